Context: an optimization exercise on an open-source flow, tuned for small area. The choices shown serve that exercise and are no tape-out recipe. At most, simulation tests tie the RTL to the original design; equivalence was not proved. Runs are listed by start time; runs that overlapped did not see each other's results, and the first one shown may already differ from the original design. Not every run is shown, and edits may drop behaviour that the tests do not exercise. Function not checked in run 2: the RTL went through the layout flow alone. Power figures rest on the tool's default switching activity, not on a simulated workload.

==> flow/design.v <==
`timescale 1ns / 1ps
module alu_decoder (
    input            opb5,
    input [2:0]      funct3,
    input            funct7b5,
    input [1:0]      ALUOp,
    output reg [3:0] ALUControl
);
always @(*) begin
    case (ALUOp)
        2'b00: ALUControl = 4'b0000;              
        2'b01: ALUControl = 4'b0001;              
        default:
            case (funct3)  
                3'b000: begin
                    if   (funct7b5 & opb5) ALUControl = 4'b0001;  
                    else ALUControl = 4'b0000;  
                end
                3'b001:  ALUControl = 4'b0100;  
                3'b010:  ALUControl = 4'b0101;  
                3'b011:  ALUControl = 4'b0101;  
                3'b100:  ALUControl = 4'b0110;  
                3'b101: begin
                    if (funct7b5) ALUControl = 4'b0111;  
                    else ALUControl = 4'b1000;           
                end
                3'b110:  ALUControl = 4'b0011;  
                3'b111:  ALUControl = 4'b0010;  
                default: ALUControl = 4'b0000;  
            endcase
    endcase
end
endmodule
module main_decoder (
    input  [6:0] op,
    input  [2:0] funct3,
    output [1:0] ResultSrc,
    output       MemWrite, Branch,
    input        ALUR31,
    output       ALUSrc,
    output       RegWrite,
    input        Zero,
    output       Jump, Jalr,
    output reg   Take_Branch,
    output [1:0] ImmSrc,
    output [1:0] ALUOp, Store,
    output [2:0] Load
);
reg [16:0] controls;
always @(*) begin
    case (op)
        7'b0000011: begin
                        case (funct3)
                        3'b000: controls = 17'b1_00_1_0_01_0_00_0_00_000_0;  
                        3'b001: controls = 17'b1_00_1_0_01_0_00_0_00_001_0;  
                        3'b010: controls = 17'b1_00_1_0_01_0_00_0_00_010_0;  
                        3'b100: controls = 17'b1_00_1_0_01_0_00_0_00_011_0;  
                        3'b101: controls = 17'b1_00_1_0_01_0_00_0_00_100_0;  
                        default: controls = 17'b0;
                        endcase
                    end
        7'b0100011: begin
                        case (funct3)
                        3'b000: controls = 17'b0_01_1_1_00_0_00_0_00_000_0;  
                        3'b001: controls = 17'b0_01_1_1_00_0_00_0_01_000_0;  
                        3'b010: controls = 17'b0_01_1_1_00_0_00_0_10_000_0;  
                        default: controls = 17'b0;
                        endcase
                    end
        7'b0110011: controls = 17'b1_00_0_0_00_0_10_0_00_010_0;  
        7'b1100011: controls = 17'b0_10_0_0_00_1_01_0_00_010_0;  
        7'b0010011: controls = 17'b1_00_1_0_00_0_10_0_00_010_0;  
        7'b1100111: controls = 17'b1_00_1_0_10_0_00_0_00_010_1;  
        7'b1101111: controls = 17'b1_11_0_0_10_0_00_1_00_010_0;  
        7'b0010111: controls = 17'b1_00_0_0_11_0_00_0_00_010_0;  
        7'b0110111: controls = 17'b1_00_0_0_11_0_00_0_00_010_0;  
        default:    controls = 17'b0;  
    endcase
    Take_Branch = 0;
    if (Branch) begin
        case (funct3)
            3'b000:  Take_Branch = Zero;
            3'b001:  Take_Branch = ~Zero;
            3'b100:  Take_Branch = ALUR31;
            3'b101:  Take_Branch = !ALUR31;
            default: Take_Branch = 0;
        endcase
    end
end
assign {RegWrite, ImmSrc, ALUSrc, MemWrite, ResultSrc, Branch, ALUOp, Jump, Store, Load, Jalr} = controls;
endmodule
module controller (
    input [6:0]  op,
    input [2:0]  funct3,
    input        funct7b5,
    input        Zero, ALUR31,
    output [1:0] ResultSrc,
    output       MemWrite,
    output       PCSrc, Jalr, ALUSrc,
    output       RegWrite, Op5,
    output [1:0] ImmSrc, Store,
    output [2:0] Load,
    output [3:0] ALUControl
);
wire [1:0] ALUOp;
wire       Branch, Jump, Take_Branch;
main_decoder    md (op, funct3, ResultSrc, MemWrite, Branch, ALUR31,
                    ALUSrc, RegWrite, Zero, Jump, Jalr, Take_Branch,
                    ImmSrc, ALUOp, Store, Load);
alu_decoder     ad (op[5], funct3, funct7b5, ALUOp, ALUControl);
assign PCSrc = (Branch & Take_Branch) | Jump;
assign Op5 = op[5];
endmodule
`timescale 1ns / 1ps
module store_extend (
    input   [31:0] y,
    input   [1:0] sel,
    output reg [31:0] data
);
always @(*) begin
    case(sel)
        2'b00: data = y;
        2'b01: data = {24'b0, y[7:0]};
        2'b10: data = {16'b0, y[15:0]};
        default: data = y;
    endcase
end
endmodule
module reg_file #(parameter DATA_WIDTH = 32) (
    input       clk,
    input       wr_en,
    input       [4:0] rd_addr1, rd_addr2, wr_addr,
    input       [DATA_WIDTH-1:0] wr_data,
    output      [DATA_WIDTH-1:0] rd_data1, rd_data2
);
reg [DATA_WIDTH-1:0] reg_file_arr [0:31];
always @(posedge clk) begin
    if (wr_en) reg_file_arr[wr_addr] <= wr_data;
end
assign rd_data1 = ( rd_addr1 != 0 ) ? reg_file_arr[rd_addr1] : 0;
assign rd_data2 = ( rd_addr2 != 0 ) ? reg_file_arr[rd_addr2] : 0;
endmodule
module mux4 #(parameter WIDTH = 8) (
    input       [WIDTH-1:0] d0, d1, d2, d3,
    input       [1:0] sel,
    output      [WIDTH-1:0] y
);
assign y = sel[1] ? (sel[0] ? d3 : d2) : (sel[0] ? d1 : d0);
endmodule
module reset_ff #(parameter WIDTH = 8) (
    input       clk, rst,
    input       [WIDTH-1:0] d,
    output reg  [WIDTH-1:0] q
);
always @(posedge clk or posedge rst) begin
    if (rst) q <= 0;
    else     q <= d;
end
endmodule
module mux2 #(parameter WIDTH = 8) (
    input       [WIDTH-1:0] d0, d1,
    input       sel,
    output      [WIDTH-1:0] y
);
assign y = sel ? d1 : d0;
endmodule
module load_extend (
    input [31:0] y,
    input [ 2:0] sel,
    output reg [31:0] data
);
always @(*) begin
    case (sel)
    3'b000: data = {{24{y[7]}}, y[7:0]};
    3'b001: data = {{16{y[15]}}, y[15:0]};
    3'b010: data = y;
    3'b011: data = {24'b0, y[7:0]};
    3'b100: data = {16'b0, y[15:0]};
    default: data = y;
    endcase
end
endmodule
module imm_extend (
    input  [31:7]     instr,
    input  [ 1:0]     immsrc,
    output reg [31:0] immext
);
always @(*) begin
    case(immsrc)
        2'b00:   immext = {{20{instr[31]}}, instr[31:20]};
        2'b01:   immext = {{20{instr[31]}}, instr[31:25], instr[11:7]};
        2'b10:   immext = {{20{instr[31]}}, instr[7], instr[30:25], instr[11:8], 1'b0};
        2'b11:   immext = {{12{instr[31]}}, instr[19:12], instr[20], instr[30:21], 1'b0};
        default: immext = 32'bx;  
    endcase
end
endmodule
module adder #(parameter WIDTH = 32) (
    input       [WIDTH-1:0] a, b,
    output      [WIDTH-1:0] sum
);
assign sum = a + b;
endmodule
module alu #(parameter WIDTH = 32) (
    input       [WIDTH-1:0] a, b,        
    input       [3:0] alu_ctrl,          
    output reg  [WIDTH-1:0] alu_out,     
    output      zero                     
);
always @(a, b, alu_ctrl) begin
    case (alu_ctrl)
        4'b0000: alu_out <= a + b;        
        4'b0001: alu_out <= a + ~b + 1;   
        4'b0010: alu_out <= a & b;        
        4'b0011: alu_out <= a | b;        
        4'b0100: alu_out <= a << b[4:0];  
        4'b0101: begin                    
                    if (a[31] != b[31]) alu_out <= a[31] ? 0 : 1;
                    else alu_out <= a < b ? 1 : 0;
                end
        4'b0110: alu_out <= a ^ b;          
        4'b0111: alu_out <= a >> b[4:0];    
        4'b1000: alu_out <= a >>> b[4:0];   
        default: alu_out = 0;
    endcase
end
assign zero = (alu_out == 0) ? 1'b1 : 1'b0;
endmodule
module datapath (
    input         clk, reset,
    input   [1:0] ResultSrc,
    input         PCSrc, Jalr, ALUSrc,
    input         RegWrite, Op5,
    input   [1:0] ImmSrc, Store,
    input   [2:0] Load,
    input   [3:0] ALUControl,
    output        Zero, ALUR31,
    output [31:0] PC,
    input  [31:0] Instr,
    output [31:0] Mem_WrAddr, Mem_WrData,
    input  [31:0] ReadData
);
wire [31:0] PCNext, PCNextJalr, PCPlus4, PCTarget;
wire [31:0] ImmExt, SrcA, SrcB, Result, WriteData, ALUResult;
wire [31:0] ReadDataMem, AUIPc, URd;
reset_ff #(32)  pcreg (clk, reset, PCNextJalr, PC);
adder           pcadd4 (PC, 32'd4, PCPlus4);
adder           pcaddbranch (PC, ImmExt, PCTarget);
mux2 #(32)      pcjalrmux(PCNext, ALUResult, Jalr, PCNextJalr);
mux2 #(32)      pcmux (PCPlus4, PCTarget, PCSrc, PCNext);
reg_file       rf (clk, RegWrite, Instr[19:15], Instr[24:20], Instr[11:7], Result, SrcA, WriteData);
imm_extend    ext (Instr[31:7], ImmSrc, ImmExt);
mux2 #(32)     srcbmux (WriteData, ImmExt, ALUSrc, SrcB);
alu            alu (SrcA, SrcB, ALUControl, ALUResult, Zero);
load_extend     ldextd (ReadData, Load, ReadDataMem);
adder       auipcadd  (PC, {Instr[31:12], 12'b0}, AUIPc);
mux2 #(32)  luipcmux  (AUIPc, {Instr[31:12], 12'b0}, Op5, URd);
mux4 #(32)  resultmux (ALUResult, ReadDataMem, PCPlus4, URd, ResultSrc, Result);
store_extend strextd (WriteData, Store, Mem_WrData);
assign Mem_WrAddr = ALUResult;
assign ALUR31 = ALUResult[31];
endmodule
`timescale 1ns / 1ps
module risc_cpu (
    input         clk, reset,
    output [31:0] PC,
    input  [31:0] Instr,
    output        MemWrite,
    output [31:0] Mem_WrAddr, Mem_WrData,
    input  [31:0] ReadData
);
wire       ALUSrc, RegWrite, Zero, ALUR31;
wire       PCSrc, Jalr, Jump, Op5;
wire [1:0] ResultSrc, ImmSrc, Store;
wire [3:0] ALUControl;
wire [2:0] Load;
controller  c  (Instr[6:0], Instr[14:12], Instr[30], Zero, ALUR31,
                ResultSrc, MemWrite, PCSrc, Jalr, ALUSrc, RegWrite,
                Op5, ImmSrc, Store, Load, ALUControl);
datapath    dp (clk, reset, ResultSrc, PCSrc, Jalr, ALUSrc, RegWrite,
                Op5, ImmSrc, Store, Load, ALUControl, Zero, ALUR31, PC,
                Instr, Mem_WrAddr, Mem_WrData, ReadData);
endmodule
==> flow/run.sh <==
#!/bin/bash
# synth_recipe.tcl (not shown) runs the flow's synth.tcl, then flattens the netlist and writes it again
# the make line also repeats each setting of config.mk as NAME=value (left out here)
make -C /OpenROAD-flow-scripts/flow DESIGN_CONFIG=/design/flow/config.mk WORK_HOME=/design/flow/orfs CLKGATE_MAP_FILE= SYNTH_SCRIPT=/design/flow/synth_recipe.tcl finish
==> flow/config.mk <==
export PLATFORM = sky130hd
export DESIGN_NAME = risc_cpu
export DESIGN_NICKNAME = risc_cpu
export VERILOG_FILES = /design/flow/design.v
export SDC_FILE = /design/flow/constraint.sdc
export NUM_CORES = 4
export LEC_CHECK = 0
export CAP_MARGIN = 20
export CORE_MARGIN = 2
export CORE_UTILIZATION = 40
export SLEW_MARGIN = 20
==> flow/constraint.sdc <==
create_clock -name core_clock -period 20.0 [get_ports {clk}]
set_input_delay 4.0000 -clock core_clock [delete_from_list [all_inputs] [get_ports {clk}]]
set_output_delay 4.0000 -clock core_clock [all_outputs]
set_load 0.01 [all_outputs]
==> results.txt, run 1 <==
Once placement completed, the tool counted placed cells totaling 6721. The most common library cell in the layout ignoring fill and taps is sky130_fd_sc_hd__edfxtp_1. The worst slew margin relative to its limit is 22.6%.

The count of buffers inserted at the top-level ports came out at 162. At the end of the flow the core is filled with cells to 45.5%. The number of cell instances on the worst register-to-register path is 25. The sort of element at the end of the critical path is a primary output. Among all flip-flop cells after synthesis, the most frequent one is sky130_fd_sc_hd__edfxtp_1. The final antenna-violating net count is 0. The worst setup path is of the primary input to primary output kind. The die outline width came out at 401 µm. The number of antenna violations at the first check in global routing came out at 9.

The total standard cell area after synthesis is 63200 µm². The detailed-route via count came out at 46800. In the routed layout, each cell is associated on average with a via count of 6.77. The iteration-0 DRC count of the detailed router came out at 6575.

The standard cell core area came out at 157000 µm². The instance count of the mapped netlist came out at 4653. The boundary pin count is 163. The element type at the critical path start is a primary input. The highest clock rate came out at 59.2 MHz.

The initial core utilization came out at 40.3%. The clock edge transition at the registers on the reported setup and hold paths came out at 0.07 ns. The total track usage is 30.9%. After the flow finishes, the layout carries non-filler instances totaling 6918. The worst-skew pair later-pin latency came out at 0.75 ns. The total of max-cap violations came out at 0. Power spread over the standard cell area amounts to 102 nW/µm². The portion of the post-synthesis area used by sequential elements came out at 50.0%. The count of unresolved DRC violations after routing is 0.

The number of nets in the layout is 4995. The flip-flop and latch count after synthesis came out at 1056. The max-slew violation count is 0. The weighted congestion at the end of routability-driven global placement is 1.00. In this run, synthesis inferred 1024 flip-flops with an integrated enable.

The setup clock skew after layout came out at 0.0511 ns. Leaving out fill and tap cells, the most frequent cells in the layout are sky130_fd_sc_hd__edfxtp_1 (1024), sky130_fd_sc_hd__mux4_2 (510), sky130_fd_sc_hd__nand2_1 (292). The number of cells upsized or downsized after cts is 0.

The die height is 401 µm. The clock root buffer master is sky130_fd_sc_hd__clkbuf_16. The layout has 13800 filler cells.

The final-layout setup total negative slack is 0 ns. Yosys printed 8 warnings. The share of async-settable or async-resettable flops after synthesis is 3.03%. From synthesis to final layout, the design area changed by 12.7%. The leakage dissipation came out at 23.9 nW. The sink count of the clock tree is 1056. The mean routed wirelength per cell is 36.7 µm. The setup fix buffers added after clock tree synthesis is 0. The cts-stage hold buffer count came out at 0. The largest net degree at the start of global routing came out at 85. The number of optimization iterations in the first detailed-route pass came out at 8. The share of the clock period used by the worst path after layout is 84.5%. VDD sags by at most 0.0820 mV. The number of buffers created by CTS came out at 107. The number of distinct standard cells referenced by the synthesized netlist came out at 102. Setup repair after global routing left no endpoint under its margin.

The first-pass GRT wire length came out at 354000 µm. The data arrival time of the critical path came out at 12.89 ns. The pin slew with the least headroom to its limit is 1.15 ns. The total power came out at 7.27 mW. The global-route congestion overflow total came out at 0. After detailed routing, the total wire length is 254000 µm. After synthesis, the largest area contributor takes up 48.7% of total cell area.

The flow ran to the end and the layout has no timing, DRC or antenna violations. The dominant cell type by area after synthesis is sky130_fd_sc_hd__edfxtp_1. The total die area is 161000 µm².

The post-detailed-placement half-perimeter wirelength came out at 167000 µm. Of the cells placed in the final design, the portion with a size suffix greater than 1 is 22.9%. The path category of the worst min-delay check is register to register. The standard-cell row count is 145. The maximum clock insertion buffer count is 3. The worst hold path was traced through 2 stages.

For the worst setup path, the data required time is 16.00 ns. The H-tree level count came out at 3. The maximum fanout along the worst path came out at 39. The final-report setup violation count is 0. The number of failing hold endpoints at the final stage is 0. A synthesized cell averages 13.6 µm². After layout, the minimum clock period comes to 16.89 ns. Ranked by total cell area, the synthesized netlist is headed by sky130_fd_sc_hd__edfxtp_1 (49%), sky130_fd_sc_hd__mux4_2 (18%), sky130_fd_sc_hd__mux2i_1 (3.1%). TritonCTS built the clock tree.

The number of global-route vias before repair came to 45700.
## final timing paths
kind / from / endpoint / slack, ns
worst max-delay path: Instr[3] / Mem_WrAddr[31] / 3.11
worst min-delay path: dp.pcreg.q[0]$_DFFE_PP0P_ / dp.pcreg.q[0]$_DFFE_PP0P_ / 0.64
worst max register to register: dp.rf.reg_file_arr[20][0]$_DFFE_PP_ / dp.pcreg.q[19]$_DFF_PP0_ / 10.65
worst min register to register: dp.pcreg.q[0]$_DFFE_PP0P_ / dp.pcreg.q[0]$_DFFE_PP0P_ / 0.64
max in group asynchronous: reset / dp.pcreg.q[16]$_DFF_PP0_ / 15.98
min in group asynchronous: reset / dp.pcreg.q[10]$_DFF_PP0_ / 3.68
## kinds of logic after synthesis
| logic type | count (synthesis) | share of synthesized area, % |
|---|---|---|
| flops | 1056 | 50.0 |
| buf+inv | 484 | 3.50 |
| mux | 804 | 23.1 |
| fa+ha+maj | 157 | 3.16 |
| xor+xnor | 81 | 1.12 |
| compound gates | 1017 | 11.2 |
| simple gates | 1054 | 7.96 |
## registers in the layout, summed over array words and instances, names as in the netlist
signal              flops
dp.pcreg.q             32
dp.rf.reg_file_arr   1024
## metal layers
metal | global-route usage [%] | up-vias | wire [µm]
met2 | 49.6 | 2968 | 118000
li1 | - | 19100 | -
met1 | 40.8 | 24200 | 96500
met5 | 0 | - | 71
met3 | 5.82 | 637 | 25200
met4 | 14.4 | 10 | 14100
## per-stage QoR
step | setup WS, ns | instance area (µm²) | hold WS (ns)
3_3_place_gp | 3.50 | 67700 | 0.594
4_1_cts | 3.33 | 71200 | 0.631
3_5_place_dp | 3.42 | 67700 | 0.616
5_1_grt | 2.88 | 71200 | 0.674
2_1_floorplan | 5.67 | 63200 | 0.606
6_report | 3.11 | 71200 | 0.637
## layout make-up
cell class	count	area, µm²	area share, %
Antenna cell	4	10.0	0.0141
Timing Repair Buffer	336	2950	4.14
Sequential cell	1056	31600	44.3
Clock inverter	71	682	0.958
Clock buffer	122	2780	3.90
Tap cell	2058	2570	3.62
Multi-Input combinational cell	3113	30000	42.2
Inverter	158	596	0.837
## worst max-delay path: stages
cell	delay (ns)
sky130_fd_sc_hd__clkdlybuf4s50_1	0.40
sky130_fd_sc_hd__buf_4	0.28
sky130_fd_sc_hd__inv_1	0.47
sky130_fd_sc_hd__nand4_1	0.79
sky130_fd_sc_hd__o211a_1	0.61
sky130_fd_sc_hd__o31a_1	0.21
sky130_fd_sc_hd__buf_4	0.22
sky130_fd_sc_hd__nor2_8	0.45
sky130_fd_sc_hd__inv_4	0.30
sky130_fd_sc_hd__ha_1	0.31
sky130_fd_sc_hd__nand2b_1	0.18
sky130_fd_sc_hd__a2111oi_0	0.79
sky130_fd_sc_hd__or3_1	0.27
sky130_fd_sc_hd__a211oi_1	0.14
sky130_fd_sc_hd__o41ai_1	0.74
sky130_fd_sc_hd__a221oi_1	0.29
sky130_fd_sc_hd__a211o_1	0.37
sky130_fd_sc_hd__a211oi_1	0.27
sky130_fd_sc_hd__or3_1	0.16
sky130_fd_sc_hd__a21oi_1	0.07
sky130_fd_sc_hd__or4_1	0.85
sky130_fd_sc_hd__clkdlybuf4s50_1	0.64
## power breakdown
group          switching [mW]  internal, mW
sequential             0.0890          2.77
combinational            1.60         0.804
clock                   0.893          1.11
total                    2.58          4.68
## cells in the mapped netlist (17+ instances only)
cell type,n
sky130_fd_sc_hd__xor2_1,35
sky130_fd_sc_hd__inv_1,151
sky130_fd_sc_hd__and2_1,27
sky130_fd_sc_hd__a21oi_1,260
sky130_fd_sc_hd__edfxtp_1,1024
sky130_fd_sc_hd__mux2i_1,198
sky130_fd_sc_hd__a31oi_1,24
sky130_fd_sc_hd__buf_6,22
sky130_fd_sc_hd__a211oi_1,95
sky130_fd_sc_hd__nor3_1,121
sky130_fd_sc_hd__or3_1,35
sky130_fd_sc_hd__nand3_1,96
sky130_fd_sc_hd__and3_1,24
sky130_fd_sc_hd__dfrtp_1,32
sky130_fd_sc_hd__a211o_1,17
sky130_fd_sc_hd__mux2_2,91
sky130_fd_sc_hd__o2111ai_1,21
sky130_fd_sc_hd__buf_2,71
sky130_fd_sc_hd__o21ai_0,146
sky130_fd_sc_hd__xnor2_1,46
sky130_fd_sc_hd__nor2b_1,30
sky130_fd_sc_hd__nand2_1,293
sky130_fd_sc_hd__a21o_1,29
sky130_fd_sc_hd__o211ai_1,40
sky130_fd_sc_hd__mux4_2,510
sky130_fd_sc_hd__clkbuf_1,164
sky130_fd_sc_hd__nor2_1,297
sky130_fd_sc_hd__o221ai_1,27
sky130_fd_sc_hd__buf_4,21
sky130_fd_sc_hd__o22ai_1,39
sky130_fd_sc_hd__nand2b_1,20
sky130_fd_sc_hd__ha_1,153
sky130_fd_sc_hd__nor4_1,21
sky130_fd_sc_hd__a22oi_1,48
sky130_fd_sc_hd__a221oi_1,59
sky130_fd_sc_hd__buf_1,43
==> run 2, diff against run 1 <==
==> flow/design.v (replaced) <==
module controller (
    input  [31:0] instr,
    output        is_load, is_store, is_branch, is_jump,
    output        reg_write,
    output        a_pc, a_rs1,          
    output        b_rs2,                
    output        alu_class,            
    output        sub,                  
    output [31:0] imm
);
wire [2:0] f3 = instr[14:12];
assign is_load   = ~instr[6] & ~instr[5] & ~instr[4];
assign is_store  = ~instr[6] &  instr[5] & ~instr[4];
assign is_branch =  instr[6] & ~instr[2];
wire   is_jal    =  instr[6] &  instr[3];
assign is_jump   =  instr[6] &  instr[2];
wire   is_u      = ~instr[6] &  instr[4] & instr[2];
assign alu_class = ~instr[6] &  instr[4] & ~instr[2];
assign reg_write = ~is_store & ~is_branch;
assign a_pc  = instr[2] & (instr[3] | ~instr[5]);    
assign a_rs1 = ~instr[2] | (instr[6] & ~instr[3]);   
assign b_rs2 = instr[5] & ~instr[2] & (instr[4] | instr[6]);
assign sub = is_branch | (alu_class & ((f3 == 3'b000 & instr[30] & instr[5]) |
                                       (f3[2:1] == 2'b01)));
wire t_s = is_store;
wire t_b = is_branch;
wire t_u = is_u;
wire t_j = is_jal;
wire t_i = ~(t_s | t_b | t_u | t_j);
wire s   = instr[31];
assign imm[0]     = t_i ? instr[20] : t_s ? instr[7] : 1'b0;
assign imm[4:1]   = t_u ? 4'b0 : (t_s | t_b) ? instr[11:8] : instr[24:21];
assign imm[10:5]  = t_u ? 6'b0 : instr[30:25];
assign imm[11]    = t_u ? 1'b0 : t_b ? instr[7] : t_j ? instr[20] : s;
assign imm[19:12] = (t_u | t_j) ? instr[19:12] : {8{s}};
assign imm[30:20] = t_u ? instr[30:20] : {11{s}};
assign imm[31]    = s;
endmodule
module rf_row (
    input             clk,
    input             s, ns,
    input      [31:0] wdx,
    output reg [31:0] q
);
always @(posedge clk) q <= ~((q & {32{ns}}) | (wdx & {32{s}}));
endmodule
module rf_aoi3 (
    input  [2:0] a, b,
    output       y
);
assign y = ~|(a & b);
endmodule
module rf_rdbit (
    input  [30:0] q,
    input  [30:0] sel,
    input         t,
    output        y
);
wire [10:0] n;
genvar g;
generate
    for (g = 0; g < 10; g = g + 1) begin : g3
        rf_aoi3 a (q[3*g+2:3*g], sel[3*g+2:3*g], n[g]);
    end
endgenerate
assign n[10] = ~(q[30] & sel[30]);
rf_rdcomb c (n, t, y);
endmodule
module rf_rdcomb (
    input  [10:0] n,
    input         t,
    output        y
);
assign y = ~&n ^ t;
endmodule
module rf_dec (
    input  [4:0]  a,
    input         en,
    output [30:0] sel
);
genvar g;
generate
    for (g = 1; g < 32; g = g + 1) begin : d
        assign sel[g-1] = en & (a == g);
    end
endgenerate
endmodule
module reg_file (
    input         clk,
    input         we,
    input  [4:0]  ra1, ra2, wa,
    input  [31:0] wd,
    output [31:0] rd1, rd2
);
reg t;
always @(posedge clk) t <= ~t;
wire [30:0] ws, s1, s2;
rf_dec dw (wa, we, ws);
rf_dec d1 (ra1, 1'b1, s1);
rf_dec d2 (ra2, 1'b1, s2);
wire [31:0] wdx = wd ^ {32{t}};
wire [31:0] q [0:30];
genvar g, b;
generate
    for (g = 0; g < 31; g = g + 1) begin : row
        rf_row r (clk, ws[g], ~ws[g], wdx, q[g]);
    end
    for (b = 0; b < 32; b = b + 1) begin : col_b
        wire [30:0] col;
        for (g = 0; g < 31; g = g + 1) begin : c
            assign col[g] = q[g][b];
        end
        rf_rdbit p1 (col, s1, t & (ra1 != 0), rd1[b]);
        rf_rdbit p2 (col, s2, t & (ra2 != 0), rd2[b]);
    end
endgenerate
endmodule
module alu (
    input  [31:0] a, b,
    input         sub,
    input         alu_class,
    input  [2:0]  f3,
    output [31:0] sum,
    output [31:0] y
);
assign sum = a + (b ^ {32{sub}}) + {31'b0, sub};
wire slt = (a[31] ^ b[31]) ? ~a[31] : sum[31];
wire        right = f3[2];
reg  [31:0] a_rev;
integer i;
always @(*) for (i = 0; i < 32; i = i + 1) a_rev[i] = a[31-i];
wire [31:0] sh_in = right ? a_rev : a;
wire [31:0] sh    = sh_in << b[4:0];
reg  [31:0] sh_rev;
always @(*) for (i = 0; i < 32; i = i + 1) sh_rev[i] = sh[31-i];
reg [31:0] res;
always @(*) begin
    case (f3)
        3'b000:  res = sum;
        3'b001:  res = sh;
        3'b010,
        3'b011:  res = {31'b0, slt};
        3'b100:  res = a ^ b;
        3'b101:  res = sh_rev;
        3'b110:  res = a | b;
        default: res = a & b;
    endcase
end
assign y = alu_class ? res : sum;
endmodule
module risc_cpu (
    input         clk, reset,
    output [31:0] PC,
    input  [31:0] Instr,
    output        MemWrite,
    output [31:0] Mem_WrAddr, Mem_WrData,
    input  [31:0] ReadData
);
wire        is_load, is_store, is_branch, is_jump, reg_write;
wire        a_pc, a_rs1, b_rs2, alu_class, sub;
wire [31:0] imm;
wire [2:0]  f3 = Instr[14:12];
controller c (Instr, is_load, is_store, is_branch, is_jump, reg_write,
              a_pc, a_rs1, b_rs2, alu_class, sub, imm);
wire [31:0] rs1, rs2, result;
reg_file rf (clk, reg_write, Instr[19:15], Instr[24:20], Instr[11:7],
             result, rs1, rs2);
wire [31:0] a = ({32{a_rs1}} & rs1) | ({32{a_pc}} & PC);
wire [31:0] b = b_rs2 ? rs2 : imm;
wire [31:0] sum, alu_y;
alu alu (a, b, sub, alu_class, f3, sum, alu_y);
wire zero  = (sum == 32'b0);
wire taken = is_branch & ~f3[1] & (f3[2] ? (sum[31] ^ f3[0]) : (zero ^ f3[0]));
wire [31:0] pc_add = PC + (taken ? imm : 32'd4);
reg [31:0] pc_q;
always @(posedge clk or posedge reset)
    if (reset) pc_q <= 32'b0;
    else       pc_q <= is_jump ? sum : pc_add;
assign PC = pc_q;
wire        ld_word = f3[1];
wire        ld_half = f3[0];
wire        ld_sign = ~f3[2] & (ld_half ? ReadData[15] : ReadData[7]);
wire [31:0] ld_data = {ld_word ? ReadData[31:16] : {16{ld_sign}},
                       (ld_word | ld_half) ? ReadData[15:8] : {8{ld_sign}},
                       ReadData[7:0]};
assign result = is_load ? ld_data : is_jump ? pc_add : alu_y;
assign MemWrite   = is_store;
assign Mem_WrAddr = sum;
assign Mem_WrData = {(f3[1:0] == 2'b00) ? rs2[31:16] : 16'b0,
                     f3[0] ? 8'b0 : rs2[15:8],
                     rs2[7:0]};
endmodule
--- a/flow/config.mk
+++ b/flow/config.mk
@@ -11 +11,2 @@
 export SLEW_MARGIN = 20
+export SYNTH_HIERARCHICAL = 1
==> results.txt, run 2 <==
The die outline width came out at 361 µm. STA classifies the critical path startpoint as a primary input. TritonCTS built the clock tree. In this design, the critical path's most frequently occurring cell is sky130_fd_sc_hd__nand4_1. The cts-stage hold buffer count is 0. The area of the multi-input gates is 28900 µm².

The mean instance size in the synthesized netlist came out at 10.1 µm². The met1 routing resource usage after global routing is 46.2%. The data arrival time of the critical path came out at 17.74 ns. The flip-flop and latch area came out at 20700 µm². The multiplexer area fraction after synthesis came out at 3.73%. The largest net degree at the start of global routing came out at 55. The share of the clock period used by the worst path after layout came out at 86.1%. The first detailed-routing pass took 17 iterations. The standard-cell row count is 130. The die covers 130000 µm².

The number of antenna diodes in the final layout is 0. At the end of routability-driven placement, the weighted congestion stood at 1.03. The number of antenna violations at the first check in global routing came to 6.

The maximum fanout along the worst path came out at 31. The post-route netlist has 13.1% of its cells at a drive strength greater than 1. The register with the most flip-flops in the final layout is rf.row.r.q. The library cell used most frequently in the layout, excluding fill and tap cells, is sky130_fd_sc_hd__a22oi_1.

Among all stages on the critical path, the largest delay is contributed by sky130_fd_sc_hd__a222oi_1. The number of buffers created by CTS is 106. The analysis attributes to cell leakage a power of 22.2 nW. The most used routing layer in global routing is met2. The final worst-path setup slack came out at 2.77 ns. The peak supply drop is 0.0988 mV. The synthesized design contains 0 enable-type register cells. Excluding fillers, the count of instances in the completed layout stands at 6931. The worst path required time came out at 20.51 ns. After clock tree synthesis, the clock-pin slew on the worst setup and hold paths is 0.06 ns. Global routing consumed, on the met3 layer, 10.9% of the routing resources. The sink count of the clock tree came out at 1025.

The area added between synthesis and finish is 15.6%. The share of synthesized cell area in and, or, nand and nor gates is 10.3%. The dominant cell type by area after synthesis is sky130_fd_sc_hd__dfxtp_1. Sequential elements use 40.6% of the synthesized area. The highest clock rate is 58.0 MHz. The worst-skew pair later-pin latency is 0.74 ns. After synthesis, the cell types taking the most area are sky130_fd_sc_hd__dfxtp_1 (39%), sky130_fd_sc_hd__a22oi_1 (15%), sky130_fd_sc_hd__a222oi_1 (13%).

Once detail routing completed, the nets flagged for antenna violations numbered 0. Once the clock tree was built, the setup fixing pass inserted 0 buffers. The total length of routed wires is 248000 µm. The smallest clock period supported by the final layout is computed as 17.23 ns. For the pin with the worst max-slew slack, the measured transition is 1.26 ns. The final-layout fill cell count is 12000. The iteration-0 DRC count of the detailed router is 12100. The total power is 9.38 mW. In the synthesized netlist, the cells that appear most often are sky130_fd_sc_hd__a22oi_1 (1008), sky130_fd_sc_hd__dfxtp_1 (993), sky130_fd_sc_hd__a222oi_1 (644), sky130_fd_sc_hd__nand2_1 (296), sky130_fd_sc_hd__nor2_1 (187). The sort of element at the end of the critical path is a register.

Including well taps, the total number of placed cells is 6727. The worst pin sits at a relative slew slack of 15.6%. The mean routed wirelength per cell is 35.7 µm. The maximum clock insertion buffer count is 3.

The flow ran to the end and the layout has no timing, DRC or antenna violations. The final hold slack came out at 0.484 ns. The top cell type by area accounts for 39.0% of the synthesized area. The number of failing hold endpoints at the final stage is 0. The routed via count divided by cell count is 7.52. The fraction of synthesized cell area in xor and xnor cells came out at 3.23%. The fraction of the mapped netlist area in compound gates came out at 33.9%.

The instance count of the mapped netlist is 5047. The register with the most flip-flops in the layout has 992 of them. The number of warnings reported in the yosys synthesis log came out at 10. The number of distinct standard cells referenced by the synthesized netlist came out at 84. The detailed-route via count is 52100. The total of max-cap violations came out at 0.

The setup clock skew after layout is 0.0522 ns. Leaving out fill and tap cells, the most frequent cells in the layout are sky130_fd_sc_hd__a22oi_1 (1008), sky130_fd_sc_hd__dfxtp_1 (992), sky130_fd_sc_hd__a222oi_1 (644). By startpoint and endpoint, the worst setup path is classified as primary input to register. Setup repair after global routing left no endpoint under its margin. After Yosys synthesis, full adders, half adders and majority gates account for 3.15% of the synthesized area.

The total track usage is 36.0%. After legalization and detailed placement, the total HPWL measured 161000 µm. The final-report setup violation count came out at 0.

The path class of the tightest hold or removal check is register to register. The standard cell core area came out at 126000 µm². The number of global-route vias before repair is 48100.

The fraction of met2 tracks used by global routing came out at 52.8%. The first-pass GRT wire length is 348000 µm. In the final timing run, aggregate negative setup slack is 0 ns. The cell type group with the largest total delay on the critical path is compound AO/OA/AOI/OAI gates. The share of async-settable or async-resettable flops after synthesis came out at 3.12%. The count of buffers added on input and output ports is 160.

The boundary pin count came out at 163. The max-slew violation count is 0. The global-route congestion overflow total is 0. The total standard cell area after synthesis is 51000 µm². The flip-flop and latch count after synthesis is 1025.

The number of cells upsized or downsized after cts is 0. By area, the combinational part of the netlist is dominated by compound AO/OA/AOI/OAI gates. sky130_fd_sc_hd__a22oi_1 is the most common cell in the netlist. In the synthesized netlist the dominant register cell turns out to be sky130_fd_sc_hd__dfxtp_1.

In this run the vertical extent of the chip is 361 µm. Timing analysis after detailed placement gives a worst setup slack of 2.84 ns. After detailed routing, the number of remaining DRC violations is 0. The clock tree synthesis step divided the H-tree into 3 levels. The largest registers in the layout are rf.row.r.q: 992 flops, pc_q: 32 flops, rf.t: 1 flops.

For this run, the slowest stage of the critical path takes 0.93 ns. The power density over cell area is 159 nW/µm². The critical path contains buffers and inverters numbering 3 combined. The tree is rooted in a sky130_fd_sc_hd__clkbuf_16.

The number of nets in the layout is 5387. The initial core utilization is 40.4%.
## run 2: changes by cell type after synthesis, moves of 69 or more
cell	delta
sky130_fd_sc_hd__a211oi_1	-75
sky130_fd_sc_hd__a21oi_1	-163
sky130_fd_sc_hd__a222oi_1	+638
sky130_fd_sc_hd__a22oi_1	+960
sky130_fd_sc_hd__buf_6	+76
sky130_fd_sc_hd__clkbuf_1	-69
sky130_fd_sc_hd__dfxtp_1	+993
sky130_fd_sc_hd__edfxtp_1	-1024
sky130_fd_sc_hd__mux2i_1	-154
sky130_fd_sc_hd__mux4_2	-477
sky130_fd_sc_hd__nand4_1	+134
sky130_fd_sc_hd__nor2_1	-110
sky130_fd_sc_hd__nor3_1	-102
## run 2: kinds of logic after synthesis
kind of cell / after synthesis
AO/OA/AOI/OAI: 2137
flip-flops: 1025
AND/OR/NAND/NOR: 993
buffers and inverters: 440
XOR/XNOR: 188
multiplexers: 136
adder cells (fa/ha/maj): 127
other: 1
## run 2: cell type report
class	instances	share of cell area, %
multi-input combinational	3597	49.1
sequential	1025	35.1
timing repair buffer	344	5.43
clock buffer	154	5.39
tap	1650	3.50
inverter	120	0.764
clock inverter	41	0.760
## run 2: final timing paths
check | from | to | slack [ns] | cells past startpoint
min in group asynchronous | reset | pc_q[23]$_DFF_PP0_ | 3.73 | 3
hold reg to reg | rf.row[4].r.q[4]$_DFF_P_ | rf.row[4].r.q[4]$_DFF_P_ | 0.48 | 1
setup reg to reg | rf.t$_DFF_P_ | rf.row[28].r.q[15]$_DFF_P_ | 7.47 | 35
hold / removal | rf.row[4].r.q[4]$_DFF_P_ | rf.row[4].r.q[4]$_DFF_P_ | 0.48 | 1
setup / recovery | Instr[21] | rf.row[28].r.q[15]$_DFF_P_ | 2.77 | 36
max in group asynchronous | reset | pc_q[30]$_DFF_PP0_ | 15.87 | 3
## run 2: routing by layer
layer / wire length [µm] / up-vias
met5: 54 / -
met1: 91700 / 25800
met4: 18200 / 8
li1: - / 21500
met3: 34500 / 812
met2: 103000 / 4057
## run 2: per-module statistics from Yosys, one instance, submodules excluded, a selection
module      flip-flops and latches  copies in the design
rf_row                          32                    31
rf_aoi3                          0                   640
controller                       0                     1
rf_dec                           0                     3
reg_file                         1                     1
risc_cpu                        32                     1
alu                              0                     1
rf_rdbit                         0                    64
## run 2: stage by stage
stage | area, µm² | util [%]
floorplan | 51000 | -
global placement | 55000 | 43.6
detailed placement | 55100 | 43.7
CTS | 58700 | 46.6
global route | 58900 | 46.7
finish | 58900 | 46.7
## run 2: report_power, final
group	internal, mW	total [mW]	switching (mW)	leakage [nW]
combinational	1.41	3.58	2.17	11.5
sequential	2.98	3.73	0.749	8.87
clock	1.17	2.07	0.895	1.79
==> run 3, diff against run 2 <==
==> flow/design.v (replaced) <==
module controller (
    input  [31:0] instr,
    output        is_load, is_store, is_branch, is_jump,
    output        reg_write,
    output        a_pc, a_rs1,          
    output        b_rs2,                
    output        sub,                  
    output [31:0] imm,                  
    output [31:0] immm,                 
    output        s_sum, s_xor, s_and, ns_sh, s_slt, s_j,
    output        st_mid, st_hi
);
wire [2:0] f3 = instr[14:12];
assign is_load   = ~instr[6] & ~instr[5] & ~instr[4];
assign is_store  = ~instr[6] &  instr[5] & ~instr[4];
assign is_branch =  instr[6] & ~instr[2];
wire   is_jal    =  instr[6] &  instr[3];
assign is_jump   =  instr[6] &  instr[2];
wire   is_u      = ~instr[6] &  instr[4] & instr[2];
wire   alu_class = ~instr[6] &  instr[4] & ~instr[2];
assign reg_write = ~is_store & ~is_branch;
assign a_pc  = instr[2] & (instr[3] | ~instr[5]);    
assign a_rs1 = ~instr[2] | (instr[6] & ~instr[3]);   
assign b_rs2 = instr[5] & ~instr[2] & (instr[4] | instr[6]);
assign sub = is_branch | (alu_class & ((f3 == 3'b000 & instr[30] & instr[5]) |
                                       (f3[2:1] == 2'b01)));
wire t_s = is_store;
wire t_b = is_branch;
wire t_u = is_u;
wire t_j = is_jal;
wire t_i = ~(t_s | t_b | t_u | t_j);
wire s   = instr[31];
assign imm[0]     = t_i ? instr[20] : t_s ? instr[7] : 1'b0;
assign imm[4:1]   = t_u ? 4'b0 : (t_s | t_b) ? instr[11:8] : instr[24:21];
assign imm[10:5]  = t_u ? 6'b0 : instr[30:25];
assign imm[11]    = t_u ? 1'b0 : t_b ? instr[7] : t_j ? instr[20] : s;
assign imm[19:12] = (t_u | t_j) ? instr[19:12] : {8{s}};
assign imm[30:20] = t_u ? instr[30:20] : {11{s}};
assign imm[31]    = s;
assign immm = b_rs2 ? 32'b0 : imm ^ {32{sub}};
assign s_sum = ~is_load & ~is_jump & (~alu_class | f3 == 3'b000);
assign s_xor = alu_class & f3[2] & ~f3[0];           
assign s_and = alu_class & f3[2] & f3[1];            
assign ns_sh = ~(alu_class & ~f3[1] & f3[0]);        
assign s_slt = alu_class & ~f3[2] & f3[1];           
assign s_j   = is_jump;
assign st_mid = ~f3[0];
assign st_hi  = ~f3[1] & ~f3[0];
endmodule
module rf_row (
    input             clk,
    input             s, ns,
    input      [31:0] wdx,
    output reg [31:0] q
);
always @(posedge clk) q <= ~((q | {32{s}}) & (wdx | {32{ns}}));
endmodule
module rf_dec (
    input  [4:0]  a,
    input         en,
    output [30:0] sel
);
genvar g;
generate
    for (g = 1; g < 32; g = g + 1) begin : d
        assign sel[g-1] = en & (a == g);
    end
endgenerate
endmodule
module rf_wdec (
    input  [4:0]  a,
    input         en,
    output [30:0] s, ns
);
genvar g;
generate
    for (g = 1; g < 32; g = g + 1) begin : d
        assign s[g-1]  = en & (a == g);
        assign ns[g-1] = ~(en & (a == g));
    end
endgenerate
endmodule
module rf_toggle (
    input      clk,
    output reg t
);
always @(posedge clk) t <= ~t;
endmodule
module rf_pol (
    input        t,
    input  [4:0] ra1, ra2,
    input        en1, inv2,
    output       pol1, pol2
);
assign pol1 = t & en1 & (ra1 != 5'd0);
assign pol2 = (t & (ra2 != 5'd0)) ^ inv2;
endmodule
module reg_file (
    input         clk,
    input         we,
    input  [4:0]  wa,
    input  [31:0] wdx,
    input  [4:0]  ra1,
    input         en1,
    input  [31:0] x1,
    input         x1sel,
    input  [4:0]  ra2,
    input         inv2,
    output [31:0] rd1, rd2,
    output        t
);
wire [30:0] ws, wns, s1, s2;
wire        pol1, pol2;
rf_toggle tg (clk, t);
rf_wdec   dw (wa, we, ws, wns);
rf_dec    d1 (ra1, en1, s1);
rf_dec    d2 (ra2, 1'b1, s2);
rf_pol    pl (t, ra1, ra2, en1, inv2, pol1, pol2);
wire [31:0] q [0:30];
genvar g, b;
generate
    for (g = 0; g < 31; g = g + 1) begin : row
        rf_row r (clk, ws[g], wns[g], wdx, q[g]);
    end
    for (b = 0; b < 32; b = b + 1) begin : col_b
        wire [30:0] col;
        for (g = 0; g < 31; g = g + 1) begin : c
            assign col[g] = q[g][b];
        end
        rf_rdbit  p1 (col, s1, x1[b], x1sel, pol1, rd1[b]);
        rf_rdbit2 p2 (col, s2, pol2, rd2[b]);
    end
endgenerate
endmodule
module alu_flags (
    input  [31:0] sum,
    input         a31, bx31,
    input         is_branch, is_jump,
    input  [2:0]  f3,
    output        slt, p_j, p_t, p_n
);
wire zero = (sum == 32'b0);
assign slt = (a31 == bx31) ? ~a31 : sum[31];
wire taken = is_branch & ~f3[1] & (f3[2] ? (sum[31] ^ f3[0]) : (zero ^ f3[0]));
assign p_j = is_jump;
assign p_t = taken;
assign p_n = ~is_jump & ~taken;
endmodule
module sh_sel (
    input  [4:0] n,
    input        right,
    output [4:0] k0, kl, kr
);
assign k0 = ~n;
assign kl = n & {5{~right}};
assign kr = n & {5{right}};
endmodule
module ld_sel (
    input  [2:0] f3,
    input        is_load,
    input        r7, r15,
    output       s_ld0, s_ld1, s_ld2, sx1, sx2
);
wire sign = ~f3[2] & (f3[0] ? r15 : r7);
assign s_ld0 = is_load;
assign s_ld1 = is_load & (f3[0] | f3[1]);
assign s_ld2 = is_load & f3[1];
assign sx1   = is_load & ~f3[0] & ~f3[1] & sign;
assign sx2   = is_load & ~f3[1] & sign;
endmodule
module pc_reg (
    input             clk, reset,
    input      [31:0] d,
    output reg [31:0] q
);
always @(posedge clk or posedge reset)
    if (reset) q <= 32'b0;
    else       q <= d;
endmodule
module g_inv (input a, output y);
assign y = ~a;
endmodule
module g_nand2 (input a, b, output y);
assign y = ~(a & b);
endmodule
module g_nor2 (input a, b, output y);
assign y = ~(a | b);
endmodule
module g_and2 (input a, b, output y);
assign y = a & b;
endmodule
module g_nand3 (input a, b, c, output y);
assign y = ~(a & b & c);
endmodule
module g_nor3 (input a, b, c, output y);
assign y = ~(a | b | c);
endmodule
module g_nand4 (input a, b, c, d, output y);
assign y = ~(a & b & c & d);
endmodule
module g_xor2 (input a, b, output y);
assign y = a ^ b;
endmodule
module g_xnor2 (input a, b, output y);
assign y = ~(a ^ b);
endmodule
module g_a21oi (input a1, a2, b1, output y);
assign y = ~((a1 & a2) | b1);
endmodule
module g_a21o (input a1, a2, b1, output y);
assign y = (a1 & a2) | b1;
endmodule
module g_a22oi (input a1, a2, b1, b2, output y);
assign y = ~((a1 & a2) | (b1 & b2));
endmodule
module g_a221oi (input a1, a2, b1, b2, c1, output y);
assign y = ~((a1 & a2) | (b1 & b2) | c1);
endmodule
module g_a222oi (input a1, a2, b1, b2, c1, c2, output y);
assign y = ~((a1 & a2) | (b1 & b2) | (c1 & c2));
endmodule
module g_o211ai (input a1, a2, b1, c1, output y);
assign y = ~((a1 | a2) & b1 & c1);
endmodule
module g_ha (input a, b, output s, co);
assign {co, s} = a + b;
endmodule
module g_fa (input a, b, ci, output s, co);
assign {co, s} = a + b + ci;
endmodule
module alu_shift (
    input  [31:0] a,
    input  [4:0]  k0, kl, kr,
    output [31:0] yn
);
    wire [31:0] d0;
    wire [31:0] d1;
    wire [31:0] d2;
    wire [31:0] d3;
    wire [31:0] d4;
    wire [31:0] d5;
    assign d0 = a;
    g_a22oi u1 (d0[0], k0[0], d0[1], kr[0], d1[0]);
    g_a222oi u2 (d0[1], k0[0], d0[0], kl[0], d0[2], kr[0], d1[1]);
    g_a222oi u3 (d0[2], k0[0], d0[1], kl[0], d0[3], kr[0], d1[2]);
    g_a222oi u4 (d0[3], k0[0], d0[2], kl[0], d0[4], kr[0], d1[3]);
    g_a222oi u5 (d0[4], k0[0], d0[3], kl[0], d0[5], kr[0], d1[4]);
    g_a222oi u6 (d0[5], k0[0], d0[4], kl[0], d0[6], kr[0], d1[5]);
    g_a222oi u7 (d0[6], k0[0], d0[5], kl[0], d0[7], kr[0], d1[6]);
    g_a222oi u8 (d0[7], k0[0], d0[6], kl[0], d0[8], kr[0], d1[7]);
    g_a222oi u9 (d0[8], k0[0], d0[7], kl[0], d0[9], kr[0], d1[8]);
    g_a222oi u10 (d0[9], k0[0], d0[8], kl[0], d0[10], kr[0], d1[9]);
    g_a222oi u11 (d0[10], k0[0], d0[9], kl[0], d0[11], kr[0], d1[10]);
    g_a222oi u12 (d0[11], k0[0], d0[10], kl[0], d0[12], kr[0], d1[11]);
    g_a222oi u13 (d0[12], k0[0], d0[11], kl[0], d0[13], kr[0], d1[12]);
    g_a222oi u14 (d0[13], k0[0], d0[12], kl[0], d0[14], kr[0], d1[13]);
    g_a222oi u15 (d0[14], k0[0], d0[13], kl[0], d0[15], kr[0], d1[14]);
    g_a222oi u16 (d0[15], k0[0], d0[14], kl[0], d0[16], kr[0], d1[15]);
    g_a222oi u17 (d0[16], k0[0], d0[15], kl[0], d0[17], kr[0], d1[16]);
    g_a222oi u18 (d0[17], k0[0], d0[16], kl[0], d0[18], kr[0], d1[17]);
    g_a222oi u19 (d0[18], k0[0], d0[17], kl[0], d0[19], kr[0], d1[18]);
    g_a222oi u20 (d0[19], k0[0], d0[18], kl[0], d0[20], kr[0], d1[19]);
    g_a222oi u21 (d0[20], k0[0], d0[19], kl[0], d0[21], kr[0], d1[20]);
    g_a222oi u22 (d0[21], k0[0], d0[20], kl[0], d0[22], kr[0], d1[21]);
    g_a222oi u23 (d0[22], k0[0], d0[21], kl[0], d0[23], kr[0], d1[22]);
    g_a222oi u24 (d0[23], k0[0], d0[22], kl[0], d0[24], kr[0], d1[23]);
    g_a222oi u25 (d0[24], k0[0], d0[23], kl[0], d0[25], kr[0], d1[24]);
    g_a222oi u26 (d0[25], k0[0], d0[24], kl[0], d0[26], kr[0], d1[25]);
    g_a222oi u27 (d0[26], k0[0], d0[25], kl[0], d0[27], kr[0], d1[26]);
    g_a222oi u28 (d0[27], k0[0], d0[26], kl[0], d0[28], kr[0], d1[27]);
    g_a222oi u29 (d0[28], k0[0], d0[27], kl[0], d0[29], kr[0], d1[28]);
    g_a222oi u30 (d0[29], k0[0], d0[28], kl[0], d0[30], kr[0], d1[29]);
    g_a222oi u31 (d0[30], k0[0], d0[29], kl[0], d0[31], kr[0], d1[30]);
    g_a22oi u32 (d0[31], k0[0], d0[30], kl[0], d1[31]);
    g_a221oi u33 (d1[0], k0[1], d1[2], kr[1], kl[1], d2[0]);
    g_a221oi u34 (d1[1], k0[1], d1[3], kr[1], kl[1], d2[1]);
    g_a222oi u35 (d1[2], k0[1], d1[0], kl[1], d1[4], kr[1], d2[2]);
    g_a222oi u36 (d1[3], k0[1], d1[1], kl[1], d1[5], kr[1], d2[3]);
    g_a222oi u37 (d1[4], k0[1], d1[2], kl[1], d1[6], kr[1], d2[4]);
    g_a222oi u38 (d1[5], k0[1], d1[3], kl[1], d1[7], kr[1], d2[5]);
    g_a222oi u39 (d1[6], k0[1], d1[4], kl[1], d1[8], kr[1], d2[6]);
    g_a222oi u40 (d1[7], k0[1], d1[5], kl[1], d1[9], kr[1], d2[7]);
    g_a222oi u41 (d1[8], k0[1], d1[6], kl[1], d1[10], kr[1], d2[8]);
    g_a222oi u42 (d1[9], k0[1], d1[7], kl[1], d1[11], kr[1], d2[9]);
    g_a222oi u43 (d1[10], k0[1], d1[8], kl[1], d1[12], kr[1], d2[10]);
    g_a222oi u44 (d1[11], k0[1], d1[9], kl[1], d1[13], kr[1], d2[11]);
    g_a222oi u45 (d1[12], k0[1], d1[10], kl[1], d1[14], kr[1], d2[12]);
    g_a222oi u46 (d1[13], k0[1], d1[11], kl[1], d1[15], kr[1], d2[13]);
    g_a222oi u47 (d1[14], k0[1], d1[12], kl[1], d1[16], kr[1], d2[14]);
    g_a222oi u48 (d1[15], k0[1], d1[13], kl[1], d1[17], kr[1], d2[15]);
    g_a222oi u49 (d1[16], k0[1], d1[14], kl[1], d1[18], kr[1], d2[16]);
    g_a222oi u50 (d1[17], k0[1], d1[15], kl[1], d1[19], kr[1], d2[17]);
    g_a222oi u51 (d1[18], k0[1], d1[16], kl[1], d1[20], kr[1], d2[18]);
    g_a222oi u52 (d1[19], k0[1], d1[17], kl[1], d1[21], kr[1], d2[19]);
    g_a222oi u53 (d1[20], k0[1], d1[18], kl[1], d1[22], kr[1], d2[20]);
    g_a222oi u54 (d1[21], k0[1], d1[19], kl[1], d1[23], kr[1], d2[21]);
    g_a222oi u55 (d1[22], k0[1], d1[20], kl[1], d1[24], kr[1], d2[22]);
    g_a222oi u56 (d1[23], k0[1], d1[21], kl[1], d1[25], kr[1], d2[23]);
    g_a222oi u57 (d1[24], k0[1], d1[22], kl[1], d1[26], kr[1], d2[24]);
    g_a222oi u58 (d1[25], k0[1], d1[23], kl[1], d1[27], kr[1], d2[25]);
    g_a222oi u59 (d1[26], k0[1], d1[24], kl[1], d1[28], kr[1], d2[26]);
    g_a222oi u60 (d1[27], k0[1], d1[25], kl[1], d1[29], kr[1], d2[27]);
    g_a222oi u61 (d1[28], k0[1], d1[26], kl[1], d1[30], kr[1], d2[28]);
    g_a222oi u62 (d1[29], k0[1], d1[27], kl[1], d1[31], kr[1], d2[29]);
    g_a221oi u63 (d1[30], k0[1], d1[28], kl[1], kr[1], d2[30]);
    g_a221oi u64 (d1[31], k0[1], d1[29], kl[1], kr[1], d2[31]);
    g_a22oi u65 (d2[0], k0[2], d2[4], kr[2], d3[0]);
    g_a22oi u66 (d2[1], k0[2], d2[5], kr[2], d3[1]);
    g_a22oi u67 (d2[2], k0[2], d2[6], kr[2], d3[2]);
    g_a22oi u68 (d2[3], k0[2], d2[7], kr[2], d3[3]);
    g_a222oi u69 (d2[4], k0[2], d2[0], kl[2], d2[8], kr[2], d3[4]);
    g_a222oi u70 (d2[5], k0[2], d2[1], kl[2], d2[9], kr[2], d3[5]);
    g_a222oi u71 (d2[6], k0[2], d2[2], kl[2], d2[10], kr[2], d3[6]);
    g_a222oi u72 (d2[7], k0[2], d2[3], kl[2], d2[11], kr[2], d3[7]);
    g_a222oi u73 (d2[8], k0[2], d2[4], kl[2], d2[12], kr[2], d3[8]);
    g_a222oi u74 (d2[9], k0[2], d2[5], kl[2], d2[13], kr[2], d3[9]);
    g_a222oi u75 (d2[10], k0[2], d2[6], kl[2], d2[14], kr[2], d3[10]);
    g_a222oi u76 (d2[11], k0[2], d2[7], kl[2], d2[15], kr[2], d3[11]);
    g_a222oi u77 (d2[12], k0[2], d2[8], kl[2], d2[16], kr[2], d3[12]);
    g_a222oi u78 (d2[13], k0[2], d2[9], kl[2], d2[17], kr[2], d3[13]);
    g_a222oi u79 (d2[14], k0[2], d2[10], kl[2], d2[18], kr[2], d3[14]);
    g_a222oi u80 (d2[15], k0[2], d2[11], kl[2], d2[19], kr[2], d3[15]);
    g_a222oi u81 (d2[16], k0[2], d2[12], kl[2], d2[20], kr[2], d3[16]);
    g_a222oi u82 (d2[17], k0[2], d2[13], kl[2], d2[21], kr[2], d3[17]);
    g_a222oi u83 (d2[18], k0[2], d2[14], kl[2], d2[22], kr[2], d3[18]);
    g_a222oi u84 (d2[19], k0[2], d2[15], kl[2], d2[23], kr[2], d3[19]);
    g_a222oi u85 (d2[20], k0[2], d2[16], kl[2], d2[24], kr[2], d3[20]);
    g_a222oi u86 (d2[21], k0[2], d2[17], kl[2], d2[25], kr[2], d3[21]);
    g_a222oi u87 (d2[22], k0[2], d2[18], kl[2], d2[26], kr[2], d3[22]);
    g_a222oi u88 (d2[23], k0[2], d2[19], kl[2], d2[27], kr[2], d3[23]);
    g_a222oi u89 (d2[24], k0[2], d2[20], kl[2], d2[28], kr[2], d3[24]);
    g_a222oi u90 (d2[25], k0[2], d2[21], kl[2], d2[29], kr[2], d3[25]);
    g_a222oi u91 (d2[26], k0[2], d2[22], kl[2], d2[30], kr[2], d3[26]);
    g_a222oi u92 (d2[27], k0[2], d2[23], kl[2], d2[31], kr[2], d3[27]);
    g_a22oi u93 (d2[28], k0[2], d2[24], kl[2], d3[28]);
    g_a22oi u94 (d2[29], k0[2], d2[25], kl[2], d3[29]);
    g_a22oi u95 (d2[30], k0[2], d2[26], kl[2], d3[30]);
    g_a22oi u96 (d2[31], k0[2], d2[27], kl[2], d3[31]);
    g_a221oi u97 (d3[0], k0[3], d3[8], kr[3], kl[3], d4[0]);
    g_a221oi u98 (d3[1], k0[3], d3[9], kr[3], kl[3], d4[1]);
    g_a221oi u99 (d3[2], k0[3], d3[10], kr[3], kl[3], d4[2]);
    g_a221oi u100 (d3[3], k0[3], d3[11], kr[3], kl[3], d4[3]);
    g_a221oi u101 (d3[4], k0[3], d3[12], kr[3], kl[3], d4[4]);
    g_a221oi u102 (d3[5], k0[3], d3[13], kr[3], kl[3], d4[5]);
    g_a221oi u103 (d3[6], k0[3], d3[14], kr[3], kl[3], d4[6]);
    g_a221oi u104 (d3[7], k0[3], d3[15], kr[3], kl[3], d4[7]);
    g_a222oi u105 (d3[8], k0[3], d3[0], kl[3], d3[16], kr[3], d4[8]);
    g_a222oi u106 (d3[9], k0[3], d3[1], kl[3], d3[17], kr[3], d4[9]);
    g_a222oi u107 (d3[10], k0[3], d3[2], kl[3], d3[18], kr[3], d4[10]);
    g_a222oi u108 (d3[11], k0[3], d3[3], kl[3], d3[19], kr[3], d4[11]);
    g_a222oi u109 (d3[12], k0[3], d3[4], kl[3], d3[20], kr[3], d4[12]);
    g_a222oi u110 (d3[13], k0[3], d3[5], kl[3], d3[21], kr[3], d4[13]);
    g_a222oi u111 (d3[14], k0[3], d3[6], kl[3], d3[22], kr[3], d4[14]);
    g_a222oi u112 (d3[15], k0[3], d3[7], kl[3], d3[23], kr[3], d4[15]);
    g_a222oi u113 (d3[16], k0[3], d3[8], kl[3], d3[24], kr[3], d4[16]);
    g_a222oi u114 (d3[17], k0[3], d3[9], kl[3], d3[25], kr[3], d4[17]);
    g_a222oi u115 (d3[18], k0[3], d3[10], kl[3], d3[26], kr[3], d4[18]);
    g_a222oi u116 (d3[19], k0[3], d3[11], kl[3], d3[27], kr[3], d4[19]);
    g_a222oi u117 (d3[20], k0[3], d3[12], kl[3], d3[28], kr[3], d4[20]);
    g_a222oi u118 (d3[21], k0[3], d3[13], kl[3], d3[29], kr[3], d4[21]);
    g_a222oi u119 (d3[22], k0[3], d3[14], kl[3], d3[30], kr[3], d4[22]);
    g_a222oi u120 (d3[23], k0[3], d3[15], kl[3], d3[31], kr[3], d4[23]);
    g_a221oi u121 (d3[24], k0[3], d3[16], kl[3], kr[3], d4[24]);
    g_a221oi u122 (d3[25], k0[3], d3[17], kl[3], kr[3], d4[25]);
    g_a221oi u123 (d3[26], k0[3], d3[18], kl[3], kr[3], d4[26]);
    g_a221oi u124 (d3[27], k0[3], d3[19], kl[3], kr[3], d4[27]);
    g_a221oi u125 (d3[28], k0[3], d3[20], kl[3], kr[3], d4[28]);
    g_a221oi u126 (d3[29], k0[3], d3[21], kl[3], kr[3], d4[29]);
    g_a221oi u127 (d3[30], k0[3], d3[22], kl[3], kr[3], d4[30]);
    g_a221oi u128 (d3[31], k0[3], d3[23], kl[3], kr[3], d4[31]);
    g_a22oi u129 (d4[0], k0[4], d4[16], kr[4], d5[0]);
    g_a22oi u130 (d4[1], k0[4], d4[17], kr[4], d5[1]);
    g_a22oi u131 (d4[2], k0[4], d4[18], kr[4], d5[2]);
    g_a22oi u132 (d4[3], k0[4], d4[19], kr[4], d5[3]);
    g_a22oi u133 (d4[4], k0[4], d4[20], kr[4], d5[4]);
    g_a22oi u134 (d4[5], k0[4], d4[21], kr[4], d5[5]);
    g_a22oi u135 (d4[6], k0[4], d4[22], kr[4], d5[6]);
    g_a22oi u136 (d4[7], k0[4], d4[23], kr[4], d5[7]);
    g_a22oi u137 (d4[8], k0[4], d4[24], kr[4], d5[8]);
    g_a22oi u138 (d4[9], k0[4], d4[25], kr[4], d5[9]);
    g_a22oi u139 (d4[10], k0[4], d4[26], kr[4], d5[10]);
    g_a22oi u140 (d4[11], k0[4], d4[27], kr[4], d5[11]);
    g_a22oi u141 (d4[12], k0[4], d4[28], kr[4], d5[12]);
    g_a22oi u142 (d4[13], k0[4], d4[29], kr[4], d5[13]);
    g_a22oi u143 (d4[14], k0[4], d4[30], kr[4], d5[14]);
    g_a22oi u144 (d4[15], k0[4], d4[31], kr[4], d5[15]);
    g_a22oi u145 (d4[16], k0[4], d4[0], kl[4], d5[16]);
    g_a22oi u146 (d4[17], k0[4], d4[1], kl[4], d5[17]);
    g_a22oi u147 (d4[18], k0[4], d4[2], kl[4], d5[18]);
    g_a22oi u148 (d4[19], k0[4], d4[3], kl[4], d5[19]);
    g_a22oi u149 (d4[20], k0[4], d4[4], kl[4], d5[20]);
    g_a22oi u150 (d4[21], k0[4], d4[5], kl[4], d5[21]);
    g_a22oi u151 (d4[22], k0[4], d4[6], kl[4], d5[22]);
    g_a22oi u152 (d4[23], k0[4], d4[7], kl[4], d5[23]);
    g_a22oi u153 (d4[24], k0[4], d4[8], kl[4], d5[24]);
    g_a22oi u154 (d4[25], k0[4], d4[9], kl[4], d5[25]);
    g_a22oi u155 (d4[26], k0[4], d4[10], kl[4], d5[26]);
    g_a22oi u156 (d4[27], k0[4], d4[11], kl[4], d5[27]);
    g_a22oi u157 (d4[28], k0[4], d4[12], kl[4], d5[28]);
    g_a22oi u158 (d4[29], k0[4], d4[13], kl[4], d5[29]);
    g_a22oi u159 (d4[30], k0[4], d4[14], kl[4], d5[30]);
    g_a22oi u160 (d4[31], k0[4], d4[15], kl[4], d5[31]);
    assign yn = d5;
endmodule
module alu_add (
    input  [31:0] a, b,
    input         ci,
    output [31:0] s
);
    wire [16:0] c;
    wire [31:16] h, hc, pr, nx;
    assign c[0] = ci;
    g_fa u161 (a[0], b[0], c[0], s[0], c[1]);
    g_fa u162 (a[1], b[1], c[1], s[1], c[2]);
    g_fa u163 (a[2], b[2], c[2], s[2], c[3]);
    g_fa u164 (a[3], b[3], c[3], s[3], c[4]);
    g_fa u165 (a[4], b[4], c[4], s[4], c[5]);
    g_fa u166 (a[5], b[5], c[5], s[5], c[6]);
    g_fa u167 (a[6], b[6], c[6], s[6], c[7]);
    g_fa u168 (a[7], b[7], c[7], s[7], c[8]);
    g_fa u169 (a[8], b[8], c[8], s[8], c[9]);
    g_fa u170 (a[9], b[9], c[9], s[9], c[10]);
    g_fa u171 (a[10], b[10], c[10], s[10], c[11]);
    g_fa u172 (a[11], b[11], c[11], s[11], c[12]);
    g_fa u173 (a[12], b[12], c[12], s[12], c[13]);
    g_fa u174 (a[13], b[13], c[13], s[13], c[14]);
    g_fa u175 (a[14], b[14], c[14], s[14], c[15]);
    g_fa u176 (a[15], b[15], c[15], s[15], c[16]);
    g_ha u177 (a[16], b[16], h[16], hc[16]);
    g_fa u178 (a[17], b[17], hc[16], h[17], hc[17]);
    g_fa u179 (a[18], b[18], hc[17], h[18], hc[18]);
    g_fa u180 (a[19], b[19], hc[18], h[19], hc[19]);
    g_fa u181 (a[20], b[20], hc[19], h[20], hc[20]);
    g_fa u182 (a[21], b[21], hc[20], h[21], hc[21]);
    g_fa u183 (a[22], b[22], hc[21], h[22], hc[22]);
    g_fa u184 (a[23], b[23], hc[22], h[23], hc[23]);
    g_fa u185 (a[24], b[24], hc[23], h[24], hc[24]);
    g_fa u186 (a[25], b[25], hc[24], h[25], hc[25]);
    g_fa u187 (a[26], b[26], hc[25], h[26], hc[26]);
    g_fa u188 (a[27], b[27], hc[26], h[27], hc[27]);
    g_fa u189 (a[28], b[28], hc[27], h[28], hc[28]);
    g_fa u190 (a[29], b[29], hc[28], h[29], hc[29]);
    g_fa u191 (a[30], b[30], hc[29], h[30], hc[30]);
    g_fa u192 (a[31], b[31], hc[30], h[31], hc[31]);
    g_xor2 u193 (h[16], c[16], s[16]);
    assign pr[17] = h[16];
    g_and2 u194 (pr[17], h[17], pr[18]);
    g_and2 u195 (pr[18], h[18], pr[19]);
    g_and2 u196 (pr[19], h[19], pr[20]);
    g_and2 u197 (pr[20], h[20], pr[21]);
    g_and2 u198 (pr[21], h[21], pr[22]);
    g_and2 u199 (pr[22], h[22], pr[23]);
    g_and2 u200 (pr[23], h[23], pr[24]);
    g_and2 u201 (pr[24], h[24], pr[25]);
    g_and2 u202 (pr[25], h[25], pr[26]);
    g_and2 u203 (pr[26], h[26], pr[27]);
    g_and2 u204 (pr[27], h[27], pr[28]);
    g_and2 u205 (pr[28], h[28], pr[29]);
    g_and2 u206 (pr[29], h[29], pr[30]);
    g_and2 u207 (pr[30], h[30], pr[31]);
    g_nand2 u208 (c[16], pr[17], nx[17]);
    g_xnor2 u209 (h[17], nx[17], s[17]);
    g_nand2 u210 (c[16], pr[18], nx[18]);
    g_xnor2 u211 (h[18], nx[18], s[18]);
    g_nand2 u212 (c[16], pr[19], nx[19]);
    g_xnor2 u213 (h[19], nx[19], s[19]);
    g_nand2 u214 (c[16], pr[20], nx[20]);
    g_xnor2 u215 (h[20], nx[20], s[20]);
    g_nand2 u216 (c[16], pr[21], nx[21]);
    g_xnor2 u217 (h[21], nx[21], s[21]);
    g_nand2 u218 (c[16], pr[22], nx[22]);
    g_xnor2 u219 (h[22], nx[22], s[22]);
    g_nand2 u220 (c[16], pr[23], nx[23]);
    g_xnor2 u221 (h[23], nx[23], s[23]);
    g_nand2 u222 (c[16], pr[24], nx[24]);
    g_xnor2 u223 (h[24], nx[24], s[24]);
    g_nand2 u224 (c[16], pr[25], nx[25]);
    g_xnor2 u225 (h[25], nx[25], s[25]);
    g_nand2 u226 (c[16], pr[26], nx[26]);
    g_xnor2 u227 (h[26], nx[26], s[26]);
    g_nand2 u228 (c[16], pr[27], nx[27]);
    g_xnor2 u229 (h[27], nx[27], s[27]);
    g_nand2 u230 (c[16], pr[28], nx[28]);
    g_xnor2 u231 (h[28], nx[28], s[28]);
    g_nand2 u232 (c[16], pr[29], nx[29]);
    g_xnor2 u233 (h[29], nx[29], s[29]);
    g_nand2 u234 (c[16], pr[30], nx[30]);
    g_xnor2 u235 (h[30], nx[30], s[30]);
    g_nand2 u236 (c[16], pr[31], nx[31]);
    g_xnor2 u237 (h[31], nx[31], s[31]);
endmodule
module pc_add (
    input  [31:0] pc, imm,
    output [31:0] y
);
    wire [31:0] c;
    assign y[0] = pc[0];
    g_ha u238 (pc[1], imm[1], y[1], c[1]);
    g_fa u239 (pc[2], imm[2], c[1], y[2], c[2]);
    g_fa u240 (pc[3], imm[3], c[2], y[3], c[3]);
    g_fa u241 (pc[4], imm[4], c[3], y[4], c[4]);
    g_fa u242 (pc[5], imm[5], c[4], y[5], c[5]);
    g_fa u243 (pc[6], imm[6], c[5], y[6], c[6]);
    g_fa u244 (pc[7], imm[7], c[6], y[7], c[7]);
    g_fa u245 (pc[8], imm[8], c[7], y[8], c[8]);
    g_fa u246 (pc[9], imm[9], c[8], y[9], c[9]);
    g_fa u247 (pc[10], imm[10], c[9], y[10], c[10]);
    g_fa u248 (pc[11], imm[11], c[10], y[11], c[11]);
    g_fa u249 (pc[12], imm[12], c[11], y[12], c[12]);
    g_fa u250 (pc[13], imm[13], c[12], y[13], c[13]);
    g_fa u251 (pc[14], imm[14], c[13], y[14], c[14]);
    g_fa u252 (pc[15], imm[15], c[14], y[15], c[15]);
    g_fa u253 (pc[16], imm[16], c[15], y[16], c[16]);
    g_fa u254 (pc[17], imm[17], c[16], y[17], c[17]);
    g_fa u255 (pc[18], imm[18], c[17], y[18], c[18]);
    g_fa u256 (pc[19], imm[19], c[18], y[19], c[19]);
    g_fa u257 (pc[20], imm[20], c[19], y[20], c[20]);
    g_fa u258 (pc[21], imm[21], c[20], y[21], c[21]);
    g_fa u259 (pc[22], imm[22], c[21], y[22], c[22]);
    g_fa u260 (pc[23], imm[23], c[22], y[23], c[23]);
    g_fa u261 (pc[24], imm[24], c[23], y[24], c[24]);
    g_fa u262 (pc[25], imm[25], c[24], y[25], c[25]);
    g_fa u263 (pc[26], imm[26], c[25], y[26], c[26]);
    g_fa u264 (pc[27], imm[27], c[26], y[27], c[27]);
    g_fa u265 (pc[28], imm[28], c[27], y[28], c[28]);
    g_fa u266 (pc[29], imm[29], c[28], y[29], c[29]);
    g_fa u267 (pc[30], imm[30], c[29], y[30], c[30]);
    g_fa u268 (pc[31], imm[31], c[30], y[31], c[31]);
endmodule
module pc_inc (
    input  [31:0] pc,
    output [31:0] y
);
    wire [31:0] c;
    assign y[1:0] = pc[1:0];
    assign c[1] = 1'b1;
    g_inv u269 (pc[2], y[2]);
    assign c[2] = pc[2];
    g_ha u270 (pc[3], c[2], y[3], c[3]);
    g_ha u271 (pc[4], c[3], y[4], c[4]);
    g_ha u272 (pc[5], c[4], y[5], c[5]);
    g_ha u273 (pc[6], c[5], y[6], c[6]);
    g_ha u274 (pc[7], c[6], y[7], c[7]);
    g_ha u275 (pc[8], c[7], y[8], c[8]);
    g_ha u276 (pc[9], c[8], y[9], c[9]);
    g_ha u277 (pc[10], c[9], y[10], c[10]);
    g_ha u278 (pc[11], c[10], y[11], c[11]);
    g_ha u279 (pc[12], c[11], y[12], c[12]);
    g_ha u280 (pc[13], c[12], y[13], c[13]);
    g_ha u281 (pc[14], c[13], y[14], c[14]);
    g_ha u282 (pc[15], c[14], y[15], c[15]);
    g_ha u283 (pc[16], c[15], y[16], c[16]);
    g_ha u284 (pc[17], c[16], y[17], c[17]);
    g_ha u285 (pc[18], c[17], y[18], c[18]);
    g_ha u286 (pc[19], c[18], y[19], c[19]);
    g_ha u287 (pc[20], c[19], y[20], c[20]);
    g_ha u288 (pc[21], c[20], y[21], c[21]);
    g_ha u289 (pc[22], c[21], y[22], c[22]);
    g_ha u290 (pc[23], c[22], y[23], c[23]);
    g_ha u291 (pc[24], c[23], y[24], c[24]);
    g_ha u292 (pc[25], c[24], y[25], c[25]);
    g_ha u293 (pc[26], c[25], y[26], c[26]);
    g_ha u294 (pc[27], c[26], y[27], c[27]);
    g_ha u295 (pc[28], c[27], y[28], c[28]);
    g_ha u296 (pc[29], c[28], y[29], c[29]);
    g_ha u297 (pc[30], c[29], y[30], c[30]);
    g_xor2 u298 (pc[31], c[30], y[31]);
endmodule
module dp_slices (
    input  [31:0] a, rs2x, immm, sum, shn, pc4, pcimm, rdata,
    input         b_rs2,
    input         s_sum, s_xor, s_and, ns_sh, s_slt, slt,
    input         s_ld0, s_ld1, s_ld2, sx1, sx2, s_j,
    input         p_j, p_t, p_n,
    input         t,
    input         st_mid, st_hi,
    output [31:0] bx, wdx, pcn, wdata
);
    wire [31:0] p, g, x1, x2, res, pcnn;
    g_a21o u299 (rs2x[0], b_rs2, immm[0], bx[0]);
    g_a21o u300 (rs2x[1], b_rs2, immm[1], bx[1]);
    g_a21o u301 (rs2x[2], b_rs2, immm[2], bx[2]);
    g_a21o u302 (rs2x[3], b_rs2, immm[3], bx[3]);
    g_a21o u303 (rs2x[4], b_rs2, immm[4], bx[4]);
    g_a21o u304 (rs2x[5], b_rs2, immm[5], bx[5]);
    g_a21o u305 (rs2x[6], b_rs2, immm[6], bx[6]);
    g_a21o u306 (rs2x[7], b_rs2, immm[7], bx[7]);
    g_a21o u307 (rs2x[8], b_rs2, immm[8], bx[8]);
    g_a21o u308 (rs2x[9], b_rs2, immm[9], bx[9]);
    g_a21o u309 (rs2x[10], b_rs2, immm[10], bx[10]);
    g_a21o u310 (rs2x[11], b_rs2, immm[11], bx[11]);
    g_a21o u311 (rs2x[12], b_rs2, immm[12], bx[12]);
    g_a21o u312 (rs2x[13], b_rs2, immm[13], bx[13]);
    g_a21o u313 (rs2x[14], b_rs2, immm[14], bx[14]);
    g_a21o u314 (rs2x[15], b_rs2, immm[15], bx[15]);
    g_a21o u315 (rs2x[16], b_rs2, immm[16], bx[16]);
    g_a21o u316 (rs2x[17], b_rs2, immm[17], bx[17]);
    g_a21o u317 (rs2x[18], b_rs2, immm[18], bx[18]);
    g_a21o u318 (rs2x[19], b_rs2, immm[19], bx[19]);
    g_a21o u319 (rs2x[20], b_rs2, immm[20], bx[20]);
    g_a21o u320 (rs2x[21], b_rs2, immm[21], bx[21]);
    g_a21o u321 (rs2x[22], b_rs2, immm[22], bx[22]);
    g_a21o u322 (rs2x[23], b_rs2, immm[23], bx[23]);
    g_a21o u323 (rs2x[24], b_rs2, immm[24], bx[24]);
    g_a21o u324 (rs2x[25], b_rs2, immm[25], bx[25]);
    g_a21o u325 (rs2x[26], b_rs2, immm[26], bx[26]);
    g_a21o u326 (rs2x[27], b_rs2, immm[27], bx[27]);
    g_a21o u327 (rs2x[28], b_rs2, immm[28], bx[28]);
    g_a21o u328 (rs2x[29], b_rs2, immm[29], bx[29]);
    g_a21o u329 (rs2x[30], b_rs2, immm[30], bx[30]);
    g_a21o u330 (rs2x[31], b_rs2, immm[31], bx[31]);
    g_ha u331 (a[0], bx[0], p[0], g[0]);
    g_a222oi u332 (sum[0], s_sum, p[0], s_xor, g[0], s_and, x1[0]);
    g_a222oi u333 (rdata[0], s_ld0, pc4[0], s_j, slt, s_slt, x2[0]);
    g_o211ai u334 (shn[0], ns_sh, x1[0], x2[0], res[0]);
    g_xor2 u335 (res[0], t, wdx[0]);
    g_ha u336 (a[1], bx[1], p[1], g[1]);
    g_a222oi u337 (sum[1], s_sum, p[1], s_xor, g[1], s_and, x1[1]);
    g_a22oi u338 (rdata[1], s_ld0, pc4[1], s_j, x2[1]);
    g_o211ai u339 (shn[1], ns_sh, x1[1], x2[1], res[1]);
    g_xor2 u340 (res[1], t, wdx[1]);
    g_ha u341 (a[2], bx[2], p[2], g[2]);
    g_a222oi u342 (sum[2], s_sum, p[2], s_xor, g[2], s_and, x1[2]);
    g_a22oi u343 (rdata[2], s_ld0, pc4[2], s_j, x2[2]);
    g_o211ai u344 (shn[2], ns_sh, x1[2], x2[2], res[2]);
    g_xor2 u345 (res[2], t, wdx[2]);
    g_ha u346 (a[3], bx[3], p[3], g[3]);
    g_a222oi u347 (sum[3], s_sum, p[3], s_xor, g[3], s_and, x1[3]);
    g_a22oi u348 (rdata[3], s_ld0, pc4[3], s_j, x2[3]);
    g_o211ai u349 (shn[3], ns_sh, x1[3], x2[3], res[3]);
    g_xor2 u350 (res[3], t, wdx[3]);
    g_ha u351 (a[4], bx[4], p[4], g[4]);
    g_a222oi u352 (sum[4], s_sum, p[4], s_xor, g[4], s_and, x1[4]);
    g_a22oi u353 (rdata[4], s_ld0, pc4[4], s_j, x2[4]);
    g_o211ai u354 (shn[4], ns_sh, x1[4], x2[4], res[4]);
    g_xor2 u355 (res[4], t, wdx[4]);
    g_ha u356 (a[5], bx[5], p[5], g[5]);
    g_a222oi u357 (sum[5], s_sum, p[5], s_xor, g[5], s_and, x1[5]);
    g_a22oi u358 (rdata[5], s_ld0, pc4[5], s_j, x2[5]);
    g_o211ai u359 (shn[5], ns_sh, x1[5], x2[5], res[5]);
    g_xor2 u360 (res[5], t, wdx[5]);
    g_ha u361 (a[6], bx[6], p[6], g[6]);
    g_a222oi u362 (sum[6], s_sum, p[6], s_xor, g[6], s_and, x1[6]);
    g_a22oi u363 (rdata[6], s_ld0, pc4[6], s_j, x2[6]);
    g_o211ai u364 (shn[6], ns_sh, x1[6], x2[6], res[6]);
    g_xor2 u365 (res[6], t, wdx[6]);
    g_ha u366 (a[7], bx[7], p[7], g[7]);
    g_a222oi u367 (sum[7], s_sum, p[7], s_xor, g[7], s_and, x1[7]);
    g_a22oi u368 (rdata[7], s_ld0, pc4[7], s_j, x2[7]);
    g_o211ai u369 (shn[7], ns_sh, x1[7], x2[7], res[7]);
    g_xor2 u370 (res[7], t, wdx[7]);
    g_ha u371 (a[8], bx[8], p[8], g[8]);
    g_a222oi u372 (sum[8], s_sum, p[8], s_xor, g[8], s_and, x1[8]);
    g_a221oi u373 (rdata[8], s_ld1, pc4[8], s_j, sx1, x2[8]);
    g_o211ai u374 (shn[8], ns_sh, x1[8], x2[8], res[8]);
    g_xor2 u375 (res[8], t, wdx[8]);
    g_ha u376 (a[9], bx[9], p[9], g[9]);
    g_a222oi u377 (sum[9], s_sum, p[9], s_xor, g[9], s_and, x1[9]);
    g_a221oi u378 (rdata[9], s_ld1, pc4[9], s_j, sx1, x2[9]);
    g_o211ai u379 (shn[9], ns_sh, x1[9], x2[9], res[9]);
    g_xor2 u380 (res[9], t, wdx[9]);
    g_ha u381 (a[10], bx[10], p[10], g[10]);
    g_a222oi u382 (sum[10], s_sum, p[10], s_xor, g[10], s_and, x1[10]);
    g_a221oi u383 (rdata[10], s_ld1, pc4[10], s_j, sx1, x2[10]);
    g_o211ai u384 (shn[10], ns_sh, x1[10], x2[10], res[10]);
    g_xor2 u385 (res[10], t, wdx[10]);
    g_ha u386 (a[11], bx[11], p[11], g[11]);
    g_a222oi u387 (sum[11], s_sum, p[11], s_xor, g[11], s_and, x1[11]);
    g_a221oi u388 (rdata[11], s_ld1, pc4[11], s_j, sx1, x2[11]);
    g_o211ai u389 (shn[11], ns_sh, x1[11], x2[11], res[11]);
    g_xor2 u390 (res[11], t, wdx[11]);
    g_ha u391 (a[12], bx[12], p[12], g[12]);
    g_a222oi u392 (sum[12], s_sum, p[12], s_xor, g[12], s_and, x1[12]);
    g_a221oi u393 (rdata[12], s_ld1, pc4[12], s_j, sx1, x2[12]);
    g_o211ai u394 (shn[12], ns_sh, x1[12], x2[12], res[12]);
    g_xor2 u395 (res[12], t, wdx[12]);
    g_ha u396 (a[13], bx[13], p[13], g[13]);
    g_a222oi u397 (sum[13], s_sum, p[13], s_xor, g[13], s_and, x1[13]);
    g_a221oi u398 (rdata[13], s_ld1, pc4[13], s_j, sx1, x2[13]);
    g_o211ai u399 (shn[13], ns_sh, x1[13], x2[13], res[13]);
    g_xor2 u400 (res[13], t, wdx[13]);
    g_ha u401 (a[14], bx[14], p[14], g[14]);
    g_a222oi u402 (sum[14], s_sum, p[14], s_xor, g[14], s_and, x1[14]);
    g_a221oi u403 (rdata[14], s_ld1, pc4[14], s_j, sx1, x2[14]);
    g_o211ai u404 (shn[14], ns_sh, x1[14], x2[14], res[14]);
    g_xor2 u405 (res[14], t, wdx[14]);
    g_ha u406 (a[15], bx[15], p[15], g[15]);
    g_a222oi u407 (sum[15], s_sum, p[15], s_xor, g[15], s_and, x1[15]);
    g_a221oi u408 (rdata[15], s_ld1, pc4[15], s_j, sx1, x2[15]);
    g_o211ai u409 (shn[15], ns_sh, x1[15], x2[15], res[15]);
    g_xor2 u410 (res[15], t, wdx[15]);
    g_ha u411 (a[16], bx[16], p[16], g[16]);
    g_a222oi u412 (sum[16], s_sum, p[16], s_xor, g[16], s_and, x1[16]);
    g_a221oi u413 (rdata[16], s_ld2, pc4[16], s_j, sx2, x2[16]);
    g_o211ai u414 (shn[16], ns_sh, x1[16], x2[16], res[16]);
    g_xor2 u415 (res[16], t, wdx[16]);
    g_ha u416 (a[17], bx[17], p[17], g[17]);
    g_a222oi u417 (sum[17], s_sum, p[17], s_xor, g[17], s_and, x1[17]);
    g_a221oi u418 (rdata[17], s_ld2, pc4[17], s_j, sx2, x2[17]);
    g_o211ai u419 (shn[17], ns_sh, x1[17], x2[17], res[17]);
    g_xor2 u420 (res[17], t, wdx[17]);
    g_ha u421 (a[18], bx[18], p[18], g[18]);
    g_a222oi u422 (sum[18], s_sum, p[18], s_xor, g[18], s_and, x1[18]);
    g_a221oi u423 (rdata[18], s_ld2, pc4[18], s_j, sx2, x2[18]);
    g_o211ai u424 (shn[18], ns_sh, x1[18], x2[18], res[18]);
    g_xor2 u425 (res[18], t, wdx[18]);
    g_ha u426 (a[19], bx[19], p[19], g[19]);
    g_a222oi u427 (sum[19], s_sum, p[19], s_xor, g[19], s_and, x1[19]);
    g_a221oi u428 (rdata[19], s_ld2, pc4[19], s_j, sx2, x2[19]);
    g_o211ai u429 (shn[19], ns_sh, x1[19], x2[19], res[19]);
    g_xor2 u430 (res[19], t, wdx[19]);
    g_ha u431 (a[20], bx[20], p[20], g[20]);
    g_a222oi u432 (sum[20], s_sum, p[20], s_xor, g[20], s_and, x1[20]);
    g_a221oi u433 (rdata[20], s_ld2, pc4[20], s_j, sx2, x2[20]);
    g_o211ai u434 (shn[20], ns_sh, x1[20], x2[20], res[20]);
    g_xor2 u435 (res[20], t, wdx[20]);
    g_ha u436 (a[21], bx[21], p[21], g[21]);
    g_a222oi u437 (sum[21], s_sum, p[21], s_xor, g[21], s_and, x1[21]);
    g_a221oi u438 (rdata[21], s_ld2, pc4[21], s_j, sx2, x2[21]);
    g_o211ai u439 (shn[21], ns_sh, x1[21], x2[21], res[21]);
    g_xor2 u440 (res[21], t, wdx[21]);
    g_ha u441 (a[22], bx[22], p[22], g[22]);
    g_a222oi u442 (sum[22], s_sum, p[22], s_xor, g[22], s_and, x1[22]);
    g_a221oi u443 (rdata[22], s_ld2, pc4[22], s_j, sx2, x2[22]);
    g_o211ai u444 (shn[22], ns_sh, x1[22], x2[22], res[22]);
    g_xor2 u445 (res[22], t, wdx[22]);
    g_ha u446 (a[23], bx[23], p[23], g[23]);
    g_a222oi u447 (sum[23], s_sum, p[23], s_xor, g[23], s_and, x1[23]);
    g_a221oi u448 (rdata[23], s_ld2, pc4[23], s_j, sx2, x2[23]);
    g_o211ai u449 (shn[23], ns_sh, x1[23], x2[23], res[23]);
    g_xor2 u450 (res[23], t, wdx[23]);
    g_ha u451 (a[24], bx[24], p[24], g[24]);
    g_a222oi u452 (sum[24], s_sum, p[24], s_xor, g[24], s_and, x1[24]);
    g_a221oi u453 (rdata[24], s_ld2, pc4[24], s_j, sx2, x2[24]);
    g_o211ai u454 (shn[24], ns_sh, x1[24], x2[24], res[24]);
    g_xor2 u455 (res[24], t, wdx[24]);
    g_ha u456 (a[25], bx[25], p[25], g[25]);
    g_a222oi u457 (sum[25], s_sum, p[25], s_xor, g[25], s_and, x1[25]);
    g_a221oi u458 (rdata[25], s_ld2, pc4[25], s_j, sx2, x2[25]);
    g_o211ai u459 (shn[25], ns_sh, x1[25], x2[25], res[25]);
    g_xor2 u460 (res[25], t, wdx[25]);
    g_ha u461 (a[26], bx[26], p[26], g[26]);
    g_a222oi u462 (sum[26], s_sum, p[26], s_xor, g[26], s_and, x1[26]);
    g_a221oi u463 (rdata[26], s_ld2, pc4[26], s_j, sx2, x2[26]);
    g_o211ai u464 (shn[26], ns_sh, x1[26], x2[26], res[26]);
    g_xor2 u465 (res[26], t, wdx[26]);
    g_ha u466 (a[27], bx[27], p[27], g[27]);
    g_a222oi u467 (sum[27], s_sum, p[27], s_xor, g[27], s_and, x1[27]);
    g_a221oi u468 (rdata[27], s_ld2, pc4[27], s_j, sx2, x2[27]);
    g_o211ai u469 (shn[27], ns_sh, x1[27], x2[27], res[27]);
    g_xor2 u470 (res[27], t, wdx[27]);
    g_ha u471 (a[28], bx[28], p[28], g[28]);
    g_a222oi u472 (sum[28], s_sum, p[28], s_xor, g[28], s_and, x1[28]);
    g_a221oi u473 (rdata[28], s_ld2, pc4[28], s_j, sx2, x2[28]);
    g_o211ai u474 (shn[28], ns_sh, x1[28], x2[28], res[28]);
    g_xor2 u475 (res[28], t, wdx[28]);
    g_ha u476 (a[29], bx[29], p[29], g[29]);
    g_a222oi u477 (sum[29], s_sum, p[29], s_xor, g[29], s_and, x1[29]);
    g_a221oi u478 (rdata[29], s_ld2, pc4[29], s_j, sx2, x2[29]);
    g_o211ai u479 (shn[29], ns_sh, x1[29], x2[29], res[29]);
    g_xor2 u480 (res[29], t, wdx[29]);
    g_ha u481 (a[30], bx[30], p[30], g[30]);
    g_a222oi u482 (sum[30], s_sum, p[30], s_xor, g[30], s_and, x1[30]);
    g_a221oi u483 (rdata[30], s_ld2, pc4[30], s_j, sx2, x2[30]);
    g_o211ai u484 (shn[30], ns_sh, x1[30], x2[30], res[30]);
    g_xor2 u485 (res[30], t, wdx[30]);
    g_ha u486 (a[31], bx[31], p[31], g[31]);
    g_a222oi u487 (sum[31], s_sum, p[31], s_xor, g[31], s_and, x1[31]);
    g_a221oi u488 (rdata[31], s_ld2, pc4[31], s_j, sx2, x2[31]);
    g_o211ai u489 (shn[31], ns_sh, x1[31], x2[31], res[31]);
    g_xor2 u490 (res[31], t, wdx[31]);
    g_a222oi u491 (sum[0], p_j, pcimm[0], p_t, pc4[0], p_n, pcnn[0]);
    g_inv u492 (pcnn[0], pcn[0]);
    g_a222oi u493 (sum[1], p_j, pcimm[1], p_t, pc4[1], p_n, pcnn[1]);
    g_inv u494 (pcnn[1], pcn[1]);
    g_a222oi u495 (sum[2], p_j, pcimm[2], p_t, pc4[2], p_n, pcnn[2]);
    g_inv u496 (pcnn[2], pcn[2]);
    g_a222oi u497 (sum[3], p_j, pcimm[3], p_t, pc4[3], p_n, pcnn[3]);
    g_inv u498 (pcnn[3], pcn[3]);
    g_a222oi u499 (sum[4], p_j, pcimm[4], p_t, pc4[4], p_n, pcnn[4]);
    g_inv u500 (pcnn[4], pcn[4]);
    g_a222oi u501 (sum[5], p_j, pcimm[5], p_t, pc4[5], p_n, pcnn[5]);
    g_inv u502 (pcnn[5], pcn[5]);
    g_a222oi u503 (sum[6], p_j, pcimm[6], p_t, pc4[6], p_n, pcnn[6]);
    g_inv u504 (pcnn[6], pcn[6]);
    g_a222oi u505 (sum[7], p_j, pcimm[7], p_t, pc4[7], p_n, pcnn[7]);
    g_inv u506 (pcnn[7], pcn[7]);
    g_a222oi u507 (sum[8], p_j, pcimm[8], p_t, pc4[8], p_n, pcnn[8]);
    g_inv u508 (pcnn[8], pcn[8]);
    g_a222oi u509 (sum[9], p_j, pcimm[9], p_t, pc4[9], p_n, pcnn[9]);
    g_inv u510 (pcnn[9], pcn[9]);
    g_a222oi u511 (sum[10], p_j, pcimm[10], p_t, pc4[10], p_n, pcnn[10]);
    g_inv u512 (pcnn[10], pcn[10]);
    g_a222oi u513 (sum[11], p_j, pcimm[11], p_t, pc4[11], p_n, pcnn[11]);
    g_inv u514 (pcnn[11], pcn[11]);
    g_a222oi u515 (sum[12], p_j, pcimm[12], p_t, pc4[12], p_n, pcnn[12]);
    g_inv u516 (pcnn[12], pcn[12]);
    g_a222oi u517 (sum[13], p_j, pcimm[13], p_t, pc4[13], p_n, pcnn[13]);
    g_inv u518 (pcnn[13], pcn[13]);
    g_a222oi u519 (sum[14], p_j, pcimm[14], p_t, pc4[14], p_n, pcnn[14]);
    g_inv u520 (pcnn[14], pcn[14]);
    g_a222oi u521 (sum[15], p_j, pcimm[15], p_t, pc4[15], p_n, pcnn[15]);
    g_inv u522 (pcnn[15], pcn[15]);
    g_a222oi u523 (sum[16], p_j, pcimm[16], p_t, pc4[16], p_n, pcnn[16]);
    g_inv u524 (pcnn[16], pcn[16]);
    g_a222oi u525 (sum[17], p_j, pcimm[17], p_t, pc4[17], p_n, pcnn[17]);
    g_inv u526 (pcnn[17], pcn[17]);
    g_a222oi u527 (sum[18], p_j, pcimm[18], p_t, pc4[18], p_n, pcnn[18]);
    g_inv u528 (pcnn[18], pcn[18]);
    g_a222oi u529 (sum[19], p_j, pcimm[19], p_t, pc4[19], p_n, pcnn[19]);
    g_inv u530 (pcnn[19], pcn[19]);
    g_a222oi u531 (sum[20], p_j, pcimm[20], p_t, pc4[20], p_n, pcnn[20]);
    g_inv u532 (pcnn[20], pcn[20]);
    g_a222oi u533 (sum[21], p_j, pcimm[21], p_t, pc4[21], p_n, pcnn[21]);
    g_inv u534 (pcnn[21], pcn[21]);
    g_a222oi u535 (sum[22], p_j, pcimm[22], p_t, pc4[22], p_n, pcnn[22]);
    g_inv u536 (pcnn[22], pcn[22]);
    g_a222oi u537 (sum[23], p_j, pcimm[23], p_t, pc4[23], p_n, pcnn[23]);
    g_inv u538 (pcnn[23], pcn[23]);
    g_a222oi u539 (sum[24], p_j, pcimm[24], p_t, pc4[24], p_n, pcnn[24]);
    g_inv u540 (pcnn[24], pcn[24]);
    g_a222oi u541 (sum[25], p_j, pcimm[25], p_t, pc4[25], p_n, pcnn[25]);
    g_inv u542 (pcnn[25], pcn[25]);
    g_a222oi u543 (sum[26], p_j, pcimm[26], p_t, pc4[26], p_n, pcnn[26]);
    g_inv u544 (pcnn[26], pcn[26]);
    g_a222oi u545 (sum[27], p_j, pcimm[27], p_t, pc4[27], p_n, pcnn[27]);
    g_inv u546 (pcnn[27], pcn[27]);
    g_a222oi u547 (sum[28], p_j, pcimm[28], p_t, pc4[28], p_n, pcnn[28]);
    g_inv u548 (pcnn[28], pcn[28]);
    g_a222oi u549 (sum[29], p_j, pcimm[29], p_t, pc4[29], p_n, pcnn[29]);
    g_inv u550 (pcnn[29], pcn[29]);
    g_a222oi u551 (sum[30], p_j, pcimm[30], p_t, pc4[30], p_n, pcnn[30]);
    g_inv u552 (pcnn[30], pcn[30]);
    g_a222oi u553 (sum[31], p_j, pcimm[31], p_t, pc4[31], p_n, pcnn[31]);
    g_inv u554 (pcnn[31], pcn[31]);
    assign wdata[0] = rs2x[0];
    assign wdata[1] = rs2x[1];
    assign wdata[2] = rs2x[2];
    assign wdata[3] = rs2x[3];
    assign wdata[4] = rs2x[4];
    assign wdata[5] = rs2x[5];
    assign wdata[6] = rs2x[6];
    assign wdata[7] = rs2x[7];
    g_and2 u555 (rs2x[8], st_mid, wdata[8]);
    g_and2 u556 (rs2x[9], st_mid, wdata[9]);
    g_and2 u557 (rs2x[10], st_mid, wdata[10]);
    g_and2 u558 (rs2x[11], st_mid, wdata[11]);
    g_and2 u559 (rs2x[12], st_mid, wdata[12]);
    g_and2 u560 (rs2x[13], st_mid, wdata[13]);
    g_and2 u561 (rs2x[14], st_mid, wdata[14]);
    g_and2 u562 (rs2x[15], st_mid, wdata[15]);
    g_and2 u563 (rs2x[16], st_hi, wdata[16]);
    g_and2 u564 (rs2x[17], st_hi, wdata[17]);
    g_and2 u565 (rs2x[18], st_hi, wdata[18]);
    g_and2 u566 (rs2x[19], st_hi, wdata[19]);
    g_and2 u567 (rs2x[20], st_hi, wdata[20]);
    g_and2 u568 (rs2x[21], st_hi, wdata[21]);
    g_and2 u569 (rs2x[22], st_hi, wdata[22]);
    g_and2 u570 (rs2x[23], st_hi, wdata[23]);
    g_and2 u571 (rs2x[24], st_hi, wdata[24]);
    g_and2 u572 (rs2x[25], st_hi, wdata[25]);
    g_and2 u573 (rs2x[26], st_hi, wdata[26]);
    g_and2 u574 (rs2x[27], st_hi, wdata[27]);
    g_and2 u575 (rs2x[28], st_hi, wdata[28]);
    g_and2 u576 (rs2x[29], st_hi, wdata[29]);
    g_and2 u577 (rs2x[30], st_hi, wdata[30]);
    g_and2 u578 (rs2x[31], st_hi, wdata[31]);
endmodule
module rf_rdbit (
    input  [30:0] q,
    input  [30:0] sel,
    input         x, xsel,
    input         pol,
    output        y
);
    wire [10:0] n;
    wire [2:0]  o;
    wire        on;
    g_a222oi u579 (q[0], sel[0], q[1], sel[1], q[2], sel[2], n[0]);
    g_a222oi u580 (q[3], sel[3], q[4], sel[4], q[5], sel[5], n[1]);
    g_a222oi u581 (q[6], sel[6], q[7], sel[7], q[8], sel[8], n[2]);
    g_a222oi u582 (q[9], sel[9], q[10], sel[10], q[11], sel[11], n[3]);
    g_a222oi u583 (q[12], sel[12], q[13], sel[13], q[14], sel[14], n[4]);
    g_a222oi u584 (q[15], sel[15], q[16], sel[16], q[17], sel[17], n[5]);
    g_a222oi u585 (q[18], sel[18], q[19], sel[19], q[20], sel[20], n[6]);
    g_a222oi u586 (q[21], sel[21], q[22], sel[22], q[23], sel[23], n[7]);
    g_a222oi u587 (q[24], sel[24], q[25], sel[25], q[26], sel[26], n[8]);
    g_a222oi u588 (q[27], sel[27], q[28], sel[28], q[29], sel[29], n[9]);
    g_a22oi u589 (q[30], sel[30], x, xsel, n[10]);
    g_nand4 u590 (n[0], n[1], n[2], n[3], o[0]);
    g_nand4 u591 (n[4], n[5], n[6], n[7], o[1]);
    g_nand3 u592 (n[8], n[9], n[10], o[2]);
    g_nor3 u593 (o[0], o[1], o[2], on);
    g_xnor2 u594 (on, pol, y);
endmodule
module rf_rdbit2 (
    input  [30:0] q,
    input  [30:0] sel,
    input         pol,
    output        y
);
    wire [10:0] n;
    wire [2:0]  o;
    wire        on;
    g_a222oi u595 (q[0], sel[0], q[1], sel[1], q[2], sel[2], n[0]);
    g_a222oi u596 (q[3], sel[3], q[4], sel[4], q[5], sel[5], n[1]);
    g_a222oi u597 (q[6], sel[6], q[7], sel[7], q[8], sel[8], n[2]);
    g_a222oi u598 (q[9], sel[9], q[10], sel[10], q[11], sel[11], n[3]);
    g_a222oi u599 (q[12], sel[12], q[13], sel[13], q[14], sel[14], n[4]);
    g_a222oi u600 (q[15], sel[15], q[16], sel[16], q[17], sel[17], n[5]);
    g_a222oi u601 (q[18], sel[18], q[19], sel[19], q[20], sel[20], n[6]);
    g_a222oi u602 (q[21], sel[21], q[22], sel[22], q[23], sel[23], n[7]);
    g_a222oi u603 (q[24], sel[24], q[25], sel[25], q[26], sel[26], n[8]);
    g_a222oi u604 (q[27], sel[27], q[28], sel[28], q[29], sel[29], n[9]);
    g_nand2 u605 (q[30], sel[30], n[10]);
    g_nand4 u606 (n[0], n[1], n[2], n[3], o[0]);
    g_nand4 u607 (n[4], n[5], n[6], n[7], o[1]);
    g_nand3 u608 (n[8], n[9], n[10], o[2]);
    g_nor3 u609 (o[0], o[1], o[2], on);
    g_xnor2 u610 (on, pol, y);
endmodule
module risc_cpu (
    input         clk, reset,
    output [31:0] PC,
    input  [31:0] Instr,
    output        MemWrite,
    output [31:0] Mem_WrAddr, Mem_WrData,
    input  [31:0] ReadData
);
wire        is_load, is_store, is_branch, is_jump, reg_write;
wire        a_pc, a_rs1, b_rs2, sub;
wire        s_sum, s_xor, s_and, ns_sh, s_slt, s_j, st_mid, st_hi;
wire [31:0] imm, immm;
wire [2:0]  f3 = Instr[14:12];
controller c (Instr, is_load, is_store, is_branch, is_jump, reg_write,
              a_pc, a_rs1, b_rs2, sub, imm, immm,
              s_sum, s_xor, s_and, ns_sh, s_slt, s_j, st_mid, st_hi);
wire [31:0] a, rs2x, wdx;
wire        t;
reg_file rf (clk, reg_write, Instr[11:7], wdx,
             Instr[19:15], a_rs1, PC, a_pc,
             Instr[24:20], sub, a, rs2x, t);
wire [31:0] bx, sum, shn, pc4, pcimm, pcn;
wire [4:0]  k0, kl, kr;
wire        slt, p_j, p_t, p_n;
wire        s_ld0, s_ld1, s_ld2, sx1, sx2;
alu_add   add (a, bx, sub, sum);
sh_sel    ss  (bx[4:0], f3[2], k0, kl, kr);
alu_shift shf (a, k0, kl, kr, shn);
alu_flags flg (sum, a[31], bx[31], is_branch, is_jump, f3, slt, p_j, p_t, p_n);
ld_sel    ls  (f3, is_load, ReadData[7], ReadData[15], s_ld0, s_ld1, s_ld2, sx1, sx2);
pc_inc    inc (PC, pc4);
pc_add    pad (PC, imm, pcimm);
dp_slices sl (a, rs2x, immm, sum, shn, pc4, pcimm, ReadData,
              b_rs2,
              s_sum, s_xor, s_and, ns_sh, s_slt, slt,
              s_ld0, s_ld1, s_ld2, sx1, sx2, s_j,
              p_j, p_t, p_n,
              t,
              st_mid, st_hi,
              bx, wdx, pcn, Mem_WrData);
pc_reg pcr (clk, reset, pcn, PC);
assign MemWrite   = is_store;
assign Mem_WrAddr = sum;
endmodule
==> results.txt, run 3 <==
The run finished with no timing, DRC or antenna violations. The worst setup path is launched from a primary input. The startpoint identified for the worst register-to-register timing path is pcr.q[1]$_DFF_PP0_.

Leaving out fill and tap cells, the most frequent cell in the layout is sky130_fd_sc_hd__o22ai_1. The power density over cell area is 167 nW/µm². Global routing finished with a remaining overflow of 0.

The count of unresolved DRC violations after routing came out at 0. The H-tree level count is 3. The post-route netlist has 17.1% of its cells at a drive strength greater than 1. The detailed-route via count is 48300. The flip-flop count of the largest register, all copies and words added is 992.

The area added between synthesis and finish came out at 17.5%. The highest clock rate came out at 51.4 MHz. Leaving out fill and tap cells, the most frequent cells in the layout are sky130_fd_sc_hd__o22ai_1 (994), sky130_fd_sc_hd__dfxtp_1 (992), sky130_fd_sc_hd__a222oi_1 (803). After clock tree synthesis, the clock-pin slew on the worst setup and hold paths is 0.06 ns. The path category of the worst min-delay check is register to register. The worst-skew pair later-pin latency is 0.72 ns. The weighted congestion at the end of routability-driven global placement is 1.01. Following the worst setup path forward leads to its endpoint at Mem_WrAddr[27]. The share of the clock period used by the worst path after layout is 97.2%. The total die area is 119000 µm².

The die outline width is 345 µm. At the worst endpoint, the required time is 16.00 ns. The library cell contributing the largest single delay on the critical path is sky130_fd_sc_hd__clkdlybuf4s50_1. The time the worst path needs with I/O delays and setup came out at 19.44 ns.

The number of buffers and inverters on the critical path is 2. The routed via count divided by cell count is 7.92. Final hold analysis gives a worst-case slack of 0.471 ns. The average instance in the mapped netlist occupies 11.0 µm². The post-placement worst setup slack came out at 0.870 ns.

The final-layout setup total negative slack is 0 ns. The number of nets in the layout is 4697. The initialized floorplan defines 124 standard-cell rows. The peak supply drop is 0.110 mV.

STA classifies the critical path endpoint as a primary output. The largest registers in the layout are rf.row.r.q: 992 flops, pcr.q: 32 flops, rf.tg.t: 1 flops. Entering global routing, the biggest net connects 66 pins.

The cts-stage hold buffer count came out at 0. Counting stages on the worst path, the most repeated cell is sky130_fd_sc_hd__fa_1. The reg-to-reg critical path endpoint is pcr.q[31]$_DFF_PP0_. The number of standard cells in the layout, taps in and fillers out came out at 6101. The die height came out at 345 µm. The final antenna-violating net count is 0.

The number of optimization iterations in the first detailed-route pass came out at 14. The number of global-route vias before repair came out at 44700. TritonCTS created 104 clock buffers. The total of max-cap violations is 0. The leakage dissipation is 19.3 nW. The instance count of the mapped netlist came out at 4232. The tree is rooted in a sky130_fd_sc_hd__clkbuf_16. The number of failing hold endpoints at the final stage came out at 0.

The final worst-path setup slack came out at 0.560 ns. Input and output buffers added on the ports amount to 160. TritonCTS built the clock tree.

The max-slew violation count was 0. The setup clock skew after layout came out at 0.0343 ns. The number of warnings reported in the yosys synthesis log came out at 10. In this run the tightest slew margin relative to its limit is 16.7%.

The number of cells upsized or downsized after cts is 0. Setup repair after global routing left no endpoint under its margin. At the worst endpoint, the arrival time is 15.44 ns. The number of logic stages on the critical path including buffering is 27. The worst register-to-register path has a depth of 33. The total length of routed wires is 221000 µm. The standard cell core area is 115000 µm². The setup fix buffers added after clock tree synthesis is 0. Detailed placement ended at an HPWL of 138000 µm. The sink count of the clock tree came out at 1025. After synthesis the cells add up to 46400 µm².

The longest clock path from root to sink contains 3 buffers. The initial core utilization came out at 40.5%. The setup slack on the worst flop-to-flop path is 6.53 ns. The final-report setup violation count is 0. The kind of cell with the highest combined delay along the critical path is adder cells. The setup path with the least slack is of type primary input to primary output. The number of antenna violations at the first check in global routing is 4. Once placement completed, the tool counted placed cells totaling 5907. The boundary pin count came out at 163. The first-pass GRT wire length is 313000 µm.

At the pin with the least slew margin, the transition time is 1.25 ns. The iteration-0 DRC count of the detailed router is 13000. The total track usage came out at 35.3%. rf.row.r.q holds more flip-flops than any other register. In the final routed layout, each cell accounts on average for 36.3 µm. Tracing the worst setup path back leads to its startpoint at Instr[20]. In this design, the stage delay of the slowest critical-path cell is 0.85 ns. The maximum fanout along the worst path came out at 16.
-- run 3: worst min-delay path by stage --
stage | start | to | cells after the start
2_1_floorplan | rf.row[0].r.q[0]$_DFF_P_ | rf.row[0].r.q[0]$_DFF_P_ | 1
3_3_place_gp | rf.row[18].r.q[21]$_DFF_P_ | rf.row[18].r.q[21]$_DFF_P_ | 1
3_5_place_dp | rf.row[15].r.q[27]$_DFF_P_ | rf.row[15].r.q[27]$_DFF_P_ | 1
4_1_cts | rf.row[18].r.q[2]$_DFF_P_ | rf.row[18].r.q[2]$_DFF_P_ | 1
5_1_grt | rf.row[4].r.q[1]$_DFF_P_ | rf.row[4].r.q[1]$_DFF_P_ | 1
6_report | rf.row[18].r.q[28]$_DFF_P_ | rf.row[18].r.q[28]$_DFF_P_ | 1
-- run 3: per-layer routing --
metal / GRT usage, % / up-vias / share of wire [%]
li1: - / 19500 / -
met1: 44.7 / 23500 / 36
met2: 51.8 / 4423 / 42
met3: 13.3 / 967 / 16
met4: 19.5 / 6 / 6.6
met5: 0 / - / 0.018
-- run 3: area by class of cell --
cell class | count | area, µm²
fillers | 10600 | 60100
multi-input cells | 2923 | 24600
flip-flops and latches | 1025 | 20700
repair buffers | 395 | 3560
clock buffers | 143 | 2990
well taps | 1512 | 1890
clock inverters | 43 | 558
inverters | 59 | 221
diodes | 1 | 2.50
-- run 3: power by group --
group          leakage (nW)  internal (mW)  switching (mW)  total [mW]
clock network          1.74           1.17           0.877        2.04
registers              8.86           3.01           0.827        3.84
logic                  8.74           1.31            1.88        3.20
-- run 3: worst reg2reg max path: cells and delay by family, from the launching register on --
family                     cells  cell delay, ns
AOI/OAI and AO/OA              1            0.28
adders and majority gates     31           12.53
DFF                            1            0.52
buffers and inverters          1            0.07
-- run 3: per-stage QoR --
stage                     area [µm²]  util (%)  total power [mW]
after CTS                      54300      47.4              8.93
after detailed placement       50800      44.3              6.91
after global routing           54500      47.6              9.44
after floorplan                46400         -              5.58
after global placement         50700      44.2              6.81
final                          54500      47.6              9.08
==> run 4, diff against run 3 <==
--- a/flow/design.v
+++ b/flow/design.v
@@ -7,3 +7,3 @@
     output        sub,                  
-    output [31:0] imm,                  
+    output        inv_a,                
     output [31:0] immm,                 
@@ -24,18 +24,16 @@
 assign b_rs2 = instr[5] & ~instr[2] & (instr[4] | instr[6]);
-assign sub = is_branch | (alu_class & ((f3 == 3'b000 & instr[30] & instr[5]) |
-                                       (f3[2:1] == 2'b01)));
+assign sub   = is_branch | (alu_class & f3 == 3'b000 & instr[30] & instr[5]);
+assign inv_a = alu_class & f3[2:1] == 2'b01;
 wire t_s = is_store;
-wire t_b = is_branch;
 wire t_u = is_u;
 wire t_j = is_jal;
-wire t_i = ~(t_s | t_b | t_u | t_j);
+wire t_i = ~b_rs2 & ~(t_s | t_u | t_j);
 wire s   = instr[31];
-assign imm[0]     = t_i ? instr[20] : t_s ? instr[7] : 1'b0;
-assign imm[4:1]   = t_u ? 4'b0 : (t_s | t_b) ? instr[11:8] : instr[24:21];
-assign imm[10:5]  = t_u ? 6'b0 : instr[30:25];
-assign imm[11]    = t_u ? 1'b0 : t_b ? instr[7] : t_j ? instr[20] : s;
-assign imm[19:12] = (t_u | t_j) ? instr[19:12] : {8{s}};
-assign imm[30:20] = t_u ? instr[30:20] : {11{s}};
-assign imm[31]    = s;
-assign immm = b_rs2 ? 32'b0 : imm ^ {32{sub}};
+assign immm[0]     = (t_i & instr[20]) | (t_s & instr[7]);
+assign immm[4:1]   = t_s ? instr[11:8] : (t_i | t_j) ? instr[24:21] : 4'b0;
+assign immm[10:5]  = (t_i | t_s | t_j) ? instr[30:25] : 6'b0;
+assign immm[11]    = t_j ? instr[20] : (t_i | t_s) & s;
+assign immm[19:12] = (t_u | t_j) ? instr[19:12] : {8{(t_i | t_s) & s}};
+assign immm[30:20] = t_u ? instr[30:20] : {11{(t_i | t_s | t_j) & s}};
+assign immm[31]    = ~b_rs2 & s;
 assign s_sum = ~is_load & ~is_jump & (~alu_class | f3 == 3'b000);
@@ -91,6 +89,6 @@
     input  [4:0] ra1, ra2,
-    input        en1, inv2,
+    input        en1, inv1, inv2,
     output       pol1, pol2
 );
-assign pol1 = t & en1 & (ra1 != 5'd0);
+assign pol1 = (t & en1 & (ra1 != 5'd0)) ^ inv1;
 assign pol2 = (t & (ra2 != 5'd0)) ^ inv2;
@@ -101,5 +99,5 @@
     input  [4:0]  wa,
-    input  [31:0] wdx,
+    input  [31:0] wdx_lo, wdx_hi,    
     input  [4:0]  ra1,
-    input         en1,
+    input         en1, inv1,
     input  [31:0] x1,
@@ -111,9 +109,11 @@
 );
-wire [30:0] ws, wns, s1, s2;
+wire [30:0] ws, wns, s1a, s1b, s2a, s2b;
 wire        pol1, pol2;
-rf_toggle tg (clk, t);
-rf_wdec   dw (wa, we, ws, wns);
-rf_dec    d1 (ra1, en1, s1);
-rf_dec    d2 (ra2, 1'b1, s2);
-rf_pol    pl (t, ra1, ra2, en1, inv2, pol1, pol2);
+rf_toggle tg  (clk, t);
+rf_wdec   dw  (wa, we, ws, wns);
+rf_dec    d1a (ra1, en1, s1a);
+rf_dec    d1b (ra1, en1, s1b);
+rf_dec    d2a (ra2, 1'b1, s2a);
+rf_dec    d2b (ra2, 1'b1, s2b);
+rf_pol    pl (t, ra1, ra2, en1, inv1, inv2, pol1, pol2);
 wire [31:0] q [0:30];
@@ -122,3 +122,3 @@
     for (g = 0; g < 31; g = g + 1) begin : row
-        rf_row r (clk, ws[g], wns[g], wdx, q[g]);
+        rf_row r (clk, ws[g], wns[g], (g < 16) ? wdx_lo : wdx_hi, q[g]);
     end
@@ -129,4 +129,4 @@
         end
-        rf_rdbit  p1 (col, s1, x1[b], x1sel, pol1, rd1[b]);
-        rf_rdbit2 p2 (col, s2, pol2, rd2[b]);
+        rf_rdbit  p1 (col, (b < 16) ? s1a : s1b, x1[b], x1sel, pol1, rd1[b]);
+        rf_rdbit2 p2 (col, (b < 16) ? s2a : s2b, pol2, rd2[b]);
     end
@@ -136,3 +136,3 @@
     input  [31:0] sum,
-    input         a31, bx31,
+    input         ax31, bx31,
     input         is_branch, is_jump,
@@ -142,3 +142,3 @@
 wire zero = (sum == 32'b0);
-assign slt = (a31 == bx31) ? ~a31 : sum[31];
+assign slt = (ax31 == bx31) ? ax31 : ~sum[31];
 wire taken = is_branch & ~f3[1] & (f3[2] ? (sum[31] ^ f3[0]) : (zero ^ f3[0]));
@@ -576,3 +576,3 @@
     input         st_mid, st_hi,
-    output [31:0] bx, wdx, pcn, wdata
+    output [31:0] bx, wdx_lo, wdx_hi, pcn, wdata
 );
@@ -615,222 +615,254 @@
     g_o211ai u334 (shn[0], ns_sh, x1[0], x2[0], res[0]);
-    g_xor2 u335 (res[0], t, wdx[0]);
-    g_ha u336 (a[1], bx[1], p[1], g[1]);
-    g_a222oi u337 (sum[1], s_sum, p[1], s_xor, g[1], s_and, x1[1]);
-    g_a22oi u338 (rdata[1], s_ld0, pc4[1], s_j, x2[1]);
-    g_o211ai u339 (shn[1], ns_sh, x1[1], x2[1], res[1]);
-    g_xor2 u340 (res[1], t, wdx[1]);
-    g_ha u341 (a[2], bx[2], p[2], g[2]);
-    g_a222oi u342 (sum[2], s_sum, p[2], s_xor, g[2], s_and, x1[2]);
-    g_a22oi u343 (rdata[2], s_ld0, pc4[2], s_j, x2[2]);
-    g_o211ai u344 (shn[2], ns_sh, x1[2], x2[2], res[2]);
-    g_xor2 u345 (res[2], t, wdx[2]);
-    g_ha u346 (a[3], bx[3], p[3], g[3]);
-    g_a222oi u347 (sum[3], s_sum, p[3], s_xor, g[3], s_and, x1[3]);
-    g_a22oi u348 (rdata[3], s_ld0, pc4[3], s_j, x2[3]);
-    g_o211ai u349 (shn[3], ns_sh, x1[3], x2[3], res[3]);
-    g_xor2 u350 (res[3], t, wdx[3]);
-    g_ha u351 (a[4], bx[4], p[4], g[4]);
-    g_a222oi u352 (sum[4], s_sum, p[4], s_xor, g[4], s_and, x1[4]);
-    g_a22oi u353 (rdata[4], s_ld0, pc4[4], s_j, x2[4]);
-    g_o211ai u354 (shn[4], ns_sh, x1[4], x2[4], res[4]);
-    g_xor2 u355 (res[4], t, wdx[4]);
-    g_ha u356 (a[5], bx[5], p[5], g[5]);
-    g_a222oi u357 (sum[5], s_sum, p[5], s_xor, g[5], s_and, x1[5]);
-    g_a22oi u358 (rdata[5], s_ld0, pc4[5], s_j, x2[5]);
-    g_o211ai u359 (shn[5], ns_sh, x1[5], x2[5], res[5]);
-    g_xor2 u360 (res[5], t, wdx[5]);
-    g_ha u361 (a[6], bx[6], p[6], g[6]);
-    g_a222oi u362 (sum[6], s_sum, p[6], s_xor, g[6], s_and, x1[6]);
-    g_a22oi u363 (rdata[6], s_ld0, pc4[6], s_j, x2[6]);
-    g_o211ai u364 (shn[6], ns_sh, x1[6], x2[6], res[6]);
-    g_xor2 u365 (res[6], t, wdx[6]);
-    g_ha u366 (a[7], bx[7], p[7], g[7]);
-    g_a222oi u367 (sum[7], s_sum, p[7], s_xor, g[7], s_and, x1[7]);
-    g_a22oi u368 (rdata[7], s_ld0, pc4[7], s_j, x2[7]);
-    g_o211ai u369 (shn[7], ns_sh, x1[7], x2[7], res[7]);
-    g_xor2 u370 (res[7], t, wdx[7]);
-    g_ha u371 (a[8], bx[8], p[8], g[8]);
-    g_a222oi u372 (sum[8], s_sum, p[8], s_xor, g[8], s_and, x1[8]);
-    g_a221oi u373 (rdata[8], s_ld1, pc4[8], s_j, sx1, x2[8]);
-    g_o211ai u374 (shn[8], ns_sh, x1[8], x2[8], res[8]);
-    g_xor2 u375 (res[8], t, wdx[8]);
-    g_ha u376 (a[9], bx[9], p[9], g[9]);
-    g_a222oi u377 (sum[9], s_sum, p[9], s_xor, g[9], s_and, x1[9]);
-    g_a221oi u378 (rdata[9], s_ld1, pc4[9], s_j, sx1, x2[9]);
-    g_o211ai u379 (shn[9], ns_sh, x1[9], x2[9], res[9]);
-    g_xor2 u380 (res[9], t, wdx[9]);
-    g_ha u381 (a[10], bx[10], p[10], g[10]);
-    g_a222oi u382 (sum[10], s_sum, p[10], s_xor, g[10], s_and, x1[10]);
-    g_a221oi u383 (rdata[10], s_ld1, pc4[10], s_j, sx1, x2[10]);
-    g_o211ai u384 (shn[10], ns_sh, x1[10], x2[10], res[10]);
-    g_xor2 u385 (res[10], t, wdx[10]);
-    g_ha u386 (a[11], bx[11], p[11], g[11]);
-    g_a222oi u387 (sum[11], s_sum, p[11], s_xor, g[11], s_and, x1[11]);
-    g_a221oi u388 (rdata[11], s_ld1, pc4[11], s_j, sx1, x2[11]);
-    g_o211ai u389 (shn[11], ns_sh, x1[11], x2[11], res[11]);
-    g_xor2 u390 (res[11], t, wdx[11]);
-    g_ha u391 (a[12], bx[12], p[12], g[12]);
-    g_a222oi u392 (sum[12], s_sum, p[12], s_xor, g[12], s_and, x1[12]);
-    g_a221oi u393 (rdata[12], s_ld1, pc4[12], s_j, sx1, x2[12]);
-    g_o211ai u394 (shn[12], ns_sh, x1[12], x2[12], res[12]);
-    g_xor2 u395 (res[12], t, wdx[12]);
-    g_ha u396 (a[13], bx[13], p[13], g[13]);
-    g_a222oi u397 (sum[13], s_sum, p[13], s_xor, g[13], s_and, x1[13]);
-    g_a221oi u398 (rdata[13], s_ld1, pc4[13], s_j, sx1, x2[13]);
-    g_o211ai u399 (shn[13], ns_sh, x1[13], x2[13], res[13]);
-    g_xor2 u400 (res[13], t, wdx[13]);
-    g_ha u401 (a[14], bx[14], p[14], g[14]);
-    g_a222oi u402 (sum[14], s_sum, p[14], s_xor, g[14], s_and, x1[14]);
-    g_a221oi u403 (rdata[14], s_ld1, pc4[14], s_j, sx1, x2[14]);
-    g_o211ai u404 (shn[14], ns_sh, x1[14], x2[14], res[14]);
-    g_xor2 u405 (res[14], t, wdx[14]);
-    g_ha u406 (a[15], bx[15], p[15], g[15]);
-    g_a222oi u407 (sum[15], s_sum, p[15], s_xor, g[15], s_and, x1[15]);
-    g_a221oi u408 (rdata[15], s_ld1, pc4[15], s_j, sx1, x2[15]);
-    g_o211ai u409 (shn[15], ns_sh, x1[15], x2[15], res[15]);
-    g_xor2 u410 (res[15], t, wdx[15]);
-    g_ha u411 (a[16], bx[16], p[16], g[16]);
-    g_a222oi u412 (sum[16], s_sum, p[16], s_xor, g[16], s_and, x1[16]);
-    g_a221oi u413 (rdata[16], s_ld2, pc4[16], s_j, sx2, x2[16]);
-    g_o211ai u414 (shn[16], ns_sh, x1[16], x2[16], res[16]);
-    g_xor2 u415 (res[16], t, wdx[16]);
-    g_ha u416 (a[17], bx[17], p[17], g[17]);
-    g_a222oi u417 (sum[17], s_sum, p[17], s_xor, g[17], s_and, x1[17]);
-    g_a221oi u418 (rdata[17], s_ld2, pc4[17], s_j, sx2, x2[17]);
-    g_o211ai u419 (shn[17], ns_sh, x1[17], x2[17], res[17]);
-    g_xor2 u420 (res[17], t, wdx[17]);
-    g_ha u421 (a[18], bx[18], p[18], g[18]);
-    g_a222oi u422 (sum[18], s_sum, p[18], s_xor, g[18], s_and, x1[18]);
-    g_a221oi u423 (rdata[18], s_ld2, pc4[18], s_j, sx2, x2[18]);
-    g_o211ai u424 (shn[18], ns_sh, x1[18], x2[18], res[18]);
-    g_xor2 u425 (res[18], t, wdx[18]);
-    g_ha u426 (a[19], bx[19], p[19], g[19]);
-    g_a222oi u427 (sum[19], s_sum, p[19], s_xor, g[19], s_and, x1[19]);
-    g_a221oi u428 (rdata[19], s_ld2, pc4[19], s_j, sx2, x2[19]);
-    g_o211ai u429 (shn[19], ns_sh, x1[19], x2[19], res[19]);
-    g_xor2 u430 (res[19], t, wdx[19]);
-    g_ha u431 (a[20], bx[20], p[20], g[20]);
-    g_a222oi u432 (sum[20], s_sum, p[20], s_xor, g[20], s_and, x1[20]);
-    g_a221oi u433 (rdata[20], s_ld2, pc4[20], s_j, sx2, x2[20]);
-    g_o211ai u434 (shn[20], ns_sh, x1[20], x2[20], res[20]);
-    g_xor2 u435 (res[20], t, wdx[20]);
-    g_ha u436 (a[21], bx[21], p[21], g[21]);
-    g_a222oi u437 (sum[21], s_sum, p[21], s_xor, g[21], s_and, x1[21]);
-    g_a221oi u438 (rdata[21], s_ld2, pc4[21], s_j, sx2, x2[21]);
-    g_o211ai u439 (shn[21], ns_sh, x1[21], x2[21], res[21]);
-    g_xor2 u440 (res[21], t, wdx[21]);
-    g_ha u441 (a[22], bx[22], p[22], g[22]);
-    g_a222oi u442 (sum[22], s_sum, p[22], s_xor, g[22], s_and, x1[22]);
-    g_a221oi u443 (rdata[22], s_ld2, pc4[22], s_j, sx2, x2[22]);
-    g_o211ai u444 (shn[22], ns_sh, x1[22], x2[22], res[22]);
-    g_xor2 u445 (res[22], t, wdx[22]);
-    g_ha u446 (a[23], bx[23], p[23], g[23]);
-    g_a222oi u447 (sum[23], s_sum, p[23], s_xor, g[23], s_and, x1[23]);
-    g_a221oi u448 (rdata[23], s_ld2, pc4[23], s_j, sx2, x2[23]);
-    g_o211ai u449 (shn[23], ns_sh, x1[23], x2[23], res[23]);
-    g_xor2 u450 (res[23], t, wdx[23]);
-    g_ha u451 (a[24], bx[24], p[24], g[24]);
-    g_a222oi u452 (sum[24], s_sum, p[24], s_xor, g[24], s_and, x1[24]);
-    g_a221oi u453 (rdata[24], s_ld2, pc4[24], s_j, sx2, x2[24]);
-    g_o211ai u454 (shn[24], ns_sh, x1[24], x2[24], res[24]);
-    g_xor2 u455 (res[24], t, wdx[24]);
-    g_ha u456 (a[25], bx[25], p[25], g[25]);
-    g_a222oi u457 (sum[25], s_sum, p[25], s_xor, g[25], s_and, x1[25]);
-    g_a221oi u458 (rdata[25], s_ld2, pc4[25], s_j, sx2, x2[25]);
-    g_o211ai u459 (shn[25], ns_sh, x1[25], x2[25], res[25]);
-    g_xor2 u460 (res[25], t, wdx[25]);
-    g_ha u461 (a[26], bx[26], p[26], g[26]);
-    g_a222oi u462 (sum[26], s_sum, p[26], s_xor, g[26], s_and, x1[26]);
-    g_a221oi u463 (rdata[26], s_ld2, pc4[26], s_j, sx2, x2[26]);
-    g_o211ai u464 (shn[26], ns_sh, x1[26], x2[26], res[26]);
-    g_xor2 u465 (res[26], t, wdx[26]);
-    g_ha u466 (a[27], bx[27], p[27], g[27]);
-    g_a222oi u467 (sum[27], s_sum, p[27], s_xor, g[27], s_and, x1[27]);
-    g_a221oi u468 (rdata[27], s_ld2, pc4[27], s_j, sx2, x2[27]);
-    g_o211ai u469 (shn[27], ns_sh, x1[27], x2[27], res[27]);
-    g_xor2 u470 (res[27], t, wdx[27]);
-    g_ha u471 (a[28], bx[28], p[28], g[28]);
-    g_a222oi u472 (sum[28], s_sum, p[28], s_xor, g[28], s_and, x1[28]);
-    g_a221oi u473 (rdata[28], s_ld2, pc4[28], s_j, sx2, x2[28]);
-    g_o211ai u474 (shn[28], ns_sh, x1[28], x2[28], res[28]);
-    g_xor2 u475 (res[28], t, wdx[28]);
-    g_ha u476 (a[29], bx[29], p[29], g[29]);
-    g_a222oi u477 (sum[29], s_sum, p[29], s_xor, g[29], s_and, x1[29]);
-    g_a221oi u478 (rdata[29], s_ld2, pc4[29], s_j, sx2, x2[29]);
-    g_o211ai u479 (shn[29], ns_sh, x1[29], x2[29], res[29]);
-    g_xor2 u480 (res[29], t, wdx[29]);
-    g_ha u481 (a[30], bx[30], p[30], g[30]);
-    g_a222oi u482 (sum[30], s_sum, p[30], s_xor, g[30], s_and, x1[30]);
-    g_a221oi u483 (rdata[30], s_ld2, pc4[30], s_j, sx2, x2[30]);
-    g_o211ai u484 (shn[30], ns_sh, x1[30], x2[30], res[30]);
-    g_xor2 u485 (res[30], t, wdx[30]);
-    g_ha u486 (a[31], bx[31], p[31], g[31]);
-    g_a222oi u487 (sum[31], s_sum, p[31], s_xor, g[31], s_and, x1[31]);
-    g_a221oi u488 (rdata[31], s_ld2, pc4[31], s_j, sx2, x2[31]);
-    g_o211ai u489 (shn[31], ns_sh, x1[31], x2[31], res[31]);
-    g_xor2 u490 (res[31], t, wdx[31]);
-    g_a222oi u491 (sum[0], p_j, pcimm[0], p_t, pc4[0], p_n, pcnn[0]);
-    g_inv u492 (pcnn[0], pcn[0]);
-    g_a222oi u493 (sum[1], p_j, pcimm[1], p_t, pc4[1], p_n, pcnn[1]);
-    g_inv u494 (pcnn[1], pcn[1]);
-    g_a222oi u495 (sum[2], p_j, pcimm[2], p_t, pc4[2], p_n, pcnn[2]);
-    g_inv u496 (pcnn[2], pcn[2]);
-    g_a222oi u497 (sum[3], p_j, pcimm[3], p_t, pc4[3], p_n, pcnn[3]);
-    g_inv u498 (pcnn[3], pcn[3]);
-    g_a222oi u499 (sum[4], p_j, pcimm[4], p_t, pc4[4], p_n, pcnn[4]);
-    g_inv u500 (pcnn[4], pcn[4]);
-    g_a222oi u501 (sum[5], p_j, pcimm[5], p_t, pc4[5], p_n, pcnn[5]);
-    g_inv u502 (pcnn[5], pcn[5]);
-    g_a222oi u503 (sum[6], p_j, pcimm[6], p_t, pc4[6], p_n, pcnn[6]);
-    g_inv u504 (pcnn[6], pcn[6]);
-    g_a222oi u505 (sum[7], p_j, pcimm[7], p_t, pc4[7], p_n, pcnn[7]);
-    g_inv u506 (pcnn[7], pcn[7]);
-    g_a222oi u507 (sum[8], p_j, pcimm[8], p_t, pc4[8], p_n, pcnn[8]);
-    g_inv u508 (pcnn[8], pcn[8]);
-    g_a222oi u509 (sum[9], p_j, pcimm[9], p_t, pc4[9], p_n, pcnn[9]);
-    g_inv u510 (pcnn[9], pcn[9]);
-    g_a222oi u511 (sum[10], p_j, pcimm[10], p_t, pc4[10], p_n, pcnn[10]);
-    g_inv u512 (pcnn[10], pcn[10]);
-    g_a222oi u513 (sum[11], p_j, pcimm[11], p_t, pc4[11], p_n, pcnn[11]);
-    g_inv u514 (pcnn[11], pcn[11]);
-    g_a222oi u515 (sum[12], p_j, pcimm[12], p_t, pc4[12], p_n, pcnn[12]);
-    g_inv u516 (pcnn[12], pcn[12]);
-    g_a222oi u517 (sum[13], p_j, pcimm[13], p_t, pc4[13], p_n, pcnn[13]);
-    g_inv u518 (pcnn[13], pcn[13]);
-    g_a222oi u519 (sum[14], p_j, pcimm[14], p_t, pc4[14], p_n, pcnn[14]);
-    g_inv u520 (pcnn[14], pcn[14]);
-    g_a222oi u521 (sum[15], p_j, pcimm[15], p_t, pc4[15], p_n, pcnn[15]);
-    g_inv u522 (pcnn[15], pcn[15]);
-    g_a222oi u523 (sum[16], p_j, pcimm[16], p_t, pc4[16], p_n, pcnn[16]);
-    g_inv u524 (pcnn[16], pcn[16]);
-    g_a222oi u525 (sum[17], p_j, pcimm[17], p_t, pc4[17], p_n, pcnn[17]);
-    g_inv u526 (pcnn[17], pcn[17]);
-    g_a222oi u527 (sum[18], p_j, pcimm[18], p_t, pc4[18], p_n, pcnn[18]);
-    g_inv u528 (pcnn[18], pcn[18]);
-    g_a222oi u529 (sum[19], p_j, pcimm[19], p_t, pc4[19], p_n, pcnn[19]);
-    g_inv u530 (pcnn[19], pcn[19]);
-    g_a222oi u531 (sum[20], p_j, pcimm[20], p_t, pc4[20], p_n, pcnn[20]);
-    g_inv u532 (pcnn[20], pcn[20]);
-    g_a222oi u533 (sum[21], p_j, pcimm[21], p_t, pc4[21], p_n, pcnn[21]);
-    g_inv u534 (pcnn[21], pcn[21]);
-    g_a222oi u535 (sum[22], p_j, pcimm[22], p_t, pc4[22], p_n, pcnn[22]);
-    g_inv u536 (pcnn[22], pcn[22]);
-    g_a222oi u537 (sum[23], p_j, pcimm[23], p_t, pc4[23], p_n, pcnn[23]);
-    g_inv u538 (pcnn[23], pcn[23]);
-    g_a222oi u539 (sum[24], p_j, pcimm[24], p_t, pc4[24], p_n, pcnn[24]);
-    g_inv u540 (pcnn[24], pcn[24]);
-    g_a222oi u541 (sum[25], p_j, pcimm[25], p_t, pc4[25], p_n, pcnn[25]);
-    g_inv u542 (pcnn[25], pcn[25]);
-    g_a222oi u543 (sum[26], p_j, pcimm[26], p_t, pc4[26], p_n, pcnn[26]);
-    g_inv u544 (pcnn[26], pcn[26]);
-    g_a222oi u545 (sum[27], p_j, pcimm[27], p_t, pc4[27], p_n, pcnn[27]);
-    g_inv u546 (pcnn[27], pcn[27]);
-    g_a222oi u547 (sum[28], p_j, pcimm[28], p_t, pc4[28], p_n, pcnn[28]);
-    g_inv u548 (pcnn[28], pcn[28]);
-    g_a222oi u549 (sum[29], p_j, pcimm[29], p_t, pc4[29], p_n, pcnn[29]);
-    g_inv u550 (pcnn[29], pcn[29]);
-    g_a222oi u551 (sum[30], p_j, pcimm[30], p_t, pc4[30], p_n, pcnn[30]);
-    g_inv u552 (pcnn[30], pcn[30]);
-    g_a222oi u553 (sum[31], p_j, pcimm[31], p_t, pc4[31], p_n, pcnn[31]);
-    g_inv u554 (pcnn[31], pcn[31]);
+    g_xor2 u335 (res[0], t, wdx_lo[0]);
+    g_xor2 u336 (res[0], t, wdx_hi[0]);
+    g_ha u337 (a[1], bx[1], p[1], g[1]);
+    g_a222oi u338 (sum[1], s_sum, p[1], s_xor, g[1], s_and, x1[1]);
+    g_a22oi u339 (rdata[1], s_ld0, pc4[1], s_j, x2[1]);
+    g_o211ai u340 (shn[1], ns_sh, x1[1], x2[1], res[1]);
+    g_xor2 u341 (res[1], t, wdx_lo[1]);
+    g_xor2 u342 (res[1], t, wdx_hi[1]);
+    g_ha u343 (a[2], bx[2], p[2], g[2]);
+    g_a222oi u344 (sum[2], s_sum, p[2], s_xor, g[2], s_and, x1[2]);
+    g_a22oi u345 (rdata[2], s_ld0, pc4[2], s_j, x2[2]);
+    g_o211ai u346 (shn[2], ns_sh, x1[2], x2[2], res[2]);
+    g_xor2 u347 (res[2], t, wdx_lo[2]);
+    g_xor2 u348 (res[2], t, wdx_hi[2]);
+    g_ha u349 (a[3], bx[3], p[3], g[3]);
+    g_a222oi u350 (sum[3], s_sum, p[3], s_xor, g[3], s_and, x1[3]);
+    g_a22oi u351 (rdata[3], s_ld0, pc4[3], s_j, x2[3]);
+    g_o211ai u352 (shn[3], ns_sh, x1[3], x2[3], res[3]);
+    g_xor2 u353 (res[3], t, wdx_lo[3]);
+    g_xor2 u354 (res[3], t, wdx_hi[3]);
+    g_ha u355 (a[4], bx[4], p[4], g[4]);
+    g_a222oi u356 (sum[4], s_sum, p[4], s_xor, g[4], s_and, x1[4]);
+    g_a22oi u357 (rdata[4], s_ld0, pc4[4], s_j, x2[4]);
+    g_o211ai u358 (shn[4], ns_sh, x1[4], x2[4], res[4]);
+    g_xor2 u359 (res[4], t, wdx_lo[4]);
+    g_xor2 u360 (res[4], t, wdx_hi[4]);
+    g_ha u361 (a[5], bx[5], p[5], g[5]);
+    g_a222oi u362 (sum[5], s_sum, p[5], s_xor, g[5], s_and, x1[5]);
+    g_a22oi u363 (rdata[5], s_ld0, pc4[5], s_j, x2[5]);
+    g_o211ai u364 (shn[5], ns_sh, x1[5], x2[5], res[5]);
+    g_xor2 u365 (res[5], t, wdx_lo[5]);
+    g_xor2 u366 (res[5], t, wdx_hi[5]);
+    g_ha u367 (a[6], bx[6], p[6], g[6]);
+    g_a222oi u368 (sum[6], s_sum, p[6], s_xor, g[6], s_and, x1[6]);
+    g_a22oi u369 (rdata[6], s_ld0, pc4[6], s_j, x2[6]);
+    g_o211ai u370 (shn[6], ns_sh, x1[6], x2[6], res[6]);
+    g_xor2 u371 (res[6], t, wdx_lo[6]);
+    g_xor2 u372 (res[6], t, wdx_hi[6]);
+    g_ha u373 (a[7], bx[7], p[7], g[7]);
+    g_a222oi u374 (sum[7], s_sum, p[7], s_xor, g[7], s_and, x1[7]);
+    g_a22oi u375 (rdata[7], s_ld0, pc4[7], s_j, x2[7]);
+    g_o211ai u376 (shn[7], ns_sh, x1[7], x2[7], res[7]);
+    g_xor2 u377 (res[7], t, wdx_lo[7]);
+    g_xor2 u378 (res[7], t, wdx_hi[7]);
+    g_ha u379 (a[8], bx[8], p[8], g[8]);
+    g_a222oi u380 (sum[8], s_sum, p[8], s_xor, g[8], s_and, x1[8]);
+    g_a221oi u381 (rdata[8], s_ld1, pc4[8], s_j, sx1, x2[8]);
+    g_o211ai u382 (shn[8], ns_sh, x1[8], x2[8], res[8]);
+    g_xor2 u383 (res[8], t, wdx_lo[8]);
+    g_xor2 u384 (res[8], t, wdx_hi[8]);
+    g_ha u385 (a[9], bx[9], p[9], g[9]);
+    g_a222oi u386 (sum[9], s_sum, p[9], s_xor, g[9], s_and, x1[9]);
+    g_a221oi u387 (rdata[9], s_ld1, pc4[9], s_j, sx1, x2[9]);
+    g_o211ai u388 (shn[9], ns_sh, x1[9], x2[9], res[9]);
+    g_xor2 u389 (res[9], t, wdx_lo[9]);
+    g_xor2 u390 (res[9], t, wdx_hi[9]);
+    g_ha u391 (a[10], bx[10], p[10], g[10]);
+    g_a222oi u392 (sum[10], s_sum, p[10], s_xor, g[10], s_and, x1[10]);
+    g_a221oi u393 (rdata[10], s_ld1, pc4[10], s_j, sx1, x2[10]);
+    g_o211ai u394 (shn[10], ns_sh, x1[10], x2[10], res[10]);
+    g_xor2 u395 (res[10], t, wdx_lo[10]);
+    g_xor2 u396 (res[10], t, wdx_hi[10]);
+    g_ha u397 (a[11], bx[11], p[11], g[11]);
+    g_a222oi u398 (sum[11], s_sum, p[11], s_xor, g[11], s_and, x1[11]);
+    g_a221oi u399 (rdata[11], s_ld1, pc4[11], s_j, sx1, x2[11]);
+    g_o211ai u400 (shn[11], ns_sh, x1[11], x2[11], res[11]);
+    g_xor2 u401 (res[11], t, wdx_lo[11]);
+    g_xor2 u402 (res[11], t, wdx_hi[11]);
+    g_ha u403 (a[12], bx[12], p[12], g[12]);
+    g_a222oi u404 (sum[12], s_sum, p[12], s_xor, g[12], s_and, x1[12]);
+    g_a221oi u405 (rdata[12], s_ld1, pc4[12], s_j, sx1, x2[12]);
+    g_o211ai u406 (shn[12], ns_sh, x1[12], x2[12], res[12]);
+    g_xor2 u407 (res[12], t, wdx_lo[12]);
+    g_xor2 u408 (res[12], t, wdx_hi[12]);
+    g_ha u409 (a[13], bx[13], p[13], g[13]);
+    g_a222oi u410 (sum[13], s_sum, p[13], s_xor, g[13], s_and, x1[13]);
+    g_a221oi u411 (rdata[13], s_ld1, pc4[13], s_j, sx1, x2[13]);
+    g_o211ai u412 (shn[13], ns_sh, x1[13], x2[13], res[13]);
+    g_xor2 u413 (res[13], t, wdx_lo[13]);
+    g_xor2 u414 (res[13], t, wdx_hi[13]);
+    g_ha u415 (a[14], bx[14], p[14], g[14]);
+    g_a222oi u416 (sum[14], s_sum, p[14], s_xor, g[14], s_and, x1[14]);
+    g_a221oi u417 (rdata[14], s_ld1, pc4[14], s_j, sx1, x2[14]);
+    g_o211ai u418 (shn[14], ns_sh, x1[14], x2[14], res[14]);
+    g_xor2 u419 (res[14], t, wdx_lo[14]);
+    g_xor2 u420 (res[14], t, wdx_hi[14]);
+    g_ha u421 (a[15], bx[15], p[15], g[15]);
+    g_a222oi u422 (sum[15], s_sum, p[15], s_xor, g[15], s_and, x1[15]);
+    g_a221oi u423 (rdata[15], s_ld1, pc4[15], s_j, sx1, x2[15]);
+    g_o211ai u424 (shn[15], ns_sh, x1[15], x2[15], res[15]);
+    g_xor2 u425 (res[15], t, wdx_lo[15]);
+    g_xor2 u426 (res[15], t, wdx_hi[15]);
+    g_ha u427 (a[16], bx[16], p[16], g[16]);
+    g_a222oi u428 (sum[16], s_sum, p[16], s_xor, g[16], s_and, x1[16]);
+    g_a221oi u429 (rdata[16], s_ld2, pc4[16], s_j, sx2, x2[16]);
+    g_o211ai u430 (shn[16], ns_sh, x1[16], x2[16], res[16]);
+    g_xor2 u431 (res[16], t, wdx_lo[16]);
+    g_xor2 u432 (res[16], t, wdx_hi[16]);
+    g_ha u433 (a[17], bx[17], p[17], g[17]);
+    g_a222oi u434 (sum[17], s_sum, p[17], s_xor, g[17], s_and, x1[17]);
+    g_a221oi u435 (rdata[17], s_ld2, pc4[17], s_j, sx2, x2[17]);
+    g_o211ai u436 (shn[17], ns_sh, x1[17], x2[17], res[17]);
+    g_xor2 u437 (res[17], t, wdx_lo[17]);
+    g_xor2 u438 (res[17], t, wdx_hi[17]);
+    g_ha u439 (a[18], bx[18], p[18], g[18]);
+    g_a222oi u440 (sum[18], s_sum, p[18], s_xor, g[18], s_and, x1[18]);
+    g_a221oi u441 (rdata[18], s_ld2, pc4[18], s_j, sx2, x2[18]);
+    g_o211ai u442 (shn[18], ns_sh, x1[18], x2[18], res[18]);
+    g_xor2 u443 (res[18], t, wdx_lo[18]);
+    g_xor2 u444 (res[18], t, wdx_hi[18]);
+    g_ha u445 (a[19], bx[19], p[19], g[19]);
+    g_a222oi u446 (sum[19], s_sum, p[19], s_xor, g[19], s_and, x1[19]);
+    g_a221oi u447 (rdata[19], s_ld2, pc4[19], s_j, sx2, x2[19]);
+    g_o211ai u448 (shn[19], ns_sh, x1[19], x2[19], res[19]);
+    g_xor2 u449 (res[19], t, wdx_lo[19]);
+    g_xor2 u450 (res[19], t, wdx_hi[19]);
+    g_ha u451 (a[20], bx[20], p[20], g[20]);
+    g_a222oi u452 (sum[20], s_sum, p[20], s_xor, g[20], s_and, x1[20]);
+    g_a221oi u453 (rdata[20], s_ld2, pc4[20], s_j, sx2, x2[20]);
+    g_o211ai u454 (shn[20], ns_sh, x1[20], x2[20], res[20]);
+    g_xor2 u455 (res[20], t, wdx_lo[20]);
+    g_xor2 u456 (res[20], t, wdx_hi[20]);
+    g_ha u457 (a[21], bx[21], p[21], g[21]);
+    g_a222oi u458 (sum[21], s_sum, p[21], s_xor, g[21], s_and, x1[21]);
+    g_a221oi u459 (rdata[21], s_ld2, pc4[21], s_j, sx2, x2[21]);
+    g_o211ai u460 (shn[21], ns_sh, x1[21], x2[21], res[21]);
+    g_xor2 u461 (res[21], t, wdx_lo[21]);
+    g_xor2 u462 (res[21], t, wdx_hi[21]);
+    g_ha u463 (a[22], bx[22], p[22], g[22]);
+    g_a222oi u464 (sum[22], s_sum, p[22], s_xor, g[22], s_and, x1[22]);
+    g_a221oi u465 (rdata[22], s_ld2, pc4[22], s_j, sx2, x2[22]);
+    g_o211ai u466 (shn[22], ns_sh, x1[22], x2[22], res[22]);
+    g_xor2 u467 (res[22], t, wdx_lo[22]);
+    g_xor2 u468 (res[22], t, wdx_hi[22]);
+    g_ha u469 (a[23], bx[23], p[23], g[23]);
+    g_a222oi u470 (sum[23], s_sum, p[23], s_xor, g[23], s_and, x1[23]);
+    g_a221oi u471 (rdata[23], s_ld2, pc4[23], s_j, sx2, x2[23]);
+    g_o211ai u472 (shn[23], ns_sh, x1[23], x2[23], res[23]);
+    g_xor2 u473 (res[23], t, wdx_lo[23]);
+    g_xor2 u474 (res[23], t, wdx_hi[23]);
+    g_ha u475 (a[24], bx[24], p[24], g[24]);
+    g_a222oi u476 (sum[24], s_sum, p[24], s_xor, g[24], s_and, x1[24]);
+    g_a221oi u477 (rdata[24], s_ld2, pc4[24], s_j, sx2, x2[24]);
+    g_o211ai u478 (shn[24], ns_sh, x1[24], x2[24], res[24]);
+    g_xor2 u479 (res[24], t, wdx_lo[24]);
+    g_xor2 u480 (res[24], t, wdx_hi[24]);
+    g_ha u481 (a[25], bx[25], p[25], g[25]);
+    g_a222oi u482 (sum[25], s_sum, p[25], s_xor, g[25], s_and, x1[25]);
+    g_a221oi u483 (rdata[25], s_ld2, pc4[25], s_j, sx2, x2[25]);
+    g_o211ai u484 (shn[25], ns_sh, x1[25], x2[25], res[25]);
+    g_xor2 u485 (res[25], t, wdx_lo[25]);
+    g_xor2 u486 (res[25], t, wdx_hi[25]);
+    g_ha u487 (a[26], bx[26], p[26], g[26]);
+    g_a222oi u488 (sum[26], s_sum, p[26], s_xor, g[26], s_and, x1[26]);
+    g_a221oi u489 (rdata[26], s_ld2, pc4[26], s_j, sx2, x2[26]);
+    g_o211ai u490 (shn[26], ns_sh, x1[26], x2[26], res[26]);
+    g_xor2 u491 (res[26], t, wdx_lo[26]);
+    g_xor2 u492 (res[26], t, wdx_hi[26]);
+    g_ha u493 (a[27], bx[27], p[27], g[27]);
+    g_a222oi u494 (sum[27], s_sum, p[27], s_xor, g[27], s_and, x1[27]);
+    g_a221oi u495 (rdata[27], s_ld2, pc4[27], s_j, sx2, x2[27]);
+    g_o211ai u496 (shn[27], ns_sh, x1[27], x2[27], res[27]);
+    g_xor2 u497 (res[27], t, wdx_lo[27]);
+    g_xor2 u498 (res[27], t, wdx_hi[27]);
+    g_ha u499 (a[28], bx[28], p[28], g[28]);
+    g_a222oi u500 (sum[28], s_sum, p[28], s_xor, g[28], s_and, x1[28]);
+    g_a221oi u501 (rdata[28], s_ld2, pc4[28], s_j, sx2, x2[28]);
+    g_o211ai u502 (shn[28], ns_sh, x1[28], x2[28], res[28]);
+    g_xor2 u503 (res[28], t, wdx_lo[28]);
+    g_xor2 u504 (res[28], t, wdx_hi[28]);
+    g_ha u505 (a[29], bx[29], p[29], g[29]);
+    g_a222oi u506 (sum[29], s_sum, p[29], s_xor, g[29], s_and, x1[29]);
+    g_a221oi u507 (rdata[29], s_ld2, pc4[29], s_j, sx2, x2[29]);
+    g_o211ai u508 (shn[29], ns_sh, x1[29], x2[29], res[29]);
+    g_xor2 u509 (res[29], t, wdx_lo[29]);
+    g_xor2 u510 (res[29], t, wdx_hi[29]);
+    g_ha u511 (a[30], bx[30], p[30], g[30]);
+    g_a222oi u512 (sum[30], s_sum, p[30], s_xor, g[30], s_and, x1[30]);
+    g_a221oi u513 (rdata[30], s_ld2, pc4[30], s_j, sx2, x2[30]);
+    g_o211ai u514 (shn[30], ns_sh, x1[30], x2[30], res[30]);
+    g_xor2 u515 (res[30], t, wdx_lo[30]);
+    g_xor2 u516 (res[30], t, wdx_hi[30]);
+    g_ha u517 (a[31], bx[31], p[31], g[31]);
+    g_a222oi u518 (sum[31], s_sum, p[31], s_xor, g[31], s_and, x1[31]);
+    g_a221oi u519 (rdata[31], s_ld2, pc4[31], s_j, sx2, x2[31]);
+    g_o211ai u520 (shn[31], ns_sh, x1[31], x2[31], res[31]);
+    g_xor2 u521 (res[31], t, wdx_lo[31]);
+    g_xor2 u522 (res[31], t, wdx_hi[31]);
+    g_a222oi u523 (sum[0], p_j, pcimm[0], p_t, pc4[0], p_n, pcnn[0]);
+    g_inv u524 (pcnn[0], pcn[0]);
+    g_a222oi u525 (sum[1], p_j, pcimm[1], p_t, pc4[1], p_n, pcnn[1]);
+    g_inv u526 (pcnn[1], pcn[1]);
+    g_a222oi u527 (sum[2], p_j, pcimm[2], p_t, pc4[2], p_n, pcnn[2]);
+    g_inv u528 (pcnn[2], pcn[2]);
+    g_a222oi u529 (sum[3], p_j, pcimm[3], p_t, pc4[3], p_n, pcnn[3]);
+    g_inv u530 (pcnn[3], pcn[3]);
+    g_a222oi u531 (sum[4], p_j, pcimm[4], p_t, pc4[4], p_n, pcnn[4]);
+    g_inv u532 (pcnn[4], pcn[4]);
+    g_a222oi u533 (sum[5], p_j, pcimm[5], p_t, pc4[5], p_n, pcnn[5]);
+    g_inv u534 (pcnn[5], pcn[5]);
+    g_a222oi u535 (sum[6], p_j, pcimm[6], p_t, pc4[6], p_n, pcnn[6]);
+    g_inv u536 (pcnn[6], pcn[6]);
+    g_a222oi u537 (sum[7], p_j, pcimm[7], p_t, pc4[7], p_n, pcnn[7]);
+    g_inv u538 (pcnn[7], pcn[7]);
+    g_a222oi u539 (sum[8], p_j, pcimm[8], p_t, pc4[8], p_n, pcnn[8]);
+    g_inv u540 (pcnn[8], pcn[8]);
+    g_a222oi u541 (sum[9], p_j, pcimm[9], p_t, pc4[9], p_n, pcnn[9]);
+    g_inv u542 (pcnn[9], pcn[9]);
+    g_a222oi u543 (sum[10], p_j, pcimm[10], p_t, pc4[10], p_n, pcnn[10]);
+    g_inv u544 (pcnn[10], pcn[10]);
+    g_a222oi u545 (sum[11], p_j, pcimm[11], p_t, pc4[11], p_n, pcnn[11]);
+    g_inv u546 (pcnn[11], pcn[11]);
+    g_a222oi u547 (sum[12], p_j, pcimm[12], p_t, pc4[12], p_n, pcnn[12]);
+    g_inv u548 (pcnn[12], pcn[12]);
+    g_a222oi u549 (sum[13], p_j, pcimm[13], p_t, pc4[13], p_n, pcnn[13]);
+    g_inv u550 (pcnn[13], pcn[13]);
+    g_a222oi u551 (sum[14], p_j, pcimm[14], p_t, pc4[14], p_n, pcnn[14]);
+    g_inv u552 (pcnn[14], pcn[14]);
+    g_a222oi u553 (sum[15], p_j, pcimm[15], p_t, pc4[15], p_n, pcnn[15]);
+    g_inv u554 (pcnn[15], pcn[15]);
+    g_a222oi u555 (sum[16], p_j, pcimm[16], p_t, pc4[16], p_n, pcnn[16]);
+    g_inv u556 (pcnn[16], pcn[16]);
+    g_a222oi u557 (sum[17], p_j, pcimm[17], p_t, pc4[17], p_n, pcnn[17]);
+    g_inv u558 (pcnn[17], pcn[17]);
+    g_a222oi u559 (sum[18], p_j, pcimm[18], p_t, pc4[18], p_n, pcnn[18]);
+    g_inv u560 (pcnn[18], pcn[18]);
+    g_a222oi u561 (sum[19], p_j, pcimm[19], p_t, pc4[19], p_n, pcnn[19]);
+    g_inv u562 (pcnn[19], pcn[19]);
+    g_a222oi u563 (sum[20], p_j, pcimm[20], p_t, pc4[20], p_n, pcnn[20]);
+    g_inv u564 (pcnn[20], pcn[20]);
+    g_a222oi u565 (sum[21], p_j, pcimm[21], p_t, pc4[21], p_n, pcnn[21]);
+    g_inv u566 (pcnn[21], pcn[21]);
+    g_a222oi u567 (sum[22], p_j, pcimm[22], p_t, pc4[22], p_n, pcnn[22]);
+    g_inv u568 (pcnn[22], pcn[22]);
+    g_a222oi u569 (sum[23], p_j, pcimm[23], p_t, pc4[23], p_n, pcnn[23]);
+    g_inv u570 (pcnn[23], pcn[23]);
+    g_a222oi u571 (sum[24], p_j, pcimm[24], p_t, pc4[24], p_n, pcnn[24]);
+    g_inv u572 (pcnn[24], pcn[24]);
+    g_a222oi u573 (sum[25], p_j, pcimm[25], p_t, pc4[25], p_n, pcnn[25]);
+    g_inv u574 (pcnn[25], pcn[25]);
+    g_a222oi u575 (sum[26], p_j, pcimm[26], p_t, pc4[26], p_n, pcnn[26]);
+    g_inv u576 (pcnn[26], pcn[26]);
+    g_a222oi u577 (sum[27], p_j, pcimm[27], p_t, pc4[27], p_n, pcnn[27]);
+    g_inv u578 (pcnn[27], pcn[27]);
+    g_a222oi u579 (sum[28], p_j, pcimm[28], p_t, pc4[28], p_n, pcnn[28]);
+    g_inv u580 (pcnn[28], pcn[28]);
+    g_a222oi u581 (sum[29], p_j, pcimm[29], p_t, pc4[29], p_n, pcnn[29]);
+    g_inv u582 (pcnn[29], pcn[29]);
+    g_a222oi u583 (sum[30], p_j, pcimm[30], p_t, pc4[30], p_n, pcnn[30]);
+    g_inv u584 (pcnn[30], pcn[30]);
+    g_a222oi u585 (sum[31], p_j, pcimm[31], p_t, pc4[31], p_n, pcnn[31]);
+    g_inv u586 (pcnn[31], pcn[31]);
     assign wdata[0] = rs2x[0];
@@ -843,26 +875,26 @@
     assign wdata[7] = rs2x[7];
-    g_and2 u555 (rs2x[8], st_mid, wdata[8]);
-    g_and2 u556 (rs2x[9], st_mid, wdata[9]);
-    g_and2 u557 (rs2x[10], st_mid, wdata[10]);
-    g_and2 u558 (rs2x[11], st_mid, wdata[11]);
-    g_and2 u559 (rs2x[12], st_mid, wdata[12]);
-    g_and2 u560 (rs2x[13], st_mid, wdata[13]);
-    g_and2 u561 (rs2x[14], st_mid, wdata[14]);
-    g_and2 u562 (rs2x[15], st_mid, wdata[15]);
-    g_and2 u563 (rs2x[16], st_hi, wdata[16]);
-    g_and2 u564 (rs2x[17], st_hi, wdata[17]);
-    g_and2 u565 (rs2x[18], st_hi, wdata[18]);
-    g_and2 u566 (rs2x[19], st_hi, wdata[19]);
-    g_and2 u567 (rs2x[20], st_hi, wdata[20]);
-    g_and2 u568 (rs2x[21], st_hi, wdata[21]);
-    g_and2 u569 (rs2x[22], st_hi, wdata[22]);
-    g_and2 u570 (rs2x[23], st_hi, wdata[23]);
-    g_and2 u571 (rs2x[24], st_hi, wdata[24]);
-    g_and2 u572 (rs2x[25], st_hi, wdata[25]);
-    g_and2 u573 (rs2x[26], st_hi, wdata[26]);
-    g_and2 u574 (rs2x[27], st_hi, wdata[27]);
-    g_and2 u575 (rs2x[28], st_hi, wdata[28]);
-    g_and2 u576 (rs2x[29], st_hi, wdata[29]);
-    g_and2 u577 (rs2x[30], st_hi, wdata[30]);
-    g_and2 u578 (rs2x[31], st_hi, wdata[31]);
+    g_and2 u587 (rs2x[8], st_mid, wdata[8]);
+    g_and2 u588 (rs2x[9], st_mid, wdata[9]);
+    g_and2 u589 (rs2x[10], st_mid, wdata[10]);
+    g_and2 u590 (rs2x[11], st_mid, wdata[11]);
+    g_and2 u591 (rs2x[12], st_mid, wdata[12]);
+    g_and2 u592 (rs2x[13], st_mid, wdata[13]);
+    g_and2 u593 (rs2x[14], st_mid, wdata[14]);
+    g_and2 u594 (rs2x[15], st_mid, wdata[15]);
+    g_and2 u595 (rs2x[16], st_hi, wdata[16]);
+    g_and2 u596 (rs2x[17], st_hi, wdata[17]);
+    g_and2 u597 (rs2x[18], st_hi, wdata[18]);
+    g_and2 u598 (rs2x[19], st_hi, wdata[19]);
+    g_and2 u599 (rs2x[20], st_hi, wdata[20]);
+    g_and2 u600 (rs2x[21], st_hi, wdata[21]);
+    g_and2 u601 (rs2x[22], st_hi, wdata[22]);
+    g_and2 u602 (rs2x[23], st_hi, wdata[23]);
+    g_and2 u603 (rs2x[24], st_hi, wdata[24]);
+    g_and2 u604 (rs2x[25], st_hi, wdata[25]);
+    g_and2 u605 (rs2x[26], st_hi, wdata[26]);
+    g_and2 u606 (rs2x[27], st_hi, wdata[27]);
+    g_and2 u607 (rs2x[28], st_hi, wdata[28]);
+    g_and2 u608 (rs2x[29], st_hi, wdata[29]);
+    g_and2 u609 (rs2x[30], st_hi, wdata[30]);
+    g_and2 u610 (rs2x[31], st_hi, wdata[31]);
 endmodule
@@ -878,18 +910,18 @@
     wire        on;
-    g_a222oi u579 (q[0], sel[0], q[1], sel[1], q[2], sel[2], n[0]);
-    g_a222oi u580 (q[3], sel[3], q[4], sel[4], q[5], sel[5], n[1]);
-    g_a222oi u581 (q[6], sel[6], q[7], sel[7], q[8], sel[8], n[2]);
-    g_a222oi u582 (q[9], sel[9], q[10], sel[10], q[11], sel[11], n[3]);
-    g_a222oi u583 (q[12], sel[12], q[13], sel[13], q[14], sel[14], n[4]);
-    g_a222oi u584 (q[15], sel[15], q[16], sel[16], q[17], sel[17], n[5]);
-    g_a222oi u585 (q[18], sel[18], q[19], sel[19], q[20], sel[20], n[6]);
-    g_a222oi u586 (q[21], sel[21], q[22], sel[22], q[23], sel[23], n[7]);
-    g_a222oi u587 (q[24], sel[24], q[25], sel[25], q[26], sel[26], n[8]);
-    g_a222oi u588 (q[27], sel[27], q[28], sel[28], q[29], sel[29], n[9]);
-    g_a22oi u589 (q[30], sel[30], x, xsel, n[10]);
-    g_nand4 u590 (n[0], n[1], n[2], n[3], o[0]);
-    g_nand4 u591 (n[4], n[5], n[6], n[7], o[1]);
-    g_nand3 u592 (n[8], n[9], n[10], o[2]);
-    g_nor3 u593 (o[0], o[1], o[2], on);
-    g_xnor2 u594 (on, pol, y);
+    g_a222oi u611 (q[0], sel[0], q[1], sel[1], q[2], sel[2], n[0]);
+    g_a222oi u612 (q[3], sel[3], q[4], sel[4], q[5], sel[5], n[1]);
+    g_a222oi u613 (q[6], sel[6], q[7], sel[7], q[8], sel[8], n[2]);
+    g_a222oi u614 (q[9], sel[9], q[10], sel[10], q[11], sel[11], n[3]);
+    g_a222oi u615 (q[12], sel[12], q[13], sel[13], q[14], sel[14], n[4]);
+    g_a222oi u616 (q[15], sel[15], q[16], sel[16], q[17], sel[17], n[5]);
+    g_a222oi u617 (q[18], sel[18], q[19], sel[19], q[20], sel[20], n[6]);
+    g_a222oi u618 (q[21], sel[21], q[22], sel[22], q[23], sel[23], n[7]);
+    g_a222oi u619 (q[24], sel[24], q[25], sel[25], q[26], sel[26], n[8]);
+    g_a222oi u620 (q[27], sel[27], q[28], sel[28], q[29], sel[29], n[9]);
+    g_a22oi u621 (q[30], sel[30], x, xsel, n[10]);
+    g_nand4 u622 (n[0], n[1], n[2], n[3], o[0]);
+    g_nand4 u623 (n[4], n[5], n[6], n[7], o[1]);
+    g_nand3 u624 (n[8], n[9], n[10], o[2]);
+    g_nor3 u625 (o[0], o[1], o[2], on);
+    g_xnor2 u626 (on, pol, y);
 endmodule
@@ -904,18 +936,18 @@
     wire        on;
-    g_a222oi u595 (q[0], sel[0], q[1], sel[1], q[2], sel[2], n[0]);
-    g_a222oi u596 (q[3], sel[3], q[4], sel[4], q[5], sel[5], n[1]);
-    g_a222oi u597 (q[6], sel[6], q[7], sel[7], q[8], sel[8], n[2]);
-    g_a222oi u598 (q[9], sel[9], q[10], sel[10], q[11], sel[11], n[3]);
-    g_a222oi u599 (q[12], sel[12], q[13], sel[13], q[14], sel[14], n[4]);
-    g_a222oi u600 (q[15], sel[15], q[16], sel[16], q[17], sel[17], n[5]);
-    g_a222oi u601 (q[18], sel[18], q[19], sel[19], q[20], sel[20], n[6]);
-    g_a222oi u602 (q[21], sel[21], q[22], sel[22], q[23], sel[23], n[7]);
-    g_a222oi u603 (q[24], sel[24], q[25], sel[25], q[26], sel[26], n[8]);
-    g_a222oi u604 (q[27], sel[27], q[28], sel[28], q[29], sel[29], n[9]);
-    g_nand2 u605 (q[30], sel[30], n[10]);
-    g_nand4 u606 (n[0], n[1], n[2], n[3], o[0]);
-    g_nand4 u607 (n[4], n[5], n[6], n[7], o[1]);
-    g_nand3 u608 (n[8], n[9], n[10], o[2]);
-    g_nor3 u609 (o[0], o[1], o[2], on);
-    g_xnor2 u610 (on, pol, y);
+    g_a222oi u627 (q[0], sel[0], q[1], sel[1], q[2], sel[2], n[0]);
+    g_a222oi u628 (q[3], sel[3], q[4], sel[4], q[5], sel[5], n[1]);
+    g_a222oi u629 (q[6], sel[6], q[7], sel[7], q[8], sel[8], n[2]);
+    g_a222oi u630 (q[9], sel[9], q[10], sel[10], q[11], sel[11], n[3]);
+    g_a222oi u631 (q[12], sel[12], q[13], sel[13], q[14], sel[14], n[4]);
+    g_a222oi u632 (q[15], sel[15], q[16], sel[16], q[17], sel[17], n[5]);
+    g_a222oi u633 (q[18], sel[18], q[19], sel[19], q[20], sel[20], n[6]);
+    g_a222oi u634 (q[21], sel[21], q[22], sel[22], q[23], sel[23], n[7]);
+    g_a222oi u635 (q[24], sel[24], q[25], sel[25], q[26], sel[26], n[8]);
+    g_a222oi u636 (q[27], sel[27], q[28], sel[28], q[29], sel[29], n[9]);
+    g_nand2 u637 (q[30], sel[30], n[10]);
+    g_nand4 u638 (n[0], n[1], n[2], n[3], o[0]);
+    g_nand4 u639 (n[4], n[5], n[6], n[7], o[1]);
+    g_nand3 u640 (n[8], n[9], n[10], o[2]);
+    g_nor3 u641 (o[0], o[1], o[2], on);
+    g_xnor2 u642 (on, pol, y);
 endmodule
@@ -930,13 +962,13 @@
 wire        is_load, is_store, is_branch, is_jump, reg_write;
-wire        a_pc, a_rs1, b_rs2, sub;
+wire        a_pc, a_rs1, b_rs2, sub, inv_a;
 wire        s_sum, s_xor, s_and, ns_sh, s_slt, s_j, st_mid, st_hi;
-wire [31:0] imm, immm;
+wire [31:0] immm;
 wire [2:0]  f3 = Instr[14:12];
 controller c (Instr, is_load, is_store, is_branch, is_jump, reg_write,
-              a_pc, a_rs1, b_rs2, sub, imm, immm,
+              a_pc, a_rs1, b_rs2, sub, inv_a, immm,
               s_sum, s_xor, s_and, ns_sh, s_slt, s_j, st_mid, st_hi);
-wire [31:0] a, rs2x, wdx;
+wire [31:0] a, rs2x, wdx_lo, wdx_hi;
 wire        t;
-reg_file rf (clk, reg_write, Instr[11:7], wdx,
-             Instr[19:15], a_rs1, PC, a_pc,
+reg_file rf (clk, reg_write, Instr[11:7], wdx_lo, wdx_hi,
+             Instr[19:15], a_rs1, inv_a, PC, a_pc,
              Instr[24:20], sub, a, rs2x, t);
@@ -952,3 +984,4 @@
 pc_inc    inc (PC, pc4);
-pc_add    pad (PC, imm, pcimm);
+wire [31:0] boff = {{20{Instr[31]}}, Instr[7], Instr[30:25], Instr[11:8], 1'b0};
+pc_add    pad (PC, boff, pcimm);
 dp_slices sl (a, rs2x, immm, sum, shn, pc4, pcimm, ReadData,
@@ -960,3 +993,3 @@
               st_mid, st_hi,
-              bx, wdx, pcn, Mem_WrData);
+              bx, wdx_lo, wdx_hi, pcn, Mem_WrData);
 pc_reg pcr (clk, reset, pcn, PC);
==> flow/flow/run.sh (new file) <==
#!/bin/bash
# Own flow: the standard layout (standard.sh) with
#  - the synthesised cells taken down to drive strength 1 after the
#    floorplan (the later repair steps size up what timing, slew and
#    capacitance need),
#  - drive-strength-1 port buffers,
#  - a clock tree of clkbuf_8 with larger sink clusters and no dummy loads,
#  - power recovery (downsizing of non-critical cells) after global routing.
# Each step's full output goes to a log file of its own here.
set -euo pipefail
HERE=$(pwd)
KNOBS=(
  "POST_FLOORPLAN_TCL=$HERE/flow/downsize_hook.tcl"
  "BUFFER_PORTS_ARGS=-buffer_cell sky130_fd_sc_hd__buf_1"
  "CTS_ARGS=-sink_clustering_enable -repair_clock_nets -dont_use_dummy_load -buf_list sky130_fd_sc_hd__clkbuf_8 -sink_clustering_size 12 -sink_clustering_max_diameter 80"
  "RECOVER_POWER=100"
)
bash standard.sh synth > synth.log 2>&1
bash standard.sh "${KNOBS[@]}" floorplan > floorplan.log 2>&1
bash standard.sh "${KNOBS[@]}" place > place.log 2>&1
bash standard.sh "${KNOBS[@]}" cts > cts.log 2>&1
bash standard.sh "${KNOBS[@]}" finish > finish.log 2>&1
==> flow/flow/downsize_hook.tcl (new file) <==
# POST_FLOORPLAN hook: swap every cell for the drive-strength-1 cell of its
# kind; the later repair steps size up what timing, slew and capacitance need.
set db [ord::get_db]
set n 0
foreach inst [[ord::get_db_block] getInsts] {
  set name [[$inst getMaster] getName]
  if {[regexp {^(sky130_fd_sc_hd__[a-z0-9]+)_([0-9]+)$} $name -> base drv] && $drv > 1} {
    set m [$db findMaster ${base}_1]
    if {$m != "NULL"} {
      $inst swapMaster $m
      incr n
    }
  }
}
puts "downsized $n cells"
==> flow/standard.sh (new file) <==
#!/bin/bash
# synth_recipe.tcl (not shown) runs the flow's synth.tcl, then flattens the netlist and writes it again
# the make line also repeats each setting of config.mk as NAME=value (left out here)
make -C /OpenROAD-flow-scripts/flow DESIGN_CONFIG=/design/flow/config.mk WORK_HOME=/design/flow/orfs CLKGATE_MAP_FILE= SYNTH_SCRIPT=/design/flow/synth_recipe.tcl "${@:-finish}"
--- a/flow/config.mk
+++ b/flow/config.mk
@@ -8,4 +8,7 @@
 export CAP_MARGIN = 20
+export CELL_PAD_IN_SITES_DETAIL_PLACEMENT = 1
+export CELL_PAD_IN_SITES_GLOBAL_PLACEMENT = 1
 export CORE_MARGIN = 2
-export CORE_UTILIZATION = 40
+export CORE_UTILIZATION = 35
+export GPL_TIMING_DRIVEN = 0
 export SLEW_MARGIN = 20
removed: flow/run.sh
==> results.txt, run 4 <==
The flow ran to the end, but the layout failed its checks. The layout checks failed on capacitance limit, slew limit. The slowest stage of the critical path belongs to the cell sky130_fd_sc_hd__xnor2_1. The maximum fanout along the worst path came out at 16. STA classifies the critical path endpoint as a primary output. For this run, the post-layout net count is 4808. Detailed placement finished with a half-perimeter wire length of 168000 µm. The final-layout setup total negative slack came out at 0 ns.

The mean routed wirelength per cell is 34.5 µm. The peak supply drop is 0.0925 mV. The max-slew violation count is 243. Each instance of the synthesized netlist takes up on average 10.9 µm². The maximum clock insertion buffer count came out at 3. The standard cell core area came out at 133000 µm². Across the run, the number of max-cap violations was 16.

The delay of the slowest cell on the worst path is 0.84 ns. The worst path required time is 16.00 ns. The total length of routed wires came out at 220000 µm. The total die area is 136000 µm². Input and output buffers added on the ports amount to 159.

Grouping stages by cell kind, the critical path spends the most delay in adder cells. The pin slew with the least headroom to its limit is 2.18 ns. The number of antenna violations at the first check in global routing was 8. The clock share of power came out at 14.8%. Timing analysis after detailed placement gives a worst setup slack of 0.386 ns.

Compared with the post-synthesis result, the final layout area differs by 7.15%. After detailed placement, the total cell area comes to 49300 µm². Ranked by flip-flop count, first place goes to rf.row.r.q. The highest clock rate is 50.6 MHz. The instance count of the mapped netlist came out at 4268. The sequential share of power is 48.6%.

The standard-cell row count came out at 134. The power density over cell area is 158 nW/µm². Net switching is 43.5% of the power.

The time the worst path needs with I/O delays and setup came out at 19.75 ns. The finished layout cell area came out at 50100 µm². Setup repair after global routing left no endpoint under its margin. The first-pass GRT wire length came out at 316000 µm.

The cts-stage hold buffer count is 0. The worst-skew pair later-pin latency is 0.83 ns. Fill cells in the final layout number 14900. Once the floorplan was initialized, standard cells occupied 35.1% of the core. In this run the power spent charging and discharging nets is 3.43 mW. In this run the tightest slew margin relative to its limit is -45.7%. The largest net degree at the start of global routing came out at 33.

The count of unresolved DRC violations after routing is 0. The number of global-route vias before repair is 44700. The internal power consumption came out at 4.46 mW. Among the stages of the critical path, the cell type that occurs most often is sky130_fd_sc_hd__fa_1. The total standard cell area after synthesis came out at 46700 µm². The total track usage came out at 30.9%. The final-report setup violation count came out at 0.

The number of optimization iterations in the first detailed-route pass is 14. Together, buffers and inverters on the worst path number 3. The iteration-0 DRC count of the detailed router is 7749. The detailed-route via count came out at 46300. The sink count of the clock tree came out at 1025.

By startpoint and endpoint, the worst setup path is classified as primary input to primary output. The design draws 7.89 mW. The data arrival time of the critical path came out at 15.75 ns. STA classifies the critical path startpoint as a primary input. The path category of the worst min-delay check is register to register. The die height came out at 369 µm.

For this run, the number of Yosys warnings is 10. The die outline width came out at 369 µm. The weighted congestion at the end of routability-driven global placement is 0.920.

The clock root buffer master is sky130_fd_sc_hd__clkbuf_8. The largest registers in the layout are rf.row.r.q: 992 flops, pcr.q: 32 flops, rf.tg.t: 1 flops. Using the TritonRoute via totals, the vias-per-cell ratio works out to 7.24.

The analysis attributes to cell leakage a power of 17.1 nW. The flip-flop count of the largest register, all copies and words added is 992. Once the clock tree was built, the setup fixing pass inserted 0 buffers.

Cells fill 37.7% of the core in the end. In the layout the commonest cells are sky130_fd_sc_hd__o22ai_1 (993), sky130_fd_sc_hd__dfxtp_1 (993), sky130_fd_sc_hd__a222oi_1 (803). The fraction of final layout cells sized beyond drive strength 1 is 6.39%. The clock edge transition at the registers on the reported setup and hold paths came out at 0.08 ns. The H-tree level count is 3. The total overflow left after global routing is 0.

Across all setup checks in the final design, the least slack found is 0.251 ns. The final hold slack is 0.477 ns. In this run, post-CTS repair resized a total of 0 instances.

The boundary pin count came out at 163. Once layout is complete, the cells apart from fillers number 6388. The share of the clock period used by the worst path after layout came out at 98.7%. The final antenna-violating net count came out at 0. The number of buffers created by CTS is 97.

The count of placed standard cells including taps came out at 6287. Between clock sinks in the finished design, the worst skew comes to 0.0942 ns. TritonCTS built the clock tree. The combinational power share came out at 36.6%. The number of failing hold endpoints at the final stage came out at 0.
==> run 4: cell types whose count changed in the layout (fill, tap and decap cells not counted), sizes merged, moves of 8 or more <==
cell and delta:
o21ai -8, nor2 +66, o2bb2ai +8, buf +187
nand3 -8, clkinv -25, a21oi -30, nand2 -9
conb +8, inv -18, bufinv -9, xor2 +32
clkdlybuf4s50 -160
==> run 4: power groups by stage <==
stage | Clock, mW | Sequential, mW | Combinational [mW]
6_report | 1.17 | 3.84 | 2.89
2_1_floorplan | 0 | 3.60 | 1.90
4_1_cts | 1.19 | 3.80 | 2.91
3_5_place_dp | 0 | 3.83 | 2.91
3_3_place_gp | 0 | 3.79 | 2.69
5_1_grt | 1.26 | 3.94 | 3.06
==> run 4: area by class of cell <==
type / count / area [µm²] / area share, %
multi-input cells: 2985 / 23300 / 46.6
flip-flops and latches: 1025 / 20700 / 41.3
well taps: 1768 / 2210 / 4.42
repair buffers: 237 / 1460 / 2.91
clock buffers: 97 / 1340 / 2.67
plain buffers: 229 / 862 / 1.72
inverters: 44 / 165 / 0.330
diodes: 3 / 7.51 / 0.0150
==> run 4: final timing paths <==
| check | startpoint | endpoint | slack, ns | cells past startpoint |
|---|---|---|---|---|
| setup / recovery | Instr[21] | Mem_WrAddr[31] | 0.25 | 27 |
| hold / removal | rf.row[4].r.q[28]$_DFF_P_ | rf.row[4].r.q[28]$_DFF_P_ | 0.48 | 1 |
| setup reg to reg | pcr.q[1]$_DFF_PP0_ | pcr.q[31]$_DFF_PP0_ | 6.49 | 33 |
| hold reg to reg | rf.row[4].r.q[28]$_DFF_P_ | rf.row[4].r.q[28]$_DFF_P_ | 0.48 | 1 |
| max in group asynchronous | reset | pcr.q[15]$_DFF_PP0_ | 14.98 | 3 |
| min in group asynchronous | reset | pcr.q[7]$_DFF_PP0_ | 3.14 | 2 |
==> run 4: worst reg2reg max path, delay by kind of cell, from the launching register on <==
kind | cells | cell delay, ns
buffers and inverters | 1 | 0.08
adders and majority gates | 31 | 12.52
AOI/OAI and AO/OA | 1 | 0.27
DFF | 1 | 0.48
==> run 4: layer usage <==
layer / global-route usage, % / up-vias / part of all wire, %
met5: 0 / - / 0.017
met4: 14.1 / 6 / 4.8
met3: 6.91 / 391 / 9.7
met2: 48.7 / 2454 / 45
met1: 40.1 / 23700 / 41
li1: - / 19700 / -
==> run 5, diff against run 4 <==
==> flow/design.v (replaced) <==
module controller (
    input  [31:0] instr,
    output        is_load, is_store, is_branch, is_jump,
    output        reg_write,
    output        a_pc, a_rs1,          
    output        b_rs2,                
    output        sub,                  
    output        inv_a,                
    output [31:0] immm,                 
    output        s_slt,                
    output        st_mid, st_hi
);
wire [2:0] f3 = instr[14:12];
assign is_load   = ~instr[6] & ~instr[5] & ~instr[4];
assign is_store  = ~instr[6] &  instr[5] & ~instr[4];
assign is_branch =  instr[6] & ~instr[2];
wire   is_jal    =  instr[6] &  instr[3];
assign is_jump   =  instr[6] &  instr[2];
wire   is_u      = ~instr[6] &  instr[4] & instr[2];
wire   alu_class = ~instr[6] &  instr[4] & ~instr[2];
assign reg_write = ~is_store & ~is_branch;
assign a_pc  = instr[2] & (instr[3] | ~instr[5]);    
assign a_rs1 = ~instr[2] | (instr[6] & ~instr[3]);   
assign b_rs2 = instr[5] & ~instr[2] & (instr[4] | instr[6]);
assign sub   = is_branch | (alu_class & f3 == 3'b000 & instr[30] & instr[5]);
assign inv_a = alu_class & f3[2:1] == 2'b01;
wire t_s = is_store;
wire t_u = is_u;
wire t_j = is_jal;
wire t_i = ~b_rs2 & ~(t_s | t_u | t_j);
wire s   = instr[31];
assign immm[0]     = (t_i & instr[20]) | (t_s & instr[7]);
assign immm[4:1]   = t_s ? instr[11:8] : (t_i | t_j) ? instr[24:21] : 4'b0;
assign immm[10:5]  = (t_i | t_s | t_j) ? instr[30:25] : 6'b0;
assign immm[11]    = t_j ? instr[20] : (t_i | t_s) & s;
assign immm[19:12] = (t_u | t_j) ? instr[19:12] : {8{(t_i | t_s) & s}};
assign immm[30:20] = t_u ? instr[30:20] : {11{(t_i | t_s | t_j) & s}};
assign immm[31]    = ~b_rs2 & s;
assign s_slt = alu_class & ~f3[2] & f3[1];           
assign st_mid = ~f3[0];
assign st_hi  = ~f3[1] & ~f3[0];
endmodule
module rf_row (
    input             clk,
    input             s_lo, ns_lo, s_hi, ns_hi,
    input      [31:0] wdx,
    output reg [31:0] q
);
wire [31:0] s  = {{16{s_hi}},  {16{s_lo}}};
wire [31:0] ns = {{16{ns_hi}}, {16{ns_lo}}};
always @(posedge clk) q <= ~((q | s) & (wdx | ns));
endmodule
module rf_dec (
    input  [4:0]  a,
    input         en,
    output [30:0] sel
);
genvar g;
generate
    for (g = 1; g < 32; g = g + 1) begin : d
        assign sel[g-1] = en & (a == g);
    end
endgenerate
endmodule
module rf_wdec (
    input  [4:0]  a,
    input         en,
    output [30:0] s, ns
);
genvar g;
generate
    for (g = 1; g < 32; g = g + 1) begin : d
        assign s[g-1]  = en & (a == g);
        assign ns[g-1] = ~(en & (a == g));
    end
endgenerate
endmodule
module rf_toggle (
    input      clk,
    output reg t
);
always @(posedge clk) t <= ~t;
endmodule
module rf_pol (
    input        t,
    input  [4:0] ra1, ra2,
    input        en1, inv1, inv2,
    output       pol1, pol2
);
assign pol1 = (t & en1 & (ra1 != 5'd0)) ^ inv1;
assign pol2 = (t & (ra2 != 5'd0)) ^ inv2;
endmodule
module reg_file (
    input         clk,
    input         we,
    input  [4:0]  wa,
    input  [31:0] wdx_lo, wdx_hi,    
    input  [4:0]  ra1,
    input         en1, inv1,
    input  [31:0] x1,
    input         x1sel,
    input  [4:0]  ra2,
    input         inv2,
    output [31:0] rd1, rd2,
    output        t
);
wire [30:0] wsa, wnsa, wsb, wnsb, s1a, s1b, s2a, s2b;
wire        pol1, pol2;
rf_toggle tg  (clk, t);
rf_wdec   dwa (wa, we, wsa, wnsa);
rf_wdec   dwb (wa, we, wsb, wnsb);
rf_dec    d1a (ra1, en1, s1a);
rf_dec    d1b (ra1, en1, s1b);
rf_dec    d2a (ra2, 1'b1, s2a);
rf_dec    d2b (ra2, 1'b1, s2b);
rf_pol    pl (t, ra1, ra2, en1, inv1, inv2, pol1, pol2);
wire [31:0] q [0:30];
genvar g, b;
generate
    for (g = 0; g < 31; g = g + 1) begin : row
        rf_row r (clk, wsa[g], wnsa[g], wsb[g], wnsb[g], (g < 16) ? wdx_lo : wdx_hi, q[g]);
    end
    for (b = 0; b < 32; b = b + 1) begin : col_b
        wire [30:0] col;
        for (g = 0; g < 31; g = g + 1) begin : c
            assign col[g] = q[g][b];
        end
        rf_rdbit  p1 (col, (b < 16) ? s1a : s1b, x1[b], x1sel, pol1, rd1[b]);
        rf_rdbit2 p2 (col, (b < 16) ? s2a : s2b, pol2, rd2[b]);
    end
endgenerate
endmodule
module alu_flags (
    input  [31:0] sum,
    input         ax31, bx31,
    input         is_branch,
    input  [2:0]  f3,
    output        slt, taken
);
wire zero = (sum == 32'b0);
assign slt = (ax31 == bx31) ? ax31 : ~sum[31];
assign taken = is_branch & ~f3[1] & (f3[2] ? (sum[31] ^ f3[0]) : (zero ^ f3[0]));
endmodule
module pc_sel (
    input  is_jump, taken,
    output p_j, p_t, p_n
);
assign p_j = is_jump;
assign p_t = taken;
assign p_n = ~is_jump & ~taken;
endmodule
module wb_sel (
    input  [6:2] op,
    input  [2:0] f3,
    output       b_rs2, s_sum, s_xor, s_and, ns_sh, s_j
);
wire is_load   = ~op[6] & ~op[5] & ~op[4];
wire is_jump   =  op[6] &  op[2];
wire alu_class = ~op[6] &  op[4] & ~op[2];
assign b_rs2 = op[5] & ~op[2] & (op[4] | op[6]);
assign s_sum = ~is_load & ~is_jump & (~alu_class | f3 == 3'b000);
assign s_xor = alu_class & f3[2] & ~f3[0];           
assign s_and = alu_class & f3[2] & f3[1];            
assign ns_sh = ~(alu_class & ~f3[1] & f3[0]);        
assign s_j   = is_jump;
endmodule
module sh_sel (
    input  [4:0] n,
    input        right,
    output [4:0] k0, kl, kr
);
assign k0 = ~n;
assign kl = n & {5{~right}};
assign kr = n & {5{right}};
endmodule
module ld_sel (
    input  [2:0] f3,
    input        is_load,
    input        r7, r15,
    output       s_ld0, s_ld1, s_ld2, sx1, sx2
);
wire sign = ~f3[2] & (f3[0] ? r15 : r7);
assign s_ld0 = is_load;
assign s_ld1 = is_load & (f3[0] | f3[1]);
assign s_ld2 = is_load & f3[1];
assign sx1   = is_load & ~f3[0] & ~f3[1] & sign;
assign sx2   = is_load & ~f3[1] & sign;
endmodule
module pc_reg (
    input             clk, reset,
    input      [31:0] d,
    output reg [31:0] q
);
always @(posedge clk or posedge reset)
    if (reset) q <= 32'b0;
    else       q <= d;
endmodule
module g_inv (input a, output y);
assign y = ~a;
endmodule
module g_nand2 (input a, b, output y);
assign y = ~(a & b);
endmodule
module g_nor2 (input a, b, output y);
assign y = ~(a | b);
endmodule
module g_and2 (input a, b, output y);
assign y = a & b;
endmodule
module g_nand3 (input a, b, c, output y);
assign y = ~(a & b & c);
endmodule
module g_nor3 (input a, b, c, output y);
assign y = ~(a | b | c);
endmodule
module g_nand4 (input a, b, c, d, output y);
assign y = ~(a & b & c & d);
endmodule
module g_xor2 (input a, b, output y);
assign y = a ^ b;
endmodule
module g_xnor2 (input a, b, output y);
assign y = ~(a ^ b);
endmodule
module g_a21oi (input a1, a2, b1, output y);
assign y = ~((a1 & a2) | b1);
endmodule
module g_a21o (input a1, a2, b1, output y);
assign y = (a1 & a2) | b1;
endmodule
module g_a22oi (input a1, a2, b1, b2, output y);
assign y = ~((a1 & a2) | (b1 & b2));
endmodule
module g_a221oi (input a1, a2, b1, b2, c1, output y);
assign y = ~((a1 & a2) | (b1 & b2) | c1);
endmodule
module g_a222oi (input a1, a2, b1, b2, c1, c2, output y);
assign y = ~((a1 & a2) | (b1 & b2) | (c1 & c2));
endmodule
module g_o211ai (input a1, a2, b1, c1, output y);
assign y = ~((a1 | a2) & b1 & c1);
endmodule
module g_ha (input a, b, output s, co);
assign {co, s} = a + b;
endmodule
module g_fa (input a, b, ci, output s, co);
assign {co, s} = a + b + ci;
endmodule
module alu_shift (
    input  [31:0] a,
    input  [4:0]  k0_lo, kl_lo, kr_lo,    
    input  [4:0]  k0_hi, kl_hi, kr_hi,    
    output [31:0] yn
);
    wire [31:0] d0;
    wire [31:0] d1;
    wire [31:0] d2;
    wire [31:0] d3;
    wire [31:0] d4;
    wire [31:0] d5;
    assign d0 = a;
    g_a22oi u1 (d0[0], k0_lo[0], d0[1], kr_lo[0], d1[0]);
    g_a222oi u2 (d0[1], k0_lo[0], d0[0], kl_lo[0], d0[2], kr_lo[0], d1[1]);
    g_a222oi u3 (d0[2], k0_lo[0], d0[1], kl_lo[0], d0[3], kr_lo[0], d1[2]);
    g_a222oi u4 (d0[3], k0_lo[0], d0[2], kl_lo[0], d0[4], kr_lo[0], d1[3]);
    g_a222oi u5 (d0[4], k0_lo[0], d0[3], kl_lo[0], d0[5], kr_lo[0], d1[4]);
    g_a222oi u6 (d0[5], k0_lo[0], d0[4], kl_lo[0], d0[6], kr_lo[0], d1[5]);
    g_a222oi u7 (d0[6], k0_lo[0], d0[5], kl_lo[0], d0[7], kr_lo[0], d1[6]);
    g_a222oi u8 (d0[7], k0_lo[0], d0[6], kl_lo[0], d0[8], kr_lo[0], d1[7]);
    g_a222oi u9 (d0[8], k0_lo[0], d0[7], kl_lo[0], d0[9], kr_lo[0], d1[8]);
    g_a222oi u10 (d0[9], k0_lo[0], d0[8], kl_lo[0], d0[10], kr_lo[0], d1[9]);
    g_a222oi u11 (d0[10], k0_lo[0], d0[9], kl_lo[0], d0[11], kr_lo[0], d1[10]);
    g_a222oi u12 (d0[11], k0_lo[0], d0[10], kl_lo[0], d0[12], kr_lo[0], d1[11]);
    g_a222oi u13 (d0[12], k0_lo[0], d0[11], kl_lo[0], d0[13], kr_lo[0], d1[12]);
    g_a222oi u14 (d0[13], k0_lo[0], d0[12], kl_lo[0], d0[14], kr_lo[0], d1[13]);
    g_a222oi u15 (d0[14], k0_lo[0], d0[13], kl_lo[0], d0[15], kr_lo[0], d1[14]);
    g_a222oi u16 (d0[15], k0_lo[0], d0[14], kl_lo[0], d0[16], kr_lo[0], d1[15]);
    g_a222oi u17 (d0[16], k0_hi[0], d0[15], kl_hi[0], d0[17], kr_hi[0], d1[16]);
    g_a222oi u18 (d0[17], k0_hi[0], d0[16], kl_hi[0], d0[18], kr_hi[0], d1[17]);
    g_a222oi u19 (d0[18], k0_hi[0], d0[17], kl_hi[0], d0[19], kr_hi[0], d1[18]);
    g_a222oi u20 (d0[19], k0_hi[0], d0[18], kl_hi[0], d0[20], kr_hi[0], d1[19]);
    g_a222oi u21 (d0[20], k0_hi[0], d0[19], kl_hi[0], d0[21], kr_hi[0], d1[20]);
    g_a222oi u22 (d0[21], k0_hi[0], d0[20], kl_hi[0], d0[22], kr_hi[0], d1[21]);
    g_a222oi u23 (d0[22], k0_hi[0], d0[21], kl_hi[0], d0[23], kr_hi[0], d1[22]);
    g_a222oi u24 (d0[23], k0_hi[0], d0[22], kl_hi[0], d0[24], kr_hi[0], d1[23]);
    g_a222oi u25 (d0[24], k0_hi[0], d0[23], kl_hi[0], d0[25], kr_hi[0], d1[24]);
    g_a222oi u26 (d0[25], k0_hi[0], d0[24], kl_hi[0], d0[26], kr_hi[0], d1[25]);
    g_a222oi u27 (d0[26], k0_hi[0], d0[25], kl_hi[0], d0[27], kr_hi[0], d1[26]);
    g_a222oi u28 (d0[27], k0_hi[0], d0[26], kl_hi[0], d0[28], kr_hi[0], d1[27]);
    g_a222oi u29 (d0[28], k0_hi[0], d0[27], kl_hi[0], d0[29], kr_hi[0], d1[28]);
    g_a222oi u30 (d0[29], k0_hi[0], d0[28], kl_hi[0], d0[30], kr_hi[0], d1[29]);
    g_a222oi u31 (d0[30], k0_hi[0], d0[29], kl_hi[0], d0[31], kr_hi[0], d1[30]);
    g_a22oi u32 (d0[31], k0_hi[0], d0[30], kl_hi[0], d1[31]);
    g_a221oi u33 (d1[0], k0_lo[1], d1[2], kr_lo[1], kl_lo[1], d2[0]);
    g_a221oi u34 (d1[1], k0_lo[1], d1[3], kr_lo[1], kl_lo[1], d2[1]);
    g_a222oi u35 (d1[2], k0_lo[1], d1[0], kl_lo[1], d1[4], kr_lo[1], d2[2]);
    g_a222oi u36 (d1[3], k0_lo[1], d1[1], kl_lo[1], d1[5], kr_lo[1], d2[3]);
    g_a222oi u37 (d1[4], k0_lo[1], d1[2], kl_lo[1], d1[6], kr_lo[1], d2[4]);
    g_a222oi u38 (d1[5], k0_lo[1], d1[3], kl_lo[1], d1[7], kr_lo[1], d2[5]);
    g_a222oi u39 (d1[6], k0_lo[1], d1[4], kl_lo[1], d1[8], kr_lo[1], d2[6]);
    g_a222oi u40 (d1[7], k0_lo[1], d1[5], kl_lo[1], d1[9], kr_lo[1], d2[7]);
    g_a222oi u41 (d1[8], k0_lo[1], d1[6], kl_lo[1], d1[10], kr_lo[1], d2[8]);
    g_a222oi u42 (d1[9], k0_lo[1], d1[7], kl_lo[1], d1[11], kr_lo[1], d2[9]);
    g_a222oi u43 (d1[10], k0_lo[1], d1[8], kl_lo[1], d1[12], kr_lo[1], d2[10]);
    g_a222oi u44 (d1[11], k0_lo[1], d1[9], kl_lo[1], d1[13], kr_lo[1], d2[11]);
    g_a222oi u45 (d1[12], k0_lo[1], d1[10], kl_lo[1], d1[14], kr_lo[1], d2[12]);
    g_a222oi u46 (d1[13], k0_lo[1], d1[11], kl_lo[1], d1[15], kr_lo[1], d2[13]);
    g_a222oi u47 (d1[14], k0_lo[1], d1[12], kl_lo[1], d1[16], kr_lo[1], d2[14]);
    g_a222oi u48 (d1[15], k0_lo[1], d1[13], kl_lo[1], d1[17], kr_lo[1], d2[15]);
    g_a222oi u49 (d1[16], k0_hi[1], d1[14], kl_hi[1], d1[18], kr_hi[1], d2[16]);
    g_a222oi u50 (d1[17], k0_hi[1], d1[15], kl_hi[1], d1[19], kr_hi[1], d2[17]);
    g_a222oi u51 (d1[18], k0_hi[1], d1[16], kl_hi[1], d1[20], kr_hi[1], d2[18]);
    g_a222oi u52 (d1[19], k0_hi[1], d1[17], kl_hi[1], d1[21], kr_hi[1], d2[19]);
    g_a222oi u53 (d1[20], k0_hi[1], d1[18], kl_hi[1], d1[22], kr_hi[1], d2[20]);
    g_a222oi u54 (d1[21], k0_hi[1], d1[19], kl_hi[1], d1[23], kr_hi[1], d2[21]);
    g_a222oi u55 (d1[22], k0_hi[1], d1[20], kl_hi[1], d1[24], kr_hi[1], d2[22]);
    g_a222oi u56 (d1[23], k0_hi[1], d1[21], kl_hi[1], d1[25], kr_hi[1], d2[23]);
    g_a222oi u57 (d1[24], k0_hi[1], d1[22], kl_hi[1], d1[26], kr_hi[1], d2[24]);
    g_a222oi u58 (d1[25], k0_hi[1], d1[23], kl_hi[1], d1[27], kr_hi[1], d2[25]);
    g_a222oi u59 (d1[26], k0_hi[1], d1[24], kl_hi[1], d1[28], kr_hi[1], d2[26]);
    g_a222oi u60 (d1[27], k0_hi[1], d1[25], kl_hi[1], d1[29], kr_hi[1], d2[27]);
    g_a222oi u61 (d1[28], k0_hi[1], d1[26], kl_hi[1], d1[30], kr_hi[1], d2[28]);
    g_a222oi u62 (d1[29], k0_hi[1], d1[27], kl_hi[1], d1[31], kr_hi[1], d2[29]);
    g_a221oi u63 (d1[30], k0_hi[1], d1[28], kl_hi[1], kr_hi[1], d2[30]);
    g_a221oi u64 (d1[31], k0_hi[1], d1[29], kl_hi[1], kr_hi[1], d2[31]);
    g_a22oi u65 (d2[0], k0_lo[2], d2[4], kr_lo[2], d3[0]);
    g_a22oi u66 (d2[1], k0_lo[2], d2[5], kr_lo[2], d3[1]);
    g_a22oi u67 (d2[2], k0_lo[2], d2[6], kr_lo[2], d3[2]);
    g_a22oi u68 (d2[3], k0_lo[2], d2[7], kr_lo[2], d3[3]);
    g_a222oi u69 (d2[4], k0_lo[2], d2[0], kl_lo[2], d2[8], kr_lo[2], d3[4]);
    g_a222oi u70 (d2[5], k0_lo[2], d2[1], kl_lo[2], d2[9], kr_lo[2], d3[5]);
    g_a222oi u71 (d2[6], k0_lo[2], d2[2], kl_lo[2], d2[10], kr_lo[2], d3[6]);
    g_a222oi u72 (d2[7], k0_lo[2], d2[3], kl_lo[2], d2[11], kr_lo[2], d3[7]);
    g_a222oi u73 (d2[8], k0_lo[2], d2[4], kl_lo[2], d2[12], kr_lo[2], d3[8]);
    g_a222oi u74 (d2[9], k0_lo[2], d2[5], kl_lo[2], d2[13], kr_lo[2], d3[9]);
    g_a222oi u75 (d2[10], k0_lo[2], d2[6], kl_lo[2], d2[14], kr_lo[2], d3[10]);
    g_a222oi u76 (d2[11], k0_lo[2], d2[7], kl_lo[2], d2[15], kr_lo[2], d3[11]);
    g_a222oi u77 (d2[12], k0_lo[2], d2[8], kl_lo[2], d2[16], kr_lo[2], d3[12]);
    g_a222oi u78 (d2[13], k0_lo[2], d2[9], kl_lo[2], d2[17], kr_lo[2], d3[13]);
    g_a222oi u79 (d2[14], k0_lo[2], d2[10], kl_lo[2], d2[18], kr_lo[2], d3[14]);
    g_a222oi u80 (d2[15], k0_lo[2], d2[11], kl_lo[2], d2[19], kr_lo[2], d3[15]);
    g_a222oi u81 (d2[16], k0_hi[2], d2[12], kl_hi[2], d2[20], kr_hi[2], d3[16]);
    g_a222oi u82 (d2[17], k0_hi[2], d2[13], kl_hi[2], d2[21], kr_hi[2], d3[17]);
    g_a222oi u83 (d2[18], k0_hi[2], d2[14], kl_hi[2], d2[22], kr_hi[2], d3[18]);
    g_a222oi u84 (d2[19], k0_hi[2], d2[15], kl_hi[2], d2[23], kr_hi[2], d3[19]);
    g_a222oi u85 (d2[20], k0_hi[2], d2[16], kl_hi[2], d2[24], kr_hi[2], d3[20]);
    g_a222oi u86 (d2[21], k0_hi[2], d2[17], kl_hi[2], d2[25], kr_hi[2], d3[21]);
    g_a222oi u87 (d2[22], k0_hi[2], d2[18], kl_hi[2], d2[26], kr_hi[2], d3[22]);
    g_a222oi u88 (d2[23], k0_hi[2], d2[19], kl_hi[2], d2[27], kr_hi[2], d3[23]);
    g_a222oi u89 (d2[24], k0_hi[2], d2[20], kl_hi[2], d2[28], kr_hi[2], d3[24]);
    g_a222oi u90 (d2[25], k0_hi[2], d2[21], kl_hi[2], d2[29], kr_hi[2], d3[25]);
    g_a222oi u91 (d2[26], k0_hi[2], d2[22], kl_hi[2], d2[30], kr_hi[2], d3[26]);
    g_a222oi u92 (d2[27], k0_hi[2], d2[23], kl_hi[2], d2[31], kr_hi[2], d3[27]);
    g_a22oi u93 (d2[28], k0_hi[2], d2[24], kl_hi[2], d3[28]);
    g_a22oi u94 (d2[29], k0_hi[2], d2[25], kl_hi[2], d3[29]);
    g_a22oi u95 (d2[30], k0_hi[2], d2[26], kl_hi[2], d3[30]);
    g_a22oi u96 (d2[31], k0_hi[2], d2[27], kl_hi[2], d3[31]);
    g_a221oi u97 (d3[0], k0_lo[3], d3[8], kr_lo[3], kl_lo[3], d4[0]);
    g_a221oi u98 (d3[1], k0_lo[3], d3[9], kr_lo[3], kl_lo[3], d4[1]);
    g_a221oi u99 (d3[2], k0_lo[3], d3[10], kr_lo[3], kl_lo[3], d4[2]);
    g_a221oi u100 (d3[3], k0_lo[3], d3[11], kr_lo[3], kl_lo[3], d4[3]);
    g_a221oi u101 (d3[4], k0_lo[3], d3[12], kr_lo[3], kl_lo[3], d4[4]);
    g_a221oi u102 (d3[5], k0_lo[3], d3[13], kr_lo[3], kl_lo[3], d4[5]);
    g_a221oi u103 (d3[6], k0_lo[3], d3[14], kr_lo[3], kl_lo[3], d4[6]);
    g_a221oi u104 (d3[7], k0_lo[3], d3[15], kr_lo[3], kl_lo[3], d4[7]);
    g_a222oi u105 (d3[8], k0_lo[3], d3[0], kl_lo[3], d3[16], kr_lo[3], d4[8]);
    g_a222oi u106 (d3[9], k0_lo[3], d3[1], kl_lo[3], d3[17], kr_lo[3], d4[9]);
    g_a222oi u107 (d3[10], k0_lo[3], d3[2], kl_lo[3], d3[18], kr_lo[3], d4[10]);
    g_a222oi u108 (d3[11], k0_lo[3], d3[3], kl_lo[3], d3[19], kr_lo[3], d4[11]);
    g_a222oi u109 (d3[12], k0_lo[3], d3[4], kl_lo[3], d3[20], kr_lo[3], d4[12]);
    g_a222oi u110 (d3[13], k0_lo[3], d3[5], kl_lo[3], d3[21], kr_lo[3], d4[13]);
    g_a222oi u111 (d3[14], k0_lo[3], d3[6], kl_lo[3], d3[22], kr_lo[3], d4[14]);
    g_a222oi u112 (d3[15], k0_lo[3], d3[7], kl_lo[3], d3[23], kr_lo[3], d4[15]);
    g_a222oi u113 (d3[16], k0_hi[3], d3[8], kl_hi[3], d3[24], kr_hi[3], d4[16]);
    g_a222oi u114 (d3[17], k0_hi[3], d3[9], kl_hi[3], d3[25], kr_hi[3], d4[17]);
    g_a222oi u115 (d3[18], k0_hi[3], d3[10], kl_hi[3], d3[26], kr_hi[3], d4[18]);
    g_a222oi u116 (d3[19], k0_hi[3], d3[11], kl_hi[3], d3[27], kr_hi[3], d4[19]);
    g_a222oi u117 (d3[20], k0_hi[3], d3[12], kl_hi[3], d3[28], kr_hi[3], d4[20]);
    g_a222oi u118 (d3[21], k0_hi[3], d3[13], kl_hi[3], d3[29], kr_hi[3], d4[21]);
    g_a222oi u119 (d3[22], k0_hi[3], d3[14], kl_hi[3], d3[30], kr_hi[3], d4[22]);
    g_a222oi u120 (d3[23], k0_hi[3], d3[15], kl_hi[3], d3[31], kr_hi[3], d4[23]);
    g_a221oi u121 (d3[24], k0_hi[3], d3[16], kl_hi[3], kr_hi[3], d4[24]);
    g_a221oi u122 (d3[25], k0_hi[3], d3[17], kl_hi[3], kr_hi[3], d4[25]);
    g_a221oi u123 (d3[26], k0_hi[3], d3[18], kl_hi[3], kr_hi[3], d4[26]);
    g_a221oi u124 (d3[27], k0_hi[3], d3[19], kl_hi[3], kr_hi[3], d4[27]);
    g_a221oi u125 (d3[28], k0_hi[3], d3[20], kl_hi[3], kr_hi[3], d4[28]);
    g_a221oi u126 (d3[29], k0_hi[3], d3[21], kl_hi[3], kr_hi[3], d4[29]);
    g_a221oi u127 (d3[30], k0_hi[3], d3[22], kl_hi[3], kr_hi[3], d4[30]);
    g_a221oi u128 (d3[31], k0_hi[3], d3[23], kl_hi[3], kr_hi[3], d4[31]);
    g_a22oi u129 (d4[0], k0_lo[4], d4[16], kr_lo[4], d5[0]);
    g_a22oi u130 (d4[1], k0_lo[4], d4[17], kr_lo[4], d5[1]);
    g_a22oi u131 (d4[2], k0_lo[4], d4[18], kr_lo[4], d5[2]);
    g_a22oi u132 (d4[3], k0_lo[4], d4[19], kr_lo[4], d5[3]);
    g_a22oi u133 (d4[4], k0_lo[4], d4[20], kr_lo[4], d5[4]);
    g_a22oi u134 (d4[5], k0_lo[4], d4[21], kr_lo[4], d5[5]);
    g_a22oi u135 (d4[6], k0_lo[4], d4[22], kr_lo[4], d5[6]);
    g_a22oi u136 (d4[7], k0_lo[4], d4[23], kr_lo[4], d5[7]);
    g_a22oi u137 (d4[8], k0_lo[4], d4[24], kr_lo[4], d5[8]);
    g_a22oi u138 (d4[9], k0_lo[4], d4[25], kr_lo[4], d5[9]);
    g_a22oi u139 (d4[10], k0_lo[4], d4[26], kr_lo[4], d5[10]);
    g_a22oi u140 (d4[11], k0_lo[4], d4[27], kr_lo[4], d5[11]);
    g_a22oi u141 (d4[12], k0_lo[4], d4[28], kr_lo[4], d5[12]);
    g_a22oi u142 (d4[13], k0_lo[4], d4[29], kr_lo[4], d5[13]);
    g_a22oi u143 (d4[14], k0_lo[4], d4[30], kr_lo[4], d5[14]);
    g_a22oi u144 (d4[15], k0_lo[4], d4[31], kr_lo[4], d5[15]);
    g_a22oi u145 (d4[16], k0_hi[4], d4[0], kl_hi[4], d5[16]);
    g_a22oi u146 (d4[17], k0_hi[4], d4[1], kl_hi[4], d5[17]);
    g_a22oi u147 (d4[18], k0_hi[4], d4[2], kl_hi[4], d5[18]);
    g_a22oi u148 (d4[19], k0_hi[4], d4[3], kl_hi[4], d5[19]);
    g_a22oi u149 (d4[20], k0_hi[4], d4[4], kl_hi[4], d5[20]);
    g_a22oi u150 (d4[21], k0_hi[4], d4[5], kl_hi[4], d5[21]);
    g_a22oi u151 (d4[22], k0_hi[4], d4[6], kl_hi[4], d5[22]);
    g_a22oi u152 (d4[23], k0_hi[4], d4[7], kl_hi[4], d5[23]);
    g_a22oi u153 (d4[24], k0_hi[4], d4[8], kl_hi[4], d5[24]);
    g_a22oi u154 (d4[25], k0_hi[4], d4[9], kl_hi[4], d5[25]);
    g_a22oi u155 (d4[26], k0_hi[4], d4[10], kl_hi[4], d5[26]);
    g_a22oi u156 (d4[27], k0_hi[4], d4[11], kl_hi[4], d5[27]);
    g_a22oi u157 (d4[28], k0_hi[4], d4[12], kl_hi[4], d5[28]);
    g_a22oi u158 (d4[29], k0_hi[4], d4[13], kl_hi[4], d5[29]);
    g_a22oi u159 (d4[30], k0_hi[4], d4[14], kl_hi[4], d5[30]);
    g_a22oi u160 (d4[31], k0_hi[4], d4[15], kl_hi[4], d5[31]);
    assign yn = d5;
endmodule
module alu_add (
    input  [31:0] p, g,
    input         ci,
    output [31:0] s
);
    wire [31:0] c;
    assign c[0] = ci;
    g_a21o u161 (p[0], c[0], g[0], c[1]);
    g_xor2 u162 (p[0], c[0], s[0]);
    g_a21o u163 (p[1], c[1], g[1], c[2]);
    g_xor2 u164 (p[1], c[1], s[1]);
    g_a21o u165 (p[2], c[2], g[2], c[3]);
    g_xor2 u166 (p[2], c[2], s[2]);
    g_a21o u167 (p[3], c[3], g[3], c[4]);
    g_xor2 u168 (p[3], c[3], s[3]);
    g_a21o u169 (p[4], c[4], g[4], c[5]);
    g_xor2 u170 (p[4], c[4], s[4]);
    g_a21o u171 (p[5], c[5], g[5], c[6]);
    g_xor2 u172 (p[5], c[5], s[5]);
    g_a21o u173 (p[6], c[6], g[6], c[7]);
    g_xor2 u174 (p[6], c[6], s[6]);
    g_a21o u175 (p[7], c[7], g[7], c[8]);
    g_xor2 u176 (p[7], c[7], s[7]);
    g_a21o u177 (p[8], c[8], g[8], c[9]);
    g_xor2 u178 (p[8], c[8], s[8]);
    g_a21o u179 (p[9], c[9], g[9], c[10]);
    g_xor2 u180 (p[9], c[9], s[9]);
    g_a21o u181 (p[10], c[10], g[10], c[11]);
    g_xor2 u182 (p[10], c[10], s[10]);
    g_a21o u183 (p[11], c[11], g[11], c[12]);
    g_xor2 u184 (p[11], c[11], s[11]);
    g_a21o u185 (p[12], c[12], g[12], c[13]);
    g_xor2 u186 (p[12], c[12], s[12]);
    g_a21o u187 (p[13], c[13], g[13], c[14]);
    g_xor2 u188 (p[13], c[13], s[13]);
    g_a21o u189 (p[14], c[14], g[14], c[15]);
    g_xor2 u190 (p[14], c[14], s[14]);
    g_a21o u191 (p[15], c[15], g[15], c[16]);
    g_xor2 u192 (p[15], c[15], s[15]);
    g_a21o u193 (p[16], c[16], g[16], c[17]);
    g_xor2 u194 (p[16], c[16], s[16]);
    g_a21o u195 (p[17], c[17], g[17], c[18]);
    g_xor2 u196 (p[17], c[17], s[17]);
    g_a21o u197 (p[18], c[18], g[18], c[19]);
    g_xor2 u198 (p[18], c[18], s[18]);
    g_a21o u199 (p[19], c[19], g[19], c[20]);
    g_xor2 u200 (p[19], c[19], s[19]);
    g_a21o u201 (p[20], c[20], g[20], c[21]);
    g_xor2 u202 (p[20], c[20], s[20]);
    g_a21o u203 (p[21], c[21], g[21], c[22]);
    g_xor2 u204 (p[21], c[21], s[21]);
    g_a21o u205 (p[22], c[22], g[22], c[23]);
    g_xor2 u206 (p[22], c[22], s[22]);
    g_a21o u207 (p[23], c[23], g[23], c[24]);
    g_xor2 u208 (p[23], c[23], s[23]);
    g_a21o u209 (p[24], c[24], g[24], c[25]);
    g_xor2 u210 (p[24], c[24], s[24]);
    g_a21o u211 (p[25], c[25], g[25], c[26]);
    g_xor2 u212 (p[25], c[25], s[25]);
    g_a21o u213 (p[26], c[26], g[26], c[27]);
    g_xor2 u214 (p[26], c[26], s[26]);
    g_a21o u215 (p[27], c[27], g[27], c[28]);
    g_xor2 u216 (p[27], c[27], s[27]);
    g_a21o u217 (p[28], c[28], g[28], c[29]);
    g_xor2 u218 (p[28], c[28], s[28]);
    g_a21o u219 (p[29], c[29], g[29], c[30]);
    g_xor2 u220 (p[29], c[29], s[29]);
    g_a21o u221 (p[30], c[30], g[30], c[31]);
    g_xor2 u222 (p[30], c[30], s[30]);
    g_xor2 u223 (p[31], c[31], s[31]);
endmodule
module pc_add (
    input  [31:0] pc, imm,
    output [31:0] y
);
    wire [31:0] c;
    assign y[0] = pc[0];
    g_ha u224 (pc[1], imm[1], y[1], c[1]);
    g_fa u225 (pc[2], imm[2], c[1], y[2], c[2]);
    g_fa u226 (pc[3], imm[3], c[2], y[3], c[3]);
    g_fa u227 (pc[4], imm[4], c[3], y[4], c[4]);
    g_fa u228 (pc[5], imm[5], c[4], y[5], c[5]);
    g_fa u229 (pc[6], imm[6], c[5], y[6], c[6]);
    g_fa u230 (pc[7], imm[7], c[6], y[7], c[7]);
    g_fa u231 (pc[8], imm[8], c[7], y[8], c[8]);
    g_fa u232 (pc[9], imm[9], c[8], y[9], c[9]);
    g_fa u233 (pc[10], imm[10], c[9], y[10], c[10]);
    g_fa u234 (pc[11], imm[11], c[10], y[11], c[11]);
    g_fa u235 (pc[12], imm[12], c[11], y[12], c[12]);
    g_fa u236 (pc[13], imm[13], c[12], y[13], c[13]);
    g_fa u237 (pc[14], imm[14], c[13], y[14], c[14]);
    g_fa u238 (pc[15], imm[15], c[14], y[15], c[15]);
    g_fa u239 (pc[16], imm[16], c[15], y[16], c[16]);
    g_fa u240 (pc[17], imm[17], c[16], y[17], c[17]);
    g_fa u241 (pc[18], imm[18], c[17], y[18], c[18]);
    g_fa u242 (pc[19], imm[19], c[18], y[19], c[19]);
    g_fa u243 (pc[20], imm[20], c[19], y[20], c[20]);
    g_fa u244 (pc[21], imm[21], c[20], y[21], c[21]);
    g_fa u245 (pc[22], imm[22], c[21], y[22], c[22]);
    g_fa u246 (pc[23], imm[23], c[22], y[23], c[23]);
    g_fa u247 (pc[24], imm[24], c[23], y[24], c[24]);
    g_fa u248 (pc[25], imm[25], c[24], y[25], c[25]);
    g_fa u249 (pc[26], imm[26], c[25], y[26], c[26]);
    g_fa u250 (pc[27], imm[27], c[26], y[27], c[27]);
    g_fa u251 (pc[28], imm[28], c[27], y[28], c[28]);
    g_fa u252 (pc[29], imm[29], c[28], y[29], c[29]);
    g_fa u253 (pc[30], imm[30], c[29], y[30], c[30]);
    g_fa u254 (pc[31], imm[31], c[30], y[31], c[31]);
endmodule
module pc_inc (
    input  [31:0] pc,
    output [31:0] y
);
    wire [31:0] c;
    assign y[1:0] = pc[1:0];
    assign c[1] = 1'b1;
    g_inv u255 (pc[2], y[2]);
    assign c[2] = pc[2];
    g_ha u256 (pc[3], c[2], y[3], c[3]);
    g_ha u257 (pc[4], c[3], y[4], c[4]);
    g_ha u258 (pc[5], c[4], y[5], c[5]);
    g_ha u259 (pc[6], c[5], y[6], c[6]);
    g_ha u260 (pc[7], c[6], y[7], c[7]);
    g_ha u261 (pc[8], c[7], y[8], c[8]);
    g_ha u262 (pc[9], c[8], y[9], c[9]);
    g_ha u263 (pc[10], c[9], y[10], c[10]);
    g_ha u264 (pc[11], c[10], y[11], c[11]);
    g_ha u265 (pc[12], c[11], y[12], c[12]);
    g_ha u266 (pc[13], c[12], y[13], c[13]);
    g_ha u267 (pc[14], c[13], y[14], c[14]);
    g_ha u268 (pc[15], c[14], y[15], c[15]);
    g_ha u269 (pc[16], c[15], y[16], c[16]);
    g_ha u270 (pc[17], c[16], y[17], c[17]);
    g_ha u271 (pc[18], c[17], y[18], c[18]);
    g_ha u272 (pc[19], c[18], y[19], c[19]);
    g_ha u273 (pc[20], c[19], y[20], c[20]);
    g_ha u274 (pc[21], c[20], y[21], c[21]);
    g_ha u275 (pc[22], c[21], y[22], c[22]);
    g_ha u276 (pc[23], c[22], y[23], c[23]);
    g_ha u277 (pc[24], c[23], y[24], c[24]);
    g_ha u278 (pc[25], c[24], y[25], c[25]);
    g_ha u279 (pc[26], c[25], y[26], c[26]);
    g_ha u280 (pc[27], c[26], y[27], c[27]);
    g_ha u281 (pc[28], c[27], y[28], c[28]);
    g_ha u282 (pc[29], c[28], y[29], c[29]);
    g_ha u283 (pc[30], c[29], y[30], c[30]);
    g_xor2 u284 (pc[31], c[30], y[31]);
endmodule
module dp_slices (
    input  [31:0] a, rs2x, immm, sum, shn, pc4, pcimm, rdata,
    input         b_rs2_lo, s_sum_lo, s_xor_lo, s_and_lo, ns_sh_lo, s_j_lo,
    input         b_rs2_hi, s_sum_hi, s_xor_hi, s_and_hi, ns_sh_hi, s_j_hi,
    input         p_j_lo, p_t_lo, p_n_lo, p_j_hi, p_t_hi, p_n_hi,
    input         s_slt, slt,
    input         s_ld0, s_ld1, s_ld2, sx1, sx2,
    input         t,
    input         st_mid, st_hi,
    output [31:0] bx, p, g, wdx_lo, wdx_hi, pcn, wdata
);
    wire [31:0] x1, x2, res, pcnn;
    g_a21o u285 (rs2x[0], b_rs2_lo, immm[0], bx[0]);
    g_a21o u286 (rs2x[1], b_rs2_lo, immm[1], bx[1]);
    g_a21o u287 (rs2x[2], b_rs2_lo, immm[2], bx[2]);
    g_a21o u288 (rs2x[3], b_rs2_lo, immm[3], bx[3]);
    g_a21o u289 (rs2x[4], b_rs2_lo, immm[4], bx[4]);
    g_a21o u290 (rs2x[5], b_rs2_lo, immm[5], bx[5]);
    g_a21o u291 (rs2x[6], b_rs2_lo, immm[6], bx[6]);
    g_a21o u292 (rs2x[7], b_rs2_lo, immm[7], bx[7]);
    g_a21o u293 (rs2x[8], b_rs2_lo, immm[8], bx[8]);
    g_a21o u294 (rs2x[9], b_rs2_lo, immm[9], bx[9]);
    g_a21o u295 (rs2x[10], b_rs2_lo, immm[10], bx[10]);
    g_a21o u296 (rs2x[11], b_rs2_lo, immm[11], bx[11]);
    g_a21o u297 (rs2x[12], b_rs2_lo, immm[12], bx[12]);
    g_a21o u298 (rs2x[13], b_rs2_lo, immm[13], bx[13]);
    g_a21o u299 (rs2x[14], b_rs2_lo, immm[14], bx[14]);
    g_a21o u300 (rs2x[15], b_rs2_lo, immm[15], bx[15]);
    g_a21o u301 (rs2x[16], b_rs2_hi, immm[16], bx[16]);
    g_a21o u302 (rs2x[17], b_rs2_hi, immm[17], bx[17]);
    g_a21o u303 (rs2x[18], b_rs2_hi, immm[18], bx[18]);
    g_a21o u304 (rs2x[19], b_rs2_hi, immm[19], bx[19]);
    g_a21o u305 (rs2x[20], b_rs2_hi, immm[20], bx[20]);
    g_a21o u306 (rs2x[21], b_rs2_hi, immm[21], bx[21]);
    g_a21o u307 (rs2x[22], b_rs2_hi, immm[22], bx[22]);
    g_a21o u308 (rs2x[23], b_rs2_hi, immm[23], bx[23]);
    g_a21o u309 (rs2x[24], b_rs2_hi, immm[24], bx[24]);
    g_a21o u310 (rs2x[25], b_rs2_hi, immm[25], bx[25]);
    g_a21o u311 (rs2x[26], b_rs2_hi, immm[26], bx[26]);
    g_a21o u312 (rs2x[27], b_rs2_hi, immm[27], bx[27]);
    g_a21o u313 (rs2x[28], b_rs2_hi, immm[28], bx[28]);
    g_a21o u314 (rs2x[29], b_rs2_hi, immm[29], bx[29]);
    g_a21o u315 (rs2x[30], b_rs2_hi, immm[30], bx[30]);
    g_a21o u316 (rs2x[31], b_rs2_hi, immm[31], bx[31]);
    g_ha u317 (a[0], bx[0], p[0], g[0]);
    g_a222oi u318 (sum[0], s_sum_lo, p[0], s_xor_lo, g[0], s_and_lo, x1[0]);
    g_a222oi u319 (rdata[0], s_ld0, pc4[0], s_j_lo, slt, s_slt, x2[0]);
    g_o211ai u320 (shn[0], ns_sh_lo, x1[0], x2[0], res[0]);
    g_xor2 u321 (res[0], t, wdx_lo[0]);
    g_xor2 u322 (res[0], t, wdx_hi[0]);
    g_ha u323 (a[1], bx[1], p[1], g[1]);
    g_a222oi u324 (sum[1], s_sum_lo, p[1], s_xor_lo, g[1], s_and_lo, x1[1]);
    g_a22oi u325 (rdata[1], s_ld0, pc4[1], s_j_lo, x2[1]);
    g_o211ai u326 (shn[1], ns_sh_lo, x1[1], x2[1], res[1]);
    g_xor2 u327 (res[1], t, wdx_lo[1]);
    g_xor2 u328 (res[1], t, wdx_hi[1]);
    g_ha u329 (a[2], bx[2], p[2], g[2]);
    g_a222oi u330 (sum[2], s_sum_lo, p[2], s_xor_lo, g[2], s_and_lo, x1[2]);
    g_a22oi u331 (rdata[2], s_ld0, pc4[2], s_j_lo, x2[2]);
    g_o211ai u332 (shn[2], ns_sh_lo, x1[2], x2[2], res[2]);
    g_xor2 u333 (res[2], t, wdx_lo[2]);
    g_xor2 u334 (res[2], t, wdx_hi[2]);
    g_ha u335 (a[3], bx[3], p[3], g[3]);
    g_a222oi u336 (sum[3], s_sum_lo, p[3], s_xor_lo, g[3], s_and_lo, x1[3]);
    g_a22oi u337 (rdata[3], s_ld0, pc4[3], s_j_lo, x2[3]);
    g_o211ai u338 (shn[3], ns_sh_lo, x1[3], x2[3], res[3]);
    g_xor2 u339 (res[3], t, wdx_lo[3]);
    g_xor2 u340 (res[3], t, wdx_hi[3]);
    g_ha u341 (a[4], bx[4], p[4], g[4]);
    g_a222oi u342 (sum[4], s_sum_lo, p[4], s_xor_lo, g[4], s_and_lo, x1[4]);
    g_a22oi u343 (rdata[4], s_ld0, pc4[4], s_j_lo, x2[4]);
    g_o211ai u344 (shn[4], ns_sh_lo, x1[4], x2[4], res[4]);
    g_xor2 u345 (res[4], t, wdx_lo[4]);
    g_xor2 u346 (res[4], t, wdx_hi[4]);
    g_ha u347 (a[5], bx[5], p[5], g[5]);
    g_a222oi u348 (sum[5], s_sum_lo, p[5], s_xor_lo, g[5], s_and_lo, x1[5]);
    g_a22oi u349 (rdata[5], s_ld0, pc4[5], s_j_lo, x2[5]);
    g_o211ai u350 (shn[5], ns_sh_lo, x1[5], x2[5], res[5]);
    g_xor2 u351 (res[5], t, wdx_lo[5]);
    g_xor2 u352 (res[5], t, wdx_hi[5]);
    g_ha u353 (a[6], bx[6], p[6], g[6]);
    g_a222oi u354 (sum[6], s_sum_lo, p[6], s_xor_lo, g[6], s_and_lo, x1[6]);
    g_a22oi u355 (rdata[6], s_ld0, pc4[6], s_j_lo, x2[6]);
    g_o211ai u356 (shn[6], ns_sh_lo, x1[6], x2[6], res[6]);
    g_xor2 u357 (res[6], t, wdx_lo[6]);
    g_xor2 u358 (res[6], t, wdx_hi[6]);
    g_ha u359 (a[7], bx[7], p[7], g[7]);
    g_a222oi u360 (sum[7], s_sum_lo, p[7], s_xor_lo, g[7], s_and_lo, x1[7]);
    g_a22oi u361 (rdata[7], s_ld0, pc4[7], s_j_lo, x2[7]);
    g_o211ai u362 (shn[7], ns_sh_lo, x1[7], x2[7], res[7]);
    g_xor2 u363 (res[7], t, wdx_lo[7]);
    g_xor2 u364 (res[7], t, wdx_hi[7]);
    g_ha u365 (a[8], bx[8], p[8], g[8]);
    g_a222oi u366 (sum[8], s_sum_lo, p[8], s_xor_lo, g[8], s_and_lo, x1[8]);
    g_a221oi u367 (rdata[8], s_ld1, pc4[8], s_j_lo, sx1, x2[8]);
    g_o211ai u368 (shn[8], ns_sh_lo, x1[8], x2[8], res[8]);
    g_xor2 u369 (res[8], t, wdx_lo[8]);
    g_xor2 u370 (res[8], t, wdx_hi[8]);
    g_ha u371 (a[9], bx[9], p[9], g[9]);
    g_a222oi u372 (sum[9], s_sum_lo, p[9], s_xor_lo, g[9], s_and_lo, x1[9]);
    g_a221oi u373 (rdata[9], s_ld1, pc4[9], s_j_lo, sx1, x2[9]);
    g_o211ai u374 (shn[9], ns_sh_lo, x1[9], x2[9], res[9]);
    g_xor2 u375 (res[9], t, wdx_lo[9]);
    g_xor2 u376 (res[9], t, wdx_hi[9]);
    g_ha u377 (a[10], bx[10], p[10], g[10]);
    g_a222oi u378 (sum[10], s_sum_lo, p[10], s_xor_lo, g[10], s_and_lo, x1[10]);
    g_a221oi u379 (rdata[10], s_ld1, pc4[10], s_j_lo, sx1, x2[10]);
    g_o211ai u380 (shn[10], ns_sh_lo, x1[10], x2[10], res[10]);
    g_xor2 u381 (res[10], t, wdx_lo[10]);
    g_xor2 u382 (res[10], t, wdx_hi[10]);
    g_ha u383 (a[11], bx[11], p[11], g[11]);
    g_a222oi u384 (sum[11], s_sum_lo, p[11], s_xor_lo, g[11], s_and_lo, x1[11]);
    g_a221oi u385 (rdata[11], s_ld1, pc4[11], s_j_lo, sx1, x2[11]);
    g_o211ai u386 (shn[11], ns_sh_lo, x1[11], x2[11], res[11]);
    g_xor2 u387 (res[11], t, wdx_lo[11]);
    g_xor2 u388 (res[11], t, wdx_hi[11]);
    g_ha u389 (a[12], bx[12], p[12], g[12]);
    g_a222oi u390 (sum[12], s_sum_lo, p[12], s_xor_lo, g[12], s_and_lo, x1[12]);
    g_a221oi u391 (rdata[12], s_ld1, pc4[12], s_j_lo, sx1, x2[12]);
    g_o211ai u392 (shn[12], ns_sh_lo, x1[12], x2[12], res[12]);
    g_xor2 u393 (res[12], t, wdx_lo[12]);
    g_xor2 u394 (res[12], t, wdx_hi[12]);
    g_ha u395 (a[13], bx[13], p[13], g[13]);
    g_a222oi u396 (sum[13], s_sum_lo, p[13], s_xor_lo, g[13], s_and_lo, x1[13]);
    g_a221oi u397 (rdata[13], s_ld1, pc4[13], s_j_lo, sx1, x2[13]);
    g_o211ai u398 (shn[13], ns_sh_lo, x1[13], x2[13], res[13]);
    g_xor2 u399 (res[13], t, wdx_lo[13]);
    g_xor2 u400 (res[13], t, wdx_hi[13]);
    g_ha u401 (a[14], bx[14], p[14], g[14]);
    g_a222oi u402 (sum[14], s_sum_lo, p[14], s_xor_lo, g[14], s_and_lo, x1[14]);
    g_a221oi u403 (rdata[14], s_ld1, pc4[14], s_j_lo, sx1, x2[14]);
    g_o211ai u404 (shn[14], ns_sh_lo, x1[14], x2[14], res[14]);
    g_xor2 u405 (res[14], t, wdx_lo[14]);
    g_xor2 u406 (res[14], t, wdx_hi[14]);
    g_ha u407 (a[15], bx[15], p[15], g[15]);
    g_a222oi u408 (sum[15], s_sum_lo, p[15], s_xor_lo, g[15], s_and_lo, x1[15]);
    g_a221oi u409 (rdata[15], s_ld1, pc4[15], s_j_lo, sx1, x2[15]);
    g_o211ai u410 (shn[15], ns_sh_lo, x1[15], x2[15], res[15]);
    g_xor2 u411 (res[15], t, wdx_lo[15]);
    g_xor2 u412 (res[15], t, wdx_hi[15]);
    g_ha u413 (a[16], bx[16], p[16], g[16]);
    g_a222oi u414 (sum[16], s_sum_hi, p[16], s_xor_hi, g[16], s_and_hi, x1[16]);
    g_a221oi u415 (rdata[16], s_ld2, pc4[16], s_j_hi, sx2, x2[16]);
    g_o211ai u416 (shn[16], ns_sh_hi, x1[16], x2[16], res[16]);
    g_xor2 u417 (res[16], t, wdx_lo[16]);
    g_xor2 u418 (res[16], t, wdx_hi[16]);
    g_ha u419 (a[17], bx[17], p[17], g[17]);
    g_a222oi u420 (sum[17], s_sum_hi, p[17], s_xor_hi, g[17], s_and_hi, x1[17]);
    g_a221oi u421 (rdata[17], s_ld2, pc4[17], s_j_hi, sx2, x2[17]);
    g_o211ai u422 (shn[17], ns_sh_hi, x1[17], x2[17], res[17]);
    g_xor2 u423 (res[17], t, wdx_lo[17]);
    g_xor2 u424 (res[17], t, wdx_hi[17]);
    g_ha u425 (a[18], bx[18], p[18], g[18]);
    g_a222oi u426 (sum[18], s_sum_hi, p[18], s_xor_hi, g[18], s_and_hi, x1[18]);
    g_a221oi u427 (rdata[18], s_ld2, pc4[18], s_j_hi, sx2, x2[18]);
    g_o211ai u428 (shn[18], ns_sh_hi, x1[18], x2[18], res[18]);
    g_xor2 u429 (res[18], t, wdx_lo[18]);
    g_xor2 u430 (res[18], t, wdx_hi[18]);
    g_ha u431 (a[19], bx[19], p[19], g[19]);
    g_a222oi u432 (sum[19], s_sum_hi, p[19], s_xor_hi, g[19], s_and_hi, x1[19]);
    g_a221oi u433 (rdata[19], s_ld2, pc4[19], s_j_hi, sx2, x2[19]);
    g_o211ai u434 (shn[19], ns_sh_hi, x1[19], x2[19], res[19]);
    g_xor2 u435 (res[19], t, wdx_lo[19]);
    g_xor2 u436 (res[19], t, wdx_hi[19]);
    g_ha u437 (a[20], bx[20], p[20], g[20]);
    g_a222oi u438 (sum[20], s_sum_hi, p[20], s_xor_hi, g[20], s_and_hi, x1[20]);
    g_a221oi u439 (rdata[20], s_ld2, pc4[20], s_j_hi, sx2, x2[20]);
    g_o211ai u440 (shn[20], ns_sh_hi, x1[20], x2[20], res[20]);
    g_xor2 u441 (res[20], t, wdx_lo[20]);
    g_xor2 u442 (res[20], t, wdx_hi[20]);
    g_ha u443 (a[21], bx[21], p[21], g[21]);
    g_a222oi u444 (sum[21], s_sum_hi, p[21], s_xor_hi, g[21], s_and_hi, x1[21]);
    g_a221oi u445 (rdata[21], s_ld2, pc4[21], s_j_hi, sx2, x2[21]);
    g_o211ai u446 (shn[21], ns_sh_hi, x1[21], x2[21], res[21]);
    g_xor2 u447 (res[21], t, wdx_lo[21]);
    g_xor2 u448 (res[21], t, wdx_hi[21]);
    g_ha u449 (a[22], bx[22], p[22], g[22]);
    g_a222oi u450 (sum[22], s_sum_hi, p[22], s_xor_hi, g[22], s_and_hi, x1[22]);
    g_a221oi u451 (rdata[22], s_ld2, pc4[22], s_j_hi, sx2, x2[22]);
    g_o211ai u452 (shn[22], ns_sh_hi, x1[22], x2[22], res[22]);
    g_xor2 u453 (res[22], t, wdx_lo[22]);
    g_xor2 u454 (res[22], t, wdx_hi[22]);
    g_ha u455 (a[23], bx[23], p[23], g[23]);
    g_a222oi u456 (sum[23], s_sum_hi, p[23], s_xor_hi, g[23], s_and_hi, x1[23]);
    g_a221oi u457 (rdata[23], s_ld2, pc4[23], s_j_hi, sx2, x2[23]);
    g_o211ai u458 (shn[23], ns_sh_hi, x1[23], x2[23], res[23]);
    g_xor2 u459 (res[23], t, wdx_lo[23]);
    g_xor2 u460 (res[23], t, wdx_hi[23]);
    g_ha u461 (a[24], bx[24], p[24], g[24]);
    g_a222oi u462 (sum[24], s_sum_hi, p[24], s_xor_hi, g[24], s_and_hi, x1[24]);
    g_a221oi u463 (rdata[24], s_ld2, pc4[24], s_j_hi, sx2, x2[24]);
    g_o211ai u464 (shn[24], ns_sh_hi, x1[24], x2[24], res[24]);
    g_xor2 u465 (res[24], t, wdx_lo[24]);
    g_xor2 u466 (res[24], t, wdx_hi[24]);
    g_ha u467 (a[25], bx[25], p[25], g[25]);
    g_a222oi u468 (sum[25], s_sum_hi, p[25], s_xor_hi, g[25], s_and_hi, x1[25]);
    g_a221oi u469 (rdata[25], s_ld2, pc4[25], s_j_hi, sx2, x2[25]);
    g_o211ai u470 (shn[25], ns_sh_hi, x1[25], x2[25], res[25]);
    g_xor2 u471 (res[25], t, wdx_lo[25]);
    g_xor2 u472 (res[25], t, wdx_hi[25]);
    g_ha u473 (a[26], bx[26], p[26], g[26]);
    g_a222oi u474 (sum[26], s_sum_hi, p[26], s_xor_hi, g[26], s_and_hi, x1[26]);
    g_a221oi u475 (rdata[26], s_ld2, pc4[26], s_j_hi, sx2, x2[26]);
    g_o211ai u476 (shn[26], ns_sh_hi, x1[26], x2[26], res[26]);
    g_xor2 u477 (res[26], t, wdx_lo[26]);
    g_xor2 u478 (res[26], t, wdx_hi[26]);
    g_ha u479 (a[27], bx[27], p[27], g[27]);
    g_a222oi u480 (sum[27], s_sum_hi, p[27], s_xor_hi, g[27], s_and_hi, x1[27]);
    g_a221oi u481 (rdata[27], s_ld2, pc4[27], s_j_hi, sx2, x2[27]);
    g_o211ai u482 (shn[27], ns_sh_hi, x1[27], x2[27], res[27]);
    g_xor2 u483 (res[27], t, wdx_lo[27]);
    g_xor2 u484 (res[27], t, wdx_hi[27]);
    g_ha u485 (a[28], bx[28], p[28], g[28]);
    g_a222oi u486 (sum[28], s_sum_hi, p[28], s_xor_hi, g[28], s_and_hi, x1[28]);
    g_a221oi u487 (rdata[28], s_ld2, pc4[28], s_j_hi, sx2, x2[28]);
    g_o211ai u488 (shn[28], ns_sh_hi, x1[28], x2[28], res[28]);
    g_xor2 u489 (res[28], t, wdx_lo[28]);
    g_xor2 u490 (res[28], t, wdx_hi[28]);
    g_ha u491 (a[29], bx[29], p[29], g[29]);
    g_a222oi u492 (sum[29], s_sum_hi, p[29], s_xor_hi, g[29], s_and_hi, x1[29]);
    g_a221oi u493 (rdata[29], s_ld2, pc4[29], s_j_hi, sx2, x2[29]);
    g_o211ai u494 (shn[29], ns_sh_hi, x1[29], x2[29], res[29]);
    g_xor2 u495 (res[29], t, wdx_lo[29]);
    g_xor2 u496 (res[29], t, wdx_hi[29]);
    g_ha u497 (a[30], bx[30], p[30], g[30]);
    g_a222oi u498 (sum[30], s_sum_hi, p[30], s_xor_hi, g[30], s_and_hi, x1[30]);
    g_a221oi u499 (rdata[30], s_ld2, pc4[30], s_j_hi, sx2, x2[30]);
    g_o211ai u500 (shn[30], ns_sh_hi, x1[30], x2[30], res[30]);
    g_xor2 u501 (res[30], t, wdx_lo[30]);
    g_xor2 u502 (res[30], t, wdx_hi[30]);
    g_ha u503 (a[31], bx[31], p[31], g[31]);
    g_a222oi u504 (sum[31], s_sum_hi, p[31], s_xor_hi, g[31], s_and_hi, x1[31]);
    g_a221oi u505 (rdata[31], s_ld2, pc4[31], s_j_hi, sx2, x2[31]);
    g_o211ai u506 (shn[31], ns_sh_hi, x1[31], x2[31], res[31]);
    g_xor2 u507 (res[31], t, wdx_lo[31]);
    g_xor2 u508 (res[31], t, wdx_hi[31]);
    g_a222oi u509 (sum[0], p_j_lo, pcimm[0], p_t_lo, pc4[0], p_n_lo, pcnn[0]);
    g_inv u510 (pcnn[0], pcn[0]);
    g_a222oi u511 (sum[1], p_j_lo, pcimm[1], p_t_lo, pc4[1], p_n_lo, pcnn[1]);
    g_inv u512 (pcnn[1], pcn[1]);
    g_a222oi u513 (sum[2], p_j_lo, pcimm[2], p_t_lo, pc4[2], p_n_lo, pcnn[2]);
    g_inv u514 (pcnn[2], pcn[2]);
    g_a222oi u515 (sum[3], p_j_lo, pcimm[3], p_t_lo, pc4[3], p_n_lo, pcnn[3]);
    g_inv u516 (pcnn[3], pcn[3]);
    g_a222oi u517 (sum[4], p_j_lo, pcimm[4], p_t_lo, pc4[4], p_n_lo, pcnn[4]);
    g_inv u518 (pcnn[4], pcn[4]);
    g_a222oi u519 (sum[5], p_j_lo, pcimm[5], p_t_lo, pc4[5], p_n_lo, pcnn[5]);
    g_inv u520 (pcnn[5], pcn[5]);
    g_a222oi u521 (sum[6], p_j_lo, pcimm[6], p_t_lo, pc4[6], p_n_lo, pcnn[6]);
    g_inv u522 (pcnn[6], pcn[6]);
    g_a222oi u523 (sum[7], p_j_lo, pcimm[7], p_t_lo, pc4[7], p_n_lo, pcnn[7]);
    g_inv u524 (pcnn[7], pcn[7]);
    g_a222oi u525 (sum[8], p_j_lo, pcimm[8], p_t_lo, pc4[8], p_n_lo, pcnn[8]);
    g_inv u526 (pcnn[8], pcn[8]);
    g_a222oi u527 (sum[9], p_j_lo, pcimm[9], p_t_lo, pc4[9], p_n_lo, pcnn[9]);
    g_inv u528 (pcnn[9], pcn[9]);
    g_a222oi u529 (sum[10], p_j_lo, pcimm[10], p_t_lo, pc4[10], p_n_lo, pcnn[10]);
    g_inv u530 (pcnn[10], pcn[10]);
    g_a222oi u531 (sum[11], p_j_lo, pcimm[11], p_t_lo, pc4[11], p_n_lo, pcnn[11]);
    g_inv u532 (pcnn[11], pcn[11]);
    g_a222oi u533 (sum[12], p_j_lo, pcimm[12], p_t_lo, pc4[12], p_n_lo, pcnn[12]);
    g_inv u534 (pcnn[12], pcn[12]);
    g_a222oi u535 (sum[13], p_j_lo, pcimm[13], p_t_lo, pc4[13], p_n_lo, pcnn[13]);
    g_inv u536 (pcnn[13], pcn[13]);
    g_a222oi u537 (sum[14], p_j_lo, pcimm[14], p_t_lo, pc4[14], p_n_lo, pcnn[14]);
    g_inv u538 (pcnn[14], pcn[14]);
    g_a222oi u539 (sum[15], p_j_lo, pcimm[15], p_t_lo, pc4[15], p_n_lo, pcnn[15]);
    g_inv u540 (pcnn[15], pcn[15]);
    g_a222oi u541 (sum[16], p_j_hi, pcimm[16], p_t_hi, pc4[16], p_n_hi, pcnn[16]);
    g_inv u542 (pcnn[16], pcn[16]);
    g_a222oi u543 (sum[17], p_j_hi, pcimm[17], p_t_hi, pc4[17], p_n_hi, pcnn[17]);
    g_inv u544 (pcnn[17], pcn[17]);
    g_a222oi u545 (sum[18], p_j_hi, pcimm[18], p_t_hi, pc4[18], p_n_hi, pcnn[18]);
    g_inv u546 (pcnn[18], pcn[18]);
    g_a222oi u547 (sum[19], p_j_hi, pcimm[19], p_t_hi, pc4[19], p_n_hi, pcnn[19]);
    g_inv u548 (pcnn[19], pcn[19]);
    g_a222oi u549 (sum[20], p_j_hi, pcimm[20], p_t_hi, pc4[20], p_n_hi, pcnn[20]);
    g_inv u550 (pcnn[20], pcn[20]);
    g_a222oi u551 (sum[21], p_j_hi, pcimm[21], p_t_hi, pc4[21], p_n_hi, pcnn[21]);
    g_inv u552 (pcnn[21], pcn[21]);
    g_a222oi u553 (sum[22], p_j_hi, pcimm[22], p_t_hi, pc4[22], p_n_hi, pcnn[22]);
    g_inv u554 (pcnn[22], pcn[22]);
    g_a222oi u555 (sum[23], p_j_hi, pcimm[23], p_t_hi, pc4[23], p_n_hi, pcnn[23]);
    g_inv u556 (pcnn[23], pcn[23]);
    g_a222oi u557 (sum[24], p_j_hi, pcimm[24], p_t_hi, pc4[24], p_n_hi, pcnn[24]);
    g_inv u558 (pcnn[24], pcn[24]);
    g_a222oi u559 (sum[25], p_j_hi, pcimm[25], p_t_hi, pc4[25], p_n_hi, pcnn[25]);
    g_inv u560 (pcnn[25], pcn[25]);
    g_a222oi u561 (sum[26], p_j_hi, pcimm[26], p_t_hi, pc4[26], p_n_hi, pcnn[26]);
    g_inv u562 (pcnn[26], pcn[26]);
    g_a222oi u563 (sum[27], p_j_hi, pcimm[27], p_t_hi, pc4[27], p_n_hi, pcnn[27]);
    g_inv u564 (pcnn[27], pcn[27]);
    g_a222oi u565 (sum[28], p_j_hi, pcimm[28], p_t_hi, pc4[28], p_n_hi, pcnn[28]);
    g_inv u566 (pcnn[28], pcn[28]);
    g_a222oi u567 (sum[29], p_j_hi, pcimm[29], p_t_hi, pc4[29], p_n_hi, pcnn[29]);
    g_inv u568 (pcnn[29], pcn[29]);
    g_a222oi u569 (sum[30], p_j_hi, pcimm[30], p_t_hi, pc4[30], p_n_hi, pcnn[30]);
    g_inv u570 (pcnn[30], pcn[30]);
    g_a222oi u571 (sum[31], p_j_hi, pcimm[31], p_t_hi, pc4[31], p_n_hi, pcnn[31]);
    g_inv u572 (pcnn[31], pcn[31]);
    assign wdata[0] = rs2x[0];
    assign wdata[1] = rs2x[1];
    assign wdata[2] = rs2x[2];
    assign wdata[3] = rs2x[3];
    assign wdata[4] = rs2x[4];
    assign wdata[5] = rs2x[5];
    assign wdata[6] = rs2x[6];
    assign wdata[7] = rs2x[7];
    g_and2 u573 (rs2x[8], st_mid, wdata[8]);
    g_and2 u574 (rs2x[9], st_mid, wdata[9]);
    g_and2 u575 (rs2x[10], st_mid, wdata[10]);
    g_and2 u576 (rs2x[11], st_mid, wdata[11]);
    g_and2 u577 (rs2x[12], st_mid, wdata[12]);
    g_and2 u578 (rs2x[13], st_mid, wdata[13]);
    g_and2 u579 (rs2x[14], st_mid, wdata[14]);
    g_and2 u580 (rs2x[15], st_mid, wdata[15]);
    g_and2 u581 (rs2x[16], st_hi, wdata[16]);
    g_and2 u582 (rs2x[17], st_hi, wdata[17]);
    g_and2 u583 (rs2x[18], st_hi, wdata[18]);
    g_and2 u584 (rs2x[19], st_hi, wdata[19]);
    g_and2 u585 (rs2x[20], st_hi, wdata[20]);
    g_and2 u586 (rs2x[21], st_hi, wdata[21]);
    g_and2 u587 (rs2x[22], st_hi, wdata[22]);
    g_and2 u588 (rs2x[23], st_hi, wdata[23]);
    g_and2 u589 (rs2x[24], st_hi, wdata[24]);
    g_and2 u590 (rs2x[25], st_hi, wdata[25]);
    g_and2 u591 (rs2x[26], st_hi, wdata[26]);
    g_and2 u592 (rs2x[27], st_hi, wdata[27]);
    g_and2 u593 (rs2x[28], st_hi, wdata[28]);
    g_and2 u594 (rs2x[29], st_hi, wdata[29]);
    g_and2 u595 (rs2x[30], st_hi, wdata[30]);
    g_and2 u596 (rs2x[31], st_hi, wdata[31]);
endmodule
module rf_rdbit (
    input  [30:0] q,
    input  [30:0] sel,
    input         x, xsel,
    input         pol,
    output        y
);
    wire [10:0] n;
    wire [2:0]  o;
    wire        on;
    g_a222oi u597 (q[0], sel[0], q[1], sel[1], q[2], sel[2], n[0]);
    g_a222oi u598 (q[3], sel[3], q[4], sel[4], q[5], sel[5], n[1]);
    g_a222oi u599 (q[6], sel[6], q[7], sel[7], q[8], sel[8], n[2]);
    g_a222oi u600 (q[9], sel[9], q[10], sel[10], q[11], sel[11], n[3]);
    g_a222oi u601 (q[12], sel[12], q[13], sel[13], q[14], sel[14], n[4]);
    g_a222oi u602 (q[15], sel[15], q[16], sel[16], q[17], sel[17], n[5]);
    g_a222oi u603 (q[18], sel[18], q[19], sel[19], q[20], sel[20], n[6]);
    g_a222oi u604 (q[21], sel[21], q[22], sel[22], q[23], sel[23], n[7]);
    g_a222oi u605 (q[24], sel[24], q[25], sel[25], q[26], sel[26], n[8]);
    g_a222oi u606 (q[27], sel[27], q[28], sel[28], q[29], sel[29], n[9]);
    g_a22oi u607 (q[30], sel[30], x, xsel, n[10]);
    g_nand4 u608 (n[0], n[1], n[2], n[3], o[0]);
    g_nand4 u609 (n[4], n[5], n[6], n[7], o[1]);
    g_nand3 u610 (n[8], n[9], n[10], o[2]);
    g_nor3 u611 (o[0], o[1], o[2], on);
    g_xnor2 u612 (on, pol, y);
endmodule
module rf_rdbit2 (
    input  [30:0] q,
    input  [30:0] sel,
    input         pol,
    output        y
);
    wire [10:0] n;
    wire [2:0]  o;
    wire        on;
    g_a222oi u613 (q[0], sel[0], q[1], sel[1], q[2], sel[2], n[0]);
    g_a222oi u614 (q[3], sel[3], q[4], sel[4], q[5], sel[5], n[1]);
    g_a222oi u615 (q[6], sel[6], q[7], sel[7], q[8], sel[8], n[2]);
    g_a222oi u616 (q[9], sel[9], q[10], sel[10], q[11], sel[11], n[3]);
    g_a222oi u617 (q[12], sel[12], q[13], sel[13], q[14], sel[14], n[4]);
    g_a222oi u618 (q[15], sel[15], q[16], sel[16], q[17], sel[17], n[5]);
    g_a222oi u619 (q[18], sel[18], q[19], sel[19], q[20], sel[20], n[6]);
    g_a222oi u620 (q[21], sel[21], q[22], sel[22], q[23], sel[23], n[7]);
    g_a222oi u621 (q[24], sel[24], q[25], sel[25], q[26], sel[26], n[8]);
    g_a222oi u622 (q[27], sel[27], q[28], sel[28], q[29], sel[29], n[9]);
    g_nand2 u623 (q[30], sel[30], n[10]);
    g_nand4 u624 (n[0], n[1], n[2], n[3], o[0]);
    g_nand4 u625 (n[4], n[5], n[6], n[7], o[1]);
    g_nand3 u626 (n[8], n[9], n[10], o[2]);
    g_nor3 u627 (o[0], o[1], o[2], on);
    g_xnor2 u628 (on, pol, y);
endmodule
module risc_cpu (
    input         clk, reset,
    output [31:0] PC,
    input  [31:0] Instr,
    output        MemWrite,
    output [31:0] Mem_WrAddr, Mem_WrData,
    input  [31:0] ReadData
);
wire        is_load, is_store, is_branch, is_jump, reg_write;
wire        a_pc, a_rs1, b_rs2, sub, inv_a;
wire        s_slt, st_mid, st_hi;
wire [31:0] immm;
wire [2:0]  f3 = Instr[14:12];
controller c (Instr, is_load, is_store, is_branch, is_jump, reg_write,
              a_pc, a_rs1, b_rs2, sub, inv_a, immm,
              s_slt, st_mid, st_hi);
wire [31:0] a, rs2x, wdx_lo, wdx_hi;
wire        t;
reg_file rf (clk, reg_write, Instr[11:7], wdx_lo, wdx_hi,
             Instr[19:15], a_rs1, inv_a, PC, a_pc,
             Instr[24:20], sub, a, rs2x, t);
wire [31:0] bx, p, g, sum, shn, pc4, pcimm, pcn;
wire [4:0]  k0_lo, kl_lo, kr_lo, k0_hi, kl_hi, kr_hi;
wire        slt, taken;
wire        s_ld0, s_ld1, s_ld2, sx1, sx2;
wire        b_rs2_lo, s_sum_lo, s_xor_lo, s_and_lo, ns_sh_lo, s_j_lo;
wire        b_rs2_hi, s_sum_hi, s_xor_hi, s_and_hi, ns_sh_hi, s_j_hi;
wire        p_j_lo, p_t_lo, p_n_lo, p_j_hi, p_t_hi, p_n_hi;
wb_sel    wsl (Instr[6:2], f3, b_rs2_lo, s_sum_lo, s_xor_lo, s_and_lo, ns_sh_lo, s_j_lo);
wb_sel    wsh (Instr[6:2], f3, b_rs2_hi, s_sum_hi, s_xor_hi, s_and_hi, ns_sh_hi, s_j_hi);
alu_add   add (p, g, sub, sum);
sh_sel    ssl (bx[4:0], f3[2], k0_lo, kl_lo, kr_lo);
sh_sel    ssh (bx[4:0], f3[2], k0_hi, kl_hi, kr_hi);
alu_shift shf (a, k0_lo, kl_lo, kr_lo, k0_hi, kl_hi, kr_hi, shn);
alu_flags flg (sum, a[31], bx[31], is_branch, f3, slt, taken);
pc_sel    psl (is_jump, taken, p_j_lo, p_t_lo, p_n_lo);
pc_sel    psh (is_jump, taken, p_j_hi, p_t_hi, p_n_hi);
ld_sel    ls  (f3, is_load, ReadData[7], ReadData[15], s_ld0, s_ld1, s_ld2, sx1, sx2);
pc_inc    inc (PC, pc4);
wire [31:0] boff = {{20{Instr[31]}}, Instr[7], Instr[30:25], Instr[11:8], 1'b0};
pc_add    pad (PC, boff, pcimm);
dp_slices sl (a, rs2x, immm, sum, shn, pc4, pcimm, ReadData,
              b_rs2_lo, s_sum_lo, s_xor_lo, s_and_lo, ns_sh_lo, s_j_lo,
              b_rs2_hi, s_sum_hi, s_xor_hi, s_and_hi, ns_sh_hi, s_j_hi,
              p_j_lo, p_t_lo, p_n_lo, p_j_hi, p_t_hi, p_n_hi,
              s_slt, slt,
              s_ld0, s_ld1, s_ld2, sx1, sx2,
              t,
              st_mid, st_hi,
              bx, p, g, wdx_lo, wdx_hi, pcn, Mem_WrData);
pc_reg pcr (clk, reset, pcn, PC);
assign MemWrite   = is_store;
assign Mem_WrAddr = sum;
endmodule
--- a/flow/flow/run.sh
+++ b/flow/flow/run.sh
@@ -6,4 +6,3 @@
 #  - drive-strength-1 port buffers,
-#  - a clock tree of clkbuf_8 with larger sink clusters and no dummy loads,
-#  - power recovery (downsizing of non-critical cells) after global routing.
+#  - a clock tree of clkbuf_8 with larger sink clusters and no dummy loads.
 # Each step's full output goes to a log file of its own here.
@@ -14,4 +13,3 @@
   "BUFFER_PORTS_ARGS=-buffer_cell sky130_fd_sc_hd__buf_1"
-  "CTS_ARGS=-sink_clustering_enable -repair_clock_nets -dont_use_dummy_load -buf_list sky130_fd_sc_hd__clkbuf_8 -sink_clustering_size 12 -sink_clustering_max_diameter 80"
-  "RECOVER_POWER=100"
+  "CTS_ARGS=-sink_clustering_enable -repair_clock_nets -dont_use_dummy_load -buf_list sky130_fd_sc_hd__clkbuf_8 -sink_clustering_size 14 -sink_clustering_max_diameter 80"
 )
==> results.txt, run 5 <==
After detailed routing, the number of remaining DRC violations is 0. The cell area that synthesis handed to floorplanning was 52600 µm². The final antenna-violating net count came out at 0. The total die area is 153000 µm². The worst register-to-register path begins at pcr.q[1]$_DFF_PP0_.

For this run, the top clock speed supported by timing is 51.3 MHz. After floorplanning, the core was sized to cover 149000 µm². 163 I/O pins were placed. The count of buffers inserted at the top-level ports is 160. The critical path in this run is classified as primary input to primary output. The final-layout fill cell count came out at 16900.

The iteration-0 DRC count of the detailed router is 9027. Across the run, the number of max-cap violations was 0. The largest registers in the layout are rf.row.r.q: 992 flops, pcr.q: 32 flops, rf.tg.t: 1 flops.

The initial core utilization came out at 35.2%. The instance count of the mapped netlist is 4446. The net count of the finished layout is 4954.

Once the clock tree was built, the setup fixing pass inserted 0 buffers. The sink count of the clock tree came out at 1025. Setup repair after global routing left no endpoint under its margin. The detailed-route via count is 47400.

The worst-skew pair later-pin latency is 0.87 ns. The library cells used most frequently in the layout, excluding fill and tap cells, are sky130_fd_sc_hd__o22ai_1 (993), sky130_fd_sc_hd__dfxtp_1 (992), sky130_fd_sc_hd__a222oi_1 (803). The setup slack on the worst flop-to-flop path came out at 6.53 ns. The cell sitting at the root of the clock tree is a sky130_fd_sc_hd__clkbuf_8.

On the worst path, the slowest cell contributes a delay of 0.84 ns. The clock edge transition at the registers on the reported setup and hold paths is 0.10 ns. The pin slew with the least headroom to its limit came out at 1.14 ns. The flip-flop count of the largest register, all copies and words added is 992.

Across the routed clock network, the largest skew measured is 0.167 ns. Across the VDD grid, the largest voltage drop is 0.0750 mV. Data arrives at the worst endpoint at 15.50 ns. Yosys printed 10 warnings. Hold timing on the final database bottoms out at a slack of 0.474 ns. For this design the static power due to leakage is 17.7 nW. The cell that appears most often on the critical path is sky130_fd_sc_hd__a21o_1.

The first-pass GRT wire length is 325000 µm. The path with the worst hold slack has its endpoint at rf.row[21].r.q[13]$_DFF_P_. The number of global-route vias before repair came out at 45600.

The wire-length estimate of the detail-placed layout is 171000 µm. The startpoint identified for the worst hold timing path is rf.row[21].r.q[13]$_DFF_P_. The die height came out at 392 µm. Summed over all layers, the routed wires come to 228000 µm. The register with the highest flop count is rf.row.r.q. The total track usage is 28.4%. The share of the clock period used by the worst path after layout came out at 97.5%. The mean instance size in the synthesized netlist came out at 11.8 µm². The number of buffers created by CTS is 87.

Along the worst path, the maximum fanout reaches 17. The number of cells on the worst hold path is 1. The largest net degree at the start of global routing came out at 32. The path category of the worst min-delay check is register to register. The die is 392 µm wide. The weighted congestion at the end of routability-driven global placement came out at 0.951. The H-tree level count came out at 3. The most common library cell in the layout ignoring fill and taps is sky130_fd_sc_hd__o22ai_1.

The reg-to-reg critical path endpoint is pcr.q[31]$_DFF_PP0_. TritonCTS built the clock tree. The max-slew violation count came out at 0. On the critical path, the stage with the largest delay is an instance of sky130_fd_sc_hd__nand2_1. The mean routed wirelength per cell is 33.4 µm. The first detailed-routing pass ran for 12 iterations. At the worst endpoint, the required time is 16.00 ns. Once layout is done, the placed cells without fillers occupy 51800 µm². The power density over cell area is 156 nW/µm².

The element type at the critical path start is a primary input. The global-route congestion overflow total came out at 0. The cell area after placement came out at 50500 µm². The final-report setup violation count is 0. The fraction of final layout cells sized beyond drive strength 1 came out at 8.03%. The number of cell instances on the worst register-to-register path came out at 33. The routed via count divided by cell count came out at 6.95.

The time the worst path needs with I/O delays and setup came out at 19.50 ns. The number of antenna violations at the first check in global routing is 15. The number of failing hold endpoints at the final stage was 0. The maximum clock insertion buffer count is 3. The area added between synthesis and finish is -1.47%. The flow ran to the end and the layout has no timing, DRC or antenna violations.

The worst slew margin relative to its limit came out at 23.8%. The sort of element at the end of the critical path is a primary output. In this run the core area contains 142 standard-cell rows.
run 5: report_power, final:
part	total (mW)	internal [mW]	switching, mW	leakage [nW]
logic	3.13	1.15	1.97	8.26
clock network	1.11	0.388	0.718	0.626
registers	3.83	3.00	0.835	8.85
run 5: worst max path at each step:
stage | slack, ns | endpoint | depth (start not counted) | from
after floorplan | 2.13 | Mem_WrAddr[31] | 39 | Instr[2]
after global placement | -2.95 | Mem_WrAddr[31] | 40 | Instr[23]
after detailed placement | 0.75 | Mem_WrAddr[31] | 44 | Instr[6]
after CTS | 0.71 | Mem_WrAddr[31] | 44 | Instr[6]
after global routing | 0.19 | Mem_WrAddr[31] | 44 | Instr[6]
final | 0.50 | Mem_WrAddr[31] | 44 | Instr[6]
run 5: metrics by stage:
stage	worst slack, ns	TNS (ns)	total power [mW]	utilization (%)	instances
final	0.496	0	8.07	34.7	6819
after global routing	0.187	0	8.45	34.7	6815
after CTS	0.709	0	7.99	34.6	6808
after detailed placement	0.749	0	6.90	33.8	6721
after global placement	-2.95	-204.27	6.56	32.3	6637
after floorplan	2.13	0	6.08	-	4461
run 5: final cells by class:
cell class / instances / area (µm²) / area share [%]
diodes: 8 / 20.0 / 0.0386
inverters: 48 / 180 / 0.348
multi-input cells: 3086 / 24200 / 46.8
clock buffers: 87 / 1200 / 2.31
well taps: 2016 / 2520 / 4.87
flip-flops and latches: 1025 / 20700 / 39.9
repair buffers: 247 / 1830 / 3.54
plain buffers: 302 / 1130 / 2.19
run 5: worst max-delay path, delay by kind of cell:
kind                       cells  cell delay (ns)
xor gates and xnor gates       2             0.87
adders and majority gates      1             0.34
and+or+nand+nor                6             2.90
buffers and inverters          3             1.20
AOI/OAI and AO/OA             32             6.12
run 5: repair_timing:
item                       CTS  global route
gates resized for setup      0             1
hold buffers                 0             0
setup endpoints to repair    0             1
run 5: per-layer routing:
metal / vias up / GRT usage, % / part of all wire (%)
met5: - / 0 / 0.025
met4: 10 / 16.4 / 6.3
met3: 455 / 4.33 / 7.8
met2: 2477 / 43.5 / 44
met1: 24300 / 37.8 / 42
li1: 20100 / - / -
==> run 6, diff against run 5 <==
--- a/flow/design.v
+++ b/flow/design.v
@@ -44,3 +44,3 @@
     input             clk,
-    input             s_lo, ns_lo, s_hi, ns_hi,
+    input             s, ns,
     input      [31:0] wdx,
@@ -48,5 +48,3 @@
 );
-wire [31:0] s  = {{16{s_hi}},  {16{s_lo}}};
-wire [31:0] ns = {{16{ns_hi}}, {16{ns_lo}}};
-always @(posedge clk) q <= ~((q | s) & (wdx | ns));
+always @(posedge clk) q <= ~((q | {32{s}}) & (wdx | {32{ns}}));
 endmodule
@@ -106,7 +104,6 @@
 );
-wire [30:0] wsa, wnsa, wsb, wnsb, s1a, s1b, s2a, s2b;
+wire [30:0] ws, wns, s1a, s1b, s2a, s2b;
 wire        pol1, pol2;
 rf_toggle tg  (clk, t);
-rf_wdec   dwa (wa, we, wsa, wnsa);
-rf_wdec   dwb (wa, we, wsb, wnsb);
+rf_wdec   dw  (wa, we, ws, wns);
 rf_dec    d1a (ra1, en1, s1a);
@@ -120,3 +117,3 @@
     for (g = 0; g < 31; g = g + 1) begin : row
-        rf_row r (clk, wsa[g], wnsa[g], wsb[g], wnsb[g], (g < 16) ? wdx_lo : wdx_hi, q[g]);
+        rf_row r (clk, ws[g], wns[g], (g < 16) ? wdx_lo : wdx_hi, q[g]);
     end
--- a/flow/flow/run.sh
+++ b/flow/flow/run.sh
@@ -13,3 +13,3 @@
   "BUFFER_PORTS_ARGS=-buffer_cell sky130_fd_sc_hd__buf_1"
-  "CTS_ARGS=-sink_clustering_enable -repair_clock_nets -dont_use_dummy_load -buf_list sky130_fd_sc_hd__clkbuf_8 -sink_clustering_size 14 -sink_clustering_max_diameter 80"
+  "CTS_ARGS=-sink_clustering_enable -repair_clock_nets -dont_use_dummy_load -buf_list sky130_fd_sc_hd__clkbuf_8 -sink_clustering_size 12 -sink_clustering_max_diameter 80"
 )
--- a/flow/config.mk
+++ b/flow/config.mk
@@ -10,5 +10,6 @@
 export CELL_PAD_IN_SITES_GLOBAL_PLACEMENT = 1
-export CORE_MARGIN = 2
-export CORE_UTILIZATION = 35
+export CORE_AREA = 2.5 2.5 367.5 367.5
+export DIE_AREA = 0 0 370 370
 export GPL_TIMING_DRIVEN = 0
+export SETUP_SLACK_MARGIN = 0.1
 export SLEW_MARGIN = 20
==> results.txt, run 6 <==
The run finished with no timing, DRC or antenna violations. In the final layout, the share of cells above drive strength 1 is 7.48%. The instance count of the mapped netlist is 4288. The flip-flop count of the largest register, all copies and words added came out at 992. The clock root buffer master is sky130_fd_sc_hd__clkbuf_8. The final worst-path setup slack is 0.733 ns. The post-placement worst setup slack is 0.656 ns.

The pre-antenna-repair detailed-routing pass consisted of 13 iterations. Counting instances, the worst hold path has a depth of 1. The die is 370 µm wide. The routed via count divided by cell count is 7.18. The number of warnings reported in the yosys synthesis log came out at 10. For this block, wires on met1 add up to 90700 µm. The number of failing hold endpoints at the final stage is 0. Summed over all nets, the half-perimeter wirelength after detailed placement is 169000 µm.

The congestion estimate from routability-driven global placement came to 0.950. Along the worst path, the maximum fanout reaches 17. The startpoint identified for the worst register-to-register timing path is pcr.q[1]$_DFF_PP0_. The sort of element at the end of the critical path is a primary output. The share of the clock period used by the worst path after layout came out at 96.3%. The final antenna-violating net count is 0. The initial utilization of the core area, before any placement, comes to 35.1%. The final design utilization came out at 37.8%.

In the final layout, the registers with the most flip-flops are rf.row.r.q: 992 flops, pcr.q: 32 flops, rf.tg.t: 1 flops. The floorplan step defined a die boundary enclosing 137000 µm². After filler insertion, the fill cell instance count of the layout stands at 15000. In this run, the number of DRC markers left after iteration 0 of detailed routing was 7972. The highest clock rate is 51.9 MHz.

The flip-flop and latch area is 20700 µm². The mean routed wirelength per cell is 34.4 µm. The sink count of the clock tree came out at 1025.

For the worst setup path, the data required time is 16.00 ns. Clock tree synthesis inserted a total of 96 buffers. The boundary pin count is 163. The die height came out at 370 µm. The area added between synthesis and finish came out at 7.67%. The cell area after placement is 48700 µm². The worst-skew pair later-pin latency is 0.86 ns.

The total length of routed wires is 219000 µm. The final-report setup violation count came out at 0. The most common library cell in the layout ignoring fill and taps is sky130_fd_sc_hd__o22ai_1.

The tightest min-delay check is of the register to register type. The standard-cell row count is 134. The count of unresolved DRC violations after routing is 0. The worst slew margin relative to its limit came out at 19.6%.

The detailed-routed wire length on met2 came out at 97000 µm. The delay of the slowest cell on the worst path is 0.71 ns. Clock-pin slew was measured on the worst setup and hold paths at 0.08 ns. The maximum clock insertion buffer count came out at 3. The time the worst path needs with I/O delays and setup is 19.27 ns. The setup slack on the worst flop-to-flop path is 6.53 ns. The first global-routing pass estimated 315000 µm of wire. The H-tree level count came out at 3.

The launching instance or port of the critical path is Instr[6]. The total power came out at 8.04 mW. STA classifies the critical path startpoint as a primary input. The top cell types in the final layout, fill and taps aside, are sky130_fd_sc_hd__o22ai_1 (993), sky130_fd_sc_hd__dfxtp_1 (992), sky130_fd_sc_hd__a222oi_1 (803). The category of the most critical setup path is primary input to primary output. Clock skew on the completed layout was measured at 0.107 ns. The peak supply drop is 0.0930 mV. The global-route congestion overflow total is 0. The cts-stage hold buffer count came out at 0. Across all hold checks on the routed design, the worst slack comes to 0.476 ns. Counting stages on the worst path, the most repeated cell is sky130_fd_sc_hd__a21o_1. The data arrival time of the critical path came out at 15.27 ns. The power density over cell area came out at 160 nW/µm². The count of buffers inserted at the top-level ports is 160. Setup repair after global routing left no endpoint under its margin. The number of antenna violations at the first check in global routing is 7. The total of max-cap violations is 0. The mean instance size in the synthesized netlist came out at 10.9 µm².

On the critical path, the stage with the largest delay is an instance of sky130_fd_sc_hd__nor2_2. The endpoint identified for the worst register-to-register timing path is pcr.q[31]$_DFF_PP0_. The number of global-route vias before repair was 44800. The number of nets in the layout came out at 4772.

The total standard cell area after synthesis is 46600 µm². The finished layout cell area is 50200 µm². In the global route stage, overall resource usage came out at 30.7%. The pin slew with the least headroom to its limit is 1.19 ns. Summing all multi-input logic gate instances after layout gives 23600 µm². Detailed routing inserted a total of 45800 vias. The clock tree from TritonCTS is done.

In this run the worst setup path terminates at Mem_WrAddr[31]. The largest net degree at the start of global routing is 32. The max-slew violation count is 0. After detailed routing, the met3 layer carries 20500 µm of wire. The floorplan step defined a core boundary enclosing 133000 µm². The uppermost signal routing layer after detailed routing is met4.

Counting flops per register, the top entry is rf.row.r.q. The leakage dissipation is 17.3 nW. For the worst flop-to-flop path, the logic depth is 33.
-- run 6: cell type report --
type / count / area share (%)
buffer: 230 / 1.72
multi-input combinational: 3000 / 47.0
sequential: 1025 / 41.2
inverter: 48 / 0.359
timing repair buffer: 214 / 2.60
antenna: 2 / 0.00998
tap: 1768 / 4.41
clock buffer: 96 / 2.63
-- run 6: worst min path at each step --
stage,start,end,slack [ns]
after floorplan,rf.row[0].r.q[0]$_DFF_P_,rf.row[0].r.q[0]$_DFF_P_,0.44
after global placement,rf.row[6].r.q[26]$_DFF_P_,rf.row[6].r.q[26]$_DFF_P_,0.45
after detailed placement,rf.row[9].r.q[30]$_DFF_P_,rf.row[9].r.q[30]$_DFF_P_,0.46
after CTS,rf.row[24].r.q[8]$_DFF_P_,rf.row[24].r.q[8]$_DFF_P_,0.47
after global routing,rf.row[13].r.q[18]$_DFF_P_,rf.row[13].r.q[18]$_DFF_P_,0.49
final,rf.row[13].r.q[7]$_DFF_P_,rf.row[13].r.q[7]$_DFF_P_,0.48
-- run 6: metrics by stage --
step,std cells,setup TNS (ns)
2_1_floorplan,4303,0
6_report,6383,0
3_5_place_dp,6283,0
3_3_place_gp,6231,-17.72
4_1_cts,6379,0
5_1_grt,6382,0
-- run 6: report_power, final --
part	total, mW	leakage, nW	internal (mW)	switching, mW
clock network	1.16	0.690	0.426	0.735
registers	3.86	8.85	3.00	0.855
logic	3.03	7.75	1.09	1.94
-- run 6: layer usage --
| metal | track usage (%) | vias up |
|---|---|---|
| met5 | 0 | - |
| met4 | 14.3 | 0 |
| met3 | 6.25 | 389 |
| li1 | - | 19700 |
| met1 | 40.3 | 23400 |
| met2 | 48.2 | 2396 |
-- run 6: critical path: cells and delay by family --
family          cells  cell delay, ns
simple gates        6            2.52
xor+xnor            2            0.91
buf+inv             3            1.23
fa+ha+maj           1            0.34
compound gates     32            6.21
-- run 6: timing repair --
action	in CTS	in global routing
setup endpoints to repair	0	1
gates resized for setup	0	1
setup buffers	0	0
==> run 7, diff against run 6 <==
--- a/flow/flow/run.sh
+++ b/flow/flow/run.sh
@@ -13,3 +13,3 @@
   "BUFFER_PORTS_ARGS=-buffer_cell sky130_fd_sc_hd__buf_1"
-  "CTS_ARGS=-sink_clustering_enable -repair_clock_nets -dont_use_dummy_load -buf_list sky130_fd_sc_hd__clkbuf_8 -sink_clustering_size 12 -sink_clustering_max_diameter 80"
+  "CTS_ARGS=-sink_clustering_enable -repair_clock_nets -dont_use_dummy_load -buf_list sky130_fd_sc_hd__clkbuf_8 -sink_clustering_size 14 -sink_clustering_max_diameter 80"
 )
--- a/flow/config.mk
+++ b/flow/config.mk
@@ -10,4 +10,4 @@
 export CELL_PAD_IN_SITES_GLOBAL_PLACEMENT = 1
-export CORE_AREA = 2.5 2.5 367.5 367.5
-export DIE_AREA = 0 0 370 370
+export CORE_AREA = 2.5 2.5 342.5 342.5
+export DIE_AREA = 0 0 345 345
 export GPL_TIMING_DRIVEN = 0
==> results.txt, run 7 <==
Between clock sinks in the finished design, the worst skew comes to 0.123 ns. The final antenna-violating net count came out at 0. The clock share of power came out at 13.8%. The maximum clock insertion buffer count is 3. The total standard cell area after synthesis came out at 46600 µm². STA classifies the critical path endpoint as a primary output. The critical path is of the primary input to primary output type. The finished layout cell area is 49800 µm².

After layout, the worst setup slack is 0.367 ns. By instance count, the cell type seen most on the critical path is sky130_fd_sc_hd__a21o_1. Leaving out fill and tap cells, the most frequent cell in the layout is sky130_fd_sc_hd__o22ai_1. The fraction of power spent switching nets is 43.8%. Hold repair after CTS inserted 0 buffers. Data on the critical path arrives at its endpoint at 15.63 ns.

The boundary pin count is 163. The detailed router finished its first iteration with 8736 violations. The final hold slack came out at 0.454 ns.

The number of antenna violations at the first check in global routing came out at 7. The final-report setup violation count is 0. The fraction of final layout cells sized beyond drive strength 1 is 7.58%. The pin slew with the least headroom to its limit is 1.24 ns.

The clock edge transition at the registers on the reported setup and hold paths came out at 0.09 ns. The number of global-route vias before repair came out at 44100. The final-layout setup total negative slack came out at 0 ns. The post-detailed-placement half-perimeter wirelength is 167000 µm. The weighted congestion at the end of routability-driven global placement is 0.967.

The number of nets in the layout came out at 4765. The total overflow left after global routing is 0. After detailed routing, the average wire length per cell comes to 35.8 µm. The area growth from synthesis to layout is 6.97%.

The count of buffers inserted at the top-level ports came out at 160. In this design, the stage delay of the slowest critical-path cell is 0.87 ns. The cell area after placement came out at 48500 µm².

The worst path required time is 16.00 ns. The largest net degree at the start of global routing is 32. The total of max-cap violations came out at 0.

The count of unresolved DRC violations after routing came out at 0. In this run the post-CTS setup repair buffer count came out at 0. The count of placed standard cells including taps came out at 6030. The instance count of the mapped netlist is 4288. The total die area is 119000 µm². The sink count of the clock tree is 1025. The flow ran to the end and the layout has no timing, DRC or antenna violations. The combinational power share is 38.1%. The H-tree level count came out at 3. In the layout the commonest cells are sky130_fd_sc_hd__o22ai_1 (993), sky130_fd_sc_hd__dfxtp_1 (992), sky130_fd_sc_hd__a222oi_1 (803). The maximum fanout along the worst path came out at 16.

The die outline width came out at 345 µm. The die height is 345 µm. The largest registers in the layout are rf.row.r.q: 992 flops, pcr.q: 32 flops, rf.tg.t: 1 flops. TritonCTS built the clock tree.

The root buffer cell chosen for the clock tree is sky130_fd_sc_hd__clkbuf_8. The design draws 7.98 mW. The clock period could shrink to 19.63 ns. The slowest stage of the critical path is the sky130_fd_sc_hd__buf_1 cell. The total track usage is 34.7%. The peak supply drop is 0.0818 mV.

The register with the most flip-flops in the layout has 992 of them. The tightest min-delay check is of the register to register type. The element type at the critical path start is a primary input. The share of the clock period used by the worst path after layout came out at 98.2%. The final layout contains routed wiring with a total length of 219000 µm. The number of optimization iterations in the first detailed-route pass came out at 15. The number of standard cells in the layout, taps in and fillers out is 6119. The sequential share of power came out at 48.1%. The power density over cell area came out at 160 nW/µm². The leakage dissipation came out at 17.3 nW.

Timing would allow up to 50.9 MHz. The number of failing hold endpoints at the final stage is 0. The standard-cell row count is 124.

The number of warnings reported in the yosys synthesis log came out at 10. The worst-skew pair later-pin latency is 0.80 ns. The number of buffers created by CTS is 87.

The detailed-route via count is 45800. The region available for standard cell placement spans 115000 µm². The post-placement worst setup slack is 0.715 ns. The routed via count divided by cell count is 7.49. The internal power consumption came out at 4.49 mW. The mean instance size in the synthesized netlist is 10.9 µm². The final design utilization is 43.5%. The first-pass GRT wire length came out at 312000 µm. The initial core utilization came out at 40.7%. The max-slew violation count came out at 0. The register with the most flip-flops in the final layout is rf.row.r.q.

For this design the total switching power over the nets is 3.49 mW. Setup repair after global routing left no endpoint under its margin. The worst slew margin relative to its limit is 17.2%.
-- run 7: cell count changes in the layout (fill, tap and decap cells not counted), moves of 2 or more --
cell and delta:
sky130_fd_sc_hd__buf_12 -2, sky130_fd_sc_hd__buf_16 +2, sky130_fd_sc_hd__buf_4 -4, sky130_fd_sc_hd__buf_6 -3
sky130_fd_sc_hd__buf_8 +9, sky130_fd_sc_hd__clkbuf_8 -9, sky130_fd_sc_hd__nor2_1 -10, sky130_fd_sc_hd__nor2_2 +10
sky130_fd_sc_hd__nor2b_1 -3, sky130_fd_sc_hd__nor2b_2 +3
-- run 7: final timing paths --
check / to / from / cells past startpoint / slack [ns]
setup / recovery: Mem_WrAddr[31] / Instr[21] / 43 / 0.37
hold / removal: rf.tg.t$_DFF_P_ / rf.tg.t$_DFF_P_ / 1 / 0.45
setup reg to reg: pcr.q[31]$_DFF_PP0_ / pcr.q[1]$_DFF_PP0_ / 33 / 6.56
hold reg to reg: rf.tg.t$_DFF_P_ / rf.tg.t$_DFF_P_ / 1 / 0.45
max in group asynchronous: pcr.q[20]$_DFF_PP0_ / reset / 3 / 16.37
min in group asynchronous: pcr.q[5]$_DFF_PP0_ / reset / 2 / 3.13
-- run 7: power groups by stage --
stage / Combinational, mW / Clock [mW] / Sequential (mW)
2_1_floorplan: 1.91 / 0 / 3.61
4_1_cts: 2.94 / 1.13 / 3.81
3_5_place_dp: 2.94 / 0 / 3.84
5_1_grt: 3.21 / 1.19 / 3.95
3_3_place_gp: 2.73 / 0 / 3.81
6_report: 3.04 / 1.10 / 3.84
-- run 7: metal layers --
layer  routed length [µm]  global-route usage (%)
met4                 9190                    12.9
met3                23500                    9.39
met1                92700                    47.3
met2                93600                    52.5
met5                    9                       0
-- run 7: layout make-up --
type / instances / area, µm²
clock buffers: 87 / 1200
plain buffers: 230 / 863
repair buffers: 216 / 1390
flip-flops and latches: 1025 / 20700
fillers: 12800 / 64700
well taps: 1512 / 1890
multi-input cells: 3000 / 23600
inverters: 48 / 180
diodes: 1 / 2.50
-- run 7: critical path: cells and delay by family --
| kind | cells | cell delay [ns] |
|---|---|---|
| compound gates | 33 | 6.89 |
| buf+inv | 3 | 1.74 |
| xor+xnor | 2 | 1.02 |
| fa+ha+maj | 1 | 0.34 |
| simple gates | 4 | 1.61 |
-- run 7: repair_timing --
item	in CTS	in global routing
hold endpoints to repair	0	0
gates resized for setup	0	1
endpoints found under the setup margin	0	1
==> run 8, diff against run 7 <==
--- a/flow/flow/run.sh
+++ b/flow/flow/run.sh
@@ -6,2 +6,3 @@
 #  - drive-strength-1 port buffers,
+#  - only small buffers for placement's slew and capacitance repair,
 #  - a clock tree of clkbuf_8 with larger sink clusters and no dummy loads.
@@ -13,2 +14,3 @@
   "BUFFER_PORTS_ARGS=-buffer_cell sky130_fd_sc_hd__buf_1"
+  "PRE_RESIZE_TCL=$HERE/flow/resize_hook.tcl"
   "CTS_ARGS=-sink_clustering_enable -repair_clock_nets -dont_use_dummy_load -buf_list sky130_fd_sc_hd__clkbuf_8 -sink_clustering_size 14 -sink_clustering_max_diameter 80"
==> flow/flow/resize_hook.tcl (new file) <==
# PRE_RESIZE hook: placement's slew and capacitance repair may use only
# small buffers (a chain of small buffers takes less area than the large
# buffers it otherwise picks); the drivers themselves may still be sized up.
set_dont_use [get_lib_cells {sky130_fd_sc_hd__buf_4 sky130_fd_sc_hd__buf_6 sky130_fd_sc_hd__buf_8 sky130_fd_sc_hd__buf_12 sky130_fd_sc_hd__buf_16 sky130_fd_sc_hd__bufbuf_8 sky130_fd_sc_hd__bufbuf_16 sky130_fd_sc_hd__clkbuf_4 sky130_fd_sc_hd__clkbuf_8 sky130_fd_sc_hd__clkbuf_16 sky130_fd_sc_hd__dlygate* sky130_fd_sc_hd__dlymetal* sky130_fd_sc_hd__clkdly*}]
--- a/flow/config.mk
+++ b/flow/config.mk
@@ -10,4 +10,4 @@
 export CELL_PAD_IN_SITES_GLOBAL_PLACEMENT = 1
-export CORE_AREA = 2.5 2.5 342.5 342.5
-export DIE_AREA = 0 0 345 345
+export CORE_AREA = 2.5 2.5 367.5 367.5
+export DIE_AREA = 0 0 370 370
 export GPL_TIMING_DRIVEN = 0
==> results.txt, run 8 <==
The flow ran to the end and the layout has no timing, DRC or antenna violations. The worst hold path begins at rf.row[13].r.q[6]$_DFF_P_. The count of placed standard cells including taps came out at 6284.

The register with the most flip-flops in the final layout is rf.row.r.q. In this run the power density over the cells is 160 nW/µm². The number of warnings reported in the yosys synthesis log came out at 10.

At the pin with the least slew margin, the transition time is 1.21 ns. The mean routed wirelength per cell is 34.4 µm. The number of antenna violations at the first check in global routing came to 4. Across the run, the number of max-cap violations was 0. The setup clock skew after layout is 0.0669 ns. The worst path required time came out at 16.00 ns. The data arrival time of the critical path came out at 15.31 ns. The share of the clock period used by the worst path after layout is 96.6%. The final-report setup violation count is 0. Compared with the post-synthesis result, the final layout area differs by 6.46%. Global routing finished with a remaining overflow of 0. The sink count of the clock tree came out at 1025. The largest registers in the layout are rf.row.r.q: 992 flops, pcr.q: 32 flops, rf.tg.t: 1 flops. The highest clock rate is 51.8 MHz. The number of standard cells in the layout, taps in and fillers out came out at 6371. The first global-routing pass estimated 316000 µm of wire. In this run the critical register-to-register path is launched from rf.tg.t$_DFF_P_. The worst setup path is captured at a primary output. The final-layout setup total negative slack came out at 0 ns. The congestion estimate from routability-driven global placement came to 0.950. The maximum fanout along the worst path is 17.

The largest net degree at the start of global routing is 32. Measured in cells, the most critical reg-to-reg path has a length of 45. Clock-pin slew was measured on the worst setup and hold paths at 0.08 ns. The initial core utilization is 35.1%. The post-detailed-placement half-perimeter wirelength is 169000 µm. The worst-case IR drop observed on VDD is 0.0972 mV. The count of unresolved DRC violations after routing is 0. The library cell contributing the largest single delay on the critical path is sky130_fd_sc_hd__nor2_2. The die covers 137000 µm². In this run the critical register-to-register path is captured at rf.row[5].r.q[0]$_DFF_P_. The instance count of the mapped netlist is 4288. The number of failing hold endpoints at the final stage was 0. The average instance in the mapped netlist occupies 10.9 µm². The clock root buffer master is sky130_fd_sc_hd__clkbuf_8. Setup repair after global routing left no endpoint under its margin. TritonCTS built the clock tree. The worst setup path is of the primary input to primary output kind. Detailed routing inserted a total of 45800 vias. The total track usage is 30.7%.

The library cells used most frequently in the layout, excluding fill and tap cells, are sky130_fd_sc_hd__o22ai_1 (993), sky130_fd_sc_hd__dfxtp_1 (992), sky130_fd_sc_hd__a222oi_1 (803). The fraction of final layout cells sized beyond drive strength 1 is 7.32%. TritonCTS created 85 clock buffers. The worst path in the final design needs a cycle of 19.31 ns, including I/O delays and setup.

Counting instances, the worst hold path has a depth of 1. The delay of the slowest cell on the worst path is 0.73 ns. The standard cell core area came out at 133000 µm².

The number of global-route vias before repair is 44900. The boundary pin count came out at 163. The min-delay analysis places its worst path in the category register to register. Summed over all layers, the routed wires come to 219000 µm. The number of nets in the layout came out at 4761.

The total standard cell area after synthesis came out at 46600 µm². The setup slack on the worst flop-to-flop path is 5.80 ns. The iteration-0 DRC count of the detailed router came out at 7948. The path with the worst hold slack has its endpoint at rf.row[13].r.q[6]$_DFF_P_. The analysis attributes to cell leakage a power of 17.1 nW.

The worst slew margin relative to its limit is 19.3%. The flip-flop count of the largest register, all copies and words added came out at 992. Clock latency on the worst-skew pair, taken at its later pin, is 0.83 ns. The H-tree level count is 3. The standard-cell row count is 134. The number of optimization iterations in the first detailed-route pass came out at 14. The maximum clock insertion buffer count is 3. The library cell used most frequently in the layout, excluding fill and tap cells, is sky130_fd_sc_hd__o22ai_1. The total power is 7.92 mW. The final antenna-violating net count is 0. STA classifies the critical path startpoint as a primary input.

The count of buffers added on input and output ports is 160. The routed via count divided by cell count is 7.19. Measured along the y axis, the die boundary spans 370 µm. The floorplan step set the die width to 370 µm. The max-slew violation count came out at 0. The most numerous cell type found on the critical path is sky130_fd_sc_hd__a21o_1.
[run 8: timing repair]
action	CTS	global route
buffers inserted	0	0
hold endpoints to repair	0	0
hold buffers	0	0
endpoints found under the setup margin	0	1
resized for setup	0	1
[run 8: cell type report]
type	count	area [µm²]
antenna	1	2.50
buffer	230	863
clock buffer	85	1170
fill	15000	83200
inverter	48	180
multi-input combinational	3000	23600
sequential	1025	20700
tap	1768	2210
timing repair buffer	214	885
[run 8: worst max-delay path by stage]
stage | from | to | slack [ns] | cells past startpoint
after CTS | Instr[6] | Mem_WrAddr[31] | 0.60 | 43
after detailed placement | Instr[6] | Mem_WrAddr[31] | 0.64 | 43
after global placement | Instr[23] | Mem_WrAddr[31] | -1.47 | 39
after global routing | Instr[6] | Mem_WrAddr[31] | 0.34 | 43
after floorplan | Instr[2] | Mem_WrAddr[31] | 2.13 | 39
final | Instr[6] | Mem_WrAddr[31] | 0.69 | 44
[run 8: per-stage QoR]
stage | cell area, µm² | util [%] | hold slack [ns] | worst slack (ns)
2_1_floorplan | 46600 | - | 0.443 | 2.13
6_report | 49600 | 37.3 | 0.476 | 0.688
4_1_cts | 49500 | 37.3 | 0.473 | 0.596
5_1_grt | 49600 | 37.3 | 0.493 | 0.344
3_5_place_dp | 48300 | 36.4 | 0.461 | 0.643
3_3_place_gp | 47300 | 35.6 | 0.451 | -1.47
[run 8: worst max-delay path: cells and delay by family]
kind            cells  cell delay (ns)
compound gates     32             6.11
simple gates        6             2.55
xor+xnor            2             0.93
fa+ha+maj           1             0.34
buf+inv             3             1.26
[run 8: per-layer routing]
layer  part of all wire [%]  track usage [%]  up-vias
met5                      0                0        -
met4                    4.8             13.6        0
met3                    9.5             6.55      384
met2                     44             48.5     2411
met1                     41             40.4    23400
li1                       -                -    19600
[run 8: power by group]
group	switching, mW	internal (mW)
registers	0.856	3.00
clock network	0.717	0.380
logic	1.93	1.04
==> run 9, diff against run 8 <==
--- a/flow/design.v
+++ b/flow/design.v
@@ -109,5 +109,5 @@
 rf_dec    d1a (ra1, en1, s1a);
-rf_dec    d1b (ra1, en1, s1b);
 rf_dec    d2a (ra2, 1'b1, s2a);
-rf_dec    d2b (ra2, 1'b1, s2b);
+assign s1b = s1a;
+assign s2b = s2a;
 rf_pol    pl (t, ra1, ra2, en1, inv1, inv2, pol1, pol2);
==> results.txt, run 9 <==
STA classifies the critical path startpoint as a primary input. The number of antenna violations at the first check in global routing is 10. At the later pin of the worst-skew pair, clock insertion delay measures 0.83 ns.

The standard cell core area came out at 133000 µm². In this run the remaining antenna-violating nets after routing total 0. The cell area that synthesis handed to floorplanning was 46100 µm². The number of global-route vias before repair is 44300. At the pin with the least slew margin, the transition time is 1.26 ns.

The maximum fanout along the worst path is 32. The setup clock skew after layout is 0.118 ns. Data on the critical path arrives at its endpoint at 15.43 ns.

Entering global routing, the biggest net connects 33 pins. The max-slew violation count was 0. The count of unresolved DRC violations after routing is 0. The peak supply drop came out at 0.0886 mV.

The slowest stage of the critical path is the sky130_fd_sc_hd__nor2_4 cell. The post-detailed-placement half-perimeter wirelength came out at 168000 µm. The number of standard cells in the layout, taps in and fillers out came out at 6314.

Summed over all cells, the static leakage comes to 17.2 nW. The instance count of the mapped netlist is 4196. After detailed placement, the design holds a cell count of 6221. The number of optimization iterations in the first detailed-route pass is 15. The weighted congestion at the end of routability-driven global placement is 0.983. The worst register-to-register path ends at pcr.q[31]$_DFF_PP0_. The H-tree level count is 3.

The boundary pin count is 163. Subtracting the final worst setup slack from the clock period gives 19.43 ns. The mean routed wirelength per cell came out at 34.3 µm. Wires add up to 217000 µm.

In this run the most critical hold path is launched from rf.row[30].r.q[17]$_DFF_P_. The total of max-cap violations came out at 0. The number of nets in the layout came out at 4699. The cell that appears most often on the critical path is sky130_fd_sc_hd__a21o_1. The iteration-0 DRC count of the detailed router came out at 7927. The setup fix buffers added after clock tree synthesis is 0. Setup repair after global routing left no endpoint under its margin.

The final worst-path setup slack is 0.573 ns. rf.row.r.q holds more flip-flops than any other register. The routed via count divided by cell count is 7.16.

For this design, the sink count on the clock tree is 1025. The flip-flop count of the largest register, all copies and words added is 992. The floorplan step defined a die boundary enclosing 137000 µm².

Once the floorplan was initialized, standard cells occupied 34.7% of the core. The path category of the worst min-delay check is register to register. Total power for the finished layout comes to 7.90 mW. The final design utilization came out at 37.3%. The longest clock path from root to sink contains 3 buffers.

The total track usage is 30.2%. The highest clock rate is 51.5 MHz. In the final layout, the registers with the most flip-flops are rf.row.r.q: 992 flops, pcr.q: 32 flops, rf.tg.t: 1 flops. In the final layout, the share of cells above drive strength 1 is 7.16%. The number of cells upsized or downsized after cts is 0. The first global-routing pass estimated 311000 µm of wire. The routed layout has 45200 vias. Once layout is done, the placed cells without fillers occupy 49500 µm². The count of buffers inserted at the top-level ports came out at 160. The number of cell instances on the worst register-to-register path is 33.

The number of buffers created by CTS is 87. The power density over cell area is 159 nW/µm². For the worst setup path, the data required time is 16.00 ns. The area added between synthesis and finish came out at 7.38%. The post-placement worst setup slack came out at 0.788 ns. The worst slew margin relative to its limit came out at 14.9%. The cell area after placement came out at 48300 µm². Setup violations remaining at the end of the flow were counted as 0. The setup slack on the worst flop-to-flop path came out at 6.56 ns. The number of cells on the worst hold path is 1. Measured along the x axis, the die boundary spans 370 µm. The most common library cell in the layout ignoring fill and taps is sky130_fd_sc_hd__o22ai_1. The sort of element at the end of the critical path is a primary output. The clock root buffer master is sky130_fd_sc_hd__clkbuf_8. The number of warnings reported in the yosys synthesis log came out at 10. The mean instance size in the synthesized netlist is 11.0 µm². Hold timing on the final database bottoms out at a slack of 0.471 ns. The clock tree from TritonCTS is done. The final-layout setup total negative slack is 0 ns. The delay of the slowest cell on the worst path came out at 0.88 ns. After floorplanning, the core was divided into 134 placement rows.

Tracing the worst setup path back leads to its startpoint at Instr[6]. The share of the clock period used by the worst path after layout is 97.1%. The number of failing hold endpoints at the final stage is 0. The category of the most critical setup path is primary input to primary output.

The run finished with no timing, DRC or antenna violations. The clock edge transition at the registers on the reported setup and hold paths is 0.05 ns. The die height is 370 µm. The global-route congestion overflow total came out at 0.

The startpoint identified for the worst register-to-register timing path is pcr.q[1]$_DFF_PP0_. In the layout the commonest cells are sky130_fd_sc_hd__o22ai_1 (993), sky130_fd_sc_hd__dfxtp_1 (992), sky130_fd_sc_hd__a222oi_1 (803). In this run, post-CTS hold repair placed 0 buffers. For hold timing, the worst endpoint is rf.row[30].r.q[17]$_DFF_P_.
==> run 9: cell type report <==
class | instances | area [µm²]
diodes | 6 | 15.0
plain buffers | 224 | 845
clock buffers | 87 | 1200
fillers | 14900 | 83300
inverters | 48 | 180
multi-input cells | 2906 | 23300
flip-flops and latches | 1025 | 20700
well taps | 1768 | 2210
repair buffers | 250 | 1050
==> run 9: per-layer routing <==
metal / global-route usage, % / share of wire (%) / up-vias
li1: - / - / 19500
met1: 39.5 / 41 / 23000
met2: 47.8 / 45 / 2379
met3: 6.86 / 9.3 / 362
met4: 12.6 / 4.4 / 10
met5: 0.559 / 0.073 / -
==> run 9: where the power goes <==
group	internal (mW)	total [mW]	switching [mW]
sequential	3.00	3.83	0.830
combinational	1.03	2.95	1.92
clock	0.388	1.11	0.725
==> run 9: critical path: cells and delay by family <==
kind                       cells  cell delay (ns)
adders and majority gates      1             0.38
and+or+nand+nor                6             2.55
buffers and inverters          3             1.17
xor gates and xnor gates       2             1.08
AOI/OAI and AO/OA             32             6.21
==> run 9: worst max path at each step <==
stage | to | slack [ns] | depth (start not counted)
floorplan | Mem_WrAddr[31] | 2.13 | 39
global placement | Mem_WrAddr[31] | -1.81 | 41
detailed placement | Mem_WrAddr[31] | 0.79 | 44
CTS | Mem_WrAddr[31] | 0.75 | 44
global route | Mem_WrAddr[31] | 0.25 | 44
finish | Mem_WrAddr[31] | 0.57 | 44
==> run 10, diff against run 9 <==
--- a/flow/design.v
+++ b/flow/design.v
@@ -109,5 +109,5 @@
 rf_dec    d1a (ra1, en1, s1a);
+rf_dec    d1b (ra1, en1, s1b);
 rf_dec    d2a (ra2, 1'b1, s2a);
-assign s1b = s1a;
-assign s2b = s2a;
+rf_dec    d2b (ra2, 1'b1, s2b);
 rf_pol    pl (t, ra1, ra2, en1, inv1, inv2, pol1, pol2);
--- a/flow/flow/run.sh
+++ b/flow/flow/run.sh
@@ -6,3 +6,3 @@
 #  - drive-strength-1 port buffers,
-#  - only small buffers for placement's slew and capacitance repair,
+#  - only small buffers for the repairs after placement and global routing,
 #  - a clock tree of clkbuf_8 with larger sink clusters and no dummy loads.
@@ -15,2 +15,3 @@
   "PRE_RESIZE_TCL=$HERE/flow/resize_hook.tcl"
+  "PRE_GLOBAL_ROUTE_TCL=$HERE/flow/resize_hook.tcl"
   "CTS_ARGS=-sink_clustering_enable -repair_clock_nets -dont_use_dummy_load -buf_list sky130_fd_sc_hd__clkbuf_8 -sink_clustering_size 14 -sink_clustering_max_diameter 80"
--- a/flow/flow/resize_hook.tcl
+++ b/flow/flow/resize_hook.tcl
@@ -1,2 +1,2 @@
-# PRE_RESIZE hook: placement's slew and capacitance repair may use only
+# PRE_RESIZE and PRE_GLOBAL_ROUTE hook: the repairs may use only
 # small buffers (a chain of small buffers takes less area than the large
==> results.txt, run 10 <==
The run finished with no timing, DRC or antenna violations. The mean instance size in the synthesized netlist is 10.9 µm². The count of unresolved DRC violations after routing came out at 0.

The standard-cell row count came out at 134. The H-tree level count is 3. The path with the worst hold slack has its endpoint at rf.row[21].r.q[22]$_DFF_P_. Of all nets on the critical path, the largest fanout is 17. The count of buffers inserted at the top-level ports is 160.

After layout, the minimum clock period comes to 19.30 ns. The clock reaches the later pin of the worst-skew pair after 0.82 ns. The total of max-cap violations is 0. The number of global-route vias before repair is 44900. The category of the most critical setup path is primary input to primary output. The cell area after placement is 48300 µm². The maximum clock insertion buffer count is 3. The detailed-route via count came out at 45900. The analysis attributes to cell leakage a power of 17.1 nW.

IR analysis of the VDD net gives a maximum drop of 0.0975 mV. The total track usage is 30.7%. The final hold slack came out at 0.478 ns.

The die height is 370 µm. For this run, the number of Yosys warnings is 10. In this run the critical register-to-register path is captured at rf.row[5].r.q[0]$_DFF_P_. The setup fix buffers added after clock tree synthesis came out at 0. In this run the remaining antenna-violating nets after routing total 0.

The data arrival time of the critical path came out at 15.30 ns. The share of the clock period used by the worst path after layout came out at 96.5%. The post-detailed-placement half-perimeter wirelength came out at 169000 µm. The weighted congestion at the end of routability-driven global placement came out at 0.950. The largest net degree at the start of global routing came out at 32. Of the total power, the clock network draws 13.9%. The pin slew with the least headroom to its limit is 1.23 ns. The fraction of power spent switching nets is 44.2%.

Leaving out fill and tap cells, the most frequent cell in the layout is sky130_fd_sc_hd__o22ai_1. The worst slew margin relative to its limit is 17.9%. The final-report setup violation count is 0. The synthesized netlist occupies a cell area of 46600 µm². The combinational power share came out at 37.5%. The total length of routed wires came out at 220000 µm. The clock edge transition at the registers on the reported setup and hold paths is 0.09 ns. The number of antenna violations at the first check in global routing is 4. Summed over all layers, the global routing overflow is 0.

The library cells used most frequently in the layout, excluding fill and tap cells, are sky130_fd_sc_hd__o22ai_1 (993), sky130_fd_sc_hd__dfxtp_1 (992), sky130_fd_sc_hd__a222oi_1 (803). The slowest stage of the critical path belongs to the cell sky130_fd_sc_hd__nor2_2. The number of optimization iterations in the first detailed-route pass is 13.

The total die area came out at 137000 µm². The internal power consumption is 4.42 mW. The mean routed wirelength per cell came out at 34.5 µm. Counting every instance in the synthesized netlist gives 4288. The register with the most flip-flops in the layout has 992 of them. The max-slew violation count is 0. The routed via count divided by cell count is 7.21. The sink count of the clock tree is 1025. The number of standard cells in the layout, taps in and fillers out came out at 6371. The standard cell core area came out at 133000 µm². The setup slack on the worst flop-to-flop path came out at 5.77 ns.

The power density over cell area is 160 nW/µm². The number of buffers created by CTS came out at 85. TritonCTS built the clock tree. In this run, the number of DRC markers left after iteration 0 of detailed routing was 8019. In this run the critical register-to-register path is launched from rf.tg.t$_DFF_P_. The post-route netlist has 7.32% of its cells at a drive strength greater than 1. For this run, the slowest stage of the critical path takes 0.73 ns. Among the stages of the critical path, the cell type that occurs most often is sky130_fd_sc_hd__a21o_1. Once the floorplan was initialized, standard cells occupied 35.1% of the core.

Summed over all nets, the switching power comes to 3.51 mW. The start point of the worst hold path is rf.row[21].r.q[22]$_DFF_P_. For the final routed database, the setup TNS stands at 0 ns. The sequential share of power is 48.6%. The area added between synthesis and finish is 6.45%. The clock arrives with 0.0617 ns of skew. The sort of element at the end of the critical path is a primary output. From left edge to right edge, the die measures 370 µm. The number of cell instances on the worst register-to-register path came out at 45. Including well taps, the total number of placed cells is 6284. The total power came out at 7.93 mW. The boundary pin count is 163.

More flip-flops sit in one register than any other, and that register is rf.row.r.q. The cts-stage hold buffer count came out at 0. The worst setup path is launched from a primary input. The highest clock rate is 51.8 MHz. The number of failing hold endpoints at the final stage is 0. The first global-routing pass estimated 316000 µm of wire. The number of cells on the worst hold path is 1. The worst path required time came out at 16.00 ns. Setup repair after global routing left no endpoint under its margin. The finished cells cover 49600 µm².

The clock root buffer master is sky130_fd_sc_hd__clkbuf_8. The number of nets in the layout came out at 4761. In the final layout, the registers with the most flip-flops are rf.row.r.q: 992 flops, pcr.q: 32 flops, rf.tg.t: 1 flops. The tightest min-delay check is of the register to register type.
run 10: how the worst max path moves through the flow:
stage          slack, ns  startpoint             end  cells past startpoint
2_1_floorplan       2.13    Instr[2]  Mem_WrAddr[31]                     39
3_3_place_gp       -1.47   Instr[23]  Mem_WrAddr[31]                     39
3_5_place_dp        0.64    Instr[6]  Mem_WrAddr[31]                     43
4_1_cts             0.60    Instr[6]  Mem_WrAddr[31]                     43
5_1_grt             0.34    Instr[6]  Mem_WrAddr[31]                     43
6_report            0.70    Instr[6]  Mem_WrAddr[31]                     44
run 10: metrics by stage:
step	worst slack [ns]	util (%)
CTS	0.596	37.3
finish	0.702	37.3
global placement	-1.47	35.6
global route	0.344	37.3
detailed placement	0.643	36.4
floorplan	2.13	-
run 10: power groups by stage:
| stage | clock network [mW] | logic [mW] | registers, mW |
|---|---|---|---|
| after floorplan | 0 | 1.91 | 3.61 |
| after global placement | 0 | 2.73 | 3.81 |
| after detailed placement | 0 | 2.88 | 3.85 |
| after CTS | 1.12 | 2.88 | 3.82 |
| after global routing | 1.19 | 3.16 | 3.96 |
| final | 1.10 | 2.97 | 3.86 |
run 10: timing repair:
| item | 4_1_cts | 5_1_grt |
|---|---|---|
| gates resized for setup | 0 | 1 |
| hold endpoints to repair | 0 | 0 |
| endpoints found under the setup margin | 0 | 1 |
run 10: cell type report:
type                       instances  area [µm²]
timing repair buffer             214         882
multi-input combinational       3000       23600
fill                           15000       83200
tap                             1768        2210
buffer                           230         863
sequential                      1025       20700
antenna                            1        2.50
inverter                          48         180
clock buffer                      85        1170
run 10: critical path: cells and delay by family:
family	cells	cell delay, ns
AO/OA/AOI/OAI	32	6.13
XOR/XNOR	2	0.91
buffers and inverters	3	1.26
AND/OR/NAND/NOR	6	2.55
adder cells (fa/ha/maj)	1	0.34
run 10: layer usage:
| metal | share of wire (%) | track usage [%] |
|---|---|---|
| met5 | 0 | 0 |
| met1 | 41 | 40.4 |
| met4 | 4.8 | 13.6 |
| met2 | 44 | 48.5 |
| met3 | 9.3 | 6.55 |

## separate check: timing with driven ports
No port has a modelled driver above. Below, the same layouts with a new extraction and two added sets of constraints. Step 1 sets driving cells, clkbuf_16 on the clock port and buf_2 on the other inputs (assumed; they add their load-dependent delay and slew). Step 2 moves the port delays by t, midway between the first and last clock arrival at a register: inputs arrive t later, outputs are due t later. That takes back most of the time a late clock gives input paths. Slacks: ideal / step 1 / step 2; pairs: ideal / step 1.
| run | t (ns) | setup slack, ns | worst data-port slew with drivers (ns) |
|---|---|---|---|
| run 1 | 0.806 | 3.105 / 3.074 / 3.074 | 0.08 |
| run 2 | 0.790 | 2.770 / 2.815 / 2.025 | 0.04 |
| run 3 | 0.779 | 0.560 / 0.533 / 0.533 | 0.13 |
| run 4 | 0.862 | 0.251 / 0.207 / 0.207 | 0.05 |
| run 5 | 0.862 | 0.496 / 0.470 / 0.470 | 0.21 |
| run 6 | 0.868 | 0.733 / 0.703 / 0.703 | 0.06 |
| run 7 | 0.815 | 0.367 / 0.337 / 0.337 | 0.05 |
| run 8 | 0.863 | 0.688 / 0.658 / 0.658 | 0.06 |
| run 9 | 0.850 | 0.573 / 0.549 / 0.549 | 0.16 |
| run 10 | 0.865 | 0.702 / 0.672 / 0.672 | 0.06 |
For run 2, which loses most, drivers alone change the setup slack by +0.045 ns; drivers and shift together by -0.745 ns.
